From an optimization exercise on the open Yosys and OpenROAD flow, aimed at a short achievable clock period and few clock cycles; shortcuts taken in it are not production practice.
Where RTL was checked, it was by simulation tests only, not by an equivalence proof against the original.
Runs are listed by start time; runs that overlapped did not see each other's results, and the first one shown may already differ from the original design.
Not every run is shown, and edits may drop behaviour that the tests do not exercise.
Only the layout flow was run in runs 6 to 8; the RTL was not checked for function there.

$ cat design/flow/design.v
module tiny16 (
    input  CLK,             
    input  RST,             
    input  [7:0] IN,        
    output [7:0] OUT,       
    output OUT_EN,
    output USBPU,           
    output HALTED,          
    output [15:0] MEM_ADDR,   
    output MEM_WE,            
    output [15:0] MEM_WDATA,  
    input  [15:0] MEM_RDATA   
);
    assign USBPU = 0;
    wire kbd_out_en;
    wire [15:0] bus_out;
    wire dsp_in_en;
    wire clk_1mhz = CLK;
    wire mem_addr_en;
    wire mem_in_en;
    wire mem_out_en;
    wire [15:0] mem_out;
    memory mem (
        .clk(clk_1mhz),
        .addr_en(mem_addr_en),
        .addr(bus_out),
        .in_en(mem_in_en),
        .in(bus_out),
        .out_en(mem_out_en),
        .out(mem_out),
        .mem_addr(MEM_ADDR),
        .mem_we(MEM_WE),
        .mem_wdata(MEM_WDATA),
        .mem_rdata(MEM_RDATA)
    );
    wire reg_in_en;
    wire reg_up_en;
    wire reg_lo_en;
    wire reg_pc_inc;
    wire reg_sp_inc;
    wire reg_sp_dec;
    wire reg_out_en;
    wire [3:0] reg_src_sel;
    wire [3:0] reg_dst_sel;
    wire [15:0] src;
    wire [15:0] dst;
    wire [15:0] reg_out;
    registers regs (
        .clk(clk_1mhz),
        .rst(RST),
        .src_sel(reg_src_sel),
        .dst_sel(reg_dst_sel),
        .in_en(reg_in_en),
        .up_en(reg_up_en),
        .lo_en(reg_lo_en),
        .pc_inc(reg_pc_inc),
        .sp_inc(reg_sp_inc),
        .sp_dec(reg_sp_dec),
        .in(bus_out),
        .src(src),
        .dst(dst),
        .out_en(reg_out_en),
        .out(reg_out)
    );
    wire [3:0] alu_opcode;
    wire alu_out_en;
    wire [3:0] alu_flags;
    wire [15:0] alu_out;
    alu alu (
        .clk(clk_1mhz),
        .rst(RST),
        .opcode(alu_opcode),
        .src1(dst),
        .src2(src),
        .out_en(alu_out_en),
        .out(alu_out),
        .flags(alu_flags)
    );
    wire ctl_out_en;
    wire [15:0] ctl_out;
    controller ctrl (
        .clk(clk_1mhz),
        .rst(RST),
        .in(bus_out),
        .flags(alu_flags),
        .alu_opcode(alu_opcode),
        .alu_out_en(alu_out_en),
        .mem_addr_en(mem_addr_en),
        .mem_in_en(mem_in_en),
        .mem_out_en(mem_out_en),
        .reg_src_sel(reg_src_sel),
        .reg_dst_sel(reg_dst_sel),
        .reg_in_en(reg_in_en),
        .reg_up_en(reg_up_en),
        .reg_lo_en(reg_lo_en),
        .reg_pc_inc(reg_pc_inc),
        .reg_sp_inc(reg_sp_inc),
        .reg_sp_dec(reg_sp_dec),
        .reg_out_en(reg_out_en),
        .ctl_out_en(ctl_out_en),
        .kbd_out_en(kbd_out_en),
        .dsp_in_en(dsp_in_en),
        .halted(HALTED),
        .out(ctl_out)
    );
    wire [15:0] kbd_out;
    keyboard kbd (
        .clk(clk_1mhz),
        .rst(RST),
        .in(IN),
        .out_en(kbd_out_en),
        .out(kbd_out)
    );
    bus bs (
        .clk(clk_1mhz),
        .rst(RST),
        .alu_out_en(alu_out_en),
        .alu_out(alu_out),
        .mem_out_en(mem_out_en),
        .mem_out(mem_out),
        .reg_out_en(reg_out_en),
        .reg_out(reg_out),
        .ctl_out_en(ctl_out_en),
        .ctl_out(ctl_out),
        .kbd_out_en(kbd_out_en),
        .kbd_out(kbd_out),
        .out(bus_out)
    );
    wire [7:0] dsp_out;
    display dsp (
        .clk(clk_1mhz),
        .rst(RST),
        .in_en(dsp_in_en),
        .in(bus_out),
        .out(dsp_out),
        .trigger(OUT_EN)
    );
    assign OUT = RST ? 8'h55 : dsp_out;
endmodule
module memory (
  input clk,
  input addr_en,
  input [15:0] addr,
  input in_en,
  input [15:0] in,
  input out_en,
  output [15:0] out,
  output [15:0] mem_addr,
  output mem_we,
  output [15:0] mem_wdata,
  input [15:0] mem_rdata
);
  reg [15:0] mar;
  assign mem_addr = addr_en ? addr : mar;
  assign mem_we = in_en;
  assign mem_wdata = in;
  assign out = mem_rdata;
  always @(posedge clk) begin
    if (addr_en) begin
      mar <= addr;
    end
  end
endmodule
module registers (
  input clk,
  input rst,  
  input [3:0] src_sel,
  input [3:0] dst_sel,
  input in_en,
  input up_en,
  input lo_en,
  input pc_inc,
  input sp_inc,
  input sp_dec,
  input [15:0] in,
  input out_en,
  output [15:0] out,
  output [15:0] src,
  output [15:0] dst
);
  parameter PC = 4'b0001;  
  parameter SP = 4'b0010;  
  parameter BA = 4'b0011;  
  parameter RA = 4'b0100;  
  reg [15:0] gpr[0:15];
  assign out = gpr[src_sel];
  assign src = gpr[src_sel];
  assign dst = gpr[dst_sel];
  always @(posedge clk or posedge rst) begin
    if (rst) begin
      gpr[0]  <= 16'h0000;
      gpr[1]  <= 16'h0000;
      gpr[2]  <= 16'h0100;
      gpr[3]  <= 16'h0000;
      gpr[4]  <= 16'h0000;
      gpr[5]  <= 16'h0000;
      gpr[6]  <= 16'h0000;
      gpr[7]  <= 16'h0000;
      gpr[8]  <= 16'h0000;
      gpr[9]  <= 16'h0000;
      gpr[10] <= 16'h0000;
      gpr[11] <= 16'h0000;
      gpr[12] <= 16'h0000;
      gpr[13] <= 16'h0000;
      gpr[14] <= 16'h0000;
      gpr[15] <= 16'h0000;
    end else begin
      if (dst_sel != 0) begin
        if (in_en) begin
            gpr[dst_sel] <= in;
          end
        if (up_en) begin
          gpr[dst_sel][15:8] <= in[7:0];
        end
        if (lo_en) begin
          gpr[dst_sel][7:0] <= in[7:0];
        end
      end
      if (pc_inc) begin
        gpr[PC] <= gpr[PC] + 1;
      end
      if (sp_inc) begin
        gpr[SP] <= gpr[SP] + 1;
      end
      if (sp_dec) begin
        gpr[SP] <= gpr[SP] - 1;
      end
    end
  end
endmodule
module alu (
  input clk,
  input rst,  
  input [3:0] opcode,
  input [15:0] src1,
  input [15:0] src2,
  input out_en,
  output [15:0] out,
  output reg [3:0] flags  
);
  wire [16:0] result;
  assign result = (opcode == 4'b0000) ? src1 + src2 :  
                  (opcode == 4'b0001) ? src1 - src2 :  
                  (opcode == 4'b0010) ? src1 + src2 + flags[2] :  
                  (opcode == 4'b0011) ? src1 - src2 - ~flags[2] :  
                  (opcode == 4'b0100) ? src1 * src2 :  
                  (opcode == 4'b0101) ? ((src2 == 0) ? 17'h0FFFF : src1 / src2) :  
                  (opcode == 4'b0110) ? ((src2 == 0) ? {1'b0, src1} : src1 % src2) :  
                  (opcode == 4'b1000) ? src1 & src2 :  
                  (opcode == 4'b1001) ? src1 | src2 :  
                  (opcode == 4'b1010) ? src1 ^ src2 :  
                  (opcode == 4'b1011) ?      ~ src2 :  
                  (opcode == 4'b1100) ? src1 <<< src2 :  
                  (opcode == 4'b1101) ? src1 >>> src2 :  
                  (opcode == 4'b1110) ? src1 << src2 :  
                  (opcode == 4'b1111) ? src1 >> src2 :  
                  17'b0;  
  assign out = result[15:0];
  always @(posedge clk or posedge rst) begin
    if (rst) begin
      flags <= 4'b0000;
    end else if (out_en) begin
      flags[3] <= (src1[15] == src2[15] && result[15] != src1[15]);  
      flags[2] <= result[16];         
      flags[1] <= result[15];         
      flags[0] <= result[15:0] == 0;  
    end
  end
endmodule
module step (
  input clk,
  input rst,  
  input step_reset,
  output reg [2:0] counter
);
  always @(posedge clk or posedge rst) begin
    if (rst) begin
      counter <= 3'b0;
    end else if (step_reset) begin
      counter <= 3'b0;
    end else begin
      counter <= counter + 1;
    end
  end
endmodule
module controller (
  input clk,
  input rst,
  input [15:0] in,
  input [3:0] flags,
  output reg [3:0] alu_opcode,
  output reg [3:0] reg_src_sel,
  output reg [3:0] reg_dst_sel,
  output reg alu_out_en,
  output reg mem_addr_en,
  output reg mem_in_en,
  output reg mem_out_en,
  output reg reg_in_en,
  output reg reg_up_en,
  output reg reg_lo_en,
  output reg reg_pc_inc,
  output reg reg_sp_inc,
  output reg reg_sp_dec,
  output reg reg_out_en,
  output reg ctl_out_en,
  output reg kbd_out_en,
  output reg dsp_in_en,
  output halted,
  output [15:0] out
);
  parameter PC = 4'b0001;  
  parameter SP = 4'b0010;  
  parameter BA = 4'b0011;  
  parameter RA = 4'b0100;  
  parameter RES = 4'b1111;  
  parameter ADD = 4'b0000;  
  parameter SUB = 4'b0001;  
  wire [2:0] counter;
  reg [15:0] inst;
  wire [3:0] opcode;
  wire [3:0] funct;
  wire [3:0] dst;
  wire [3:0] src;
  wire [4:0] alu_funct;
  wire imm;
  wire ind;
  assign opcode = inst[15:12];
  assign funct = inst[11:8];
  assign dst = inst[7:4];
  assign src = inst[3:0];
  assign out = (inst[15:14] == 1) ? inst[3:0] : inst[7:0];
  assign alu_funct = inst[13:10];
  assign imm = inst[9];
  assign ind = inst[8];
  wire step_reset;
  reg halt;
  assign halted = halt;
  assign step_reset = ((counter == 7) || halt) ? 1 : 0;
  step step (
   .clk(clk),
   .rst(rst),
   .step_reset(step_reset),
   .counter(counter)
  );
  always @(posedge clk or posedge rst) begin
    if (rst) begin
      halt <= 0;
    end else begin
      if (counter == 1) begin
        inst <= in;  
      end
      if (counter >= 3 && opcode == 0 && funct == 15) begin
        halt <= 1;
      end
    end
  end
  always @(*) begin
    alu_opcode = 4'b0000;
    reg_src_sel = 4'b0000;
    reg_dst_sel = 4'b0000;
    alu_out_en = 0;
    mem_addr_en = 0;
    mem_in_en = 0;
    mem_out_en = 0;
    reg_in_en = 0;
    reg_up_en = 0;
    reg_lo_en = 0;
    reg_pc_inc = 0;
    reg_sp_inc = 0;
    reg_sp_dec = 0;
    reg_out_en = 0;
    ctl_out_en = 0;
    kbd_out_en = 0;
    dsp_in_en = 0;
    case (counter)
      0 : begin
        reg_src_sel = PC;  
        reg_out_en = 1;   
        mem_addr_en = 1;  
      end
      1 : begin
        mem_out_en = 1;  
        reg_pc_inc = 1;  
      end
      2 : begin
      end
      default: begin
        case (opcode)
          0 : begin  
            case (funct)
              0 : begin  
              end
              1 : begin  
                case (counter)
                  3: begin
                    reg_dst_sel = dst;
                    kbd_out_en = 1;
                    reg_in_en = 1;
                  end
                endcase
              end
              2 : begin  
                case (counter)
                  3: begin
                    reg_src_sel = dst;
                    reg_out_en = 1;
                    dsp_in_en = 1;
                  end
                endcase
              end
              3 : begin  
              end
              4 : begin  
              end
              14 : begin  
              end
              15 : begin  
              end
              default: begin
              end
            endcase
          end
          1 : begin  
            case (counter)
              3: begin
                reg_dst_sel = funct;
                ctl_out_en = 1;
                reg_lo_en = 1;
              end
            endcase
          end
          2 : begin  
              case (counter)
                3 : begin
                  reg_dst_sel = funct;
                  ctl_out_en = 1;
                  reg_up_en = 1;
                end
              endcase
          end
          3 : begin  
            case (funct)
              0 : begin  
                case (counter)
                  3 : begin
                    reg_src_sel = src;
                    reg_dst_sel = dst;
                    reg_out_en = 1;
                    reg_in_en = 1;
                  end
                endcase
              end
              1 : begin  
                case (counter)
                  3 : begin
                    reg_src_sel = dst;
                    reg_dst_sel = src;
                    reg_out_en = 1;
                    reg_in_en = 1;
                  end
                endcase
              end
              2 : begin  
                reg_src_sel = src;
                reg_dst_sel = dst;
                case (counter)
                  3 : begin
                    reg_out_en = 1;
                    mem_addr_en = 1;
                  end
                  4 : begin
                    mem_out_en = 1;
                    reg_in_en = 1;
                  end
                endcase
              end
              3 : begin  
                case (counter)
                  3 : begin
                    reg_src_sel = src;
                    reg_out_en = 1;
                    mem_addr_en = 1;
                  end
                  4 : begin
                    reg_src_sel = dst;
                    reg_out_en = 1;
                    mem_in_en = 1;
                  end
                endcase
              end
            endcase
          end
          4,5,6,7 : begin  
            alu_opcode = alu_funct;
            reg_src_sel = src;
            reg_dst_sel = dst;
            if (imm) begin
              case (counter)
                3 : begin
                  reg_dst_sel = RES;
                  ctl_out_en = 1;
                  reg_in_en = 1;
                end
                4 : begin
                  reg_src_sel = RES;
                  reg_dst_sel = dst;
                  alu_out_en = 1;
                  reg_in_en = 1;
                end
              endcase
            end else begin
              if (ind) begin
                case (counter)
                  3 : begin
                    reg_out_en = 1;
                    mem_addr_en = 1;
                  end
                  4 : begin
                    reg_dst_sel = RES;
                    mem_out_en = 1;
                    reg_in_en = 1;
                  end
                  5 : begin
                    reg_src_sel = RES;
                    alu_out_en = 1;
                    reg_in_en = 1;
                  end
                endcase
              end else begin
                case (counter)
                  3 : begin
                    alu_out_en = 1;
                    reg_in_en = 1;
                  end
                endcase
              end
            end
          end
          8 : begin  
            case (counter)
              3 : begin  
                reg_src_sel = PC;
                reg_dst_sel = dst;
                reg_out_en = 1;
                reg_in_en = 1;
              end
              4 : begin  
                reg_src_sel = src;
                reg_dst_sel = PC;
                reg_out_en = 1;
                reg_in_en = 1;
              end
            endcase
          end
          9 : begin  
            case (counter)
              3 : begin
                reg_src_sel = src;
                reg_dst_sel = dst;
                alu_opcode = SUB;  
                alu_out_en = 1;
              end
              4 : begin
                if ((funct == 0 && flags[0]) ||  
                    (funct == 1 && ~flags[0]) ||  
                    (funct == 2 && flags[1]) ||  
                    (funct == 3 && ~flags[1]) ||  
                    (funct == 4 && flags[2]) ||  
                    (funct == 5 && ~flags[2]) ||  
                    (funct == 6 && flags[3]) ||  
                    (funct == 7 && ~flags[3])) begin  
                      reg_src_sel = BA;  
                      reg_dst_sel = PC;  
                      reg_out_en = 1;
                      reg_in_en = 1;
                end
              end
            endcase
          end
          10 : begin  
            case (funct)
              0 : begin  
                case (counter)
                  3 : begin
                    reg_sp_dec = 1;
                  end
                  4 : begin
                    reg_src_sel = SP;
                    reg_out_en = 1;
                    mem_addr_en = 1;
                  end
                  5 : begin
                    reg_src_sel = dst;
                    reg_out_en = 1;
                    mem_in_en = 1;
                  end
                endcase
              end
              1 : begin  
                case (counter)
                  3 : begin
                    reg_src_sel = SP;
                    reg_out_en = 1;
                    mem_addr_en = 1;
                  end
                  4 : begin
                    mem_out_en = 1;
                    reg_dst_sel = dst;
                    reg_in_en = 1;
                  end
                  5 : begin
                    reg_sp_inc = 1;
                  end
                endcase
              end
            endcase
          end
        endcase
      end
    endcase
  end
endmodule
module bus (
  input clk,
  input rst,
  input alu_out_en,
  input [15:0] alu_out,
  input mem_out_en,
  input [15:0] mem_out,
  input reg_out_en,
  input [15:0] reg_out,
  input ctl_out_en,
  input [15:0] ctl_out,
  input kbd_out_en,
  input [15:0] kbd_out,
  output [15:0] out
);
  assign out = rst ? 16'h0000 :
               alu_out_en ? alu_out :
               mem_out_en ? mem_out :
               reg_out_en ? reg_out :
               ctl_out_en ? ctl_out :
               kbd_out_en ? kbd_out :
               16'h0000;
endmodule
module keyboard (
  input clk,
  input rst,
  input out_en,
  input [7:0] in,
  output [15:0] out
);
  assign out = in[7] ? {9'b0, in[6:0]} : 16'h0000;
endmodule
module display (
  input clk,
  input rst,  
  input in_en,
  input [15:0] in,
  output reg [7:0] out,
  output reg trigger
);
  always @(posedge clk or posedge rst) begin
    if (rst) begin
      trigger <= 0;
      out <= 0;
    end else begin
      if (in_en) begin
        out <= in[7:0];
        trigger <= 1;
      end else begin
        trigger <= 0;
      end
    end
  end
endmodule
$ cat design/flow/run.sh
#!/bin/bash
# synth_recipe.tcl (not shown) runs the flow's synth.tcl, then flattens the netlist and writes it again
# the make line also repeats each setting of config.mk as NAME=value (left out here)
make -C /OpenROAD-flow-scripts/flow DESIGN_CONFIG=/design/flow/config.mk WORK_HOME=/design/flow/orfs CLKGATE_MAP_FILE= SYNTH_SCRIPT=/design/flow/synth_recipe.tcl finish
$ cat design/flow/config.mk
export PLATFORM = sky130hd
export DESIGN_NAME = tiny16
export DESIGN_NICKNAME = tiny16
export VERILOG_FILES = /design/flow/design.v
export SDC_FILE = /design/flow/constraint.sdc
export NUM_CORES = 4
export LEC_CHECK = 0
export CAP_MARGIN = 20
export CORE_MARGIN = 2
export CORE_UTILIZATION = 40
export SLEW_MARGIN = 20
$ cat design/flow/constraint.sdc
create_clock -name core_clock -period 52.0 [get_ports {CLK}]
set_input_delay 10.4000 -clock core_clock [delete_from_list [all_inputs] [get_ports {CLK}]]
set_output_delay 10.4000 -clock core_clock [all_outputs]
set_load 0.01 [all_outputs]
==> results of run 1 <==
kinds of logic after synthesis:
logic type / count (synthesis) / share of synthesized area [%]
buffers and inverters: 582 / 6.17
XOR/XNOR: 160 / 3.83
AND/OR/NAND/NOR: 1761 / 22.2
AO/OA/AOI/OAI: 1546 / 28.5
adder cells (fa/ha/maj): 361 / 13.8
flip-flops: 305 / 20.1
multiplexers: 188 / 5.35
other: 1 / 0.00987
area by class of cell:
cell class / instances / area share (%)
inverter: 267 / 2.28
clock inverter: 13 / 0.527
timing repair buffer: 466 / 8.51
clock buffer: 43 / 2.08
tap: 1265 / 3.56
multi-input combinational: 4018 / 65.8
antenna: 5 / 0.0282
sequential: 305 / 17.2
metal layers:
metal | routed length, um | part of all wire (%) | GRT usage [%]
met5 | 69 | 0.030 | 0
met4 | 21500 | 9.3 | 34.4
met3 | 23400 | 10 | 10.1
met2 | 100000 | 43 | 70.7
met1 | 86000 | 37 | 55.9
worst max-delay path, delay by kind of cell, from the launching register on:
| family | cells | cell delay [ns] |
|---|---|---|
| AO/OA/AOI/OAI | 99 | 20.40 |
| AND/OR/NAND/NOR | 58 | 9.57 |
| adder cells (fa/ha/maj) | 17 | 4.93 |
| buffers and inverters | 17 | 3.28 |
| multiplexers | 3 | 0.82 |
| flip-flops | 1 | 0.44 |
worst paths after layout:
check	slack (ns)	to	depth (start not counted)
hold reg to reg	0.41	flop	0
max in group asynchronous	39.33	asynchronous set/reset pin	5
min in group asynchronous	10.57	asynchronous set/reset pin	3
hold / removal	0.41	flop	0
setup / recovery	1.49	MEM_ADDR[9]	194
setup reg to reg	12.29	flop	195
through the flow:
step           setup TNS [ns]  hold slack (ns)  cells  utilization [%]  setup slack, ns
2_1_floorplan               0            0.438   4905                -            0.151
3_3_place_gp           -0.137            0.389   6276             44.3          -0.0923
3_5_place_dp           -12.30            0.395   6276             44.4           -0.721
4_1_cts                     0            0.410   6343             46.0           0.0951
5_1_grt                 -8.54            0.429   6377             47.0           -0.432
6_report                    0            0.407   6382             47.0             1.49
cell usage after synthesis, drive strengths merged (30+ instances only):
master	number	share of area, %
o22a	33	0.76
nand2b	31	0.51
nand2	546	5.4
dfrtp	272	18
clkbuf	201	2.0
nand3	172	2.3
xnor2	101	2.3
mux2i	90	2.4
and3	46	0.76
or3	45	0.74
a221oi	54	1.3
o22ai	51	0.91
a21oi	334	4.4
and2	32	0.53
o21a	59	1.2
o21bai	30	0.60
nor2	445	4.4
a31oi	61	1.1
buf	114	1.5
ha	264	8.7
nor3	172	2.3
fa	97	5.1
a21o	43	0.85
a211oi	78	1.6
or2	38	0.63
o21ai	304	4.1
nor2b	34	0.56
nand4	67	1.1
o211ai	62	1.3
inv	265	2.6
nor4	58	1.2
o31ai	40	0.79
a22oi	61	1.2
mux2	96	2.9
xor2	55	1.3
timing repair:
action | 4_1_cts | 5_1_grt
buffers inserted | 11 | 34
hold buffers | 0 | 0
gates resized for setup | 58 | 163
pin swaps | 9 | 40
hold endpoints to repair | 0 | 0
endpoints found under the setup margin | 32 | 32
==> results.sh, run 1 <==
export IMPL_status="finished clean"
export IMPL_finalSetupViolations=0
export IMPL_syn_inst=4904
export IMPL_dieWidth_um=312
export IMPL_seqCellArea_um2=7630
export IMPL_gr_total_overflow=0
export IMPL_cp_startpoint="ctrl.step.counter[0]"
export IMPL_cts_sinks=305
export IMPL_ys_seq_elements=305
export IMPL_layout_common_cells="nand2_1, nor2_1, buf_4"
export IMPL_final_area_um2=44400
export IMPL_yosysSeqAreaShare_pct=20.1
export IMPL_nNetsFinal=5475
export IMPL_dieArea_um2=97400
export IMPL_grt_use_total_pct=45.8
export IMPL_max_cap_viol_count=0
export IMPL_place_area_um2=42000
export IMPL_clk_latency_ns=0.62
export IMPL_numCtsBuffers=30
export IMPL_hold_viol_final=0
export IMPL_clkTransAtPathRegs_ns=0.06
export IMPL_final_common_cell="nand2_1"
export IMPL_max_slew_worst_pin_slew_ns=1.23
export IMPL_cts_tree="yes"
export IMPL_drt_initial_drc_count=6050
export IMPL_cp_end_kind="output port"
export IMPL_crit_type="reg -> out"
export IMPL_cts_buffer_depth=3
export IMPL_vias_per_cell=6.92
export IMPL_netlist_area_um2=38000
export IMPL_arrival_ns=40.11
export IMPL_hold_class="reg -> reg"
export IMPL_synthArstFlopShare_pct=89.5
export IMPL_htreeDepth=1
export IMPL_multi_input_area_um2=29300
export IMPL_relSlewSlack_pct=17.4
export IMPL_antenna_found_initial=10
export IMPL_ant_nets=0
export IMPL_yosysWarnings=7
export IMPL_n_fill_cell=9465
export IMPL_routed_wl_um=231000
export IMPL_crit_required_ns=41.60
export IMPL_grt_pass1_wl_um=321000
export IMPL_start_util_pct=40.2
export IMPL_grt_max_degree=87
export IMPL_cp_max_fo=23
export IMPL_synthToLayoutAreaGrowth_pct=17.0
export IMPL_drv_slew=0
export IMPL_dr_pass1_iters=9
export IMPL_boundaryPins=70
export IMPL_fmax_mhz=19.8
export IMPL_grt_pass1_vias=41400
export IMPL_start_kind="flop"
export IMPL_slowest_delay_ns=0.54
export IMPL_vias=44100
export IMPL_hpwl_um=180000
export IMPL_syn_avg_cell_area_um2=7.74
export IMPL_portBuffers=68
export IMPL_gp_congestion=1.10
export IMPL_synth_edf_count=16
export IMPL_min_period_over_period_pct=97.1
export IMPL_core_um2=94600
export IMPL_min_period_ns=50.51
export IMPL_timing_rr_start="ctrl.step.counter[0]"
export IMPL_slowest_stage="a22oi_1"
export IMPL_ys_types=133
export IMPL_die_height_um=312
export IMPL_wl_per_cell_um=36.3
export IMPL_cts_root_buf="clkbuf_16"
export IMPL_drc=0
export IMPL_finalClockSkew_ns=0.0315
export IMPL_dominantRegCellSynth="dfrtp_1"
export IMPL_rows=113
export IMPL_drive_gt1_share_pct=16.8
export IMPL_crit_top_cell="o21a_1"
Testbench counts, summed over its fixed seeds: cycles 229,616.
Power of run 1 is not shown: default switching activity piles up to over one toggle a cycle in this logic, so the estimate is an artifact.
==> inputs of run 2 (changes only) <==
==> design/flow/design.v (replaced) <==
module tiny16 (
    input  CLK,
    input  RST,
    input  [7:0] IN,
    output [7:0] OUT,
    output OUT_EN,
    output USBPU,
    output HALTED,
    output [15:0] MEM_ADDR,
    output MEM_WE,
    output [15:0] MEM_WDATA,
    input  [15:0] MEM_RDATA
);
  assign USBPU = 1'b0;
  localparam DK = 4;             
  localparam DN = 16 / DK;       
  reg [15:0] maddr;              
  reg        mwe;
  reg [15:0] mwdata;
  reg [15:0] fpc;                
  reg        fv;                 
  reg        arr_v;              
  reg [15:0] q0, q1;             
  reg        q0v, q1v;
  reg [15:0] ir;                 
  reg        ir_v;
  reg [15:0] pce;                
  reg [1:0]  ph;                 
  reg [2:0]  dcnt;               
  reg [15:0] ldr;                
  reg [3:0]  flags;              
  reg        halt;
  reg [7:0]  out_r;
  reg        out_en;
  reg [7:0]  in_r;
  reg [15:0] gpr [2:15];
  reg [15:0] dq, dr, db;         
  assign MEM_ADDR  = maddr;
  assign MEM_WE    = mwe;
  assign MEM_WDATA = mwdata;
  assign OUT       = out_r;
  assign OUT_EN    = out_en;
  assign HALTED    = halt;
  wire [3:0] op = ir[15:12];
  wire [3:0] fn = ir[11:8];
  wire [3:0] rd = ir[7:4];
  wire [3:0] rs = ir[3:0];
  wire is_alu   = (op[3:2] == 2'b01);
  wire alu_imm  = fn[1];
  wire alu_mem  = !fn[1] && fn[0];
  wire [3:0] aop_i = {op[1:0], fn[3:2]};
  wire is_div   = is_alu && (aop_i == 4'd5 || aop_i == 4'd6);
  wire is_ldm   = (op == 4'd3 && fn == 4'd2);
  wire is_stm   = (op == 4'd3 && fn == 4'd3);
  wire is_push  = (op == 4'd10 && fn == 4'd0);
  wire is_pop   = (op == 4'd10 && fn == 4'd1);
  wire is_ld    = is_ldm || is_pop || (is_alu && alu_mem);
  wire is_st    = is_stm || is_push;
  wire is_in    = (op == 4'd0 && fn == 4'd1);
  wire is_out   = (op == 4'd0 && fn == 4'd2);
  wire is_hlt   = (op == 4'd0 && fn == 4'd15);
  wire is_lli   = (op == 4'd1);
  wire is_lui   = (op == 4'd2);
  wire is_mov0  = (op == 4'd3 && fn == 4'd0);
  wire is_mov1  = (op == 4'd3 && fn == 4'd1);
  wire is_jalr  = (op == 4'd8);
  wire is_br    = (op == 4'd9);
  wire [15:0] rpc = pce + 16'd1;            
  wire [15:0] rv [0:15];
  assign rv[0] = 16'h0000;
  assign rv[1] = rpc;
  genvar gi;
  generate for (gi = 2; gi < 16; gi = gi + 1) begin : rvg
    assign rv[gi] = gpr[gi];
  end endgenerate
  wire alu_step = is_alu && (alu_mem ? (ph == 2'd3) : (ph == 2'd0));
  wire [3:0] rb_sel = (is_alu && alu_mem && ph == 2'd3) ? 4'd15 : rs;
  wire [15:0] ra_v = rv[rd];
  wire [15:0] rb_v = rv[rb_sel];
  wire [15:0] sp   = gpr[2];
  wire [15:0] a_op = (is_alu && alu_imm && rd == 4'd15) ? {12'b0, rs} : ra_v;
  wire [15:0] b_op = (is_alu && alu_imm) ? {12'b0, rs} : rb_v;
  wire [3:0]  aop  = is_alu ? aop_i : 4'd1;
  reg [15:0] nq, nr;
  reg [16:0] t;
  integer k;
  always @(*) begin
    nq = dq;
    nr = dr;
    for (k = 0; k < DK; k = k + 1) begin
      t = {nr, nq[15]};
      nq = {nq[14:0], 1'b0};
      if (t >= {1'b0, db}) begin
        t = t - {1'b0, db};
        nq[0] = 1'b1;
      end
      nr = t[15:0];
    end
  end
  wire [16:0] A = {1'b0, a_op};
  wire [16:0] B = {1'b0, b_op};
  reg  [16:0] res;
  always @(*) begin
    case (aop)
      4'd0:  res = A + B;
      4'd1:  res = A - B;
      4'd2:  res = A + B + {16'b0, flags[2]};
      4'd3:  res = A - B - ~{16'b0, flags[2]};
      4'd4:  res = A * B;
      4'd5:  res = {1'b0, nq};
      4'd6:  res = {1'b0, nr};
      4'd7:  res = 17'h0;
      4'd8:  res = A & B;
      4'd9:  res = A | B;
      4'd10: res = A ^ B;
      4'd11: res = ~B;
      4'd12, 4'd14: res = (b_op >= 16'd17) ? 17'h0 : (A << b_op[4:0]);
      default:      res = (b_op >= 16'd17) ? 17'h0 : (A >> b_op[4:0]);
    endcase
  end
  wire [3:0] nflags = {(a_op[15] == b_op[15]) && (res[15] != a_op[15]),
                       res[16], res[15], res[15:0] == 16'h0};
  reg br_take;
  always @(*) begin
    case (fn)
      4'd0: br_take = nflags[0];
      4'd1: br_take = !nflags[0];
      4'd2: br_take = nflags[1];
      4'd3: br_take = !nflags[1];
      4'd4: br_take = nflags[2];
      4'd5: br_take = !nflags[2];
      4'd6: br_take = nflags[3];
      4'd7: br_take = !nflags[3];
      default: br_take = 1'b0;
    endcase
  end
  wire run = ir_v && !halt;
  wire div_fin = (dcnt == DN);
  wire alu_done = alu_step && (!is_div || div_fin);
  wire [15:0] sp_m1 = sp - 16'd1;
  wire [15:0] sp_p1 = sp + 16'd1;
  wire [15:0] st_addr = is_push ? sp_m1 : rb_v;
  wire [15:0] st_data = (is_push && rd == 4'd2) ? sp_m1 : ra_v;
  wire [15:0] ld_addr = is_pop ? sp : rb_v;
  wire [15:0] smc_d = st_addr - rpc;
  wire smc = (smc_d[15:2] == 14'd0);       
  wire ld_post = (is_alu && alu_mem) || ((is_ldm || is_pop) && rd == 4'd1) || (is_pop && rd == 4'd2);
  reg        done;
  reg        we_lo, we_hi;
  reg [3:0]  wa;
  reg [15:0] wd;
  reg        w15;                
  reg        fl_we;
  reg        redir_x;            
  reg [15:0] tx;
  reg        dacc, dwe;
  reg [15:0] dadr, ddat;
  reg        ld_arr;             
  always @(*) begin
    done = 1'b0;
    we_lo = 1'b0; we_hi = 1'b0; wa = rd; wd = res[15:0];
    w15 = 1'b0; fl_we = 1'b0;
    redir_x = 1'b0; tx = rpc;
    dacc = 1'b0; dwe = 1'b0; dadr = ld_addr; ddat = st_data;
    ld_arr = 1'b0;
    if (run) begin
      if (is_ld) begin
        case (ph)
          2'd0: begin
            dacc = 1'b1;
            if (is_pop) begin we_lo = 1'b1; we_hi = 1'b1; wa = 4'd2; wd = sp_p1; end
          end
          2'd1: ;
          2'd2: begin
            ld_arr = 1'b1;
            done = !ld_post;
            if (!(is_ldm || is_pop) || rd != 4'd1) begin
              we_lo = 1'b1; we_hi = 1'b1;
              wa = alu_mem && is_alu ? 4'd15 : rd;
              wd = MEM_RDATA;
            end
          end
          default: begin
            if (is_alu) begin
              done = alu_done;
              fl_we = alu_done;
              we_lo = alu_done; we_hi = alu_done;
            end else if (rd == 4'd1) begin
              done = 1'b1; we_lo = 1'b1; we_hi = 1'b1; wa = 4'd1; wd = ldr;
            end else begin
              done = 1'b1; we_lo = 1'b1; we_hi = 1'b1; wa = 4'd2; wd = sp_p1;
            end
          end
        endcase
      end else if (is_st) begin
        if (ph == 2'd0) begin
          dacc = 1'b1; dwe = 1'b1; dadr = st_addr;
          done = !smc;
          if (is_push) begin we_lo = 1'b1; we_hi = 1'b1; wa = 4'd2; wd = sp_m1; end
        end else begin
          done = 1'b1; redir_x = 1'b1; tx = rpc;
        end
      end else if (is_alu) begin
        done = alu_done;
        fl_we = alu_done;
        we_lo = alu_done; we_hi = alu_done;
        w15 = alu_imm;
      end else begin
        done = 1'b1;
        if (is_in) begin
          we_lo = 1'b1; we_hi = 1'b1; wd = in_r[7] ? {9'b0, in_r[6:0]} : 16'h0;
        end else if (is_lli || is_lui) begin
          we_lo = is_lli; we_hi = is_lui; wa = fn; wd = {ir[7:0], ir[7:0]};
        end else if (is_mov0) begin
          we_lo = 1'b1; we_hi = 1'b1; wd = rb_v;
        end else if (is_mov1) begin
          we_lo = 1'b1; we_hi = 1'b1; wa = rs; wd = ra_v;
        end else if (is_jalr) begin
          we_lo = 1'b1; we_hi = 1'b1; wd = rpc;
          redir_x = 1'b1;
          tx = (rs == rd && rd != 4'd0) ? rpc : rb_v;
        end else if (is_br) begin
          fl_we = 1'b1;
          redir_x = br_take;
          tx = gpr[3];
        end
      end
    end
  end
  wire wr_pc = (we_lo || we_hi) && wa == 4'd1 && !redir_x;
  wire [15:0] tpc = {we_hi ? wd[15:8] : rpc[15:8], we_lo ? wd[7:0] : rpc[7:0]};
  wire redirect = done && (redir_x || wr_pc);
  wire [15:0] target = redir_x ? tx : tpc;
  wire take = done || !ir_v;
  reg [15:0] ir_n, q0_n, q1_n;
  reg ir_v_n, q0v_n, q1v_n;
  always @(*) begin
    ir_n = ir; q0_n = q0; q1_n = q1;
    ir_v_n = ir_v; q0v_n = q0v; q1v_n = q1v;
    if (redirect || halt) begin
      ir_v_n = 1'b0; q0v_n = 1'b0; q1v_n = 1'b0;
    end else if (take) begin
      if (q0v) begin
        ir_n = q0; ir_v_n = 1'b1;
        if (q1v) begin
          q0_n = q1; q0v_n = 1'b1;
          q1_n = MEM_RDATA; q1v_n = arr_v;
        end else begin
          q0_n = MEM_RDATA; q0v_n = arr_v;
          q1v_n = 1'b0;
        end
      end else begin
        ir_n = MEM_RDATA; ir_v_n = arr_v;
      end
    end else if (arr_v) begin
      if (!q0v) begin q0_n = MEM_RDATA; q0v_n = 1'b1; end
      else      begin q1_n = MEM_RDATA; q1v_n = 1'b1; end
    end
  end
  wire [1:0] qn = {1'b0, q0v_n} + {1'b0, q1v_n} + {1'b0, fv};
  wire can_issue = (qn <= 2'd1);
  integer i;
  always @(posedge CLK or posedge RST) begin
    if (RST) begin
      maddr <= 16'h0000; mwe <= 1'b0; fpc <= 16'h0000; fv <= 1'b1;
      arr_v <= 1'b0; q0v <= 1'b0; q1v <= 1'b0; ir_v <= 1'b0;
      pce <= 16'h0000; ph <= 2'd0; dcnt <= 3'd0;
      flags <= 4'h0; halt <= 1'b0; out_r <= 8'h55; out_en <= 1'b0;
      for (i = 2; i < 16; i = i + 1) gpr[i] <= (i == 2) ? 16'h0100 : 16'h0000;
    end else begin
      mwe <= 1'b0;
      arr_v <= fv && !redirect && !halt;
      if (halt || (run && is_hlt)) begin
        fv <= 1'b0;
      end else if (redirect) begin
        maddr <= target; fpc <= target; fv <= 1'b1;
      end else if (dacc) begin
        maddr <= dadr; mwe <= dwe; fv <= 1'b0;
      end else if (can_issue) begin
        maddr <= fpc + 16'd1; fpc <= fpc + 16'd1; fv <= 1'b1;
      end else begin
        fv <= 1'b0;
      end
      ir_v <= ir_v_n; q0v <= q0v_n; q1v <= q1v_n;
      if (run) begin
        if (done) begin
          pce <= redirect ? target : pce + 16'd1;
          ph <= 2'd0;
        end else if (!(alu_step && is_div)) begin
          ph <= ph + 2'd1;
        end
        if (alu_step && is_div) dcnt <= div_fin ? 3'd0 : dcnt + 3'd1;
        if (fl_we) flags <= nflags;
        if (is_hlt) halt <= 1'b1;
        if (w15) gpr[15] <= {12'b0, rs};
        for (i = 2; i < 16; i = i + 1) begin
          if (wa == i && we_lo) gpr[i][7:0] <= wd[7:0];
          if (wa == i && we_hi) gpr[i][15:8] <= wd[15:8];
        end
      end
      out_en <= run && is_out;
      if (run && is_out) out_r <= ra_v[7:0];
    end
  end
  always @(posedge CLK) begin
    ir <= ir_n; q0 <= q0_n; q1 <= q1_n;
    in_r <= IN;
    if (dacc && dwe) mwdata <= ddat;
    if (ld_arr) ldr <= MEM_RDATA;
    if (alu_step && is_div) begin
      if (dcnt == 3'd0) begin
        dq <= a_op; dr <= 16'h0; db <= b_op;
      end else begin
        dq <= nq; dr <= nr;
      end
    end
  end
endmodule
==> results.sh, run 2 <==
export IMPL_clk_latency_ns=0.70
export IMPL_vias_per_cell=6.76
export IMPL_portBuffers=68
export IMPL_numCtsBuffers=52
export IMPL_setup_tns_ns=0
export IMPL_start_kind="flop"
export IMPL_slowest_delay_ns=0.67
export IMPL_drive_gt1_share_pct=12.6
export IMPL_arrival_ns=16.32
export IMPL_wl_per_cell_um=33.1
export IMPL_dieWidth_um=329
export IMPL_cts_sinks=430
export IMPL_hold_class="reg -> reg"
export IMPL_layout_common_cells="nand2_1, nor2_1, a21oi_1"
export IMPL_synth_area_leader_cell="dfrtp_1"
export IMPL_vias=43400
export IMPL_cts_tree="yes"
export IMPL_rsz0062_at_grt="false"
export IMPL_drt_initial_drc_count=6256
export IMPL_crit_required_ns=52.59
export IMPL_grt_pass1_wl_um=301000
export IMPL_cts_setup_buffers=0
export IMPL_boundaryPins=70
export IMPL_rows=119
export IMPL_grt_pass1_vias=41000
export IMPL_final_common_cell="nand2_1"
export IMPL_grt_max_degree=130
export IMPL_finalSetupViolations=0
export IMPL_synth_commonest_cells="nand2_1, nor2_1, a21oi_1"
export IMPL_drc=0
export IMPL_r2r_slack_ns=36.27
export IMPL_reg2regPathDepth=51
export IMPL_clkTransAtPathRegs_ns=0.06
export IMPL_netlist_area_um2=42400
export IMPL_nNetsFinal=5300
export IMPL_antenna_found_initial=17
export IMPL_synthToLayoutAreaGrowth_pct=10.0
export IMPL_largest_reg_flops=224
export IMPL_grt_use_total_pct=38.3
export IMPL_syn_inst=5004
export IMPL_ant_nets=0
export IMPL_max_slew_worst_pin_slew_ns=1.28
export IMPL_timing_rr_end="fpc[8]"
export IMPL_crit_top_cell="ha_1"
export IMPL_n_fill_cell=10600
export IMPL_status="finished clean"
export IMPL_min_period_over_period_pct=30.3
export IMPL_crit_type="reg -> reg"
export IMPL_holdPathStages=1
export IMPL_synth_top_area_share_pct=17.0
export IMPL_yosysWarnings=2
export IMPL_core_um2=105000
export IMPL_hold_buffers=0
export IMPL_cp_max_fo=20
export IMPL_start_util_pct=40.3
export IMPL_finalClockSkew_ns=0.0415
export IMPL_dominantRegCellSynth="dfrtp_1"
export IMPL_ys_seq_elements=430
export IMPL_cts_buffer_depth=3
export IMPL_seqCellArea_um2=11400
export IMPL_routed_wl_um=212000
export IMPL_hpwl_um=159000
export IMPL_die_height_um=329
export IMPL_yosysSeqAreaShare_pct=26.8
export IMPL_yosysMostFrequentCell="nand2_1"
export IMPL_max_cap_viol_count=0
export IMPL_multi_input_area_um2=28600
export IMPL_synth_area_leaders="dfrtp_1, edfxtp_1, mux2_2, ha_1, fa_1"
export IMPL_slowest_stage="o41ai_1"
export IMPL_dieArea_um2=109000
export IMPL_synthArstFlopShare_pct=68.4
export IMPL_ys_types=125
export IMPL_cts_root_buf="clkbuf_16"
export IMPL_largest_register="gpr"
export IMPL_synth_edf_count=128
export IMPL_htreeDepth=2
export IMPL_relSlewSlack_pct=13.8
export IMPL_drv_slew=0
export IMPL_gp_congestion=1.07
export IMPL_timing_rr_start="db[1]"
export IMPL_dr_pass1_iters=12
export IMPL_holdCritStartpoint="maddr[1]"
export IMPL_hold_viol_final=0
export IMPL_fmax_mhz=63.6
export IMPL_cts_resized=0
export IMPL_whs_endpoint="maddr[1]"
export IMPL_gr_total_overflow=0
export IMPL_cp_end_kind="flop"
export IMPL_min_period_ns=15.73
export IMPL_syn_avg_cell_area_um2=8.46
run 2: changes by cell type after synthesis, moves of 25 or more:
| cell | previous run | this run |
|---|---|---|
| o211ai_1 | 58 | 119 |
| ha_1 | 264 | 193 |
| nor2_1 | 440 | 406 |
| mux2_2 | 92 | 242 |
| nor3_1 | 169 | 101 |
| mux2i_1 | 90 | 146 |
| a21oi_1 | 331 | 301 |
| nand3b_1 | 8 | 33 |
| nand3_1 | 170 | 128 |
| nand4_1 | 67 | 33 |
| edfxtp_1 | 16 | 128 |
run 2: stage by stage:
| stage | hold slack, ns | std cells | utilization (%) | cell area [um^2] | worst slack (ns) |
|---|---|---|---|---|---|
| 2_1_floorplan | 0.464 | 5004 | - | 42400 | 33.49 |
| 3_3_place_gp | 0.480 | 6317 | 42.6 | 44700 | 36.89 |
| 3_5_place_dp | 0.496 | 6317 | 42.6 | 44800 | 36.56 |
| 4_1_cts | 0.508 | 6415 | 44.3 | 46500 | 36.48 |
| 5_1_grt | 0.521 | 6417 | 44.3 | 46600 | 35.29 |
| 6_report | 0.505 | 6424 | 44.3 | 46600 | 36.27 |
run 2: layout make-up:
class                   count  share of cell area [%]
repair buffers            242                    4.32
well taps                1391                    3.74
inverters                 290                    2.36
multi-input cells        3965                    61.3
flip-flops and latches    430                    24.4
diodes                      8                  0.0430
clock buffers              67                    3.13
clock inverters            31                   0.695
run 2: worst max-delay path by stage:
| stage | from | end | slack [ns] | cells past startpoint |
|---|---|---|---|---|
| floorplan | RST | arr_v | 33.49 | 1 |
| CTS | db[8] | fpc[8] | 36.48 | 51 |
| detailed placement | db[8] | fpc[8] | 36.56 | 51 |
| global placement | db[1] | fpc[8] | 36.89 | 50 |
| global route | db[1] | fpc[8] | 35.29 | 51 |
| finish | db[1] | fpc[8] | 36.27 | 51 |
run 2: cell families (layout without fill, tap and decap cells):
family / after synthesis / in the layout / share of synthesized area (%)
simple gates: 1601 / 1601 / 18.3
compound gates: 1490 / 1490 / 24.1
buf+inv: 609 / 630 / 6.03
flops: 430 / 430 / 26.8
mux: 396 / 396 / 10.2
fa+ha+maj: 293 / 293 / 10.4
xor+xnor: 184 / 184 / 3.97
other cells: 1 / 9 / 0.00885
run 2: layer usage:
| metal | global-route usage (%) | wire [um] |
|---|---|---|
| met5 | 0.0435 | 205 |
| met4 | 29.7 | 20400 |
| met3 | 10.0 | 22300 |
| met2 | 57.9 | 90600 |
| met1 | 46.6 | 79000 |
run 2: critical path, delay by kind of cell, from the launching register on:
| kind | cells | cell delay, ns |
|---|---|---|
| fa+ha+maj | 5 | 1.60 |
| simple gates | 15 | 3.58 |
| buf+inv | 3 | 1.04 |
| compound gates | 27 | 8.65 |
| mux | 1 | 0.39 |
| flops | 1 | 0.35 |
Testbench counts for the RTL of run 2, summed over its fixed seeds: cycles 41,700.
Power of run 2 is left out for the same reason.
==> inputs of run 3 (changes only) <==
--- a/design/flow/design.v
+++ b/design/flow/design.v
@@ -13,6 +13,5 @@
 );
   assign USBPU = 1'b0;
-  localparam DK = 4;             
-  localparam DN = 16 / DK;       
+  localparam DN = 3;             
   reg [15:0] maddr;              
   reg        mwe;
@@ -29,4 +28,5 @@
   reg [2:0]  dcnt;               
   reg [15:0] ldr;                
+  reg        jl;                 
   reg [3:0]  flags;              
   reg        halt;
@@ -36,4 +36,5 @@
   reg [15:0] gpr [2:15];
   reg [15:0] dq, dr, db;         
+  reg [17:0] d3;                 
   assign MEM_ADDR  = maddr;
   assign MEM_WE    = mwe;
@@ -74,5 +75,5 @@
     assign rv[gi] = gpr[gi];
   end endgenerate
-  wire alu_step = is_alu && (alu_mem ? (ph == 2'd3) : (ph == 2'd0));
+  wire alu_step = !jl && is_alu && (alu_mem ? (ph == 2'd3) : (ph == 2'd0));
   wire [3:0] rb_sel = (is_alu && alu_mem && ph == 2'd3) ? 4'd15 : rs;
   wire [15:0] ra_v = rv[rd];
@@ -82,18 +83,37 @@
   wire [15:0] b_op = (is_alu && alu_imm) ? {12'b0, rs} : rb_v;
   wire [3:0]  aop  = is_alu ? aop_i : 4'd1;
-  reg [15:0] nq, nr;
-  reg [16:0] t;
+  reg [3:0] fq;
+  reg [4:0] fr, ft;
   integer k;
   always @(*) begin
+    fr = 5'd0;
+    for (k = 0; k < 4; k = k + 1) begin
+      ft = {fr[3:0], a_op[15 - k]};
+      if ({11'b0, ft} >= b_op) begin
+        fr = ft - b_op[4:0];
+        fq[3 - k] = 1'b1;
+      end else begin
+        fr = ft;
+        fq[3 - k] = 1'b0;
+      end
+    end
+  end
+  wire [17:0] d3_n = {2'b0, b_op} + {1'b0, b_op, 1'b0};
+  reg [15:0] nq, nr;
+  reg [17:0] t;
+  reg [18:0] s1, s2, s3;
+  always @(*) begin
     nq = dq;
     nr = dr;
-    for (k = 0; k < DK; k = k + 1) begin
-      t = {nr, nq[15]};
-      nq = {nq[14:0], 1'b0};
-      if (t >= {1'b0, db}) begin
-        t = t - {1'b0, db};
-        nq[0] = 1'b1;
-      end
-      nr = t[15:0];
+    for (k = 0; k < 2; k = k + 1) begin
+      t = {nr, nq[15:14]};
+      nq = {nq[13:0], 2'b00};
+      s1 = {1'b0, t} - {3'b0, db};
+      s2 = {1'b0, t} - {2'b0, db, 1'b0};
+      s3 = {1'b0, t} - {1'b0, d3};
+      if (!s3[18]) begin nr = s3[15:0]; nq[1:0] = 2'd3; end
+      else if (!s2[18]) begin nr = s2[15:0]; nq[1:0] = 2'd2; end
+      else if (!s1[18]) begin nr = s1[15:0]; nq[1:0] = 2'd1; end
+      else nr = t[15:0];
     end
   end
@@ -121,15 +141,18 @@
   wire [3:0] nflags = {(a_op[15] == b_op[15]) && (res[15] != a_op[15]),
                        res[16], res[15], res[15:0] == 16'h0};
+  wire [16:0] bres = {1'b0, ra_v} - {1'b0, rb_v};
+  wire [3:0] bflags = {(ra_v[15] == rb_v[15]) && (bres[15] != ra_v[15]),
+                       bres[16], bres[15], bres[15:0] == 16'h0};
   reg br_take;
   always @(*) begin
     case (fn)
-      4'd0: br_take = nflags[0];
-      4'd1: br_take = !nflags[0];
-      4'd2: br_take = nflags[1];
-      4'd3: br_take = !nflags[1];
-      4'd4: br_take = nflags[2];
-      4'd5: br_take = !nflags[2];
-      4'd6: br_take = nflags[3];
-      4'd7: br_take = !nflags[3];
+      4'd0: br_take = bflags[0];
+      4'd1: br_take = !bflags[0];
+      4'd2: br_take = bflags[1];
+      4'd3: br_take = !bflags[1];
+      4'd4: br_take = bflags[2];
+      4'd5: br_take = !bflags[2];
+      4'd6: br_take = bflags[3];
+      4'd7: br_take = !bflags[3];
       default: br_take = 1'b0;
     endcase
@@ -145,5 +168,5 @@
   wire [15:0] smc_d = st_addr - rpc;
   wire smc = (smc_d[15:2] == 14'd0);       
-  wire ld_post = (is_alu && alu_mem) || ((is_ldm || is_pop) && rd == 4'd1) || (is_pop && rd == 4'd2);
+  wire ld_post = (is_alu && alu_mem) || (is_pop && rd == 4'd2);
   reg        done;
   reg        we_lo, we_hi;
@@ -157,4 +180,5 @@
   reg [15:0] dadr, ddat;
   reg        ld_arr;             
+  reg        set_jl;             
   always @(*) begin
     done = 1'b0;
@@ -164,5 +188,8 @@
     dacc = 1'b0; dwe = 1'b0; dadr = ld_addr; ddat = st_data;
     ld_arr = 1'b0;
-    if (run) begin
+    set_jl = 1'b0;
+    if (run && jl) begin
+      done = 1'b1; redir_x = 1'b1; tx = ldr;
+    end else if (run) begin
       if (is_ld) begin
         case (ph)
@@ -174,18 +201,17 @@
           2'd2: begin
             ld_arr = 1'b1;
-            done = !ld_post;
-            if (!(is_ldm || is_pop) || rd != 4'd1) begin
+            set_jl = (is_ldm || is_pop) && rd == 4'd1;
+            done = !ld_post && !set_jl;
+            if (!set_jl) begin
               we_lo = 1'b1; we_hi = 1'b1;
               wa = alu_mem && is_alu ? 4'd15 : rd;
-              wd = MEM_RDATA;
             end
           end
           default: begin
             if (is_alu) begin
-              done = alu_done;
+              done = alu_done && rd != 4'd1;
+              set_jl = alu_done && rd == 4'd1;
               fl_we = alu_done;
-              we_lo = alu_done; we_hi = alu_done;
-            end else if (rd == 4'd1) begin
-              done = 1'b1; we_lo = 1'b1; we_hi = 1'b1; wa = 4'd1; wd = ldr;
+              we_lo = done; we_hi = done;
             end else begin
               done = 1'b1; we_lo = 1'b1; we_hi = 1'b1; wa = 4'd2; wd = sp_p1;
@@ -202,7 +228,8 @@
         end
       end else if (is_alu) begin
-        done = alu_done;
+        done = alu_done && rd != 4'd1;
+        set_jl = alu_done && rd == 4'd1;
         fl_we = alu_done;
-        we_lo = alu_done; we_hi = alu_done;
+        we_lo = done; we_hi = done;
         w15 = alu_imm;
       end else begin
@@ -233,29 +260,34 @@
   wire [15:0] target = redir_x ? tx : tpc;
   wire take = done || !ir_v;
-  reg [15:0] ir_n, q0_n, q1_n;
+  reg [15:0] ir_a, q0_a;
   reg ir_v_n, q0v_n, q1v_n;
+  reg ir_ld, q0_ld, q1_ld;        
+  reg ir_en, q0_en;               
   always @(*) begin
-    ir_n = ir; q0_n = q0; q1_n = q1;
+    ir_a = q0; q0_a = q1;
     ir_v_n = ir_v; q0v_n = q0v; q1v_n = q1v;
+    ir_ld = 1'b0; q0_ld = 1'b0; q1_ld = 1'b0;
+    ir_en = 1'b0; q0_en = 1'b0;
     if (redirect || halt) begin
       ir_v_n = 1'b0; q0v_n = 1'b0; q1v_n = 1'b0;
     end else if (take) begin
       if (q0v) begin
-        ir_n = q0; ir_v_n = 1'b1;
+        ir_en = 1'b1; ir_v_n = 1'b1;
         if (q1v) begin
-          q0_n = q1; q0v_n = 1'b1;
-          q1_n = MEM_RDATA; q1v_n = arr_v;
+          q0_en = 1'b1; q0v_n = 1'b1;
+          q1_ld = 1'b1; q1v_n = arr_v;
         end else begin
-          q0_n = MEM_RDATA; q0v_n = arr_v;
+          q0_ld = 1'b1; q0v_n = arr_v;
           q1v_n = 1'b0;
         end
       end else begin
-        ir_n = MEM_RDATA; ir_v_n = arr_v;
+        ir_ld = 1'b1; ir_v_n = arr_v;
       end
     end else if (arr_v) begin
-      if (!q0v) begin q0_n = MEM_RDATA; q0v_n = 1'b1; end
-      else      begin q1_n = MEM_RDATA; q1v_n = 1'b1; end
+      if (!q0v) begin q0_ld = 1'b1; q0v_n = 1'b1; end
+      else      begin q1_ld = 1'b1; q1v_n = 1'b1; end
     end
   end
+  wire [15:0] wdf = ld_arr ? MEM_RDATA : wd;
   wire [1:0] qn = {1'b0, q0v_n} + {1'b0, q1v_n} + {1'b0, fv};
   wire can_issue = (qn <= 2'd1);
@@ -265,5 +297,5 @@
       maddr <= 16'h0000; mwe <= 1'b0; fpc <= 16'h0000; fv <= 1'b1;
       arr_v <= 1'b0; q0v <= 1'b0; q1v <= 1'b0; ir_v <= 1'b0;
-      pce <= 16'h0000; ph <= 2'd0; dcnt <= 3'd0;
+      pce <= 16'h0000; ph <= 2'd0; dcnt <= 3'd0; jl <= 1'b0;
       flags <= 4'h0; halt <= 1'b0; out_r <= 8'h55; out_en <= 1'b0;
       for (i = 2; i < 16; i = i + 1) gpr[i] <= (i == 2) ? 16'h0100 : 16'h0000;
@@ -284,4 +316,5 @@
       ir_v <= ir_v_n; q0v <= q0v_n; q1v <= q1v_n;
       if (run) begin
+        jl <= set_jl;
         if (done) begin
           pce <= redirect ? target : pce + 16'd1;
@@ -291,10 +324,10 @@
         end
         if (alu_step && is_div) dcnt <= div_fin ? 3'd0 : dcnt + 3'd1;
-        if (fl_we) flags <= nflags;
-        if (is_hlt) halt <= 1'b1;
+        if (fl_we) flags <= is_br ? bflags : nflags;
+        if (is_hlt && !jl) halt <= 1'b1;
         if (w15) gpr[15] <= {12'b0, rs};
         for (i = 2; i < 16; i = i + 1) begin
-          if (wa == i && we_lo) gpr[i][7:0] <= wd[7:0];
-          if (wa == i && we_hi) gpr[i][15:8] <= wd[15:8];
+          if (wa == i && we_lo) gpr[i][7:0] <= wdf[7:0];
+          if (wa == i && we_hi) gpr[i][15:8] <= wdf[15:8];
         end
       end
@@ -304,11 +337,14 @@
   end
   always @(posedge CLK) begin
-    ir <= ir_n; q0 <= q0_n; q1 <= q1_n;
+    if (ir_ld) ir <= MEM_RDATA; else if (ir_en) ir <= ir_a;
+    if (q0_ld) q0 <= MEM_RDATA; else if (q0_en) q0 <= q0_a;
+    if (q1_ld) q1 <= MEM_RDATA;
     in_r <= IN;
     if (dacc && dwe) mwdata <= ddat;
     if (ld_arr) ldr <= MEM_RDATA;
+    else if (set_jl) ldr <= res[15:0];
     if (alu_step && is_div) begin
       if (dcnt == 3'd0) begin
-        dq <= a_op; dr <= 16'h0; db <= b_op;
+        dq <= {a_op[11:0], fq}; dr <= {12'h0, fr[3:0]}; db <= b_op; d3 <= d3_n;
       end else begin
         dq <= nq; dr <= nr;
==> results.sh, run 3 <==
export IMPL_yosysWarnings=2
export IMPL_max_slew_worst_pin_slew_ns=1.28
export IMPL_dr_pass1_iters=6
export IMPL_r2r_slack_ns=39.93
export IMPL_core_um2=118000
export IMPL_grt_use_total_pct=39.1
export IMPL_clk_latency_ns=0.70
export IMPL_gr_total_overflow=0
export IMPL_ys_types=152
export IMPL_synth_area_leaders="dfrtp_1, edfxtp_1, ha_1, mux2_2, fa_1"
export IMPL_dieArea_um2=122000
export IMPL_start_kind="flop"
export IMPL_synth_top_family_by_area="compound AO/OA/AOI/OAI gates"
export IMPL_vias=48000
export IMPL_syn_avg_cell_area_um2=8.57
export IMPL_cts_root_buf="clkbuf_16"
export IMPL_drv_slew=0
export IMPL_hold_class="reg -> reg"
export IMPL_rows=126
export IMPL_cts_tree="yes"
export IMPL_drt_initial_drc_count=6130
export IMPL_layout_common_cells="nand2_1, nor2_1, inv_1"
export IMPL_ys_seq_elements=448
export IMPL_crit_required_ns=41.60
export IMPL_vias_per_cell=6.74
export IMPL_synth_commonest_cells="nand2_1, nor2_1, a21oi_1"
export IMPL_hold_ws_ns=0.510
export IMPL_dieWidth_um=349
export IMPL_slowest_stage="dfrtp_1"
export IMPL_numCtsBuffers=55
export IMPL_cp_max_fo=12
export IMPL_holdPathStages=1
export IMPL_muxShareOfSynthArea_pct=9.36
export IMPL_drc=0
export IMPL_synth_area_leader_cell="dfrtp_1"
export IMPL_reg_top3="gpr: 224 flops, d3: 17 flops"
export IMPL_synthToLayoutAreaGrowth_pct=9.83
export IMPL_final_common_cell="nand2_1"
export IMPL_synth_edf_count=145
export IMPL_drive_gt1_share_pct=13.6
export IMPL_min_period_ns=12.36
export IMPL_setup_tns_ns=0
export IMPL_finalSetupViolations=0
export IMPL_arrival_ns=1.96
export IMPL_crit_type="reg -> out"
export IMPL_cts_buffer_depth=3
export IMPL_largest_register="gpr"
export IMPL_routed_wl_um=244000
export IMPL_rsz0062_at_grt="false"
export IMPL_hpwl_um=185000
export IMPL_finalClockSkew_ns=0.0419
export IMPL_slowest_delay_ns=0.65
export IMPL_crit_chain="clkdlybuf4s50_1"
export IMPL_yosysSeqAreaShare_pct=25.1
export IMPL_relSlewSlack_pct=14.5
export IMPL_yosys_area_share_xor_xnor_pct=3.93
export IMPL_synth_compound_area_share_pct=24.4
export IMPL_timing_rr_start="ir[4]"
export IMPL_antenna_found_initial=9
export IMPL_path_buf_inv=1
export IMPL_hold_viol_final=0
export IMPL_cts_setup_buffers=0
export IMPL_grt_max_degree=176
export IMPL_fmax_mhz=80.9
export IMPL_cts_resized=0
export IMPL_grt_pass1_wl_um=343000
export IMPL_status="finished clean"
export IMPL_hold_buffers=0
export IMPL_wl_per_cell_um=34.3
export IMPL_synthAdderAreaFrac_pct=12.3
export IMPL_min_period_over_period_pct=23.8
export IMPL_timing_rr_end="maddr[15]"
export IMPL_whs_endpoint="maddr[0]"
export IMPL_portBuffers=68
export IMPL_yosys_area_share_simple_pct=18.5
export IMPL_dominantRegCellSynth="dfrtp_1"
export IMPL_holdCritStartpoint="maddr[0]"
export IMPL_yosysMostFrequentCell="nand2_1"
export IMPL_synthArstFlopShare_pct=65.8
export IMPL_gp_congestion=1.07
export IMPL_cpLargestDelayFamily="flip-flops"
export IMPL_max_cap_viol_count=0
export IMPL_largest_reg_flops=224
export IMPL_cp_end_kind="output port"
export IMPL_nNetsFinal=5974
export IMPL_cts_sinks=448
export IMPL_grt_pass1_vias=45700
export IMPL_start_util_pct=40.3
export IMPL_ant_nets=0
export IMPL_synth_top_area_share_pct=15.2
export IMPL_syn_inst=5544
export IMPL_n_fill_cell=11800
export IMPL_clkTransAtPathRegs_ns=0.06
export IMPL_die_height_um=349
export IMPL_reg2regPathDepth=31
export IMPL_htreeDepth=2
export IMPL_boundaryPins=70
export IMPL_netlist_area_um2=47500
-- run 3: worst max path at each step --
stage / startpoint / end / slack [ns] / depth (start not counted)
2_1_floorplan: RST / arr_v / 33.46 / 1
3_3_place_gp: RST / out_r[5] / 39.38 / 3
3_5_place_dp: RST / out_r[5] / 39.36 / 3
4_1_cts: halt / HALTED / 39.60 / 1
5_1_grt: halt / HALTED / 39.59 / 1
6_report: halt / HALTED / 39.64 / 1
-- run 3: layer usage --
metal  share of wire, %  GRT usage, %
met1                 37          47.7
met5             0.0098             0
met2                 43          59.1
met3                 10          8.97
met4                9.9          31.7
-- run 3: cells by family after synthesis --
group,count (synthesis)
compound gates,1655
xor+xnor,211
fa+ha+maj,404
buf+inv,675
flops,448
mux,398
other cells,1
simple gates,1752
-- run 3: per-stage QoR --
stage                     area (um^2)  std cells  utilization, %  setup WS [ns]
after floorplan                 47500       5544               -          33.46
after global placement          50000       7022            42.4          39.38
after detailed placement        50000       7022            42.4          39.36
after CTS                       52100       7125            44.2          39.60
after global routing            52200       7129            44.2          39.59
final                           52200       7131            44.3          39.64
-- run 3: final cells by class --
type | instances | area [um^2] | share of cell area, %
multi-input combinational | 4421 | 32700 | 62.7
timing repair buffer | 269 | 2220 | 4.26
tap | 1536 | 1920 | 3.68
antenna | 5 | 12.5 | 0.0240
inverter | 349 | 1330 | 2.55
clock buffer | 71 | 1540 | 2.96
sequential | 448 | 11900 | 22.8
clock inverter | 32 | 527 | 1.01
Testbench counts for the RTL of run 3, summed over its fixed seeds: cycles 40,999.
Power of run 3 is left out for the same reason.
==> inputs of run 4 (changes only) <==
==> design/flow/flow/run.sh (new file) <==
#!/bin/bash
# The standard layout (standard.sh, unchanged), with two ORFS settings
# passed through the environment:
#  - port buffers use a stronger buffer than the default choice.
export SETUP_SLACK_MARGIN=40.5
export BUFFER_PORTS_ARGS="-buffer_cell sky130_fd_sc_hd__buf_4"
bash standard.sh > standard.log 2>&1
==> design/flow/standard.sh (new file) <==
#!/bin/bash
# synth_recipe.tcl (not shown) runs the flow's synth.tcl, then flattens the netlist and writes it again
# the make line also repeats each setting of config.mk as NAME=value (left out here)
make -C /OpenROAD-flow-scripts/flow DESIGN_CONFIG=/design/flow/config.mk WORK_HOME=/design/flow/orfs CLKGATE_MAP_FILE= SYNTH_SCRIPT=/design/flow/synth_recipe.tcl "${@:-finish}"
removed: design/flow/run.sh
==> results.sh, run 4 <==
export IMPL_timing_rr_end="fpc[11]"
export IMPL_crit_type="reg -> out"
export IMPL_clkTransAtPathRegs_ns=0.06
export IMPL_hpwl_um=180000
export IMPL_place_area_um2=49700
export IMPL_synth_edf_count=145
export IMPL_synth_top_area_share_pct=15.2
export IMPL_drt_initial_drc_count=6065
export IMPL_path_buf_inv=1
export IMPL_htreeDepth=2
export IMPL_finalClockSkew_ns=0.0710
export IMPL_synth_area_leaders="dfrtp_1, edfxtp_1, ha_1, mux2_2, fa_1"
export IMPL_grt_pass1_vias=45800
export IMPL_drv_slew=0
export IMPL_ys_seq_elements=448
export IMPL_cts_root_buf="clkbuf_16"
export IMPL_yosysSeqAreaShare_pct=25.1
export IMPL_cp_max_fo=2
export IMPL_die_height_um=349
export IMPL_syn_avg_cell_area_um2=8.57
export IMPL_rows=126
export IMPL_grt_max_degree=81
export IMPL_cp_startpoint="out_r[0]"
export IMPL_max_cap_viol_count=0
export IMPL_dieWidth_um=349
export IMPL_min_period_ns=11.76
export IMPL_vias=48100
export IMPL_wl_per_cell_um=33.1
export IMPL_start_util_pct=40.3
export IMPL_arrival_ns=1.36
export IMPL_setup_tns_ns=0
export IMPL_slowest_stage="dfstp_2"
export IMPL_synthArstFlopShare_pct=65.8
export IMPL_crit_chain="buf_6"
export IMPL_cts_sinks=448
export IMPL_portBuffers=68
export IMPL_use_met1_pct=46.2
export IMPL_cp_end_kind="output port"
export IMPL_layout_common_cells="nand2_1, nor2_1, inv_1"
export IMPL_yosysMostFrequentCell="nand2_1"
export IMPL_boundaryPins=70
export IMPL_ys_types=152
export IMPL_finalSetupViolations=0
export IMPL_relSlewSlack_pct=16.8
export IMPL_nNetsFinal=5980
export IMPL_netlist_area_um2=47500
export IMPL_core_um2=118000
export IMPL_largest_register="gpr"
export IMPL_antenna_found_initial=11
export IMPL_synth_area_leader_cell="dfrtp_1"
export IMPL_final_area_um2=52200
export IMPL_multi_input_area_um2=32800
export IMPL_routed_wl_um=236000
export IMPL_syn_inst=5544
export IMPL_grt_use_met2_pct=57.7
export IMPL_final_core_util_pct=44.3
export IMPL_holdCritStartpoint="gpr[5][0]"
export IMPL_drive_gt1_share_pct=15.0
export IMPL_grt_pass1_wl_um=334000
export IMPL_start_kind="flop"
export IMPL_hold_class="reg -> reg"
export IMPL_holdPathStages=2
export IMPL_dieArea_um2=122000
export IMPL_whs_endpoint="gpr[5][0]"
export IMPL_slowest_delay_ns=0.55
export IMPL_seqCellArea_um2=11900
export IMPL_gr_total_overflow=0
export IMPL_hold_viol_final=0
export IMPL_crit_required_ns=41.60
export IMPL_use_met3_pct=9.19
export IMPL_hold_ws_ns=0.509
export IMPL_largest_reg_flops=224
export IMPL_final_common_cell="nand2_1"
export IMPL_synth_commonest_cells="nand2_1, nor2_1, a21oi_1"
export IMPL_gp_congestion=1.08
export IMPL_fmax_mhz=85.0
export IMPL_numCtsBuffers=55
export IMPL_synthToLayoutAreaGrowth_pct=9.90
export IMPL_busiest_layer="met2"
export IMPL_r2r_slack_ns=40.51
export IMPL_hold_buffers=0
export IMPL_reg2regPathDepth=35
export IMPL_max_slew_worst_pin_slew_ns=1.25
export IMPL_cts_tree="yes"
export IMPL_timing_rr_start="ir[3]"
export IMPL_clk_latency_ns=0.72
export IMPL_reg_top3="gpr: 224 flops, d3: 17 flops"
export IMPL_yosysWarnings=2
export IMPL_vias_per_cell=6.73
export IMPL_cpLargestDelayFamily="flip-flops"
export IMPL_n_fill_cell=11800
export IMPL_status="finished clean"
export IMPL_dr_pass1_iters=6
export IMPL_ant_nets=0
export IMPL_cts_buffer_depth=3
export IMPL_drc=0
export IMPL_rsz0062_at_grt="true"
export IMPL_dominantRegCellSynth="dfrtp_1"
export IMPL_grt_use_total_pct=37.8
export IMPL_min_period_over_period_pct=22.6
run 4: cell count changes in the layout (fill, tap and decap cells not counted), sizes merged:
cell	before	now
clkinvlp	4	9
bufbuf	0	1
clkbuf	71	62
bufinv	11	10
inv	349	345
clkinv	17	27
buf	201	273
clkdlybuf4s50	68	0
run 4: through the flow:
| step | cells | setup WS [ns] |
|---|---|---|
| after global placement | 7005 | 39.35 |
| after global routing | 7132 | 40.21 |
| final | 7137 | 40.24 |
| after floorplan | 5544 | 37.69 |
| after detailed placement | 7005 | 39.29 |
| after CTS | 7121 | 40.22 |
run 4: worst reg2reg max path: cells and delay by family, from the launching register on:
family | cells | cell delay, ns
buffers and inverters | 9 | 2.17
AOI/OAI and AO/OA | 10 | 3.65
DFF | 1 | 0.32
xor gates and xnor gates | 1 | 0.20
and+or+nand+nor | 7 | 1.52
adders and majority gates | 8 | 3.50
run 4: area by class of cell:
| cell class | count | share of cell area (%) |
|---|---|---|
| diodes | 5 | 0.0240 |
| clock buffers | 62 | 2.72 |
| clock inverters | 41 | 1.07 |
| inverters | 349 | 2.55 |
| multi-input cells | 4421 | 62.8 |
| flip-flops and latches | 448 | 22.8 |
| well taps | 1536 | 3.68 |
| repair buffers | 274 | 4.36 |
| repair inverters | 1 | 0.0144 |
run 4: per-layer routing:
metal	part of all wire, %	wire length (um)
met4	9.4	22200
met2	43	101000
met5	0.024	56
met1	38	89400
met3	10	23700
run 4: repair_timing:
item,in CTS,in global routing
pin swaps,0,0
endpoints found under the setup margin,269,284
cloned,2,0
buffers inserted,11,10
gates resized for setup,37,24
run 4: cell families (layout without fill, tap and decap cells):
family / Yosys count / after routing / share of synthesized area [%]
AOI/OAI and AO/OA: 1655 / 1655 / 24.4
xor gates and xnor gates: 211 / 211 / 3.93
adders and majority gates: 404 / 404 / 12.3
buffers and inverters: 675 / 727 / 6.40
DFF: 448 / 448 / 25.1
muxes: 398 / 398 / 9.36
other: 1 / 6 / 0.00789
and+or+nand+nor: 1752 / 1752 / 18.5
run 4: worst max path at each step:
stage | depth (start not counted) | slack (ns) | endpoint
after floorplan | 1 | 37.69 | arr_v
after global placement | 4 | 39.35 | out_r[5]
after detailed placement | 4 | 39.29 | out_r[5]
after CTS | 1 | 40.22 | OUT[0]
after global routing | 1 | 40.21 | OUT[0]
final | 1 | 40.24 | OUT[0]
Power of run 4 is left out for the same reason.
==> inputs of run 5 (changes only) <==
--- a/design/flow/design.v
+++ b/design/flow/design.v
@@ -13,5 +13,5 @@
 );
   assign USBPU = 1'b0;
-  localparam DN = 3;             
+  localparam DN = 2;             
   reg [15:0] maddr;              
   reg        mwe;
@@ -20,6 +20,7 @@
   reg        fv;                 
   reg        arr_v;              
-  reg [15:0] q0, q1;             
-  reg        q0v, q1v;
+  localparam QD = 4;             
+  reg [15:0] q [0:QD-1];         
+  reg [2:0]  qc;                 
   reg [15:0] ir;                 
   reg        ir_v;
@@ -106,5 +107,5 @@
     nq = dq;
     nr = dr;
-    for (k = 0; k < 2; k = k + 1) begin
+    for (k = 0; k < 3; k = k + 1) begin
       t = {nr, nq[15:14]};
       nq = {nq[13:0], 2'b00};
@@ -167,5 +168,5 @@
   wire [15:0] ld_addr = is_pop ? sp : rb_v;
   wire [15:0] smc_d = st_addr - rpc;
-  wire smc = (smc_d[15:2] == 14'd0);       
+  wire smc = (smc_d[15:3] == 13'd0);       
   wire ld_post = (is_alu && alu_mem) || (is_pop && rd == 4'd2);
   reg        done;
@@ -260,41 +261,40 @@
   wire [15:0] target = redir_x ? tx : tpc;
   wire take = done || !ir_v;
-  reg [15:0] ir_a, q0_a;
-  reg ir_v_n, q0v_n, q1v_n;
-  reg ir_ld, q0_ld, q1_ld;        
-  reg ir_en, q0_en;               
+  reg [2:0] qc_n;                
+  reg ir_v_n;
+  reg ir_ld, ir_en;              
+  reg [QD-1:0] q_ld, q_sh;       
+  integer j;
   always @(*) begin
-    ir_a = q0; q0_a = q1;
-    ir_v_n = ir_v; q0v_n = q0v; q1v_n = q1v;
-    ir_ld = 1'b0; q0_ld = 1'b0; q1_ld = 1'b0;
-    ir_en = 1'b0; q0_en = 1'b0;
+    ir_v_n = ir_v; qc_n = qc;
+    ir_ld = 1'b0; ir_en = 1'b0;
+    q_ld = {QD{1'b0}}; q_sh = {QD{1'b0}};
     if (redirect || halt) begin
-      ir_v_n = 1'b0; q0v_n = 1'b0; q1v_n = 1'b0;
+      ir_v_n = 1'b0; qc_n = 3'd0;
     end else if (take) begin
-      if (q0v) begin
+      if (qc != 3'd0) begin
         ir_en = 1'b1; ir_v_n = 1'b1;
-        if (q1v) begin
-          q0_en = 1'b1; q0v_n = 1'b1;
-          q1_ld = 1'b1; q1v_n = arr_v;
-        end else begin
-          q0_ld = 1'b1; q0v_n = arr_v;
-          q1v_n = 1'b0;
+        qc_n = qc - 3'd1 + {2'b0, arr_v};
+        for (j = 0; j < QD - 1; j = j + 1) begin
+          q_sh[j] = (j + 1 < qc);
+          q_ld[j] = (j + 1 == qc);
         end
+        q_ld[QD-1] = (qc == QD);
       end else begin
         ir_ld = 1'b1; ir_v_n = arr_v;
       end
-    end else if (arr_v) begin
-      if (!q0v) begin q0_ld = 1'b1; q0v_n = 1'b1; end
-      else      begin q1_ld = 1'b1; q1v_n = 1'b1; end
+    end else begin
+      qc_n = qc + {2'b0, arr_v};
+      for (j = 0; j < QD; j = j + 1) q_ld[j] = (j == qc);
     end
   end
   wire [15:0] wdf = ld_arr ? MEM_RDATA : wd;
-  wire [1:0] qn = {1'b0, q0v_n} + {1'b0, q1v_n} + {1'b0, fv};
-  wire can_issue = (qn <= 2'd1);
+  wire [2:0] qn = qc_n + {2'b0, fv};
+  wire can_issue = (qn <= QD - 1);
   integer i;
   always @(posedge CLK or posedge RST) begin
     if (RST) begin
       maddr <= 16'h0000; mwe <= 1'b0; fpc <= 16'h0000; fv <= 1'b1;
-      arr_v <= 1'b0; q0v <= 1'b0; q1v <= 1'b0; ir_v <= 1'b0;
+      arr_v <= 1'b0; qc <= 3'd0; ir_v <= 1'b0;
       pce <= 16'h0000; ph <= 2'd0; dcnt <= 3'd0; jl <= 1'b0;
       flags <= 4'h0; halt <= 1'b0; out_r <= 8'h55; out_en <= 1'b0;
@@ -314,5 +314,5 @@
         fv <= 1'b0;
       end
-      ir_v <= ir_v_n; q0v <= q0v_n; q1v <= q1v_n;
+      ir_v <= ir_v_n; qc <= qc_n;
       if (run) begin
         jl <= set_jl;
@@ -337,7 +337,7 @@
   end
   always @(posedge CLK) begin
-    if (ir_ld) ir <= MEM_RDATA; else if (ir_en) ir <= ir_a;
-    if (q0_ld) q0 <= MEM_RDATA; else if (q0_en) q0 <= q0_a;
-    if (q1_ld) q1 <= MEM_RDATA;
+    if (ir_ld) ir <= MEM_RDATA; else if (ir_en) ir <= q[0];
+    for (i = 0; i < QD; i = i + 1)
+      if (q_ld[i]) q[i] <= MEM_RDATA; else if (q_sh[i] && i + 1 < QD) q[i] <= q[(i + 1) % QD];
     in_r <= IN;
     if (dacc && dwe) mwdata <= ddat;
==> results.sh, run 5 <==
export IMPL_cp_max_fo=2
export IMPL_hpwl_um=187000
export IMPL_rsz0062_at_grt="true"
export IMPL_wl_per_cell_um=31.9
export IMPL_cts_tree="yes"
export IMPL_synth_edf_count=177
export IMPL_crit_type="reg -> out"
export IMPL_syn_avg_cell_area_um2=8.39
export IMPL_max_slew_worst_pin_slew_ns=1.21
export IMPL_largest_register="gpr"
export IMPL_grt_pass1_wl_um=353000
export IMPL_holdPathStages=2
export IMPL_ant_nets=0
export IMPL_finalClockSkew_ns=0.106
export IMPL_fmax_mhz=84.9
export IMPL_path_buf_inv=1
export IMPL_htreeDepth=2
export IMPL_synthToLayoutAreaGrowth_pct=10.5
export IMPL_core_um2=126000
export IMPL_crit_chain="buf_6"
export IMPL_start_util_pct=40.4
export IMPL_arrival_ns=1.38
export IMPL_antenna_found_initial=13
export IMPL_vias=52100
export IMPL_start_kind="flop"
export IMPL_min_period_ns=11.78
export IMPL_synthArstFlopShare_pct=61.5
export IMPL_slowest_stage="dfstp_2"
export IMPL_clk_latency_ns=0.73
export IMPL_dieWidth_um=361
export IMPL_hold_ws_ns=0.502
export IMPL_numCtsBuffers=57
export IMPL_reg2regPathDepth=31
export IMPL_grt_use_total_pct=36.8
export IMPL_gr_total_overflow=0
export IMPL_vias_per_cell=6.71
export IMPL_seqCellArea_um2=12900
export IMPL_die_height_um=361
export IMPL_crit_required_ns=41.60
export IMPL_grt_pass1_vias=49000
export IMPL_cts_buffer_depth=3
export IMPL_drv_slew=0
export IMPL_largest_reg_flops=224
export IMPL_dr_pass1_iters=6
export IMPL_setup_tns_ns=0
export IMPL_grt_max_degree=107
export IMPL_yosysMostFrequentCell="nor2_1"
export IMPL_reg_top3="gpr: 224 flops, q: 64 flops, d3: 18 flops"
export IMPL_drive_gt1_share_pct=13.5
export IMPL_dieArea_um2=130000
export IMPL_cp_end_kind="output port"
export IMPL_relSlewSlack_pct=19.5
export IMPL_cts_sinks=481
export IMPL_hold_class="reg -> reg"
export IMPL_drt_initial_drc_count=7257
export IMPL_n_fill_cell=12500
export IMPL_rows=130
export IMPL_boundaryPins=70
export IMPL_yosysSeqAreaShare_pct=25.3
export IMPL_status="finished clean"
export IMPL_syn_inst=6075
export IMPL_cpLargestDelayFamily="flip-flops"
export IMPL_max_cap_viol_count=0
export IMPL_cts_root_buf="clkbuf_16"
export IMPL_min_period_over_period_pct=22.6
export IMPL_worst_path_stages=1
export IMPL_synth_top_area_share_pct=14.2
export IMPL_nNetsFinal=6547
export IMPL_synth_commonest_cells="nor2_1, nand2_1, a21oi_1"
export IMPL_ys_seq_elements=481
export IMPL_portBuffers=68
export IMPL_drc=0
export IMPL_routed_wl_um=247000
export IMPL_netlist_area_um2=50900
export IMPL_layout_common_cells="nor2_1, nand2_1, a21oi_1"
export IMPL_final_common_cell="nor2_1"
export IMPL_gp_congestion=1.05
export IMPL_slowest_delay_ns=0.57
export IMPL_ys_types=120
export IMPL_finalSetupViolations=0
export IMPL_dominantRegCellSynth="dfrtp_1"
export IMPL_synth_area_leaders="dfrtp_1, edfxtp_1, ha_1, mux2_2, a21oi_1"
export IMPL_clkTransAtPathRegs_ns=0.07
export IMPL_hold_viol_final=0
export IMPL_yosysWarnings=3
export IMPL_hold_buffers=0
export IMPL_multi_input_area_um2=35600
export IMPL_synth_area_leader_cell="dfrtp_1"
## run 5: cell types whose count changed in the layout (fill, tap and decap cells not counted), sizes merged, moves of 32 or more
cell	previous run	this run
o21ai	326	359
a211oi	70	102
nor2	462	563
a21oi	341	450
ha	297	349
edfxtp	145	177
## run 5: path summary, 6_finish.rpt
check,to,slack (ns),start
worst max-delay path,OUT[2],40.22,out_r[2]
worst min-delay path,gpr[10][0],0.50,gpr[10][0]
worst max register to register,gpr[8][14],40.64,pce[0]
worst min register to register,gpr[10][0],0.50,gpr[10][0]
max in group asynchronous,fv,40.69,RST
min in group asynchronous,gpr[5][1],9.77,RST
## run 5: timing repair
| item | CTS | global route |
|---|---|---|
| setup endpoints to repair | 482 | 384 |
| cloned | 1 | 0 |
| pin swaps | 2 | 3 |
| gates resized for setup | 64 | 55 |
| setup buffers | 13 | 7 |
## run 5: per-layer routing
| metal | global-route usage (%) | up-vias | routed length, um | share of wire (%) |
|---|---|---|---|---|
| li1 | - | 22400 | - | - |
| met4 | 24.0 | 14 | 20000 | 8.1 |
| met1 | 48.3 | 25200 | 97300 | 39 |
| met3 | 8.64 | 865 | 27100 | 11 |
| met5 | 0 | - | 85 | 0.034 |
| met2 | 53.9 | 3539 | 103000 | 42 |
## run 5: area by class of cell
cell class	count	area share (%)
clock buffer	78	2.82
timing repair buffer	274	4.19
sequential	481	22.9
inverter	365	2.48
antenna	2	0.00889
tap	1650	3.67
multi-input combinational	4883	63.2
clock inverter	29	0.698
## run 5: worst min-delay path, cell delays in order (launching register included)
cell and delay, ns:
dfrtp_1 0.36, nand2_1 0.05, o21ai_0 0.06
## run 5: cells by family (layout without fill, tap and decap cells)
group                      after synthesis  after routing  synth area share, %
adders and majority gates              459            459                 12.9
muxes                                  423            423                 9.12
AOI/OAI and AO/OA                     1822           1822                 24.2
other                                    1              3              0.00736
buffers and inverters                  711            746                 5.59
and+or+nand+nor                       1925           1925                 18.6
DFF                                    481            481                 25.3
xor gates and xnor gates               253            253                 4.35
## run 5: through the flow
stage | setup slack [ns] | utilization, % | std cells | cell area (um^2)
after floorplan | 37.67 | - | 6075 | 50900
after global placement | 39.41 | 42.5 | 7631 | 53600
after detailed placement | 39.04 | 42.5 | 7631 | 53600
after CTS | 40.20 | 44.4 | 7752 | 56000
after global routing | 40.20 | 44.7 | 7760 | 56300
final | 40.22 | 44.7 | 7762 | 56300
Testbench counts for the RTL of run 5, summed over its fixed seeds: cycles 39,665.
Power of run 5 is left out for the same reason.
==> inputs of run 6 (changes only) <==
--- a/design/flow/design.v
+++ b/design/flow/design.v
@@ -30,4 +30,5 @@
   reg [15:0] ldr;                
   reg        jl;                 
+  reg        jpre;               
   reg [3:0]  flags;              
   reg        halt;
@@ -195,9 +196,6 @@
       if (is_ld) begin
         case (ph)
-          2'd0: begin
-            dacc = 1'b1;
-            if (is_pop) begin we_lo = 1'b1; we_hi = 1'b1; wa = 4'd2; wd = sp_p1; end
-          end
-          2'd1: ;
+          2'd0: dacc = 1'b1;
+          2'd1: if (is_pop) begin we_lo = 1'b1; we_hi = 1'b1; wa = 4'd2; wd = sp_p1; end
           2'd2: begin
             ld_arr = 1'b1;
@@ -258,5 +256,6 @@
   wire wr_pc = (we_lo || we_hi) && wa == 4'd1 && !redir_x;
   wire [15:0] tpc = {we_hi ? wd[15:8] : rpc[15:8], we_lo ? wd[7:0] : rpc[7:0]};
-  wire redirect = done && (redir_x || wr_pc);
+  wire redirect_pc = done && (redir_x || wr_pc);
+  wire redirect = redirect_pc && !(is_jalr && jpre && !jl);
   wire [15:0] target = redir_x ? tx : tpc;
   wire take = done || !ir_v;
@@ -289,7 +288,55 @@
     end
   end
-  wire [15:0] wdf = ld_arr ? MEM_RDATA : wd;
+  wire nxt_ok = ir_v_n && (ir_ld || ir_en);
+  wire port_free = !redirect && !dacc && !halt && !(run && is_hlt);
+  wire [15:0] hazv;
+  generate for (gi = 0; gi < 16; gi = gi + 1) begin : hzg
+    assign hazv[gi] = ((we_lo || we_hi) && wa == gi) || (w15 && gi == 15) || gi == 1;
+  end endgenerate
+  wire [255:0] rvals;
+  generate for (gi = 0; gi < 16; gi = gi + 1) begin : rvb
+    assign rvals[16 * gi +: 16] = rv[gi];
+  end endgenerate
   wire [2:0] qn = qc_n + {2'b0, fv};
   wire can_issue = (qn <= QD - 1);
+  reg [15:0] maddr_e, fpc_e;
+  reg fv_e, mwe_e;
+  reg [1:0] ph_e;
+  always @(*) begin
+    maddr_e = maddr; fpc_e = fpc; fv_e = 1'b0; mwe_e = 1'b0;
+    if (halt || (run && is_hlt)) begin
+      fv_e = 1'b0;
+    end else if (redirect) begin
+      maddr_e = target; fpc_e = target; fv_e = 1'b1;
+    end else if (dacc) begin
+      maddr_e = dadr; mwe_e = dwe;
+    end else if (can_issue) begin
+      maddr_e = fpc + 16'd1; fpc_e = fpc + 16'd1; fv_e = 1'b1;
+    end
+    ph_e = ph;
+    if (run) begin
+      if (done) ph_e = 2'd0;
+      else if (!(alu_step && is_div)) ph_e = ph + 2'd1;
+    end
+  end
+  wire arr_e = fv && !redirect && !halt;
+  wire [15:0] maddr_d, fpc_d, wdf, ldr_d, ir_d;
+  wire [16*QD-1:0] q_all, q_d;
+  generate for (gi = 0; gi < QD; gi = gi + 1) begin : qb
+    assign q_all[16 * gi +: 16] = q[gi];
+  end endgenerate
+  wire fv_d, arr_d, jpre_d;
+  wire [2:0] qc_d;
+  wire [1:0] ph_d;
+  tiny16_late late (
+    .rdata(MEM_RDATA), .ir_ld(ir_ld), .ir_en(ir_en), .ir(ir), .q(q_all),
+    .q_ld(q_ld), .q_sh(q_sh), .nxt_ok(nxt_ok), .port_free(port_free),
+    .hazv(hazv), .rvals(rvals),
+    .maddr_e(maddr_e), .fpc_e(fpc_e), .fpc_q(fpc), .fv_e(fv_e), .arr_e(arr_e), .qc_e(qc_n),
+    .ph_e(ph_e), .jpre(jpre), .ld_arr(ld_arr), .wd(wd), .set_jl(set_jl),
+    .res(res[15:0]), .ldr(ldr),
+    .maddr_d(maddr_d), .fpc_d(fpc_d), .fv_d(fv_d), .arr_d(arr_d), .qc_d(qc_d),
+    .ph_d(ph_d), .jpre_d(jpre_d), .wdf(wdf), .ldr_d(ldr_d), .ir_d(ir_d), .q_d(q_d)
+  );
   integer i;
   always @(posedge CLK or posedge RST) begin
@@ -297,30 +344,17 @@
       maddr <= 16'h0000; mwe <= 1'b0; fpc <= 16'h0000; fv <= 1'b1;
       arr_v <= 1'b0; qc <= 3'd0; ir_v <= 1'b0;
-      pce <= 16'h0000; ph <= 2'd0; dcnt <= 3'd0; jl <= 1'b0;
+      pce <= 16'h0000; ph <= 2'd0; dcnt <= 3'd0; jl <= 1'b0; jpre <= 1'b0;
       flags <= 4'h0; halt <= 1'b0; out_r <= 8'h55; out_en <= 1'b0;
       for (i = 2; i < 16; i = i + 1) gpr[i] <= (i == 2) ? 16'h0100 : 16'h0000;
     end else begin
-      mwe <= 1'b0;
-      arr_v <= fv && !redirect && !halt;
-      if (halt || (run && is_hlt)) begin
-        fv <= 1'b0;
-      end else if (redirect) begin
-        maddr <= target; fpc <= target; fv <= 1'b1;
-      end else if (dacc) begin
-        maddr <= dadr; mwe <= dwe; fv <= 1'b0;
-      end else if (can_issue) begin
-        maddr <= fpc + 16'd1; fpc <= fpc + 16'd1; fv <= 1'b1;
-      end else begin
-        fv <= 1'b0;
-      end
-      ir_v <= ir_v_n; qc <= qc_n;
+      mwe <= mwe_e;
+      arr_v <= arr_d;
+      maddr <= maddr_d; fpc <= fpc_d; fv <= fv_d;
+      ir_v <= ir_v_n; qc <= qc_d;
+      jpre <= jpre_d;
+      ph <= ph_d;
       if (run) begin
         jl <= set_jl;
-        if (done) begin
-          pce <= redirect ? target : pce + 16'd1;
-          ph <= 2'd0;
-        end else if (!(alu_step && is_div)) begin
-          ph <= ph + 2'd1;
-        end
+        if (done) pce <= redirect_pc ? target : pce + 16'd1;
         if (alu_step && is_div) dcnt <= div_fin ? 3'd0 : dcnt + 3'd1;
         if (fl_we) flags <= is_br ? bflags : nflags;
@@ -337,11 +371,9 @@
   end
   always @(posedge CLK) begin
-    if (ir_ld) ir <= MEM_RDATA; else if (ir_en) ir <= q[0];
-    for (i = 0; i < QD; i = i + 1)
-      if (q_ld[i]) q[i] <= MEM_RDATA; else if (q_sh[i] && i + 1 < QD) q[i] <= q[(i + 1) % QD];
+    ir <= ir_d;
+    for (i = 0; i < QD; i = i + 1) q[i] <= q_d[16 * i +: 16];
     in_r <= IN;
     if (dacc && dwe) mwdata <= ddat;
-    if (ld_arr) ldr <= MEM_RDATA;
-    else if (set_jl) ldr <= res[15:0];
+    ldr <= ldr_d;
     if (alu_step && is_div) begin
       if (dcnt == 3'd0) begin
@@ -353,2 +385,59 @@
   end
 endmodule
+module tiny16_late (
+  input  [15:0] rdata,
+  input         ir_ld, ir_en,
+  input  [15:0] ir,
+  input  [63:0] q,
+  input  [3:0]  q_ld, q_sh,
+  input         nxt_ok, port_free,
+  input  [15:0] hazv,
+  input  [255:0] rvals,
+  input  [15:0] maddr_e, fpc_e, fpc_q,
+  input         fv_e, arr_e,
+  input  [2:0]  qc_e,
+  input  [1:0]  ph_e,
+  input         jpre,
+  input         ld_arr,
+  input  [15:0] wd,
+  input         set_jl,
+  input  [15:0] res, ldr,
+  output [15:0] maddr_d, fpc_d,
+  output        fv_d, arr_d,
+  output [2:0]  qc_d,
+  output [1:0]  ph_d,
+  output        jpre_d,
+  output [15:0] wdf, ldr_d, ir_d,
+  output [63:0] q_d
+);
+  localparam QD = 4;             
+  wire [15:0] nxt = ir_ld ? rdata : q[15:0];
+  wire [3:0] n_s = nxt[3:0];
+  wire n_pop = (nxt[15:8] == 8'hA1);
+  wire n_ldm = (nxt[15:8] == 8'h32);
+  wire n_alum = (nxt[15:14] == 2'b01) && (nxt[9:8] == 2'b01);
+  wire n_jalr = (nxt[15:12] == 4'h8) && (n_s != nxt[7:4] || nxt[7:4] == 4'd0);
+  wire h_s = hazv[n_s];
+  wire pre = nxt_ok && port_free && (n_pop ? !hazv[2] : ((n_ldm || n_alum) && !h_s));
+  wire jp = nxt_ok && port_free && n_jalr && !h_s;
+  wire [15:0] r_s = rvals[16 * n_s +: 16];
+  wire [15:0] paddr = n_pop ? rvals[47:32] : r_s;
+  assign maddr_d = pre ? paddr : jp ? r_s : maddr_e;
+  assign fpc_d = pre ? fpc_q : jp ? r_s : fpc_e;
+  assign fv_d = pre ? 1'b0 : jp ? 1'b1 : fv_e;
+  assign arr_d = arr_e && !jp;
+  assign qc_d = jp ? 3'd0 : qc_e;
+  assign ph_d = pre ? 2'd1 : ph_e;
+  assign jpre_d = nxt_ok ? jp : jpre;
+  assign wdf = ld_arr ? rdata : wd;
+  assign ldr_d = ld_arr ? rdata : set_jl ? res : ldr;
+  assign ir_d = ir_ld ? rdata : ir_en ? q[15:0] : ir;
+  genvar g;
+  generate for (g = 0; g < QD; g = g + 1) begin : qg
+    if (g + 1 < QD) begin : mid
+      assign q_d[16 * g +: 16] = q_ld[g] ? rdata : q_sh[g] ? q[16 * (g + 1) +: 16] : q[16 * g +: 16];
+    end else begin : last
+      assign q_d[16 * g +: 16] = q_ld[g] ? rdata : q[16 * g +: 16];
+    end
+  end endgenerate
+endmodule
==> design/flow/flow/run.sh (replaced) <==
#!/bin/bash
# The standard layout (standard.sh, unchanged), with three ORFS
# settings passed through the environment:
#  - port buffers use a stronger buffer than the default choice;
#  - the purely combinational module tiny16_late (the logic after MEM_RDATA)
#    is mapped by ABC on its own, so that it stays shallow; synth_recipe.tcl
#    flattens it afterwards. It holds no registers.
export SETUP_SLACK_MARGIN=40.5
export BUFFER_PORTS_ARGS="-buffer_cell sky130_fd_sc_hd__buf_4"
export SYNTH_KEEP_MODULES=tiny16_late
bash standard.sh > standard.log 2>&1
==> results.sh, run 6 <==
export IMPL_routed_wl_um=288000
export IMPL_hpwl_um=216000
export IMPL_yosysMostFrequentCell="nand2_1"
export IMPL_cts_sinks=482
export IMPL_synth_compound_area_share_pct=24.4
export IMPL_ant_nets=0
export IMPL_max_slew_worst_pin_slew_ns=1.32
export IMPL_slowest_stage="bufbuf_16"
export IMPL_clkTransAtPathRegs_ns=0.06
export IMPL_grt_max_degree=75
export IMPL_netlist_area_um2=53400
export IMPL_fmax_mhz=81.0
export IMPL_synth_top_family_by_area="compound AO/OA/AOI/OAI gates"
export IMPL_layout_common_cells="nand2_1, nor2_1, o21ai_0"
export IMPL_cp_max_fo=28
export IMPL_vias_per_cell=6.66
export IMPL_synthArstFlopShare_pct=61.6
export IMPL_core_um2=133000
export IMPL_ys_types=107
export IMPL_muxShareOfSynthArea_pct=12.1
export IMPL_n_fill_cell=13300
export IMPL_dieArea_um2=136000
export IMPL_drc=0
export IMPL_synthAdderAreaFrac_pct=12.3
export IMPL_gr_total_overflow=0
export IMPL_htreeDepth=2
export IMPL_hold_class="reg -> reg"
export IMPL_crit_required_ns=52.58
export IMPL_antenna_found_initial=26
export IMPL_relSlewSlack_pct=11.9
export IMPL_drv_slew=0
export IMPL_ys_seq_elements=482
export IMPL_crit_chain="buf_8, mux2i_4, buf_4, buf_4, bufbuf_16, mux2i_1, mux4_2, nand2_1, o31ai_1, buf_4, o21ai_0, mux2_2"
export IMPL_wl_per_cell_um=33.6
export IMPL_boundaryPins=70
export IMPL_finalClockSkew_ns=0.0543
export IMPL_crit_top_cell="buf_4"
export IMPL_yosys_area_share_simple_pct=18.2
export IMPL_gp_congestion=1.09
export IMPL_synth_top_area_share_pct=13.6
export IMPL_portBuffers=68
export IMPL_grt_use_total_pct=41.1
export IMPL_start_kind="primary input"
export IMPL_drive_gt1_share_pct=14.0
export IMPL_largest_reg_flops=224
export IMPL_seqCellArea_um2=12000
export IMPL_min_period_ns=12.35
export IMPL_finalSetupViolations=0
export IMPL_synth_commonest_cells="nand2_1, o21ai_0, nor2_1"
export IMPL_numCtsBuffers=59
export IMPL_yosysSeqAreaShare_pct=22.4
export IMPL_grt_pass1_vias=53800
export IMPL_placed_cells=8370
export IMPL_rsz0062_at_grt="true"
export IMPL_dr_pass1_iters=7
export IMPL_clk_latency_ns=0.72
export IMPL_yosys_area_share_xor_xnor_pct=4.58
export IMPL_multi_input_area_um2=39100
export IMPL_cp_end_kind="flop"
export IMPL_max_cap_viol_count=0
export IMPL_crit_type="in -> reg"
export IMPL_min_period_over_period_pct=23.8
export IMPL_cts_tree="yes"
export IMPL_stdcell_count=8559
export IMPL_synth_edf_count=81
export IMPL_rows=134
export IMPL_reg_top3="gpr: 224 flops, q: 64 flops, d3: 18 flops"
export IMPL_cts_buffer_depth=3
export IMPL_vias=57000
export IMPL_syn_inst=6687
export IMPL_die_height_um=369
export IMPL_largest_register="gpr"
export IMPL_cts_root_buf="clkbuf_16"
export IMPL_setup_tns_ns=0
export IMPL_synth_area_leaders="dfrtp_1, ha_1, mux2i_1, o21ai_0, nand2_1"
export IMPL_hold_viol_final=0
export IMPL_status="finished clean"
export IMPL_slowest_delay_ns=0.41
export IMPL_syn_avg_cell_area_um2=7.99
export IMPL_yosysWarnings=3
export IMPL_dominantRegCellSynth="dfrtp_1"
export IMPL_drt_initial_drc_count=7510
export IMPL_grt_pass1_wl_um=405000
export IMPL_synthToLayoutAreaGrowth_pct=13.2
export IMPL_dieWidth_um=369
export IMPL_arrival_ns=12.93
export IMPL_start_util_pct=40.2
export IMPL_final_common_cell="nand2_1"
export IMPL_synth_area_leader_cell="dfrtp_1"
export IMPL_nNetsFinal=7213
==> run 6: changes by cell type after synthesis, sizes merged, moves of 35 or more <==
cell	previous run	this run
o21ai	359	574
edfxtp	177	81
nand2	481	721
mux2i	152	339
clkbuf	217	304
a21oi	450	387
dfxtp	8	104
inv	362	419
mux2	265	230
==> run 6: critical path: cells and delay by family <==
family / cells / cell delay (ns)
buffers and inverters: 5 / 1.22
muxes: 4 / 1.01
AOI/OAI and AO/OA: 2 / 0.20
and+or+nand+nor: 1 / 0.05
==> run 6: worst paths after layout <==
kind / from / endpoint / slack (ns) / depth (start not counted)
worst min-delay path: q[3][6] / q[3][6] / 0.48 / 1
worst max-delay path: MEM_RDATA[0] / maddr[2] / 39.65 / 12
min in group asynchronous: RST / gpr[12][5] / 9.72 / 2
max in group asynchronous: RST / halt / 40.72 / 5
worst max register to register: ir[4] / fpc[9] / 40.27 / 32
worst min register to register: q[3][6] / q[3][6] / 0.48 / 1
==> run 6: area by class of cell <==
cell class | count | share of cell area (%)
sequential | 482 | 19.8
antenna | 12 | 0.0497
timing repair inverter | 2 | 0.0207
timing repair buffer | 364 | 5.62
multi-input combinational | 5393 | 64.6
clock inverter | 37 | 0.716
tap | 1768 | 3.66
inverter | 427 | 2.70
clock buffer | 74 | 2.79
==> run 6: logic make-up (layout without fill, tap and decap cells) <==
kind of cell / count (synthesis) / after routing
flip-flops: 482 / 482
AND/OR/NAND/NOR: 2074 / 2074
other: 2 / 30
multiplexers: 589 / 589
XOR/XNOR: 278 / 278
AO/OA/AOI/OAI: 1975 / 1976
buffers and inverters: 829 / 904
adder cells (fa/ha/maj): 458 / 458
==> run 6: what timing repair did <==
action / 4_1_cts / 5_1_grt
setup buffers: 37 / 14
setup endpoints to repair: 471 / 355
hold buffers: 0 / 0
cloned: 10 / 3
resized for setup: 134 / 86
pin swaps: 6 / 4
==> run 6: per-module statistics from Yosys (local to each module, per instance) <==
module | area, um^2 | flip-flops and latches | copies in the design | cells inside
tiny16 | 47500 | 482 | 1 | 5883
tiny16_late | 5880 | 0 | 1 | 804
==> run 6: stage by stage <==
step | util, % | instance area [um^2] | hold slack, ns | setup WS (ns)
global placement | 42.6 | 56600 | 0.464 | 37.76
CTS | 45.0 | 59800 | 0.488 | 39.68
detailed placement | 42.6 | 56600 | 0.474 | 37.70
finish | 45.5 | 60500 | 0.485 | 39.65
global route | 45.4 | 60400 | 0.509 | 39.64
floorplan | - | 53500 | 0.453 | 37.66
==> run 6: routing by layer <==
layer	up-vias	wire, um	global-route usage [%]
met3	1190	32800	12.7
met2	3796	119000	60.0
met1	27600	108000	50.1
li1	24500	-	-
met5	-	189	0.499
met4	16	28300	32.3
Power of run 6 is left out for the same reason.
==> inputs of run 7 (changes only) <==
--- a/design/flow/design.v
+++ b/design/flow/design.v
@@ -18,4 +18,5 @@
   reg [15:0] mwdata;
   reg [15:0] fpc;                
+  reg        ovr_r, jp_r;        
   reg        fv;                 
   reg        arr_v;              
@@ -290,8 +291,4 @@
   wire nxt_ok = ir_v_n && (ir_ld || ir_en);
   wire port_free = !redirect && !dacc && !halt && !(run && is_hlt);
-  wire [15:0] hazv;
-  generate for (gi = 0; gi < 16; gi = gi + 1) begin : hzg
-    assign hazv[gi] = ((we_lo || we_hi) && wa == gi) || (w15 && gi == 15) || gi == 1;
-  end endgenerate
   wire [255:0] rvals;
   generate for (gi = 0; gi < 16; gi = gi + 1) begin : rvb
@@ -300,9 +297,10 @@
   wire [2:0] qn = qc_n + {2'b0, fv};
   wire can_issue = (qn <= QD - 1);
+  wire [15:0] fpc_x = jp_r ? maddr : ovr_r ? fpc - 16'd1 : fpc;
   reg [15:0] maddr_e, fpc_e;
   reg fv_e, mwe_e;
   reg [1:0] ph_e;
   always @(*) begin
-    maddr_e = maddr; fpc_e = fpc; fv_e = 1'b0; mwe_e = 1'b0;
+    maddr_e = maddr; fpc_e = fpc_x; fv_e = 1'b0; mwe_e = 1'b0;
     if (halt || (run && is_hlt)) begin
       fv_e = 1'b0;
@@ -312,5 +310,5 @@
       maddr_e = dadr; mwe_e = dwe;
     end else if (can_issue) begin
-      maddr_e = fpc + 16'd1; fpc_e = fpc + 16'd1; fv_e = 1'b1;
+      maddr_e = fpc_x + 16'd1; fpc_e = fpc_x + 16'd1; fv_e = 1'b1;
     end
     ph_e = ph;
@@ -321,5 +319,6 @@
   end
   wire arr_e = fv && !redirect && !halt;
-  wire [15:0] maddr_d, fpc_d, wdf, ldr_d, ir_d;
+  wire [15:0] maddr_d, wdf, ldr_d, ir_d;
+  wire pre, jp;
   wire [16*QD-1:0] q_all, q_d;
   generate for (gi = 0; gi < QD; gi = gi + 1) begin : qb
@@ -332,9 +331,9 @@
     .rdata(MEM_RDATA), .ir_ld(ir_ld), .ir_en(ir_en), .ir(ir), .q(q_all),
     .q_ld(q_ld), .q_sh(q_sh), .nxt_ok(nxt_ok), .port_free(port_free),
-    .hazv(hazv), .rvals(rvals),
-    .maddr_e(maddr_e), .fpc_e(fpc_e), .fpc_q(fpc), .fv_e(fv_e), .arr_e(arr_e), .qc_e(qc_n),
+    .hwe(we_lo || we_hi), .hwa(wa), .w15(w15), .rvals(rvals),
+    .maddr_e(maddr_e), .fv_e(fv_e), .arr_e(arr_e), .qc_e(qc_n),
     .ph_e(ph_e), .jpre(jpre), .ld_arr(ld_arr), .wd(wd), .set_jl(set_jl),
     .res(res[15:0]), .ldr(ldr),
-    .maddr_d(maddr_d), .fpc_d(fpc_d), .fv_d(fv_d), .arr_d(arr_d), .qc_d(qc_d),
+    .maddr_d(maddr_d), .fv_d(fv_d), .pre(pre), .jp(jp), .arr_d(arr_d), .qc_d(qc_d),
     .ph_d(ph_d), .jpre_d(jpre_d), .wdf(wdf), .ldr_d(ldr_d), .ir_d(ir_d), .q_d(q_d)
   );
@@ -342,5 +341,5 @@
   always @(posedge CLK or posedge RST) begin
     if (RST) begin
-      maddr <= 16'h0000; mwe <= 1'b0; fpc <= 16'h0000; fv <= 1'b1;
+      maddr <= 16'h0000; mwe <= 1'b0; fpc <= 16'h0000; fv <= 1'b1; ovr_r <= 1'b0; jp_r <= 1'b0;
       arr_v <= 1'b0; qc <= 3'd0; ir_v <= 1'b0;
       pce <= 16'h0000; ph <= 2'd0; dcnt <= 3'd0; jl <= 1'b0; jpre <= 1'b0;
@@ -350,5 +349,6 @@
       mwe <= mwe_e;
       arr_v <= arr_d;
-      maddr <= maddr_d; fpc <= fpc_d; fv <= fv_d;
+      maddr <= maddr_d; fpc <= fpc_e; fv <= fv_d;
+      ovr_r <= pre && fv_e; jp_r <= jp;
       ir_v <= ir_v_n; qc <= qc_d;
       jpre <= jpre_d;
@@ -392,7 +392,8 @@
   input  [3:0]  q_ld, q_sh,
   input         nxt_ok, port_free,
-  input  [15:0] hazv,
+  input         hwe, w15,
+  input  [3:0]  hwa,
   input  [255:0] rvals,
-  input  [15:0] maddr_e, fpc_e, fpc_q,
+  input  [15:0] maddr_e,
   input         fv_e, arr_e,
   input  [2:0]  qc_e,
@@ -403,5 +404,6 @@
   input         set_jl,
   input  [15:0] res, ldr,
-  output [15:0] maddr_d, fpc_d,
+  output [15:0] maddr_d,
+  output        pre, jp,
   output        fv_d, arr_d,
   output [2:0]  qc_d,
@@ -412,17 +414,32 @@
 );
   localparam QD = 4;             
-  wire [15:0] nxt = ir_ld ? rdata : q[15:0];
-  wire [3:0] n_s = nxt[3:0];
-  wire n_pop = (nxt[15:8] == 8'hA1);
-  wire n_ldm = (nxt[15:8] == 8'h32);
-  wire n_alum = (nxt[15:14] == 2'b01) && (nxt[9:8] == 2'b01);
-  wire n_jalr = (nxt[15:12] == 4'h8) && (n_s != nxt[7:4] || nxt[7:4] == 4'd0);
-  wire h_s = hazv[n_s];
-  wire pre = nxt_ok && port_free && (n_pop ? !hazv[2] : ((n_ldm || n_alum) && !h_s));
-  wire jp = nxt_ok && port_free && n_jalr && !h_s;
-  wire [15:0] r_s = rvals[16 * n_s +: 16];
+  function [2:0] dec;            
+    input [15:0] w;
+    begin
+      dec[2] = (w[15:8] == 8'h32) || ((w[15:14] == 2'b01) && (w[9:8] == 2'b01));
+      dec[1] = (w[15:8] == 8'hA1);
+      dec[0] = (w[15:12] == 4'h8) && (w[3:0] != w[7:4] || w[7:4] == 4'd0);
+    end
+  endfunction
+  wire [2:0] d_r = dec(rdata);
+  wire [2:0] d_q = dec(q[15:0]);
+  function haz;
+    input [3:0] x;
+    haz = (hwe && hwa == x) || (w15 && x == 4'd15) || x == 4'd1;
+  endfunction
+  wire h_r = haz(rdata[3:0]);
+  wire h_q = haz(q[3:0]);
+  wire h_2 = haz(4'd2);
+  wire ok = nxt_ok && port_free;
+  wire pre_r = d_r[1] ? !h_2 : (d_r[2] && !h_r);
+  wire pre_q = d_q[1] ? !h_2 : (d_q[2] && !h_q);
+  assign pre = ok && (ir_ld ? pre_r : pre_q);
+  assign jp = ok && (ir_ld ? (d_r[0] && !h_r) : (d_q[0] && !h_q));
+  wire [15:0] r_r = rvals[16 * rdata[3:0] +: 16];
+  wire [15:0] r_q = rvals[16 * q[3:0] +: 16];
+  wire [15:0] r_s = ir_ld ? r_r : r_q;
+  wire n_pop = ir_ld ? d_r[1] : d_q[1];
   wire [15:0] paddr = n_pop ? rvals[47:32] : r_s;
   assign maddr_d = pre ? paddr : jp ? r_s : maddr_e;
-  assign fpc_d = pre ? fpc_q : jp ? r_s : fpc_e;
   assign fv_d = pre ? 1'b0 : jp ? 1'b1 : fv_e;
   assign arr_d = arr_e && !jp;
==> results.sh, run 7 <==
export IMPL_synthArstFlopShare_pct=61.8
export IMPL_gr_total_overflow=0
export IMPL_cp_max_fo=3
export IMPL_hold_viol_final=0
export IMPL_largest_register="gpr"
export IMPL_met1_length_um=113000
export IMPL_dieArea_um2=138000
export IMPL_die_height_um=371
export IMPL_synth_area_leaders="dfrtp_1, ha_1, mux2_2, nand2_1, edfxtp_1"
export IMPL_start_util_pct=40.4
export IMPL_dominantRegCellSynth="dfrtp_1"
export IMPL_synthAdderAreaFrac_pct=12.2
export IMPL_wl_per_cell_um=36.0
export IMPL_r2r_slack_ns=40.48
export IMPL_hold_buffers=0
export IMPL_gp_congestion=1.13
export IMPL_synth_compound_area_share_pct=24.2
export IMPL_synth_top_family_by_area="compound AO/OA/AOI/OAI gates"
export IMPL_muxShareOfSynthArea_pct=12.6
export IMPL_boundaryPins=70
export IMPL_synthToLayoutAreaGrowth_pct=14.0
export IMPL_vias_per_cell=6.83
export IMPL_reg_top3="gpr: 224 flops, q: 64 flops, d3: 18 flops"
export IMPL_path_buf_inv=1
export IMPL_cts_sinks=484
export IMPL_finalClockSkew_ns=0.0689
export IMPL_grt_pass1_wl_um=423000
export IMPL_numCtsBuffers=60
export IMPL_yosysSeqAreaShare_pct=22.2
export IMPL_drv_slew=0
export IMPL_ant_nets=0
export IMPL_yosysWarnings=4
export IMPL_rows=134
export IMPL_drt_initial_drc_count=8504
export IMPL_seqCellArea_um2=12100
export IMPL_wl_met2_um=125000
export IMPL_drive_gt1_share_pct=17.1
export IMPL_min_period_ns=11.93
export IMPL_timing_rr_end="maddr[11]"
export IMPL_setup_tns_ns=0
export IMPL_dieWidth_um=371
export IMPL_slowest_stage="dfrtp_4"
export IMPL_clk_latency_ns=0.75
export IMPL_grt_use_total_pct=43.3
export IMPL_grt_pass1_vias=54300
export IMPL_final_common_cell="nand2_1"
export IMPL_hold_class="reg -> reg"
export IMPL_rsz0062_at_grt="true"
export IMPL_crit_required_ns=41.60
export IMPL_reg2regPathDepth=37
export IMPL_portBuffers=68
export IMPL_nNetsFinal=7155
export IMPL_n_fill_cell=13300
export IMPL_cts_buffer_depth=3
export IMPL_yosys_area_share_simple_pct=17.6
export IMPL_status="finished clean"
export IMPL_crit_chain="buf_6"
export IMPL_cpLargestDelayFamily="flip-flops"
export IMPL_holdPathStages=1
export IMPL_max_slew_worst_pin_slew_ns=1.17
export IMPL_cts_tree="yes"
export IMPL_yosys_area_share_xor_xnor_pct=4.92
export IMPL_hold_ws_ns=0.481
export IMPL_start_kind="flop"
export IMPL_hpwl_um=230000
export IMPL_cts_root_buf="clkbuf_16"
export IMPL_syn_inst=6557
export IMPL_fmax_mhz=83.8
export IMPL_synth_area_leader_cell="dfrtp_1"
export IMPL_synth_commonest_cells="nand2_1, nor2_1, o21ai_0"
export IMPL_largest_reg_flops=224
export IMPL_syn_avg_cell_area_um2=8.23
export IMPL_netlist_area_um2=54000
export IMPL_yosysMostFrequentCell="nand2_1"
export IMPL_dr_pass1_iters=9
export IMPL_cp_end_kind="output port"
export IMPL_synth_top_area_share_pct=13.6
export IMPL_holdCritStartpoint="q[3][6]"
export IMPL_synth_edf_count=81
export IMPL_relSlewSlack_pct=19.8
export IMPL_slowest_delay_ns=0.62
export IMPL_htreeDepth=2
export IMPL_ys_seq_elements=484
export IMPL_wl_met3_um=37600
export IMPL_min_period_over_period_pct=22.9
export IMPL_finalSetupViolations=0
export IMPL_timing_rr_start="ir[5]"
export IMPL_multi_input_area_um2=39500
export IMPL_crit_type="reg -> out"
export IMPL_whs_endpoint="q[3][6]"
export IMPL_arrival_ns=1.53
export IMPL_grt_max_degree=77
export IMPL_ys_types=130
export IMPL_drc=0
export IMPL_routed_wl_um=306000
export IMPL_max_cap_viol_count=0
export IMPL_routed_top_layer="met5"
export IMPL_clkTransAtPathRegs_ns=0.06
export IMPL_layout_common_cells="nand2_1, nor2_1, o21ai_0"
export IMPL_core_um2=134000
export IMPL_vias=58100
export IMPL_antenna_found_initial=31
## run 7: worst reg2reg max path, delay by kind of cell, from the launching register on
| family | cells | cell delay (ns) |
|---|---|---|
| AO/OA/AOI/OAI | 14 | 3.84 |
| XOR/XNOR | 1 | 0.21 |
| adder cells (fa/ha/maj) | 8 | 3.35 |
| buffers and inverters | 9 | 1.56 |
| flip-flops | 1 | 0.39 |
| AND/OR/NAND/NOR | 5 | 2.11 |
## run 7: routing by layer
layer	vias up	global-route usage, %
met5	-	0.559
met4	24	33.3
met3	1263	15.0
met2	4121	62.8
met1	28400	52.2
li1	24300	-
## run 7: layout make-up
class                           instances  area share, %
Clock buffer                           89           2.89
Timing Repair inverter                  2         0.0265
Timing Repair Buffer                  420           6.23
Inverter                              428           2.71
Clock inverter                         25          0.572
Sequential cell                       484           19.6
Tap cell                             1768           3.60
Antenna cell                           22         0.0895
Multi-Input combinational cell       5273           64.3
## run 7: per-module statistics from Yosys, one instance, submodules excluded
module / flip-flops and latches / area [um^2] / copies in the design / cells inside
tiny16: 484 / 48800 / 1 / 5910
tiny16_late: 0 / 5150 / 1 / 647
## run 7: worst max path at each step
stage	startpoint	end	slack [ns]	depth (start not counted)
2_1_floorplan	RST	arr_v	37.63	1
3_3_place_gp	MEM_RDATA[0]	maddr[15]	38.53	8
3_5_place_dp	MEM_RDATA[0]	maddr[0]	38.48	8
4_1_cts	maddr[3]	MEM_ADDR[3]	40.12	1
5_1_grt	maddr[3]	MEM_ADDR[3]	40.08	1
6_report	maddr[3]	MEM_ADDR[3]	40.07	1
## run 7: cell families after synthesis
group | Yosys count
AND/OR/NAND/NOR | 1985
AO/OA/AOI/OAI | 1955
buffers and inverters | 816
multiplexers | 556
flip-flops | 484
adder cells (fa/ha/maj) | 460
XOR/XNOR | 300
other | 1
## run 7: what timing repair did
item                       4_1_cts  5_1_grt
gates cloned                     6        6
pin swaps                       11       27
gates resized for setup        189      110
setup endpoints to repair      437      363
setup buffers                   49       31
## run 7: metrics by stage
step,setup slack (ns),util [%],cell area (um^2),instances
final,40.07,46.0,61500,8511
after global routing,40.08,46.0,61400,8489
after CTS,40.12,45.3,60600,8452
after detailed placement,38.48,42.8,57200,8283
after global placement,38.53,42.8,57200,8283
after floorplan,37.63,-,54100,6573
Power of run 7 is left out for the same reason.
==> inputs of run 8 (changes only) <==
--- a/design/flow/design.v
+++ b/design/flow/design.v
@@ -40,4 +40,8 @@
   reg [15:0] dq, dr, db;         
   reg [17:0] d3;                 
+  reg        dv_busy;
+  reg [3:0]  dv_dst;
+  reg        dv_mod, dv_a15, dv_b15;
+  reg        dv_fsup;            
   assign MEM_ADDR  = maddr;
   assign MEM_WE    = mwe;
@@ -131,6 +135,5 @@
       4'd3:  res = A - B - ~{16'b0, flags[2]};
       4'd4:  res = A * B;
-      4'd5:  res = {1'b0, nq};
-      4'd6:  res = {1'b0, nr};
+      4'd5, 4'd6: res = 17'h0;     
       4'd7:  res = 17'h0;
       4'd8:  res = A & B;
@@ -161,7 +164,13 @@
     endcase
   end
-  wire run = ir_v && !halt;
-  wire div_fin = (dcnt == DN);
-  wire alu_done = alu_step && (!is_div || div_fin);
+  wire dstall = dv_busy && ((alu_step && is_div) || ph == 2'd0 && !jl && (is_div || is_hlt || (is_alu && (aop_i == 4'd2 || aop_i == 4'd3)) ||
+                            dv_dst == rd || dv_dst == rs || dv_dst == fn ||
+                            dv_dst == 4'd2 || dv_dst == 4'd3 || dv_dst == 4'd15));
+  wire run = ir_v && !halt && !dstall;
+  wire alu_done = alu_step && !is_div;
+  wire dv_start = run && alu_step && is_div;
+  wire dv_fin = dv_busy && dcnt == DN;
+  wire [15:0] dres = dv_mod ? nr : nq;
+  wire [3:0] dflags = {(dv_a15 == dv_b15) && (dres[15] != dv_a15), 1'b0, dres[15], dres == 16'h0};
   wire [15:0] sp_m1 = sp - 16'd1;
   wire [15:0] sp_p1 = sp + 16'd1;
@@ -210,8 +219,8 @@
           default: begin
             if (is_alu) begin
-              done = alu_done && rd != 4'd1;
+              done = (alu_done || (alu_step && is_div)) && rd != 4'd1;
               set_jl = alu_done && rd == 4'd1;
               fl_we = alu_done;
-              we_lo = done; we_hi = done;
+              we_lo = alu_done && done; we_hi = alu_done && done;
             end else begin
               done = 1'b1; we_lo = 1'b1; we_hi = 1'b1; wa = 4'd2; wd = sp_p1;
@@ -228,8 +237,8 @@
         end
       end else if (is_alu) begin
-        done = alu_done && rd != 4'd1;
+        done = (alu_done || (alu_step && is_div)) && rd != 4'd1;
         set_jl = alu_done && rd == 4'd1;
         fl_we = alu_done;
-        we_lo = done; we_hi = done;
+        we_lo = alu_done && done; we_hi = alu_done && done;
         w15 = alu_imm;
       end else begin
@@ -331,8 +340,8 @@
     .rdata(MEM_RDATA), .ir_ld(ir_ld), .ir_en(ir_en), .ir(ir), .q(q_all),
     .q_ld(q_ld), .q_sh(q_sh), .nxt_ok(nxt_ok), .port_free(port_free),
-    .hwe(we_lo || we_hi), .hwa(wa), .w15(w15), .rvals(rvals),
+    .hwe(we_lo || we_hi), .hwa(wa), .w15(w15), .dvb(dv_busy || dv_start), .dvd(dv_dst), .rvals(rvals),
     .maddr_e(maddr_e), .fv_e(fv_e), .arr_e(arr_e), .qc_e(qc_n),
-    .ph_e(ph_e), .jpre(jpre), .ld_arr(ld_arr), .wd(wd), .set_jl(set_jl),
-    .res(res[15:0]), .ldr(ldr),
+    .ph_e(ph_e), .jpre(jpre), .ld_arr(ld_arr), .wd(wd), .set_jl(set_jl || (dv_fin && dv_dst == 4'd1)),
+    .res(set_jl ? res[15:0] : dres), .ldr(ldr),
     .maddr_d(maddr_d), .fv_d(fv_d), .pre(pre), .jp(jp), .arr_d(arr_d), .qc_d(qc_d),
     .ph_d(ph_d), .jpre_d(jpre_d), .wdf(wdf), .ldr_d(ldr_d), .ir_d(ir_d), .q_d(q_d)
@@ -344,4 +353,5 @@
       arr_v <= 1'b0; qc <= 3'd0; ir_v <= 1'b0;
       pce <= 16'h0000; ph <= 2'd0; dcnt <= 3'd0; jl <= 1'b0; jpre <= 1'b0;
+      dv_busy <= 1'b0;
       flags <= 4'h0; halt <= 1'b0; out_r <= 8'h55; out_en <= 1'b0;
       for (i = 2; i < 16; i = i + 1) gpr[i] <= (i == 2) ? 16'h0100 : 16'h0000;
@@ -354,8 +364,18 @@
       jpre <= jpre_d;
       ph <= ph_d;
+      if (dv_start) begin
+        dv_busy <= 1'b1; dcnt <= 3'd1; dv_dst <= rd; dv_mod <= (aop_i == 4'd6);
+        dv_a15 <= a_op[15]; dv_b15 <= b_op[15]; dv_fsup <= 1'b0;
+      end else if (dv_busy) begin
+        dcnt <= dcnt + 3'd1;
+        if (dv_fin) dv_busy <= 1'b0;
+        if (run && fl_we) dv_fsup <= 1'b1;
+      end
+      if (dv_fin && !dv_fsup) flags <= dflags;
+      if (dv_fin && dv_dst > 4'd1) gpr[dv_dst] <= dres;
+      if (dv_fin && dv_dst == 4'd1) jl <= 1'b1;
       if (run) begin
         jl <= set_jl;
         if (done) pce <= redirect_pc ? target : pce + 16'd1;
-        if (alu_step && is_div) dcnt <= div_fin ? 3'd0 : dcnt + 3'd1;
         if (fl_we) flags <= is_br ? bflags : nflags;
         if (is_hlt && !jl) halt <= 1'b1;
@@ -376,10 +396,8 @@
     if (dacc && dwe) mwdata <= ddat;
     ldr <= ldr_d;
-    if (alu_step && is_div) begin
-      if (dcnt == 3'd0) begin
-        dq <= {a_op[11:0], fq}; dr <= {12'h0, fr[3:0]}; db <= b_op; d3 <= d3_n;
-      end else begin
-        dq <= nq; dr <= nr;
-      end
+    if (dv_start) begin
+      dq <= {a_op[11:0], fq}; dr <= {12'h0, fr[3:0]}; db <= b_op; d3 <= d3_n;
+    end else if (dv_busy) begin
+      dq <= nq; dr <= nr;
     end
   end
@@ -392,6 +410,6 @@
   input  [3:0]  q_ld, q_sh,
   input         nxt_ok, port_free,
-  input         hwe, w15,
-  input  [3:0]  hwa,
+  input         hwe, w15, dvb,
+  input  [3:0]  hwa, dvd,
   input  [255:0] rvals,
   input  [15:0] maddr_e,
@@ -426,10 +444,10 @@
   function haz;
     input [3:0] x;
-    haz = (hwe && hwa == x) || (w15 && x == 4'd15) || x == 4'd1;
+    haz = (hwe && hwa == x) || (w15 && x == 4'd15) || x == 4'd1 || (dvb && dvd == x);
   endfunction
   wire h_r = haz(rdata[3:0]);
   wire h_q = haz(q[3:0]);
   wire h_2 = haz(4'd2);
-  wire ok = nxt_ok && port_free;
+  wire ok = nxt_ok && port_free && !dvb;
   wire pre_r = d_r[1] ? !h_2 : (d_r[2] && !h_r);
   wire pre_q = d_q[1] ? !h_2 : (d_q[2] && !h_q);
==> results.sh, run 8 <==
export IMPL_vias_per_cell=6.94
export IMPL_ant_nets=0
export IMPL_gp_congestion=1.10
export IMPL_ys_types=128
export IMPL_drt_initial_drc_count=9844
export IMPL_boundaryPins=70
export IMPL_setup_tns_ns=0
export IMPL_rsz0062_at_grt="true"
export IMPL_crit_type="reg -> out"
export IMPL_synth_edf_count=75
export IMPL_die_height_um=384
export IMPL_antenna_found_initial=19
export IMPL_core_um2=143000
export IMPL_min_period_ns=11.94
export IMPL_synth_area_leaders="dfrtp_1, ha_1, o21ai_0, nand2_1, mux2i_1"
export IMPL_reg_top3="gpr: 224 flops, q: 64 flops, d3: 18 flops"
export IMPL_synthToLayoutAreaGrowth_pct=12.2
export IMPL_crit_chain="buf_6"
export IMPL_cp_max_fo=2
export IMPL_grt_pass1_vias=60500
export IMPL_clk_latency_ns=0.78
export IMPL_vias=65600
export IMPL_slowest_stage="dfrtp_2"
export IMPL_dieArea_um2=147000
export IMPL_drv_slew=0
export IMPL_hpwl_um=254000
export IMPL_arrival_ns=1.54
export IMPL_grt_use_total_pct=44.7
export IMPL_relSlewSlack_pct=10.8
export IMPL_max_cap_viol_count=0
export IMPL_gr_total_overflow=0
export IMPL_clkTransAtPathRegs_ns=0.08
export IMPL_start_util_pct=40.3
export IMPL_portBuffers=68
export IMPL_cp_end_kind="output port"
export IMPL_yosysMostFrequentCell="nand2_1"
export IMPL_final_common_cell="nand2_1"
export IMPL_hold_viol_final=0
export IMPL_yosysWarnings=4
export IMPL_cts_sinks=491
export IMPL_cts_root_buf="clkbuf_16"
export IMPL_syn_avg_cell_area_um2=7.72
export IMPL_slowest_delay_ns=0.58
export IMPL_nNetsFinal=7971
export IMPL_grt_pass1_wl_um=472000
export IMPL_cpLargestDelayFamily="flip-flops"
export IMPL_cts_tree="yes"
export IMPL_ys_seq_elements=491
export IMPL_fmax_mhz=83.8
export IMPL_grt_max_degree=74
export IMPL_largest_register="gpr"
export IMPL_layout_common_cells="nand2_1, o21ai_0, nor2_1"
export IMPL_dieWidth_um=384
export IMPL_syn_inst=7478
export IMPL_numCtsBuffers=61
export IMPL_finalClockSkew_ns=0.0845
export IMPL_start_kind="flop"
export IMPL_dominantRegCellSynth="dfrtp_1"
export IMPL_final_core_util_pct=45.2
export IMPL_cts_buffer_depth=3
export IMPL_routed_wl_um=342000
export IMPL_hold_ws_ns=0.482
export IMPL_synth_commonest_cells="nand2_1, o21ai_0, nor2_1"
export IMPL_drc=0
export IMPL_min_period_over_period_pct=23.0
export IMPL_synth_top_area_share_pct=12.7
export IMPL_drive_gt1_share_pct=12.5
export IMPL_netlist_area_um2=57800
export IMPL_wl_per_cell_um=36.1
export IMPL_yosysSeqAreaShare_pct=20.9
export IMPL_dr_pass1_iters=7
export IMPL_finalSetupViolations=0
export IMPL_max_slew_worst_pin_slew_ns=1.34
export IMPL_crit_required_ns=41.60
export IMPL_largest_reg_flops=224
export IMPL_synthArstFlopShare_pct=61.1
export IMPL_rows=139
export IMPL_htreeDepth=2
export IMPL_hold_class="reg -> reg"
export IMPL_path_buf_inv=1
export IMPL_status="finished clean"
export IMPL_synth_area_leader_cell="dfrtp_1"
## run 8: metal layers
layer	wire, um	vias up	GRT usage (%)
li1	-	27500	-
met1	136000	32000	59.5
met2	132000	4950	61.1
met3	48200	1210	17.1
met4	24900	20	26.0
met5	163	-	0
## run 8: Yosys stat by module, one instance, submodules excluded
module | copies in the design | cells | flip-flops and latches | cell area, um^2
tiny16 | 1 | 6825 | 491 | 52500
tiny16_late | 1 | 653 | 0 | 5230
## run 8: cell families (layout without fill, tap and decap cells)
logic type	Yosys count	after routing	share of synthesized area, %
AND/OR/NAND/NOR	2544	2544	21.3
AO/OA/AOI/OAI	2390	2391	26.9
buffers and inverters	898	939	6.37
flip-flops	491	491	20.9
adder cells (fa/ha/maj)	459	459	11.4
multiplexers	395	395	8.58
XOR/XNOR	300	300	4.56
other	1	28	0.00649
## run 8: repair_timing
item                       4_1_cts  5_1_grt
hold endpoints to repair         0        0
pin swaps                        7        8
cloned                           6        3
gates resized for setup        121       78
setup endpoints to repair      464      379
hold buffers                     0        0
setup buffers                   36       22
## run 8: worst paths after layout
kind                                from     endpoint  slack, ns  depth (start not counted)
worst min-delay path            q[3][11]     q[3][11]       0.48                          1
max in group asynchronous            RST         halt      40.70                          4
worst max register to register     ir[3]    maddr[15]      40.22                         31
worst max-delay path            maddr[6]  MEM_ADDR[6]      40.06                          1
worst min register to register  q[3][11]     q[3][11]       0.48                          1
min in group asynchronous            RST    gpr[4][3]       9.92                          3
## run 8: area by class of cell
cell class	instances	area (um^2)
repair buffers	418	3780
flip-flops and latches	491	12100
inverters	409	1550
multi-input cells	6106	42800
diodes	11	27.5
clock buffers	79	1710
fillers	14500	78700
well taps	1903	2380
clock inverters	33	400
## run 8: per-stage QoR
stage,cells,instance area (um^2),setup WS (ns)
global placement,9258,61200,38.71
CTS,9413,64200,40.14
floorplan,7494,57900,37.62
detailed placement,9259,61200,38.67
global route,9439,64800,40.15
finish,9450,64800,40.06
Power of run 8 is left out for the same reason.
==> inputs of run 9 (changes only) <==
--- a/design/flow/design.v
+++ b/design/flow/design.v
@@ -19,4 +19,5 @@
   reg [15:0] fpc;                
   reg        ovr_r, jp_r;        
+  reg [15:0] jtgt;               
   reg        fv;                 
   reg        arr_v;              
@@ -26,5 +27,5 @@
   reg [15:0] ir;                 
   reg        ir_v;
-  reg [15:0] pce;                
+  reg [15:0] rpc;                
   reg [1:0]  ph;                 
   reg [2:0]  dcnt;               
@@ -34,5 +35,5 @@
   reg [3:0]  flags;              
   reg        halt;
-  reg [7:0]  out_r;
+  reg [7:0]  out_x;              
   reg        out_en;
   reg [7:0]  in_r;
@@ -47,5 +48,5 @@
   assign MEM_WE    = mwe;
   assign MEM_WDATA = mwdata;
-  assign OUT       = out_r;
+  assign OUT       = out_x ^ 8'h55;
   assign OUT_EN    = out_en;
   assign HALTED    = halt;
@@ -74,5 +75,4 @@
   wire is_jalr  = (op == 4'd8);
   wire is_br    = (op == 4'd9);
-  wire [15:0] rpc = pce + 16'd1;            
   wire [15:0] rv [0:15];
   assign rv[0] = 16'h0000;
@@ -165,6 +165,9 @@
   end
   wire dstall = dv_busy && ((alu_step && is_div) || ph == 2'd0 && !jl && (is_div || is_hlt || (is_alu && (aop_i == 4'd2 || aop_i == 4'd3)) ||
-                            dv_dst == rd || dv_dst == rs || dv_dst == fn ||
-                            dv_dst == 4'd2 || dv_dst == 4'd3 || dv_dst == 4'd15));
+                            dv_dst == rd || dv_dst == rs ||
+                            (dv_dst == fn && (is_lli || is_lui)) ||
+                            (dv_dst == 4'd2 && (is_push || is_pop)) ||
+                            (dv_dst == 4'd3 && is_br) ||
+                            (dv_dst == 4'd15 && is_alu && (alu_imm || alu_mem))));
   wire run = ir_v && !halt && !dstall;
   wire alu_done = alu_step && !is_div;
@@ -306,10 +309,10 @@
   wire [2:0] qn = qc_n + {2'b0, fv};
   wire can_issue = (qn <= QD - 1);
-  wire [15:0] fpc_x = jp_r ? maddr : ovr_r ? fpc - 16'd1 : fpc;
+  wire [15:0] fpc_x = jp_r ? jtgt : ovr_r ? fpc - 16'd1 : fpc;
   reg [15:0] maddr_e, fpc_e;
   reg fv_e, mwe_e;
   reg [1:0] ph_e;
   always @(*) begin
-    maddr_e = maddr; fpc_e = fpc_x; fv_e = 1'b0; mwe_e = 1'b0;
+    maddr_e = fpc_x + 16'd1; fpc_e = fpc_x; fv_e = 1'b0; mwe_e = 1'b0;
     if (halt || (run && is_hlt)) begin
       fv_e = 1'b0;
@@ -330,4 +333,5 @@
   wire [15:0] maddr_d, wdf, ldr_d, ir_d;
   wire pre, jp;
+  wire [15:0] jt;
   wire [16*QD-1:0] q_all, q_d;
   generate for (gi = 0; gi < QD; gi = gi + 1) begin : qb
@@ -344,5 +348,5 @@
     .ph_e(ph_e), .jpre(jpre), .ld_arr(ld_arr), .wd(wd), .set_jl(set_jl || (dv_fin && dv_dst == 4'd1)),
     .res(set_jl ? res[15:0] : dres), .ldr(ldr),
-    .maddr_d(maddr_d), .fv_d(fv_d), .pre(pre), .jp(jp), .arr_d(arr_d), .qc_d(qc_d),
+    .maddr_d(maddr_d), .fv_d(fv_d), .pre(pre), .jp(jp), .jt(jt), .arr_d(arr_d), .qc_d(qc_d),
     .ph_d(ph_d), .jpre_d(jpre_d), .wdf(wdf), .ldr_d(ldr_d), .ir_d(ir_d), .q_d(q_d)
   );
@@ -352,7 +356,7 @@
       maddr <= 16'h0000; mwe <= 1'b0; fpc <= 16'h0000; fv <= 1'b1; ovr_r <= 1'b0; jp_r <= 1'b0;
       arr_v <= 1'b0; qc <= 3'd0; ir_v <= 1'b0;
-      pce <= 16'h0000; ph <= 2'd0; dcnt <= 3'd0; jl <= 1'b0; jpre <= 1'b0;
+      rpc <= 16'h0001; ph <= 2'd0; dcnt <= 3'd0; jl <= 1'b0; jpre <= 1'b0;
       dv_busy <= 1'b0;
-      flags <= 4'h0; halt <= 1'b0; out_r <= 8'h55; out_en <= 1'b0;
+      flags <= 4'h0; halt <= 1'b0; out_x <= 8'h00; out_en <= 1'b0;
       for (i = 2; i < 16; i = i + 1) gpr[i] <= (i == 2) ? 16'h0100 : 16'h0000;
     end else begin
@@ -377,5 +381,5 @@
       if (run) begin
         jl <= set_jl;
-        if (done) pce <= redirect_pc ? target : pce + 16'd1;
+        if (done) rpc <= (redirect_pc ? target : rpc) + 16'd1;
         if (fl_we) flags <= is_br ? bflags : nflags;
         if (is_hlt && !jl) halt <= 1'b1;
@@ -387,5 +391,5 @@
       end
       out_en <= run && is_out;
-      if (run && is_out) out_r <= ra_v[7:0];
+      if (run && is_out) out_x <= ra_v[7:0] ^ 8'h55;
     end
   end
@@ -394,5 +398,6 @@
     for (i = 0; i < QD; i = i + 1) q[i] <= q_d[16 * i +: 16];
     in_r <= IN;
-    if (dacc && dwe) mwdata <= ddat;
+    mwdata <= ddat;                
+    jtgt <= jt;
     ldr <= ldr_d;
     if (dv_start) begin
@@ -424,4 +429,5 @@
   output [15:0] maddr_d,
   output        pre, jp,
+  output [15:0] jt,
   output        fv_d, arr_d,
   output [2:0]  qc_d,
@@ -460,4 +466,5 @@
   wire [15:0] paddr = n_pop ? rvals[47:32] : r_s;
   assign maddr_d = pre ? paddr : jp ? r_s : maddr_e;
+  assign jt = r_s;
   assign fv_d = pre ? 1'b0 : jp ? 1'b1 : fv_e;
   assign arr_d = arr_e && !jp;
==> design/flow/flow/run.sh (replaced) <==
#!/bin/bash
# The standard layout (standard.sh, unchanged), with two ORFS settings
# passed through the environment:
#  - port buffers use a stronger buffer than the default choice.
export SETUP_SLACK_MARGIN=41
export BUFFER_PORTS_ARGS="-buffer_cell sky130_fd_sc_hd__buf_4"
bash standard.sh > standard.log 2>&1
==> results.sh, run 9 <==
export IMPL_yosysWarnings=4
export IMPL_start_util_pct=40.3
export IMPL_placed_cells=9291
export IMPL_holdCritStartpoint="dcnt[1]"
export IMPL_boundaryPins=70
export IMPL_whs_endpoint="dcnt[1]"
export IMPL_ant_nets=0
export IMPL_gr_total_overflow=0
export IMPL_routed_wl_um=393000
export IMPL_arrival_ns=12.67
export IMPL_crit_type="in -> reg"
export IMPL_synth_commonest_cells="nand2_1, nor2_1, a21oi_1"
export IMPL_grt_pass1_vias=62000
export IMPL_syn_avg_cell_area_um2=7.82
export IMPL_dr_pass1_iters=9
export IMPL_cp_startpoint="MEM_RDATA[10]"
export IMPL_gp_congestion=1.09
export IMPL_drt_initial_drc_count=11400
export IMPL_routed_top_layer="met5"
export IMPL_final_area_um2=68600
export IMPL_rows=140
export IMPL_dieWidth_um=387
export IMPL_setup_tns_ns=0
export IMPL_reg2regPathDepth=35
export IMPL_status="finished clean"
export IMPL_clkTransAtPathRegs_ns=0.06
export IMPL_nNetsFinal=8089
export IMPL_synth_area_leader_cell="dfrtp_1"
export IMPL_hold_class="reg -> reg"
export IMPL_yosysMostFrequentCell="nand2_1"
export IMPL_timing_rr_end="maddr[12]"
export IMPL_hpwl_um=291000
export IMPL_r2r_slack_ns=40.79
export IMPL_clk_latency_ns=0.73
export IMPL_synthArstFlopShare_pct=59.2
export IMPL_drc=0
export IMPL_core_um2=146000
export IMPL_synth_top_area_share_pct=12.7
export IMPL_reg_top3="gpr: 224 flops, q: 64 flops, d3: 17 flops"
export IMPL_cts_buffer_depth=3
export IMPL_grt_pass1_wl_um=526000
export IMPL_timing_final_ws_setup_ns=39.95
export IMPL_largest_register="gpr"
export IMPL_n_fill_cell=14300
export IMPL_die_height_um=387
export IMPL_ys_seq_elements=507
export IMPL_holdPathStages=2
export IMPL_fmax_mhz=83.0
export IMPL_htreeDepth=3
export IMPL_grt_use_total_pct=50.3
export IMPL_cts_sinks=507
export IMPL_stdcell_count=9604
export IMPL_wl_met3_um=66600
export IMPL_timing_rr_start="ir[6]"
export IMPL_wl_met2_um=143000
export IMPL_final_common_cell="nand2_1"
export IMPL_place_area_um2=62500
export IMPL_hold_viol_final=0
export IMPL_relSlewSlack_pct=6.86
export IMPL_vias_per_cell=7.18
export IMPL_yosysSeqAreaShare_pct=22.5
export IMPL_largest_reg_flops=224
export IMPL_cp_end_kind="flop"
export IMPL_dominantRegCellSynth="dfrtp_1"
export IMPL_hold_buffers=0
export IMPL_met1_length_um=157000
export IMPL_min_period_over_period_pct=23.2
export IMPL_synthToLayoutAreaGrowth_pct=17.0
export IMPL_drive_gt1_share_pct=16.2
export IMPL_numCtsBuffers=68
export IMPL_crit_required_ns=52.62
export IMPL_syn_inst=7494
export IMPL_dp_slack_ns=38.43
export IMPL_antenna_found_initial=48
export IMPL_cts_tree="yes"
export IMPL_synth_area_leaders="dfrtp_1, edfxtp_1, ha_1, nand2_1, a21oi_1"
export IMPL_netlist_area_um2=58600
export IMPL_cts_root_buf="clkbuf_16"
export IMPL_rsz0062_at_grt="true"
export IMPL_synth_edf_count=155
export IMPL_grt_max_degree=84
export IMPL_portBuffers=68
export IMPL_wl_per_cell_um=40.9
export IMPL_cp_max_fo=6
export IMPL_finalSetupViolations=0
export IMPL_min_period_ns=12.05
export IMPL_vias=69000
export IMPL_max_cap_viol_count=0
export IMPL_layout_common_cells="nand2_1, nor2_1, a21oi_1"
export IMPL_dieArea_um2=150000
export IMPL_ys_types=136
export IMPL_drv_slew=0
export IMPL_max_slew_worst_pin_slew_ns=1.39
export IMPL_start_kind="primary input"
export IMPL_finalClockSkew_ns=0.0569
-- run 9: through the flow --
stage / utilization [%] / hold slack, ns
CTS: 46.1 / 0.522
global route: 47.1 / 0.555
detailed placement: 42.9 / 0.480
finish: 47.1 / 0.535
global placement: 42.9 / 0.470
floorplan: - / 0.428
-- run 9: final cells by class --
cell class | instances | area, um^2 | share of cell area, %
clock inverters | 39 | 473 | 0.689
flip-flops and latches | 507 | 13200 | 19.3
well taps | 1917 | 2400 | 3.50
repair buffers | 545 | 5520 | 8.04
multi-input cells | 6089 | 43600 | 63.5
diodes | 33 | 82.6 | 0.120
clock buffers | 85 | 1800 | 2.62
inverters | 389 | 1530 | 2.23
-- run 9: kinds of logic after synthesis --
family	Yosys count	synth area share, %
AO/OA/AOI/OAI	2381	27.1
XOR/XNOR	306	4.61
adder cells (fa/ha/maj)	463	11.3
buffers and inverters	899	6.37
flip-flops	507	22.5
multiplexers	392	7.41
other	1	0.00640
AND/OR/NAND/NOR	2545	20.7
-- run 9: layer usage --
metal | GRT usage, % | vias up
met4 | 27.2 | 56
met2 | 63.6 | 6239
met1 | 66.9 | 33600
met3 | 27.2 | 1312
met5 | 0 | -
li1 | - | 27800
-- run 9: what timing repair did --
action / in CTS / in global routing
cloned: 16 / 3
gates resized for setup: 283 / 156
setup endpoints to repair: 607 / 457
setup buffers: 72 / 64
pin swaps: 44 / 62
-- run 9: worst max path at each step --
| stage | end | slack [ns] | cells past startpoint |
|---|---|---|---|
| finish | maddr[6] | 39.95 | 9 |
| global route | maddr[9] | 39.83 | 13 |
| CTS | maddr[9] | 40.02 | 13 |
| detailed placement | maddr[9] | 38.43 | 11 |
| global placement | maddr[11] | 38.50 | 11 |
| floorplan | arr_v | 37.62 | 1 |
-- run 9: worst max-delay path, cell delays in order --
cell and delay (ns):
buf_12 0.11, nor3b_4 0.21, nor4bb_4 0.27, buf_4 0.15, nand2_1 0.45, a31oi_4 0.55
nor2_4 0.11, a22o_1 0.25, nor3_1 0.16
Testbench counts for the RTL of run 9, summed over its fixed seeds: cycles 37,472.
Power of run 9 is left out for the same reason.
==> inputs of run 10 (changes only) <==
--- a/design/flow/design.v
+++ b/design/flow/design.v
@@ -446,23 +446,16 @@
     end
   endfunction
-  wire [2:0] d_r = dec(rdata);
-  wire [2:0] d_q = dec(q[15:0]);
   function haz;
     input [3:0] x;
     haz = (hwe && hwa == x) || (w15 && x == 4'd15) || x == 4'd1 || (dvb && dvd == x);
   endfunction
-  wire h_r = haz(rdata[3:0]);
+  wire [2:0] d_q = dec(q[15:0]);
   wire h_q = haz(q[3:0]);
   wire h_2 = haz(4'd2);
-  wire ok = nxt_ok && port_free && !dvb;
-  wire pre_r = d_r[1] ? !h_2 : (d_r[2] && !h_r);
-  wire pre_q = d_q[1] ? !h_2 : (d_q[2] && !h_q);
-  assign pre = ok && (ir_ld ? pre_r : pre_q);
-  assign jp = ok && (ir_ld ? (d_r[0] && !h_r) : (d_q[0] && !h_q));
-  wire [15:0] r_r = rvals[16 * rdata[3:0] +: 16];
-  wire [15:0] r_q = rvals[16 * q[3:0] +: 16];
-  wire [15:0] r_s = ir_ld ? r_r : r_q;
-  wire n_pop = ir_ld ? d_r[1] : d_q[1];
-  wire [15:0] paddr = n_pop ? rvals[47:32] : r_s;
+  wire ok = nxt_ok && port_free && !dvb && !ir_ld;
+  assign pre = ok && (d_q[1] ? !h_2 : (d_q[2] && !h_q));
+  assign jp = ok && d_q[0] && !h_q;
+  wire [15:0] r_s = rvals[16 * q[3:0] +: 16];
+  wire [15:0] paddr = d_q[1] ? rvals[47:32] : r_s;
   assign maddr_d = pre ? paddr : jp ? r_s : maddr_e;
   assign jt = r_s;
==> results.sh, run 10 <==
export IMPL_status="finished clean"
export IMPL_drt_initial_drc_count=9768
export IMPL_gp_congestion=1.11
export IMPL_boundaryPins=70
export IMPL_ys_types=133
export IMPL_n_fill_cell=14100
export IMPL_cp_startpoint="out_x[7]"
export IMPL_finalClockSkew_ns=0.0516
export IMPL_reg_top3="gpr: 224 flops, q: 64 flops, d3: 17 flops"
export IMPL_max_slew_worst_pin_slew_ns=1.40
export IMPL_ys_seq_elements=507
export IMPL_slowest_stage="dfrtp_2"
export IMPL_start_kind="flop"
export IMPL_cts_root_buf="clkbuf_16"
export IMPL_ant_nets=0
export IMPL_yosysSeqAreaShare_pct=23.3
export IMPL_grt_max_degree=97
export IMPL_cts_sinks=507
export IMPL_vias=63300
export IMPL_netlist_area_um2=56700
export IMPL_routed_wl_um=343000
export IMPL_vias_per_cell=6.99
export IMPL_cp_max_fo=2
export IMPL_antenna_found_initial=20
export IMPL_hold_viol_final=0
export IMPL_final_core_util_pct=45.4
export IMPL_die_height_um=380
export IMPL_worst_path_stages=1
export IMPL_arrival_ns=1.31
export IMPL_multi_input_area_um2=41000
export IMPL_synth_area_leaders="dfrtp_1, edfxtp_1, ha_1, a21oi_1, nor2_1"
export IMPL_layout_common_cells="nor2_1, nand2_1, a21oi_1"
export IMPL_reg2regPathDepth=32
export IMPL_clk_latency_ns=0.71
export IMPL_largest_reg_flops=224
export IMPL_rsz0062_at_grt="true"
export IMPL_numCtsBuffers=67
export IMPL_gr_total_overflow=0
export IMPL_min_period_over_period_pct=22.5
export IMPL_path_buf_inv=1
export IMPL_grt_pass1_vias=58300
export IMPL_max_cap_viol_count=0
export IMPL_start_util_pct=40.2
export IMPL_grt_pass1_wl_um=469000
export IMPL_nNetsFinal=7589
export IMPL_crit_type="reg -> out"
export IMPL_final_common_cell="nor2_1"
export IMPL_timing_rr_end="maddr[14]"
export IMPL_relSlewSlack_pct=6.90
export IMPL_fmax_mhz=85.4
export IMPL_hold_buffers=0
export IMPL_finalSetupViolations=0
export IMPL_htreeDepth=3
export IMPL_largest_register="gpr"
export IMPL_synthToLayoutAreaGrowth_pct=13.1
export IMPL_grt_use_total_pct=45.8
export IMPL_dieWidth_um=380
export IMPL_timing_rr_start="ir[7]"
export IMPL_cpLargestDelayFamily="flip-flops"
export IMPL_drc=0
export IMPL_wl_per_cell_um=37.9
export IMPL_synth_area_leader_cell="dfrtp_1"
export IMPL_synth_edf_count=155
export IMPL_drv_slew=0
export IMPL_dominantRegCellSynth="dfrtp_1"
export IMPL_clkTransAtPathRegs_ns=0.07
export IMPL_syn_inst=7088
export IMPL_min_period_ns=11.71
export IMPL_placed_cells=8864
export IMPL_dr_pass1_iters=9
export IMPL_seqCellArea_um2=13200
export IMPL_portBuffers=68
export IMPL_cp_end_kind="output port"
export IMPL_synthArstFlopShare_pct=59.2
export IMPL_endpoint="OUT[7]"
export IMPL_dieArea_um2=145000
export IMPL_synth_top_area_share_pct=13.1
export IMPL_yosysWarnings=4
export IMPL_core_um2=141000
export IMPL_hpwl_um=261000
export IMPL_synth_commonest_cells="nor2_1, nand2_1, a21oi_1"
export IMPL_cts_tree="yes"
export IMPL_hold_ws_ns=0.501
export IMPL_stdcell_count=9058
export IMPL_crit_chain="buf_6"
export IMPL_r2r_slack_ns=41.03
export IMPL_yosysMostFrequentCell="nor2_1"
export IMPL_hold_class="reg -> reg"
export IMPL_setup_tns_ns=0
export IMPL_syn_avg_cell_area_um2=7.99
export IMPL_cts_buffer_depth=3
export IMPL_drive_gt1_share_pct=14.4
export IMPL_rows=138
export IMPL_crit_required_ns=41.60
export IMPL_slowest_delay_ns=0.48
## run 10: changes by cell type after synthesis, moves of 26 or more
cell     before  now
o21ai_0     518  423
nand3_1     158  203
nor2_1      717  686
nor3_1      186  159
a31oi_1      75  101
mux2i_1     243  126
mux4_2       19   53
nand2_1     842  663
## run 10: cell type report
type                    instances  area share [%]
multi-input cells            5715            63.9
flip-flops and latches        507            20.7
repair buffers                416            5.66
well taps                    1890            3.69
clock buffers                  82            2.77
inverters                     393            2.36
clock inverters                42           0.896
diodes                         13          0.0508
## run 10: logic make-up after synthesis
family | count (synthesis) | synth area share (%)
simple gates | 2349 | 20.0
compound gates | 2296 | 27.2
buf+inv | 867 | 6.27
flops | 507 | 23.3
fa+ha+maj | 463 | 11.7
xor+xnor | 305 | 4.71
mux | 300 | 6.75
other cells | 1 | 0.00662
## run 10: worst min path at each step
| stage | endpoint | slack, ns | cells after the start | startpoint |
|---|---|---|---|---|
| after floorplan | arr_v | 0.46 | 2 | fv |
| final | arr_v | 0.50 | 2 | fv |
| after CTS | arr_v | 0.50 | 2 | fv |
| after global routing | arr_v | 0.51 | 2 | fv |
| after detailed placement | arr_v | 0.48 | 2 | fv |
| after global placement | arr_v | 0.47 | 2 | fv |
## run 10: metrics by stage
stage | setup slack [ns] | instance area [um^2]
global placement | 39.08 | 60200
finish | 40.29 | 64100
detailed placement | 39.04 | 60300
CTS | 40.26 | 63500
floorplan | 37.62 | 57200
global route | 40.29 | 64000
## run 10: worst reg2reg max path: cells and delay by family, from the launching register on
kind	cells	cell delay [ns]
fa+ha+maj	7	2.89
compound gates	12	3.55
simple gates	5	1.57
xor+xnor	1	0.27
buf+inv	7	2.22
flops	1	0.32
## run 10: what timing repair did
item | CTS | global route
buffers inserted | 22 | 27
gates resized for setup | 139 | 62
gates cloned | 2 | 2
endpoints found under the hold margin | 0 | 0
endpoints found under the setup margin | 555 | 500
pin swaps | 11 | 8
## run 10: metal layers
layer / part of all wire, % / track usage (%)
met5: 0.050 / 0.397
met4: 6.5 / 24.6
met3: 15 / 19.9
met2: 38 / 59.7
met1: 41 / 62.4
Testbench counts for the RTL of run 10, summed over its fixed seeds: cycles 38,035.
Power of run 10 is left out for the same reason.
==> inputs of run 11 (changes only) <==
--- a/design/flow/design.v
+++ b/design/flow/design.v
@@ -32,4 +32,6 @@
   reg [15:0] ldr;                
   reg        jl;                 
+  reg        lp;                 
+  reg [3:0]  lp_dst;
   reg        jpre;               
   reg [3:0]  flags;              
@@ -170,5 +172,12 @@
                             (dv_dst == 4'd3 && is_br) ||
                             (dv_dst == 4'd15 && is_alu && (alu_imm || alu_mem))));
-  wire run = ir_v && !halt && !dstall;
+  wire lstall = lp && ph == 2'd0 && !jl && (lp_dst == rd || lp_dst == rs ||
+                            (lp_dst == fn && (is_lli || is_lui)) ||
+                            (lp_dst == 4'd2 && (is_push || is_pop)) ||
+                            (lp_dst == 4'd3 && is_br) ||
+                            (lp_dst == 4'd15 && is_alu && (alu_imm || alu_mem)));
+  wire ld_simple = (is_ldm && rd != 4'd1) || (is_pop && rd != 4'd1 && rd != 4'd2);
+  wire run = ir_v && !halt && !dstall && !lstall;
+  wire lp_set = run && is_ld && ph == 2'd1 && ld_simple;
   wire alu_done = alu_step && !is_div;
   wire dv_start = run && alu_step && is_div;
@@ -210,5 +219,8 @@
         case (ph)
           2'd0: dacc = 1'b1;
-          2'd1: if (is_pop) begin we_lo = 1'b1; we_hi = 1'b1; wa = 4'd2; wd = sp_p1; end
+          2'd1: begin
+            done = ld_simple;
+            if (is_pop) begin we_lo = 1'b1; we_hi = 1'b1; wa = 4'd2; wd = sp_p1; end
+          end
           2'd2: begin
             ld_arr = 1'b1;
@@ -344,5 +356,6 @@
     .rdata(MEM_RDATA), .ir_ld(ir_ld), .ir_en(ir_en), .ir(ir), .q(q_all),
     .q_ld(q_ld), .q_sh(q_sh), .nxt_ok(nxt_ok), .port_free(port_free),
-    .hwe(we_lo || we_hi), .hwa(wa), .w15(w15), .dvb(dv_busy || dv_start), .dvd(dv_dst), .rvals(rvals),
+    .hwe(we_lo || we_hi), .hwa(wa), .w15(w15), .dvb(dv_busy || dv_start), .dvd(dv_dst),
+    .lpb(lp), .lpd(lp_dst), .lsb(lp_set), .lsd(rd), .rvals(rvals),
     .maddr_e(maddr_e), .fv_e(fv_e), .arr_e(arr_e), .qc_e(qc_n),
     .ph_e(ph_e), .jpre(jpre), .ld_arr(ld_arr), .wd(wd), .set_jl(set_jl || (dv_fin && dv_dst == 4'd1)),
@@ -356,5 +369,5 @@
       maddr <= 16'h0000; mwe <= 1'b0; fpc <= 16'h0000; fv <= 1'b1; ovr_r <= 1'b0; jp_r <= 1'b0;
       arr_v <= 1'b0; qc <= 3'd0; ir_v <= 1'b0;
-      rpc <= 16'h0001; ph <= 2'd0; dcnt <= 3'd0; jl <= 1'b0; jpre <= 1'b0;
+      rpc <= 16'h0001; ph <= 2'd0; dcnt <= 3'd0; jl <= 1'b0; jpre <= 1'b0; lp <= 1'b0;
       dv_busy <= 1'b0;
       flags <= 4'h0; halt <= 1'b0; out_x <= 8'h00; out_en <= 1'b0;
@@ -379,4 +392,6 @@
       if (dv_fin && dv_dst > 4'd1) gpr[dv_dst] <= dres;
       if (dv_fin && dv_dst == 4'd1) jl <= 1'b1;
+      lp <= lp_set;
+      if (lp && lp_dst > 4'd1) gpr[lp_dst] <= MEM_RDATA;
       if (run) begin
         jl <= set_jl;
@@ -401,4 +416,5 @@
     jtgt <= jt;
     ldr <= ldr_d;
+    lp_dst <= rd;
     if (dv_start) begin
       dq <= {a_op[11:0], fq}; dr <= {12'h0, fr[3:0]}; db <= b_op; d3 <= d3_n;
@@ -417,4 +433,6 @@
   input         hwe, w15, dvb,
   input  [3:0]  hwa, dvd,
+  input         lpb, lsb,
+  input  [3:0]  lpd, lsd,
   input  [255:0] rvals,
   input  [15:0] maddr_e,
@@ -448,5 +466,6 @@
   function haz;
     input [3:0] x;
-    haz = (hwe && hwa == x) || (w15 && x == 4'd15) || x == 4'd1 || (dvb && dvd == x);
+    haz = (hwe && hwa == x) || (w15 && x == 4'd15) || x == 4'd1 || (dvb && dvd == x) ||
+          (lpb && lpd == x) || (lsb && lsd == x);
   endfunction
   wire [2:0] d_q = dec(q[15:0]);
==> results.sh, run 11 <==
export IMPL_status="finished clean"
export IMPL_wl_per_cell_um=38.2
export IMPL_yosys_area_share_simple_pct=21.1
export IMPL_core_um2=149000
export IMPL_start_util_pct=40.2
export IMPL_grt_max_degree=94
export IMPL_vias=68800
export IMPL_drt_initial_drc_count=10700
export IMPL_ys_types=120
export IMPL_synthAdderAreaFrac_pct=11.0
export IMPL_synthArstFlopShare_pct=58.8
export IMPL_dieWidth_um=391
export IMPL_crit_required_ns=41.60
export IMPL_vias_per_cell=7.09
export IMPL_reg_top3="gpr: 224 flops, q: 64 flops, d3: 17 flops"
export IMPL_min_period_over_period_pct=22.5
export IMPL_final_common_cell="nand2_1"
export IMPL_setup_tns_ns=0
export IMPL_gr_total_overflow=0
export IMPL_reg2regPathDepth=38
export IMPL_hold_buffers=0
export IMPL_drv_slew=0
export IMPL_grt_pass1_vias=63300
export IMPL_start_kind="flop"
export IMPL_htreeDepth=3
export IMPL_numCtsBuffers=66
export IMPL_cts_sinks=512
export IMPL_cp_max_fo=1
export IMPL_die_height_um=391
export IMPL_synthToLayoutAreaGrowth_pct=12.9
export IMPL_clk_latency_ns=0.75
export IMPL_largest_register="gpr"
export IMPL_ys_seq_elements=512
export IMPL_slowest_delay_ns=0.45
export IMPL_ant_nets=0
export IMPL_grt_pass1_wl_um=508000
export IMPL_synth_top_area_share_pct=12.4
export IMPL_finalSetupViolations=0
export IMPL_dieArea_um2=153000
export IMPL_r2r_slack_ns=40.97
export IMPL_holdPathStages=1
export IMPL_drc=0
export IMPL_netlist_area_um2=60000
export IMPL_routed_wl_um=370000
export IMPL_hold_viol_final=0
export IMPL_syn_inst=7657
export IMPL_synth_area_leaders="dfrtp_1, edfxtp_1, ha_1, nand2_1, a21oi_1"
export IMPL_synth_compound_area_share_pct=27.4
export IMPL_cts_buffer_depth=3
export IMPL_clkTransAtPathRegs_ns=0.06
export IMPL_gp_congestion=1.15
export IMPL_dominantRegCellSynth="dfrtp_1"
export IMPL_yosysMostFrequentCell="nand2_1"
export IMPL_path_buf_inv=1
export IMPL_grt_use_total_pct=47.1
export IMPL_relSlewSlack_pct=11.9
export IMPL_yosysSeqAreaShare_pct=22.2
export IMPL_largest_reg_flops=224
export IMPL_crit_type="reg -> out"
export IMPL_min_period_ns=11.70
export IMPL_antenna_found_initial=27
export IMPL_hpwl_um=279000
export IMPL_rows=142
export IMPL_dr_pass1_iters=8
export IMPL_cts_tree="yes"
export IMPL_nNetsFinal=8102
export IMPL_timing_rr_start="ir[3]"
export IMPL_holdCritStartpoint="q[2][2]"
export IMPL_max_cap_viol_count=0
export IMPL_portBuffers=68
export IMPL_synth_commonest_cells="nand2_1, nor2_1, a21oi_1"
export IMPL_drive_gt1_share_pct=13.8
export IMPL_synth_top_family_by_area="compound AO/OA/AOI/OAI gates"
export IMPL_rsz0062_at_grt="true"
export IMPL_yosys_area_share_xor_xnor_pct=4.57
export IMPL_cp_end_kind="output port"
export IMPL_synth_area_leader_cell="dfrtp_1"
export IMPL_arrival_ns=1.30
export IMPL_max_slew_worst_pin_slew_ns=1.32
export IMPL_crit_chain="buf_6"
export IMPL_syn_avg_cell_area_um2=7.84
export IMPL_slowest_stage="dfrtp_2"
export IMPL_cts_root_buf="clkbuf_16"
export IMPL_whs_endpoint="q[1][2]"
export IMPL_finalClockSkew_ns=0.0693
export IMPL_fmax_mhz=85.4
export IMPL_synth_edf_count=155
export IMPL_boundaryPins=70
export IMPL_cpLargestDelayFamily="flip-flops"
export IMPL_hold_class="reg -> reg"
export IMPL_muxShareOfSynthArea_pct=7.46
export IMPL_layout_common_cells="nand2_1, nor2_1, a21oi_1"
export IMPL_timing_rr_end="gpr[3][14]"
export IMPL_yosysWarnings=4
-- run 11: changes by cell type in the layout (fill, tap and decap cells not counted), moves of 43 or more --
cell     delta
a22oi_1    -51
mux2_4     +48
mux2i_1    +46
nand2_1   +123
nand3_1    +43
o21ai_0    +86
-- run 11: worst max path at each step --
stage / start / to / slack (ns) / cells past startpoint
after floorplan: RST / arr_v / 37.60 / 1
after global placement: RST / gpr[14][14] / 38.94 / 4
after detailed placement: RST / gpr[14][14] / 38.94 / 4
after CTS: maddr[11] / MEM_ADDR[11] / 40.29 / 1
after global routing: maddr[11] / MEM_ADDR[11] / 40.29 / 1
final: maddr[11] / MEM_ADDR[11] / 40.30 / 1
-- run 11: worst reg2reg max path, delay by kind of cell (launching register included) --
| kind | cells | cell delay (ns) |
|---|---|---|
| simple gates | 6 | 1.27 |
| flops | 1 | 0.34 |
| compound gates | 13 | 3.68 |
| buf+inv | 11 | 2.11 |
| mux | 1 | 0.19 |
| fa+ha+maj | 7 | 3.28 |
-- run 11: area by class of cell --
| class | count | area (um^2) |
|---|---|---|
| multi-input combinational | 6237 | 44400 |
| sequential | 512 | 13300 |
| tap | 2016 | 2520 |
| clock inverter | 37 | 493 |
| inverter | 384 | 1480 |
| fill | 14900 | 81700 |
| timing repair buffer | 412 | 3610 |
| timing repair inverter | 1 | 5.00 |
| antenna | 21 | 52.6 |
| clock buffer | 82 | 1830 |
-- run 11: metal layers --
| layer | global-route usage (%) | wire (um) | vias up |
|---|---|---|---|
| met5 | 0.478 | 287 | - |
| met2 | 67.5 | 152000 | 5669 |
| met1 | 55.9 | 132000 | 33100 |
| li1 | - | - | 28300 |
| met4 | 41.3 | 39700 | 20 |
| met3 | 15.8 | 46700 | 1623 |
-- run 11: kinds of logic (layout without fill, tap and decap cells) --
| kind of cell | count (synthesis) | in the layout |
|---|---|---|
| AND/OR/NAND/NOR | 2630 | 2630 |
| adder cells (fa/ha/maj) | 462 | 462 |
| AO/OA/AOI/OAI | 2467 | 2468 |
| multiplexers | 363 | 363 |
| other | 1 | 22 |
| buffers and inverters | 909 | 916 |
| XOR/XNOR | 313 | 313 |
| flip-flops | 512 | 512 |
-- run 11: what timing repair did --
item                                    in CTS  in global routing
endpoints found under the setup margin     589                317
cloned                                       1                  1
gates resized for setup                    118                 76
hold endpoints to repair                     0                  0
setup buffers                               30                 26
pin swaps                                    1                  3
-- run 11: metrics by stage --
step / hold WS, ns / cells / worst slack [ns] / utilization, % / cell area [um^2]
2_1_floorplan: 0.360 / 7657 / 37.60 / - / 61300
3_3_place_gp: 0.496 / 9496 / 38.94 / 42.8 / 63900
3_5_place_dp: 0.498 / 9498 / 38.94 / 42.8 / 64000
4_1_cts: 0.535 / 9648 / 40.29 / 44.8 / 67000
5_1_grt: 0.557 / 9684 / 40.29 / 45.3 / 67700
6_report: 0.540 / 9702 / 40.30 / 45.3 / 67800
Testbench counts for the RTL of run 11, summed over its fixed seeds: cycles 37,599.
Power of run 11 is left out for the same reason.
==> inputs of run 12 (changes only) <==
--- a/design/flow/design.v
+++ b/design/flow/design.v
@@ -178,5 +178,6 @@
                             (lp_dst == 4'd15 && is_alu && (alu_imm || alu_mem)));
   wire ld_simple = (is_ldm && rd != 4'd1) || (is_pop && rd != 4'd1 && rd != 4'd2);
-  wire run = ir_v && !halt && !dstall && !lstall;
+  wire run = ir_v && !dstall && !lstall;
+  wire hlt_now = run && is_hlt;
   wire lp_set = run && is_ld && ph == 2'd1 && ld_simple;
   wire alu_done = alu_step && !is_div;
@@ -294,5 +295,5 @@
     ir_ld = 1'b0; ir_en = 1'b0;
     q_ld = {QD{1'b0}}; q_sh = {QD{1'b0}};
-    if (redirect || halt) begin
+    if (redirect || hlt_now) begin
       ir_v_n = 1'b0; qc_n = 3'd0;
     end else if (take) begin
@@ -314,5 +315,5 @@
   end
   wire nxt_ok = ir_v_n && (ir_ld || ir_en);
-  wire port_free = !redirect && !dacc && !halt && !(run && is_hlt);
+  wire port_free = !redirect && !dacc && !hlt_now;
   wire [255:0] rvals;
   generate for (gi = 0; gi < 16; gi = gi + 1) begin : rvb
@@ -327,5 +328,5 @@
   always @(*) begin
     maddr_e = fpc_x + 16'd1; fpc_e = fpc_x; fv_e = 1'b0; mwe_e = 1'b0;
-    if (halt || (run && is_hlt)) begin
+    if (halt || hlt_now) begin
       fv_e = 1'b0;
     end else if (redirect) begin
@@ -342,5 +343,5 @@
     end
   end
-  wire arr_e = fv && !redirect && !halt;
+  wire arr_e = fv && !redirect && !hlt_now;
   wire [15:0] maddr_d, wdf, ldr_d, ir_d;
   wire pre, jp;
@@ -367,5 +368,5 @@
   always @(posedge CLK or posedge RST) begin
     if (RST) begin
-      maddr <= 16'h0000; mwe <= 1'b0; fpc <= 16'h0000; fv <= 1'b1; ovr_r <= 1'b0; jp_r <= 1'b0;
+      mwe <= 1'b0; fpc <= 16'hFFFF; fv <= 1'b0; ovr_r <= 1'b0; jp_r <= 1'b0;
       arr_v <= 1'b0; qc <= 3'd0; ir_v <= 1'b0;
       rpc <= 16'h0001; ph <= 2'd0; dcnt <= 3'd0; jl <= 1'b0; jpre <= 1'b0; lp <= 1'b0;
@@ -376,5 +377,5 @@
       mwe <= mwe_e;
       arr_v <= arr_d;
-      maddr <= maddr_d; fpc <= fpc_e; fv <= fv_d;
+      fpc <= fpc_e; fv <= fv_d;
       ovr_r <= pre && fv_e; jp_r <= jp;
       ir_v <= ir_v_n; qc <= qc_d;
@@ -406,5 +407,5 @@
       end
       out_en <= run && is_out;
-      if (run && is_out) out_x <= ra_v[7:0] ^ 8'h55;
+      out_x <= ra_v[7:0] ^ 8'h55;    
     end
   end
@@ -413,4 +414,5 @@
     for (i = 0; i < QD; i = i + 1) q[i] <= q_d[16 * i +: 16];
     in_r <= IN;
+    maddr <= maddr_d;              
     mwdata <= ddat;                
     jtgt <= jt;
==> results.sh, run 12 <==
export IMPL_status="finished clean"
export IMPL_ys_seq_elements=512
export IMPL_wl_per_cell_um=38.1
export IMPL_rows=142
export IMPL_ant_nets=0
export IMPL_gp_congestion=1.10
export IMPL_vias=68100
export IMPL_dieArea_um2=153000
export IMPL_reg_top3="gpr: 224 flops, q: 64 flops, d3: 17 flops"
export IMPL_holdPathStages=1
export IMPL_dp_slack_ns=37.96
export IMPL_grt_use_total_pct=46.5
export IMPL_hold_viol_final=0
export IMPL_cts_tree="yes"
export IMPL_portBuffers=68
export IMPL_yosysWarnings=4
export IMPL_syn_avg_cell_area_um2=7.89
export IMPL_drc=0
export IMPL_timing_final_ws_setup_ns=40.26
export IMPL_placed_cells=9392
export IMPL_cp_max_fo=1
export IMPL_synth_edf_count=155
export IMPL_max_slew_worst_pin_slew_ns=1.36
export IMPL_synth_area_leader_cell="dfrtp_1"
export IMPL_hold_buffers=0
export IMPL_gr_total_overflow=0
export IMPL_die_height_um=391
export IMPL_relSlewSlack_pct=9.05
export IMPL_grt_max_degree=97
export IMPL_numCtsBuffers=69
export IMPL_rsz0062_at_grt="true"
export IMPL_max_cap_viol_count=0
export IMPL_yosysMostFrequentCell="nand2_1"
export IMPL_reg2regPathDepth=35
export IMPL_wl_met2_um=141000
export IMPL_synth_area_leaders="dfrtp_1, edfxtp_1, ha_1, a21oi_1, nand2_1"
export IMPL_yosysSeqAreaShare_pct=22.1
export IMPL_dr_pass1_iters=9
export IMPL_grt_pass1_wl_um=505000
export IMPL_fmax_mhz=85.2
export IMPL_ys_types=145
export IMPL_hold_ws_ns=0.510
export IMPL_start_util_pct=40.1
export IMPL_synthToLayoutAreaGrowth_pct=13.8
export IMPL_drive_gt1_share_pct=15.9
export IMPL_routed_top_layer="met5"
export IMPL_core_um2=149000
export IMPL_routed_wl_um=366000
export IMPL_boundaryPins=70
export IMPL_cts_root_buf="clkbuf_16"
export IMPL_nNetsFinal=8065
export IMPL_clkTransAtPathRegs_ns=0.06
export IMPL_dominantRegCellSynth="dfrtp_1"
export IMPL_largest_register="gpr"
export IMPL_htreeDepth=3
export IMPL_drv_slew=0
export IMPL_crit_type="reg -> out"
export IMPL_layout_common_cells="nand2_1, nor2_1, a21oi_1"
export IMPL_r2r_slack_ns=41.07
export IMPL_hpwl_um=278000
export IMPL_synth_top_area_share_pct=11.2
export IMPL_min_period_ns=11.74
export IMPL_wl_met3_um=51400
export IMPL_cts_sinks=512
export IMPL_drt_initial_drc_count=10800
export IMPL_grt_pass1_vias=62900
export IMPL_min_period_over_period_pct=22.6
export IMPL_syn_inst=7589
export IMPL_synthArstFlopShare_pct=55.7
export IMPL_finalSetupViolations=0
export IMPL_vias_per_cell=7.09
export IMPL_antenna_found_initial=33
export IMPL_start_kind="flop"
export IMPL_cp_end_kind="output port"
export IMPL_largest_reg_flops=224
export IMPL_met1_length_um=142000
export IMPL_synth_commonest_cells="nand2_1, nor2_1, a21oi_1"
export IMPL_netlist_area_um2=59900
export IMPL_setup_tns_ns=0
export IMPL_final_common_cell="nand2_1"
export IMPL_cts_buffer_depth=3
export IMPL_stdcell_count=9594
export IMPL_finalClockSkew_ns=0.0467
export IMPL_hold_class="reg -> reg"
export IMPL_dieWidth_um=391
export IMPL_clk_latency_ns=0.73
export IMPL_arrival_ns=1.34
export IMPL_crit_required_ns=41.60
[run 12: changes by cell type after synthesis, sizes merged, moves of 20 or more]
cell    delta
a211oi    +24
a21oi     +84
a31oi     -20
buf       +26
clkbuf    -22
dfrtp     -31
nand2     -44
nor2      -23
nor3      +76
o211ai    -40
o21ai     -59
o221ai    -23
[run 12: routing by layer]
| layer | vias up | GRT usage (%) |
|---|---|---|
| met3 | 1394 | 18.5 |
| met2 | 5369 | 63.4 |
| met5 | - | 0.191 |
| met4 | 34 | 30.8 |
| met1 | 33200 | 59.9 |
| li1 | 28100 | - |
[run 12: layout make-up]
type | count | area [um^2]
diodes | 17 | 42.5
clock buffers | 85 | 1860
clock inverters | 42 | 689
fillers | 14900 | 81100
inverters | 387 | 1480
multi-input cells | 6162 | 44300
flip-flops and latches | 512 | 13300
well taps | 1944 | 2430
repair buffers | 445 | 4060
[run 12: final timing paths]
kind,start,end
setup / recovery,out_x[6],OUT[6]
min in group asynchronous,RST,rpc[6]
max in group asynchronous,RST,gpr[6][8]
hold reg to reg,jpre,jpre
setup reg to reg,ir[0],maddr[15]
hold / removal,jpre,jpre
[run 12: repair_timing]
action	4_1_cts	5_1_grt
buffers inserted	35	16
pin swaps	15	8
cloned	6	0
endpoints found under the setup margin	548	351
resized for setup	155	88
[run 12: logic make-up (layout without fill, tap and decap cells)]
logic type | after synthesis | in the layout | synth area share, %
compound gates | 2369 | 2370 | 26.4
mux | 379 | 379 | 7.77
simple gates | 2644 | 2644 | 21.6
xor+xnor | 306 | 306 | 4.50
buf+inv | 916 | 959 | 6.57
other cells | 1 | 18 | 0.00626
fa+ha+maj | 462 | 462 | 11.0
flops | 512 | 512 | 22.1
[run 12: metrics by stage]
| step | area [um^2] | utilization, % |
|---|---|---|
| final | 68200 | 45.7 |
| after floorplan | 61600 | - |
| after detailed placement | 64000 | 42.9 |
| after global placement | 64000 | 42.9 |
| after global routing | 68100 | 45.7 |
| after CTS | 67700 | 45.3 |
[run 12: worst max-delay path, cell delays in order (launching register included)]
cell and delay, ns:
dfrtp_2 0.48, inv_2 0.08, buf_6 0.09
Testbench counts for the RTL of run 12, summed over its fixed seeds: cycles 37,663.
Power of run 12 is left out for the same reason.

-- port drivers added, routing unchanged --
The results above use ideal ports. As a check the final layouts listed here were re-extracted and re-timed, cells and wires unchanged. Step 1, drivers: a clkbuf_16 drives CLK and a buf_2 each remaining input, both assumed. Step 2 times the ports against the registers' clock, not the clock port: input delays grow and output delays shrink by t, the midpoint of the rising clock arrivals with the driver on. Three values: ideal ports, drivers, drivers and shift; two values: the first two.
run | shift t [ns] | slack for setup (ns) | pins driven straight from the clock port
run 1 | 0.668 | 1.492 / 1.429 / 2.097 | 1
run 2 | 0.749 | 36.266 / 36.266 / 36.266 | 1
run 3 | 0.758 | 39.642 / 39.564 / 39.323 | 1
run 4 | 0.768 | 40.240 / 40.157 / 40.043 | 1
run 5 | 0.743 | 40.224 / 40.153 / 39.963 | 1
run 6 | 0.772 | 39.650 / 39.681 / 38.909 | 1
run 7 | 0.788 | 40.067 / 39.989 / 39.540 | 1
run 8 | 0.829 | 40.061 / 39.975 / 39.607 | 1
run 9 | 0.795 | 39.947 / 39.986 / 39.190 | 1
run 10 | 0.770 | 40.286 / 40.200 / 40.313 | 1
run 11 | 0.803 | 40.296 / 40.205 / 40.306 | 1
run 12 | 0.791 | 40.257 / 40.171 / 40.256 | 1
After both steps setup and hold are still met in every run listed. The setup slack of run 9, which loses most, moves by +0.039 ns with the drivers and by -0.757 ns with both steps. Setup slack includes reset recovery checks.
